From an optimization exercise on the open Yosys and OpenROAD flow, aimed at small area and a short achievable clock period; shortcuts taken in it are not production practice.
RTL that was checked went through simulation tests only; none was proved equivalent to the original.
The runs stand in the order in which they began. Some may have run side by side, so a run need not build on the results above it, and the first need not be the original design.
Not every run is shown, and edits may drop behaviour that the tests do not exercise.
No functional check of the RTL was part of run 4.
Power figures rest on the tool's default switching activity, not on a simulated workload.

==> design.v <==
module FA(a, b, c, cout, sum);
    input a, b, c;
    output cout, sum;
    wire   e1, e2, e3;
    xor (e1, a, b);
    and (e2, a, b);
    and (e3, e1, c);
    or (cout,e2, e3);
    xor  (sum, e1, c);
endmodule
module ALU_slice( a, b, cin, inv, less, op, cout, out, sum );
	input a,b,cin,inv,less; 
	input [1:0] op;
	output cout, out,sum;
	wire bi,and1,or1,temp,sum;	
	xor(bi,inv,b);
	and(and1,a,b);
	or(or1,a,b);
	FA FA( .a(a), .b(bi), .c(cin), .cout(cout), .sum(sum) );  
	assign out = ( op[1] ) ? ( op[0] ? less : sum ) : ( op[0] ? or1 : and1 );  
endmodule
module Mux_2to1(in0, in1, sel, out);
    input  in0, in1,sel; 
    output out;
	assign out = (sel) ? in1 : in0;
endmodule
module Shifter(in, shamt, out);
	input [31:0] in ; 
	input [4:0] shamt ;  
	output [31:0] out ;
	wire [31:0] x,y,z,w;
	Mux_2to1  s4_31 (.in0(in[31]),.in1(1'b0),.sel(shamt[4]),.out(w[31]) );
	Mux_2to1  s4_30 (.in0(in[30]),.in1(1'b0),.sel(shamt[4]),.out(w[30]) );
	Mux_2to1  s4_29 (.in0(in[29]),.in1(1'b0),.sel(shamt[4]),.out(w[29]) );
	Mux_2to1  s4_28 (.in0(in[28]),.in1(1'b0),.sel(shamt[4]),.out(w[28]) );
	Mux_2to1  s4_27 (.in0(in[27]),.in1(1'b0),.sel(shamt[4]),.out(w[27]) );
	Mux_2to1  s4_26 (.in0(in[26]),.in1(1'b0),.sel(shamt[4]),.out(w[26]) );
	Mux_2to1  s4_25 (.in0(in[25]),.in1(1'b0),.sel(shamt[4]),.out(w[25]) );
	Mux_2to1  s4_24 (.in0(in[24]),.in1(1'b0),.sel(shamt[4]),.out(w[24]) );
	Mux_2to1  s4_23 (.in0(in[23]),.in1(1'b0),.sel(shamt[4]),.out(w[23]) );
	Mux_2to1  s4_22 (.in0(in[22]),.in1(1'b0),.sel(shamt[4]),.out(w[22]) );
	Mux_2to1  s4_21 (.in0(in[21]),.in1(1'b0),.sel(shamt[4]),.out(w[21]) );
	Mux_2to1  s4_20 (.in0(in[20]),.in1(1'b0),.sel(shamt[4]),.out(w[20]) );
	Mux_2to1  s4_19 (.in0(in[19]),.in1(1'b0),.sel(shamt[4]),.out(w[19]) );
	Mux_2to1  s4_18 (.in0(in[18]),.in1(1'b0),.sel(shamt[4]),.out(w[18]) );
	Mux_2to1  s4_17 (.in0(in[17]),.in1(1'b0),.sel(shamt[4]),.out(w[17]) );
	Mux_2to1  s4_16 (.in0(in[16]),.in1(1'b0),.sel(shamt[4]),.out(w[16]) );
	Mux_2to1  s4_15 (.in0(in[15]),.in1(in[31]),.sel(shamt[4]),.out(w[15]) );
	Mux_2to1  s4_14 (.in0(in[14]),.in1(in[30]),.sel(shamt[4]),.out(w[14]) );
	Mux_2to1  s4_13 (.in0(in[13]),.in1(in[29]),.sel(shamt[4]),.out(w[13]) );
	Mux_2to1  s4_12 (.in0(in[12]),.in1(in[28]),.sel(shamt[4]),.out(w[12]) );
	Mux_2to1  s4_11 (.in0(in[11]),.in1(in[27]),.sel(shamt[4]),.out(w[11]) );
	Mux_2to1  s4_10 (.in0(in[10]),.in1(in[26]),.sel(shamt[4]),.out(w[10]) );
	Mux_2to1  s4_9 (.in0(in[9]),.in1(in[25]),.sel(shamt[4]),.out(w[9]) );
	Mux_2to1  s4_8 (.in0(in[8]),.in1(in[24]),.sel(shamt[4]),.out(w[8]) );
	Mux_2to1  s4_7 (.in0(in[7]),.in1(in[23]),.sel(shamt[4]),.out(w[7]) );
	Mux_2to1  s4_6 (.in0(in[6]),.in1(in[22]),.sel(shamt[4]),.out(w[6]) );
	Mux_2to1  s4_5 (.in0(in[5]),.in1(in[21]),.sel(shamt[4]),.out(w[5]) );
	Mux_2to1  s4_4 (.in0(in[4]),.in1(in[20]),.sel(shamt[4]),.out(w[4]) );
	Mux_2to1  s4_3 (.in0(in[3]),.in1(in[19]),.sel(shamt[4]),.out(w[3]) );
	Mux_2to1  s4_2 (.in0(in[2]),.in1(in[18]),.sel(shamt[4]),.out(w[2]) );
	Mux_2to1  s4_1 (.in0(in[1]),.in1(in[17]),.sel(shamt[4]),.out(w[1]) );
	Mux_2to1  s4_0 (.in0(in[0]),.in1(in[16]),.sel(shamt[4]),.out(w[0]) );
	Mux_2to1  s3_31 (.in0(w[31]),.in1(1'b0),.sel(shamt[3]),.out(z[31]) );
	Mux_2to1  s3_30 (.in0(w[30]),.in1(1'b0),.sel(shamt[3]),.out(z[30]) );
	Mux_2to1  s3_29 (.in0(w[29]),.in1(1'b0),.sel(shamt[3]),.out(z[29]) );
	Mux_2to1  s3_28 (.in0(w[28]),.in1(1'b0),.sel(shamt[3]),.out(z[28]) );
	Mux_2to1  s3_27 (.in0(w[27]),.in1(1'b0),.sel(shamt[3]),.out(z[27]) );
	Mux_2to1  s3_26 (.in0(w[26]),.in1(1'b0),.sel(shamt[3]),.out(z[26]) );
	Mux_2to1  s3_25 (.in0(w[25]),.in1(1'b0),.sel(shamt[3]),.out(z[25]) );
	Mux_2to1  s3_24 (.in0(w[24]),.in1(1'b0),.sel(shamt[3]),.out(z[24]) );
	Mux_2to1  s3_23 (.in0(w[23]),.in1(w[31]),.sel(shamt[3]),.out(z[23]) );
	Mux_2to1  s3_22 (.in0(w[22]),.in1(w[30]),.sel(shamt[3]),.out(z[22]) );
	Mux_2to1  s3_21 (.in0(w[21]),.in1(w[29]),.sel(shamt[3]),.out(z[21]) );
	Mux_2to1  s3_20 (.in0(w[20]),.in1(w[28]),.sel(shamt[3]),.out(z[20]) );
	Mux_2to1  s3_19 (.in0(w[19]),.in1(w[27]),.sel(shamt[3]),.out(z[19]) );
	Mux_2to1  s3_18 (.in0(w[18]),.in1(w[26]),.sel(shamt[3]),.out(z[18]) );
	Mux_2to1  s3_17 (.in0(w[17]),.in1(w[25]),.sel(shamt[3]),.out(z[17]) );
	Mux_2to1  s3_16 (.in0(w[16]),.in1(w[24]),.sel(shamt[3]),.out(z[16]) );
	Mux_2to1  s3_15 (.in0(w[15]),.in1(w[23]),.sel(shamt[3]),.out(z[15]) );
	Mux_2to1  s3_14 (.in0(w[14]),.in1(w[22]),.sel(shamt[3]),.out(z[14]) );
	Mux_2to1  s3_13 (.in0(w[13]),.in1(w[21]),.sel(shamt[3]),.out(z[13]) );
	Mux_2to1  s3_12 (.in0(w[12]),.in1(w[20]),.sel(shamt[3]),.out(z[12]) );
	Mux_2to1  s3_11 (.in0(w[11]),.in1(w[19]),.sel(shamt[3]),.out(z[11]) );
	Mux_2to1  s3_10 (.in0(w[10]),.in1(w[18]),.sel(shamt[3]),.out(z[10]) );
	Mux_2to1  s3_9 (.in0(w[9]),.in1(w[17]),.sel(shamt[3]),.out(z[9]) );
	Mux_2to1  s3_8 (.in0(w[8]),.in1(w[16]),.sel(shamt[3]),.out(z[8]) );
	Mux_2to1  s3_7 (.in0(w[7]),.in1(w[15]),.sel(shamt[3]),.out(z[7]) );
	Mux_2to1  s3_6 (.in0(w[6]),.in1(w[14]),.sel(shamt[3]),.out(z[6]) );
	Mux_2to1  s3_5 (.in0(w[5]),.in1(w[13]),.sel(shamt[3]),.out(z[5]) );
	Mux_2to1  s3_4 (.in0(w[4]),.in1(w[12]),.sel(shamt[3]),.out(z[4]) );
	Mux_2to1  s3_3 (.in0(w[3]),.in1(w[11]),.sel(shamt[3]),.out(z[3]) );
	Mux_2to1  s3_2 (.in0(w[2]),.in1(w[10]),.sel(shamt[3]),.out(z[2]) );
	Mux_2to1  s3_1 (.in0(w[1]),.in1(w[9]),.sel(shamt[3]),.out(z[1]) );
	Mux_2to1  s3_0 (.in0(w[0]),.in1(w[8]),.sel(shamt[3]),.out(z[0]) );
	Mux_2to1  s2_31 (.in0(z[31]),.in1(1'b0),.sel(shamt[2]),.out(y[31]) );
	Mux_2to1  s2_30 (.in0(z[30]),.in1(1'b0),.sel(shamt[2]),.out(y[30]) );
	Mux_2to1  s2_29 (.in0(z[29]),.in1(1'b0),.sel(shamt[2]),.out(y[29]) );
	Mux_2to1  s2_28 (.in0(z[28]),.in1(1'b0),.sel(shamt[2]),.out(y[28]) );
	Mux_2to1  s2_27 (.in0(z[27]),.in1(z[31]),.sel(shamt[2]),.out(y[27]) );
	Mux_2to1  s2_26 (.in0(z[26]),.in1(z[30]),.sel(shamt[2]),.out(y[26]) );
	Mux_2to1  s2_25 (.in0(z[25]),.in1(z[29]),.sel(shamt[2]),.out(y[25]) );
	Mux_2to1  s2_24 (.in0(z[24]),.in1(z[28]),.sel(shamt[2]),.out(y[24]) );
	Mux_2to1  s2_23 (.in0(z[23]),.in1(z[27]),.sel(shamt[2]),.out(y[23]) );
	Mux_2to1  s2_22 (.in0(z[22]),.in1(z[26]),.sel(shamt[2]),.out(y[22]) );
	Mux_2to1  s2_21 (.in0(z[21]),.in1(z[25]),.sel(shamt[2]),.out(y[21]) );
	Mux_2to1  s2_20 (.in0(z[20]),.in1(z[24]),.sel(shamt[2]),.out(y[20]) );
	Mux_2to1  s2_19 (.in0(z[19]),.in1(z[23]),.sel(shamt[2]),.out(y[19]) );
	Mux_2to1  s2_18 (.in0(z[18]),.in1(z[22]),.sel(shamt[2]),.out(y[18]) );
	Mux_2to1  s2_17 (.in0(z[17]),.in1(z[21]),.sel(shamt[2]),.out(y[17]) );
	Mux_2to1  s2_16 (.in0(z[16]),.in1(z[20]),.sel(shamt[2]),.out(y[16]) );
	Mux_2to1  s2_15 (.in0(z[15]),.in1(z[19]),.sel(shamt[2]),.out(y[15]) );
	Mux_2to1  s2_14 (.in0(z[14]),.in1(z[18]),.sel(shamt[2]),.out(y[14]) );
	Mux_2to1  s2_13 (.in0(z[13]),.in1(z[17]),.sel(shamt[2]),.out(y[13]) );
	Mux_2to1  s2_12 (.in0(z[12]),.in1(z[16]),.sel(shamt[2]),.out(y[12]) );
	Mux_2to1  s2_11 (.in0(z[11]),.in1(z[15]),.sel(shamt[2]),.out(y[11]) );
	Mux_2to1  s2_10 (.in0(z[10]),.in1(z[14]),.sel(shamt[2]),.out(y[10]) );
	Mux_2to1  s2_9 (.in0(z[9]),.in1(z[13]),.sel(shamt[2]),.out(y[9]) );
	Mux_2to1  s2_8 (.in0(z[8]),.in1(z[12]),.sel(shamt[2]),.out(y[8]) );
	Mux_2to1  s2_7 (.in0(z[7]),.in1(z[11]),.sel(shamt[2]),.out(y[7]) );
	Mux_2to1  s2_6 (.in0(z[6]),.in1(z[10]),.sel(shamt[2]),.out(y[6]) );
	Mux_2to1  s2_5 (.in0(z[5]),.in1(z[9]),.sel(shamt[2]),.out(y[5]) );
	Mux_2to1  s2_4 (.in0(z[4]),.in1(z[8]),.sel(shamt[2]),.out(y[4]) );
	Mux_2to1  s2_3 (.in0(z[3]),.in1(z[7]),.sel(shamt[2]),.out(y[3]) );
	Mux_2to1  s2_2 (.in0(z[2]),.in1(z[6]),.sel(shamt[2]),.out(y[2]) );
	Mux_2to1  s2_1 (.in0(z[1]),.in1(z[5]),.sel(shamt[2]),.out(y[1]) );
	Mux_2to1  s2_0 (.in0(z[0]),.in1(z[4]),.sel(shamt[2]),.out(y[0]) );
	Mux_2to1  s1_31 (.in0(y[31]),.in1(1'b0),.sel(shamt[1]),.out(x[31]) );
	Mux_2to1  s1_30 (.in0(y[30]),.in1(1'b0),.sel(shamt[1]),.out(x[30]) );
	Mux_2to1  s1_29 (.in0(y[29]),.in1(y[31]),.sel(shamt[1]),.out(x[29]) );
	Mux_2to1  s1_28 (.in0(y[28]),.in1(y[30]),.sel(shamt[1]),.out(x[28]) );
	Mux_2to1  s1_27 (.in0(y[27]),.in1(y[29]),.sel(shamt[1]),.out(x[27]) );
	Mux_2to1  s1_26 (.in0(y[26]),.in1(y[28]),.sel(shamt[1]),.out(x[26]) );
	Mux_2to1  s1_25 (.in0(y[25]),.in1(y[27]),.sel(shamt[1]),.out(x[25]) );
	Mux_2to1  s1_24 (.in0(y[24]),.in1(y[26]),.sel(shamt[1]),.out(x[24]) );
	Mux_2to1  s1_23 (.in0(y[23]),.in1(y[25]),.sel(shamt[1]),.out(x[23]) );
	Mux_2to1  s1_22 (.in0(y[22]),.in1(y[24]),.sel(shamt[1]),.out(x[22]) );
	Mux_2to1  s1_21 (.in0(y[21]),.in1(y[23]),.sel(shamt[1]),.out(x[21]) );
	Mux_2to1  s1_20 (.in0(y[20]),.in1(y[22]),.sel(shamt[1]),.out(x[20]) );
	Mux_2to1  s1_19 (.in0(y[19]),.in1(y[21]),.sel(shamt[1]),.out(x[19]) );
	Mux_2to1  s1_18 (.in0(y[18]),.in1(y[20]),.sel(shamt[1]),.out(x[18]) );
	Mux_2to1  s1_17 (.in0(y[17]),.in1(y[19]),.sel(shamt[1]),.out(x[17]) );
	Mux_2to1  s1_16 (.in0(y[16]),.in1(y[18]),.sel(shamt[1]),.out(x[16]) );
	Mux_2to1  s1_15 (.in0(y[15]),.in1(y[17]),.sel(shamt[1]),.out(x[15]) );
	Mux_2to1  s1_14 (.in0(y[14]),.in1(y[16]),.sel(shamt[1]),.out(x[14]) );
	Mux_2to1  s1_13 (.in0(y[13]),.in1(y[15]),.sel(shamt[1]),.out(x[13]) );
	Mux_2to1  s1_12 (.in0(y[12]),.in1(y[14]),.sel(shamt[1]),.out(x[12]) );
	Mux_2to1  s1_11 (.in0(y[11]),.in1(y[13]),.sel(shamt[1]),.out(x[11]) );
	Mux_2to1  s1_10 (.in0(y[10]),.in1(y[12]),.sel(shamt[1]),.out(x[10]) );
	Mux_2to1  s1_9 (.in0(y[9]),.in1(y[11]),.sel(shamt[1]),.out(x[9]) );
	Mux_2to1  s1_8 (.in0(y[8]),.in1(y[10]),.sel(shamt[1]),.out(x[8]) );
	Mux_2to1  s1_7 (.in0(y[7]),.in1(y[9]),.sel(shamt[1]),.out(x[7]) );
	Mux_2to1  s1_6 (.in0(y[6]),.in1(y[8]),.sel(shamt[1]),.out(x[6]) );
	Mux_2to1  s1_5 (.in0(y[5]),.in1(y[7]),.sel(shamt[1]),.out(x[5]) );
	Mux_2to1  s1_4 (.in0(y[4]),.in1(y[6]),.sel(shamt[1]),.out(x[4]) );
	Mux_2to1  s1_3 (.in0(y[3]),.in1(y[5]),.sel(shamt[1]),.out(x[3]) );
	Mux_2to1  s1_2 (.in0(y[2]),.in1(y[4]),.sel(shamt[1]),.out(x[2]) );
	Mux_2to1  s1_1 (.in0(y[1]),.in1(y[3]),.sel(shamt[1]),.out(x[1]) );
	Mux_2to1  s1_0 (.in0(y[0]),.in1(y[2]),.sel(shamt[1]),.out(x[0]) );	
	Mux_2to1  s0_31 (.in0(x[31]),.in1(1'b0),.sel(shamt[0]),.out(out[31]) );
	Mux_2to1  s0_30 (.in0(x[30]),.in1(x[31]),.sel(shamt[0]),.out(out[30]) );
	Mux_2to1  s0_29 (.in0(x[29]),.in1(x[30]),.sel(shamt[0]),.out(out[29]) );
	Mux_2to1  s0_28 (.in0(x[28]),.in1(x[29]),.sel(shamt[0]),.out(out[28]) );
	Mux_2to1  s0_27 (.in0(x[27]),.in1(x[28]),.sel(shamt[0]),.out(out[27]) );
	Mux_2to1  s0_26 (.in0(x[26]),.in1(x[27]),.sel(shamt[0]),.out(out[26]) );
	Mux_2to1  s0_25 (.in0(x[25]),.in1(x[26]),.sel(shamt[0]),.out(out[25]) );
	Mux_2to1  s0_24 (.in0(x[24]),.in1(x[25]),.sel(shamt[0]),.out(out[24]) );
	Mux_2to1  s0_23 (.in0(x[23]),.in1(x[24]),.sel(shamt[0]),.out(out[23]) );
	Mux_2to1  s0_22 (.in0(x[22]),.in1(x[23]),.sel(shamt[0]),.out(out[22]) );
	Mux_2to1  s0_21 (.in0(x[21]),.in1(x[22]),.sel(shamt[0]),.out(out[21]) );
	Mux_2to1  s0_20 (.in0(x[20]),.in1(x[21]),.sel(shamt[0]),.out(out[20]) );
	Mux_2to1  s0_19 (.in0(x[19]),.in1(x[20]),.sel(shamt[0]),.out(out[19]) );
	Mux_2to1  s0_18 (.in0(x[18]),.in1(x[19]),.sel(shamt[0]),.out(out[18]) );
	Mux_2to1  s0_17 (.in0(x[17]),.in1(x[18]),.sel(shamt[0]),.out(out[17]) );
	Mux_2to1  s0_16 (.in0(x[16]),.in1(x[17]),.sel(shamt[0]),.out(out[16]) );
	Mux_2to1  s0_15 (.in0(x[15]),.in1(x[16]),.sel(shamt[0]),.out(out[15]) );
	Mux_2to1  s0_14 (.in0(x[14]),.in1(x[15]),.sel(shamt[0]),.out(out[14]) );
	Mux_2to1  s0_13 (.in0(x[13]),.in1(x[14]),.sel(shamt[0]),.out(out[13]) );
	Mux_2to1  s0_12 (.in0(x[12]),.in1(x[13]),.sel(shamt[0]),.out(out[12]) );
	Mux_2to1  s0_11 (.in0(x[11]),.in1(x[12]),.sel(shamt[0]),.out(out[11]) );
	Mux_2to1  s0_10 (.in0(x[10]),.in1(x[11]),.sel(shamt[0]),.out(out[10]) );
	Mux_2to1  s0_9 (.in0(x[9]),.in1(x[10]),.sel(shamt[0]),.out(out[9]) );
	Mux_2to1  s0_8 (.in0(x[8]),.in1(x[9]),.sel(shamt[0]),.out(out[8]) );
	Mux_2to1  s0_7 (.in0(x[7]),.in1(x[8]),.sel(shamt[0]),.out(out[7]) );
	Mux_2to1  s0_6 (.in0(x[6]),.in1(x[7]),.sel(shamt[0]),.out(out[6]) );
	Mux_2to1  s0_5 (.in0(x[5]),.in1(x[6]),.sel(shamt[0]),.out(out[5]) );
	Mux_2to1  s0_4 (.in0(x[4]),.in1(x[5]),.sel(shamt[0]),.out(out[4]) );
	Mux_2to1  s0_3 (.in0(x[3]),.in1(x[4]),.sel(shamt[0]),.out(out[3]) );
	Mux_2to1  s0_2 (.in0(x[2]),.in1(x[3]),.sel(shamt[0]),.out(out[2]) );
	Mux_2to1  s0_1 (.in0(x[1]),.in1(x[2]),.sel(shamt[0]),.out(out[1]) );
	Mux_2to1  s0_0 (.in0(x[0]),.in1(x[1]),.sel(shamt[0]),.out(out[0]) );
endmodule
module ALU( ctl, a, b, out, shamt );
  input [31:0] a,b;
  input [2:0] ctl;
  input [4:0] shamt;
  output [31:0] out;
  wire cout,inv;
  wire [1:0] op;
  wire [31:0] c,sum,temp,srl_out;  
  assign op = ctl[1:0];
  assign inv = ctl[2];
  ALU_slice i0( .a(a[0]), .b(b[0]), .cin(inv), .inv(inv), .op(op), .less(sum[31]),  .cout(c[0]), .out(temp[0]), .sum(sum[0]) );
  ALU_slice i1( .a(a[1]), .b(b[1]), .cin(c[0]), .inv(inv), .op(op), .less(1'b0), .cout(c[1]), .out(temp[1]), .sum(sum[1]));
  ALU_slice i2( .a(a[2]), .b(b[2]), .cin(c[1]), .inv(inv), .op(op), .less(1'b0), .cout(c[2]), .out(temp[2]), .sum(sum[2]));
  ALU_slice i3( .a(a[3]), .b(b[3]), .cin(c[2]), .inv(inv), .op(op), .less(1'b0), .cout(c[3]), .out(temp[3]), .sum(sum[3]));	
  ALU_slice i4( .a(a[4]), .b(b[4]), .cin(c[3]), .inv(inv), .op(op), .less(1'b0), .cout(c[4]), .out(temp[4]), .sum(sum[4]));
  ALU_slice i5( .a(a[5]), .b(b[5]), .cin(c[4]), .inv(inv), .op(op), .less(1'b0), .cout(c[5]), .out(temp[5]), .sum(sum[5]));
  ALU_slice i6( .a(a[6]), .b(b[6]), .cin(c[5]), .inv(inv), .op(op), .less(1'b0), .cout(c[6]), .out(temp[6]), .sum(sum[6]));
  ALU_slice i7( .a(a[7]), .b(b[7]), .cin(c[6]), .inv(inv), .op(op), .less(1'b0), .cout(c[7]), .out(temp[7]), .sum(sum[7]));	
  ALU_slice i8( .a(a[8]), .b(b[8]), .cin(c[7]), .inv(inv), .op(op), .less(1'b0), .cout(c[8]), .out(temp[8]), .sum(sum[8]));
  ALU_slice i9( .a(a[9]), .b(b[9]), .cin(c[8]), .inv(inv), .op(op), .less(1'b0), .cout(c[9]), .out(temp[9]), .sum(sum[9]));
  ALU_slice i10( .a(a[10]), .b(b[10]), .cin(c[9]), .inv(inv), .op(op), .less(1'b0), .cout(c[10]), .out(temp[10]), .sum(sum[10]));
  ALU_slice i11( .a(a[11]), .b(b[11]), .cin(c[10]), .inv(inv), .op(op), .less(1'b0), .cout(c[11]), .out(temp[11]), .sum(sum[11]));
  ALU_slice i12( .a(a[12]), .b(b[12]), .cin(c[11]), .inv(inv), .op(op), .less(1'b0), .cout(c[12]), .out(temp[12]), .sum(sum[12]));
  ALU_slice i13( .a(a[13]), .b(b[13]), .cin(c[12]), .inv(inv), .op(op), .less(1'b0), .cout(c[13]), .out(temp[13]), .sum(sum[13]));	
  ALU_slice i14( .a(a[14]), .b(b[14]), .cin(c[13]), .inv(inv), .op(op), .less(1'b0), .cout(c[14]), .out(temp[14]), .sum(sum[14]));
  ALU_slice i15( .a(a[15]), .b(b[15]), .cin(c[14]), .inv(inv), .op(op), .less(1'b0), .cout(c[15]), .out(temp[15]), .sum(sum[15]));
  ALU_slice i16( .a(a[16]), .b(b[16]), .cin(c[15]), .inv(inv), .op(op), .less(1'b0), .cout(c[16]), .out(temp[16]), .sum(sum[16]));
  ALU_slice i17( .a(a[17]), .b(b[17]), .cin(c[16]), .inv(inv), .op(op), .less(1'b0), .cout(c[17]), .out(temp[17]), .sum(sum[17]));	
  ALU_slice i18( .a(a[18]), .b(b[18]), .cin(c[17]), .inv(inv), .op(op), .less(1'b0), .cout(c[18]), .out(temp[18]), .sum(sum[18]));
  ALU_slice i19( .a(a[19]), .b(b[19]), .cin(c[18]), .inv(inv), .op(op), .less(1'b0), .cout(c[19]), .out(temp[19]), .sum(sum[19]));
  ALU_slice i20( .a(a[20]), .b(b[20]), .cin(c[19]), .inv(inv), .op(op), .less(1'b0), .cout(c[20]), .out(temp[20]), .sum(sum[20]));
  ALU_slice i21( .a(a[21]), .b(b[21]), .cin(c[20]), .inv(inv), .op(op), .less(1'b0), .cout(c[21]), .out(temp[21]), .sum(sum[21]));
  ALU_slice i22( .a(a[22]), .b(b[22]), .cin(c[21]), .inv(inv), .op(op), .less(1'b0), .cout(c[22]), .out(temp[22]), .sum(sum[22]));
  ALU_slice i23( .a(a[23]), .b(b[23]), .cin(c[22]), .inv(inv), .op(op), .less(1'b0), .cout(c[23]), .out(temp[23]), .sum(sum[23]));	
  ALU_slice i24( .a(a[24]), .b(b[24]), .cin(c[23]), .inv(inv), .op(op), .less(1'b0), .cout(c[24]), .out(temp[24]), .sum(sum[24]));
  ALU_slice i25( .a(a[25]), .b(b[25]), .cin(c[24]), .inv(inv), .op(op), .less(1'b0), .cout(c[25]), .out(temp[25]), .sum(sum[25]));
  ALU_slice i26( .a(a[26]), .b(b[26]), .cin(c[25]), .inv(inv), .op(op), .less(1'b0), .cout(c[26]), .out(temp[26]), .sum(sum[26]));
  ALU_slice i27( .a(a[27]), .b(b[27]), .cin(c[26]), .inv(inv), .op(op), .less(1'b0), .cout(c[27]), .out(temp[27]), .sum(sum[27]));	
  ALU_slice i28( .a(a[28]), .b(b[28]), .cin(c[27]), .inv(inv), .op(op), .less(1'b0), .cout(c[28]), .out(temp[28]), .sum(sum[28]));
  ALU_slice i29( .a(a[29]), .b(b[29]), .cin(c[28]), .inv(inv), .op(op), .less(1'b0), .cout(c[29]), .out(temp[29]), .sum(sum[29]));
  ALU_slice i30( .a(a[30]), .b(b[30]), .cin(c[29]), .inv(inv), .op(op), .less(1'b0), .cout(c[30]), .out(temp[30]), .sum(sum[30]));
  ALU_slice i31( .a(a[31]), .b(b[31]), .cin(c[30]), .inv(inv), .op(op), .less(1'b0), .cout(c[31]), .out(temp[31]), .sum(sum[31]));
  Shifter shifter( .in(b), .shamt(shamt), .out(srl_out) );
  assign out = (ctl == 3'b011) ? srl_out : temp ;   
endmodule
module add32(a, b, result);
  input [31:0] a, b;
  output [31:0] result;
  assign result = a + b;
endmodule
module sign_extend( immed_in, ext_immed_out );
	input[15:0] immed_in;
	output[31:0] ext_immed_out;
	assign ext_immed_out = { {16{immed_in[15]}}, immed_in };
endmodule
module mux2( sel, a, b, y );
    parameter bitwidth=32;
    input sel;
    input  [bitwidth-1:0] a, b;
    output [bitwidth-1:0] y;
    assign y = sel ? b : a;
endmodule
module mux4( sel, a, b, c, y );
    parameter bitwidth=32;
    input [1:0] sel ;
    input  [bitwidth-1:0] a, b, c;
    output [bitwidth-1:0] y;
    assign y = (sel == 2'b00 ) ? a :(sel == 2'b01) ? b : (sel == 2'b10) ? c : 32'bx	;
endmodule
module branch_equ( opcode, zero, a, b );
    parameter BEQ = 6'd4;
    input  [5:0] opcode;
    input  [31:0] a, b;
    output zero ;
    assign zero = (opcode == BEQ && a == b) ? 1'b1 : 1'b0;
endmodule
module control_single( opcode, RegDst, ALUSrc, MemtoReg, RegWrite,
					   MemRead, MemWrite, Branch, Jump, ALUOp);
    input[5:0] opcode;
    output RegDst, ALUSrc, MemtoReg, RegWrite, MemRead, MemWrite, Branch, Jump;
    output[1:0] ALUOp;
    reg RegDst, ALUSrc, MemtoReg, RegWrite, MemRead, MemWrite, Branch, Jump;
    reg[1:0] ALUOp;
    parameter R_FORMAT = 6'd0;
	parameter MADDU = 6'd28;
	parameter ADDIU = 6'd9;
    parameter LW = 6'd35;
    parameter SW = 6'd43;
    parameter BEQ = 6'd4;
	parameter J = 6'd2;
    always @( opcode ) begin
        case ( opcode )
          R_FORMAT :
          begin
				RegDst = 1'b1; ALUSrc = 1'b0; MemtoReg = 1'b0; RegWrite = 1'b1; MemRead = 1'b0;
				MemWrite = 1'b0; Branch = 1'b0; Jump = 1'b0; ALUOp = 2'b10;
          end
		  ADDIU :
	      begin
				RegDst = 1'b0; ALUSrc = 1'b1; MemtoReg = 1'b0; RegWrite = 1'b1; MemRead = 1'b0;
				MemWrite = 1'b0; Branch = 1'b0; Jump = 1'b0; ALUOp = 2'b00;
		  end
          MADDU :
          begin
				RegDst = 1'b1; ALUSrc = 1'b0; MemtoReg = 1'b0; RegWrite = 1'b1; MemRead = 1'b0;
				MemWrite = 1'b0; Branch = 1'b0; Jump = 1'b0; ALUOp = 2'b10;
          end
          LW :
          begin
				RegDst = 1'b0; ALUSrc = 1'b1; MemtoReg = 1'b1; RegWrite = 1'b1; MemRead = 1'b1;
				MemWrite = 1'b0; Branch = 1'b0; Jump = 1'b0; ALUOp = 2'b00;
          end
          SW :
          begin
				RegDst = 1'b0; ALUSrc = 1'b1; MemtoReg = 1'b0; RegWrite = 1'b0; MemRead = 1'b0;
				MemWrite = 1'b1; Branch = 1'b0; Jump = 1'b0; ALUOp = 2'b00;
          end
          BEQ :
          begin
				RegDst = 1'b0; ALUSrc = 1'b0; MemtoReg = 1'b0; RegWrite = 1'b0; MemRead = 1'b0;
				MemWrite = 1'b0; Branch = 1'b1; Jump = 1'b0; ALUOp = 2'b01;
          end
		  J :
		  begin
				RegDst = 1'b0; ALUSrc = 1'b0; MemtoReg = 1'b0; RegWrite = 1'b0; MemRead = 1'b0;
				MemWrite = 1'b0; Branch = 1'b1; Jump = 1'b1; ALUOp = 2'b01;
		  end
          default
          begin
				RegDst=1'b0; ALUSrc=1'b0; MemtoReg=1'b0; RegWrite=1'b0; MemRead=1'b0;
				MemWrite=1'b0; Branch=1'b0; Jump = 1'b0; ALUOp = 2'b00;
          end
        endcase
    end
endmodule
module alu_ctl(ALUOp, Funct, ALUOperation, mul, sel );
    input [1:0] ALUOp;
    input [5:0] Funct;
    output [2:0] ALUOperation;
    reg    [2:0] ALUOperation;
    output reg [1:0] mul;
    output reg [1:0] sel;
    parameter F_add = 6'd32;
    parameter F_sub = 6'd34;
    parameter F_and = 6'd36;
    parameter F_or  = 6'd37;
    parameter F_slt = 6'd42;
	parameter F_srl = 6'd02;
    parameter F_multu = 6'd25;
	parameter F_maddu = 6'd01;
	parameter F_mfhi = 6'd16;
    parameter F_mflo = 6'd18;
	parameter F_NOP = 6'd0;
    parameter ALU_add = 3'b010;
    parameter ALU_sub = 3'b110;
    parameter ALU_and = 3'b000;
    parameter ALU_or  = 3'b001;
    parameter ALU_slt = 3'b111;
	parameter ALU_srl = 3'b011;
    always @(ALUOp or Funct)
    begin
	mul = 2'b00;
	sel = 2'b00;
	ALUOperation = ALU_and;
        case (ALUOp)
            2'b00 : ALUOperation = ALU_add;
            2'b01 : ALUOperation = ALU_sub;
            2'b10 : case (Funct)
                        F_add : ALUOperation = ALU_add;
                        F_sub : ALUOperation = ALU_sub;
                        F_and : ALUOperation = ALU_and;
                        F_or  : ALUOperation = ALU_or;
                        F_slt : ALUOperation = ALU_slt;
						F_srl : ALUOperation = ALU_srl;
						F_multu :  mul = 2'b01 ;
						F_maddu :  mul = 2'b10 ;
						F_mfhi : sel = 2'b01;
						F_mflo : sel = 2'b10;
                        default ALUOperation = ALU_and;
                    endcase
            default ALUOperation = ALU_and;
        endcase
    end
endmodule
module reg32 ( clk, rst, en_reg, d_in, d_out, mul );
    input clk, rst, en_reg;
	input [1:0] mul;
    input[31:0]	d_in;
    output[31:0] d_out;
    reg [31:0] d_out;
	reg [7:0] counter;
    always @( posedge clk ) begin
        if ( rst ) begin
			d_out <= 32'b0;
			counter <= 8'd0;
		end
		else if ( mul > 0 && counter < 32 )
		  counter <= counter + 1;
        else begin
		  counter <= 8'd0;
		  if ( en_reg )
			d_out <= d_in;
		end
    end
endmodule
module IF_ID ( clk, rst, en_reg, pc_out, ins_out, pc_in, ins_in, mul  );
    input clk, rst, en_reg;
    input[31:0]	pc_in, ins_in;
    output[31:0] pc_out, ins_out;
    reg [31:0] pc_out, ins_out;
   	reg [7:0] counter;
	input [1:0] mul;
    always @( posedge clk ) begin
      if ( rst ) begin
		pc_out  <= 32'b0;
		ins_out <= 32'b0;
		counter <= 8'd0;
	  end
	  else if ( mul > 0 && counter < 32 )
	    counter <= counter + 1;
      else begin
	    counter <= 8'd0;
	    if ( en_reg ) begin
		  pc_out  <= pc_in;
		  ins_out <= ins_in;
	    end
	  end
    end
endmodule
module ID_EX ( clk, rst, en_reg, WB_out, MEM_out, EX_out, shamt_out, funct_out, RD1_out, RD2_out, immed_out, rt_out, rd_out,
							mul, WB_in,  MEM_in,  EX_in,  shamt_in,  funct_in,  RD1_in,  RD2_in,  immed_in,  rt_in,  rd_in );
    input clk, rst, en_reg;
	input [1:0]  WB_in;
	input [1:0]  MEM_in;
	input [3:0]  EX_in;
	input [4:0]	 rt_in, rd_in, shamt_in;
	input [5:0]  funct_in;
    input [31:0] RD1_in, RD2_in, immed_in;
	output reg[1:0]  WB_out;
	output reg[1:0]  MEM_out;
	output reg[3:0]  EX_out;
	output reg[4:0]  rt_out, rd_out, shamt_out;
	output reg[5:0]  funct_out;
    output reg[31:0] RD1_out, RD2_out, immed_out;
   	reg [7:0] counter;
	input [1:0] mul;
    always @( posedge clk ) begin
    if ( rst ) begin
		WB_out    <= 2'b0;
		MEM_out   <= 2'b0;
		EX_out	  <= 4'b0;
		shamt_out <= 5'b0;
		funct_out <= 6'b0;
		RD1_out   <= 32'b0;
		RD2_out   <= 32'b0;
		immed_out <= 32'b0;
		rt_out    <= 5'b0;
		rd_out    <= 5'b0;
		counter   <= 8'd0;
	end
	else if ( mul > 0 && counter < 32 )
	  counter <= counter + 1;
    else begin
	  counter <= 8'd0;
	  if ( en_reg ) begin
		WB_out    <=  WB_in;
		MEM_out   <=  MEM_in;
		EX_out	  <=  EX_in;
		shamt_out <=  shamt_in;
		funct_out <=  funct_in;
		RD1_out   <=  RD1_in;
		RD2_out   <=  RD2_in;
		immed_out <=  immed_in;
		rt_out    <=  rt_in;
		rd_out    <=  rd_in;
	  end
	end
    end
endmodule
module EX_MEM ( clk, rst, en_reg, WB_out, MEM_out, alu_out, RD2_out, WN_out,
								  WB_in,  MEM_in,  alu_in,  RD2_in,  WN_in, mul);
    input clk, rst, en_reg;
	input [1:0]  WB_in;
	input [1:0]  MEM_in;
	input [4:0]	 WN_in;
    input [31:0] RD2_in, alu_in;
	output reg [1:0]  WB_out;
	output reg [1:0]  MEM_out;
	output reg [4:0]  WN_out;
    output reg [31:0] RD2_out, alu_out;
	reg [7:0] counter;
	input [1:0] mul;
    always @( posedge clk ) begin
      if ( rst ) begin
		WB_out    <= 2'b0;
		MEM_out   <= 2'b0;
		alu_out   <= 32'b0;
		RD2_out   <= 32'b0;
		WN_out    <= 5'b0;
		counter   <= 8'd0;
	  end
	  else if ( mul > 0 && counter < 32 )
	    counter <= counter + 1;
      else begin
	    counter <= 8'd0;
	    if ( en_reg ) begin
		  WB_out    <=  WB_in;
		  MEM_out   <=  MEM_in;
		  alu_out   <=  alu_in;
		  RD2_out   <=  RD2_in;
		  WN_out    <=  WN_in;
	    end
	  end
    end
endmodule
module MEM_WB ( clk, rst, en_reg, WB_out, RD_out, ADDR_out, WN_out,
								  WB_in,  RD_in,  ADDR_in,  WN_in , mul);
    input clk, rst, en_reg;
	input [1:0]  WB_in;
	input [4:0]	 WN_in;
    input [31:0] RD_in, ADDR_in;
	output reg[1:0]  WB_out;
	output reg[4:0]  WN_out;
    output reg[31:0] RD_out, ADDR_out;
	reg [7:0] counter;
	input [1:0] mul;
    always @( posedge clk ) begin
      if ( rst ) begin
		WB_out    <= 2'b0;
		RD_out    <= 32'b0;
		ADDR_out  <= 32'b0;
		WN_out    <= 5'b0;
		counter   <= 8'd0;
	  end
	  else if ( mul > 0 && counter < 32 )
	    counter <= counter + 1;
      else begin
	    counter <= 8'd0;
	    if ( en_reg ) begin
		  WB_out    <=  WB_in;
		  RD_out    <=  RD_in;
		  ADDR_out  <=  ADDR_in;
		  WN_out    <=  WN_in;
	    end
	  end
    end
endmodule
module reg_file( clk, RegWrite, RN1, RN2, WN, WD, RD1, RD2, mul );
	input clk;
	input RegWrite;
	input[4:0] RN1, RN2, WN;
	input[31:0] WD;
	output[31:0] RD1, RD2;
	reg [7:0] counter;
	input [1:0] mul;
	reg[31:0] RD1, RD2;
	reg[31:0] file_array[31:1];
	always @( * ) begin
		if ( RN1 == 0 )
			RD1 = 32'd0;
		else
			RD1 = file_array[RN1];
	end
	always @( * ) begin
		if ( RN2 == 0 )
			RD2 = 32'd0;
		else
			RD2 = file_array[RN2];
	end
	always @( posedge clk ) begin
		if ( mul > 0 && counter < 32 )
	      counter <= counter + 1;
		else begin
		  counter <= 8'd0;
		  if ( RegWrite && (WN != 0) )
			file_array[WN] <= WD;
		end
	end
endmodule
module Multiplier( in0, in1, out, reset, clk, mul, open ) ;
    input       [31:0] in0, in1 ;
	input       reset, clk ;
	input       [1:0] mul;
	output reg  [63:0] out ;
	output      open;
	reg         [6:0] count ;
	reg         [63:0] MCND, PROD ;
	reg         [31:0] MPY ;
	assign open = ( mul > 0 && count < 32 ) ;
	always @ ( posedge clk )
	begin
	    if( reset )
		begin
		    MCND <= 0 ;
		    MPY <= 0 ;
		    PROD <= 0 ;
	        count <= 0 ;
		    out <= 0 ;
	    end
		else if( open )
		begin
		    if( count == 0 )
		    begin
		        MCND <= { 31'b0, in0, 1'b0 } ;
		        MPY  <= in1 >> 1 ;
		        PROD <= in1[0] ? { 32'b0, in0 } : 64'b0 ;
		    end
		    else
		    begin
		        if( MPY[0] == 1'b1 )
			        PROD <= PROD + MCND ;
			    MCND <= MCND << 1 ;
			    MPY  <= MPY  >> 1 ;
			    if( count == 31 )
			        out <= MPY[0] ? PROD + MCND : PROD ;
		    end
			count <= count + 1 ;
		end
		else
		    count <= 0 ;
	end
endmodule
module HiLo( clk, MulAns, HiOut, LoOut, reset, mul, open );
	input clk ;
	input reset,open ;
	input [63:0]  MulAns ;
	input [1:0]	  mul;
	output [31:0] HiOut ;
	output [31:0] LoOut ;
	reg [63:0] HiLo ;
	always@( posedge clk )  begin
	  if ( reset == 1'b1 )
		HiLo <= 64'b0 ;
	  else if( open == 0 && mul > 0 ) begin
	    if( mul == 2'b01 )
		  HiLo <= MulAns ;
	    else if( mul == 2'b10 )
	      HiLo <= HiLo + MulAns;
	  end
	end
	assign HiOut = HiLo[63:32] ;
	assign LoOut = HiLo[31:0] ;
endmodule
module mips_single( clk, rst, imem_addr, imem_rdata, dmem_addr, dmem_wdata, dmem_we, dmem_re, dmem_rdata );
	input clk, rst;
	output [31:0] imem_addr;
	input  [31:0] imem_rdata;
	output [31:0] dmem_addr, dmem_wdata;
	output dmem_we, dmem_re;
	input  [31:0] dmem_rdata;
	wire[31:0] instr;
	wire [5:0] opcode, funct;
    wire [4:0] rs, rt, rd, shamt;
    wire [15:0] immed;
    wire [31:0] extend_immed, b_offset;
    wire [25:0] jumpoffset;
    wire [4:0] rfile_wn;
    wire [31:0] rfile_rd1, rfile_rd2, rfile_wd, alu_b, alu_ans, b_tgt, pc_next,
                pc, pc_incr, dmem_rdata_w, jump_addr, branch_addr,HiOut,LoOut;
    wire RegWrite, Branch, PCSrc, RegDst, MemtoReg, MemRead, MemWrite, ALUSrc, Zero, Jump, open;
    wire [1:0] ALUOp, ALU_Out_Sel,mul;
    wire [2:0] Operation;
	wire [63:0] mul_ans;
	wire [1:0] WB_reg_1, WB_reg_2, WB_reg_3, WB_reg_4;
	wire [1:0] MEM_reg_1, MEM_reg_2, MEM_reg_3;
	wire [3:0] EX_reg_1, EX_reg_2;
	wire [4:0] wn_2, wn_3, rt_out, rd_out, shamt_out;
	wire [5:0] funct_out;
	wire [31:0] rfile_rd1_out, rfile_rd2_out, rd2ToWD, aluToADDR, alu_out, ADDR_out, b_tgt_out, pc_incr_out, dmem_rdata_out,
				result_immd_out, instr_out;
    assign opcode = instr_out[31:26];
    assign rs = instr_out[25:21];
    assign rt = instr_out[20:16];
    assign rd = instr_out[15:11];
    assign shamt = instr_out[10:6];
    assign funct = instr_out[5:0];
    assign immed = instr_out[15:0];
    assign jumpoffset = instr_out[25:0];
    assign b_offset = extend_immed << 2;
	assign jump_addr = { pc_incr[31:28], jumpoffset << 2 };
	assign WB_reg_1 = { RegWrite, MemtoReg };
	assign MEM_reg_1 = { MemRead, MemWrite };
	assign EX_reg_1 = { RegDst, ALUOp, ALUSrc };
	assign imem_addr = pc;
	assign instr = imem_rdata;
	assign dmem_addr = aluToADDR;
	assign dmem_wdata = rd2ToWD;
	assign dmem_we = MEM_reg_3[0] & ~open;
	assign dmem_re = MEM_reg_3[1];
	assign dmem_rdata_w = dmem_rdata;
	reg32 PC( .clk(clk), .rst(rst), .en_reg(1'b1), .d_in(pc_next), .d_out(pc),.mul(mul) );
	sign_extend SignExt( .immed_in(immed), .ext_immed_out(extend_immed) );
	add32 PCADD( .a(pc), .b(32'd4), .result(pc_incr) );
    add32 BRADD( .a(pc_incr_out), .b(b_offset), .result(b_tgt) );
    ALU AlU( .a(rfile_rd1_out), .b(alu_b), .ctl(Operation), .out(alu_ans), .shamt(shamt_out) );
	Multiplier  multiplier( .clk(clk), .in0(rfile_rd1_out), .in1(rfile_rd2_out), .out(mul_ans), .mul(mul), .reset(rst), .open(open) );
	HiLo Hilo( .clk(clk), .MulAns(mul_ans), .HiOut(HiOut), .LoOut(LoOut), .reset(rst), .mul(mul), .open(open) );
	branch_equ equ( .opcode(opcode), .zero(Zero), .a(rfile_rd1), .b(rfile_rd2) );
    and BR_AND(PCSrc, Branch, Zero);
    mux2 #(5) RFMUX( .sel(EX_reg_2[3]), .a(rt_out), .b(rd_out), .y(wn_2) );  
    mux2 #(32) PCMUX( .sel(PCSrc), .a(pc_incr), .b(b_tgt), .y(branch_addr) );  
	mux2 #(32) JMUX( .sel(Jump), .a(branch_addr), .b(jump_addr), .y(pc_next) );  
    mux2 #(32) ALUMUX( .sel(EX_reg_2[0]), .a(rfile_rd2_out), .b(result_immd_out), .y(alu_b) );  
    mux2 #(32) WRMUX( .sel(WB_reg_4[0]), .a(ADDR_out), .b(dmem_rdata_out), .y(rfile_wd) );  
	mux4 #(32) OUTMUX( .sel(ALU_Out_Sel), .a(alu_ans), .b(HiOut), .c(LoOut), .y(alu_out) );  
    control_single CTL(.opcode(opcode), .RegDst(RegDst), .ALUSrc(ALUSrc), .MemtoReg(MemtoReg),
                       .RegWrite(RegWrite), .MemRead(MemRead), .MemWrite(MemWrite), .Branch(Branch),
                       .Jump(Jump), .ALUOp(ALUOp) );
    alu_ctl ALUCTL( .ALUOp(EX_reg_2[2:1]), .Funct(funct_out), .ALUOperation(Operation), .mul(mul), .sel(ALU_Out_Sel) );
	reg_file RegFile( .clk(clk), .RegWrite(WB_reg_4[1]), .RN1(rs), .RN2(rt), .WN(rfile_wn), .WD(rfile_wd), .RD1(rfile_rd1), .RD2(rfile_rd2), .mul(mul) );
	IF_ID IF_ID_Reg( .clk(clk), .rst(rst), .en_reg(1'b1), .pc_out(pc_incr_out), .ins_out(instr_out), .pc_in(pc_incr), .ins_in(instr), .mul(mul) );
	ID_EX ID_EX_Reg( .clk(clk), .rst(rst), .en_reg(1'b1), .WB_out(WB_reg_2), .MEM_out(MEM_reg_2), .EX_out(EX_reg_2), .shamt_out(shamt_out), .funct_out(funct_out),
					 .RD1_out(rfile_rd1_out), .RD2_out(rfile_rd2_out), .immed_out(result_immd_out), .rt_out(rt_out), .rd_out(rd_out),
					 .WB_in(WB_reg_1), .MEM_in(MEM_reg_1), .EX_in(EX_reg_1), .shamt_in(shamt), .funct_in(funct), .RD1_in(rfile_rd1), .RD2_in(rfile_rd2),
					 .immed_in(extend_immed), .rt_in(rt), .rd_in(rd), .mul(mul) );
	EX_MEM EX_MEM_Reg( .clk(clk), .rst(rst), .en_reg(1'b1), .WB_out(WB_reg_3), .MEM_out(MEM_reg_3), .alu_out(aluToADDR), .RD2_out(rd2ToWD), .WN_out(wn_3)
											, .mul(mul) , .WB_in(WB_reg_2), .MEM_in(MEM_reg_2), .alu_in(alu_out), .RD2_in(rfile_rd2_out), .WN_in(wn_2) );
	MEM_WB MEM_WB_Reg( .clk(clk), .rst(rst), .en_reg(1'b1), .WB_out(WB_reg_4), .RD_out(dmem_rdata_out), .ADDR_out(ADDR_out), .WN_out(rfile_wn)
														  ,	.WB_in(WB_reg_3), .RD_in(dmem_rdata_w), .ADDR_in(aluToADDR), .WN_in(wn_3), .mul(mul) );
endmodule
==> run.sh <==
#!/bin/bash
# synth_recipe.tcl (not shown) runs the flow's synth.tcl, then flattens the netlist and writes it again
# the make line also repeats each setting of config.mk as NAME=value (left out here)
make -C /OpenROAD-flow-scripts/flow DESIGN_CONFIG=/design/flow/config.mk WORK_HOME=/design/flow/orfs CLKGATE_MAP_FILE= SYNTH_SCRIPT=/design/flow/synth_recipe.tcl finish
==> config.mk <==
export PLATFORM = sky130hd
export DESIGN_NAME = mips_single
export DESIGN_NICKNAME = mips_single
export VERILOG_FILES = /design/flow/design.v
export SDC_FILE = /design/flow/constraint.sdc
export NUM_CORES = 4
export LEC_CHECK = 0
export CAP_MARGIN = 20
export CORE_MARGIN = 2
export CORE_UTILIZATION = 40
export SLEW_MARGIN = 20
==> constraint.sdc <==
create_clock -name core_clock -period 16.0 [get_ports {clk}]
set_input_delay 3.2000 -clock core_clock [delete_from_list [all_inputs] [get_ports {clk}]]
set_output_delay 3.2000 -clock core_clock [all_outputs]
set_load 0.01 [all_outputs]
==> reports/qor.txt, run 1 <==
CTS tree = yes
Sw Share = 26.0%
CP Capture Type = flip-flop
flops & latches, synth = 1674
max-slew violations = 0
Port Buffer Count = 163
DP Cell Count = 10535
worst r2r src = ID_EX_Reg.immed_out[0]$_SDFFE_PP0N_
FF/Latch Area = 0.0435 sq mm
worst slew pin tran = 1.24 ns
final setup fails = 0
Critical Path AT = 16.26 ns
post-CTS setup buffers = 0
Pwr Density = 104 mW/mm^2
Post-CTS Hold Buffers = 0
later-pin clock latency in the skew report = 0.88 ns
Setup TNS Final = 0 ns
grt ovf = 0
Clock Sinks = 1674
top cells by area, synth = edfxtp_1, dfxtp_1, mux2i_1, mux4_2, nand2_1
RD Place Congestion = 0.951
Max Cap Viol = 0
crit path launch type = flip-flop
Vias = 67429
worst stage delay on the critical path = 0.47 ns
clk slew on worst S/H paths = 0.07 ns
Root Driver = clkbuf_16
hold depth = 1
Hold Path Origin = PC.counter[0]$_SDFF_PP0_
Crit path max-delay family = adder cells
Row Count = 170
All-Layer GR Usage = 27.1%
vias in the first global route = 64172
first-pass GRT wire length = 445000 microns
initial antenna violation count = 6
Synth area leader = edfxtp_1
top_reg_cell synth = edfxtp_1
Die Y-Extent = 470 microns
Leak = 0.0335 uW
RSZ-0062 raised after global routing = no
Clock Skews = 0.0807 ns
Slew HR = 16.5%
Final period util = 96.6%
Synth async-reset ratio = 0%
FILL cells = 19572
Synth Area per Inst = 10.9 sq um
CP bufs+invs = 1
worst r2r path cells = 42
CP Class = flip-flop to flip-flop
Vias per Instance = 6.19
Worst R2R End = EX_MEM_Reg.alu_out[0]$_SDFFE_PP0N_
Design Power = 10100 uW
Clock Path Buffers = 3
post-synthesis cell type count = 93
HP Class = flip-flop to flip-flop
1st-iter DRT viols = 7734
Worst Hold End = PC.counter[0]$_SDFF_PP0_
FMAX = 64.7 MHz
Non-Filler Instances = 10889
Clk network pwr share = 43.0%
Fin Hold WS = 0.438 ns
Die X = 470 microns
P_sw = 2630 uW
Post-synth EDFFs = 992
Int Power = 7500 uW
drc violations = 0
CP most frequent cell = fa_1
core area = 0.215 sq mm
cells after synthesis = 7968
share of layout cells above drive strength 1 = 10.9%
yosys warns = 10
H-tree Lvls = 4
DRT Pass-1 Iters = 12
Initial Util = 40.3%
routed len/inst = 28.3 microns
pin count of the biggest net entering global routing = 150
Hold Vio Cnt, Final = 0
CP max-delay cell = fa_1
Yosys top cell area share = 34.3%
area delta synth->final = 12.2%
status = timing/DRC/antenna clean
Flop pwr share = 47.1%
final WL = 308000 microns
Post-DRT Antenna Nets = 0
register area share after synthesis = 50.1%
minimum clock period = 15.45 ns
Num CTS Buffers = 185
Cell Area, Synth = 0.0867 sq mm
critical path peak fanout = 5
VDD IR max = 98.8 uV
Die ar. = 0.221 sq mm
combinational share of power = 9.9%
final net count = 8148
Critical Path RT = 16.81 ns
flop-to-flop setup slack = 0.55 ns
IO Count = 164
post-DP HPWL = 201000 microns
multi-input logic area = 0.0408 sq mm
worst reg2reg max path: cells and delay by family (launching register included):
| kind | cells | cell delay [ns] |
|---|---|---|
| compound gates | 4 | 0.64 |
| xor+xnor | 3 | 0.51 |
| fa+ha+maj | 30 | 13.08 |
| buf+inv | 1 | 0.15 |
| flops | 1 | 0.32 |
| mux | 2 | 0.50 |
| simple gates | 2 | 0.18 |
registers in the layout, indices dropped and copies added, names as in the netlist, 16 cells and up, named ones only:
name / count
RegFile.file_array: 992
Hilo.HiLo: 64
multiplier.PROD: 64
multiplier.out: 64
multiplier.MCND: 63
EX_MEM_Reg.RD2_out: 32
EX_MEM_Reg.alu_out: 32
ID_EX_Reg.RD1_out: 32
ID_EX_Reg.RD2_out: 32
IF_ID_Reg.ins_out: 32
IF_ID_Reg.pc_out: 32
MEM_WB_Reg.ADDR_out: 32
MEM_WB_Reg.RD_out: 32
PC.d_out: 32
multiplier.MPY: 31
ID_EX_Reg.immed_out: 16
cells by family after synthesis:
group | share of synthesized area (%)
buffers and inverters | 3.45
other | 0.00432
AOI/OAI and AO/OA | 14.3
adders and majority gates | 3.50
and+or+nand+nor | 11.2
xor gates and xnor gates | 2.38
muxes | 15.1
DFF | 50.1
layout make-up:
class | count | area share (%)
Clock inverter | 102 | 1.24
Antenna cell | 7 | 0.0180
Sequential cell | 1674 | 44.7
Clock buffer | 245 | 5.13
Inverter | 87 | 0.336
Tap cell | 2838 | 3.65
Multi-Input combinational cell | 5616 | 42.0
Timing Repair Buffer | 320 | 2.98
metrics by stage:
stage	util (%)	setup WS (ns)	instance area (sq um)
after floorplan	-	0.344	86800
after global placement	42.4	0.280	91100
after detailed placement	42.4	0.326	91100
after CTS	45.2	0.281	97300
after global routing	45.3	0.0210	97300
final	45.3	0.548	97300
layer usage:
metal | global-route usage [%] | routed length [microns]
met5 | 0 | 0
met4 | 13.0 | 16000
met3 | 4.43 | 26300
met2 | 42.7 | 140000
met1 | 36.3 | 126000
synth_stat cells (all sizes together), types with 19 or more instances:
cell type,instances
edfxtp,992
a21oi,505
mux2i,714
a311oi,83
fa,33
o21bai,30
xor2,88
dfxtp,682
o21ai,322
nand4,93
mux2,145
o21a,26
nand2b,41
a22oi,228
nor3,103
a31oi,46
ha,165
mux4,191
nor2b,72
nor2,675
nand2,824
a222oi,27
or3,19
maj3,31
and3,48
buf,191
o31ai,19
a21o,83
a211oi,230
o211ai,56
nand3,248
inv,86
o22ai,70
xnor2,148
clkbuf,412
repair_timing:
action / in CTS / in global routing
hold endpoints to repair: 0 / 0
setup endpoints to repair: 0 / 2
resized for setup: 0 / 6
power by group through the flow:
| stage | clock network (uW) | registers [uW] | logic, uW |
|---|---|---|---|
| after global routing | 4580 | 4780 | 1050 |
| after floorplan | 0 | 4800 | 595 |
| after CTS | 4410 | 4770 | 983 |
| after detailed placement | 0 | 4860 | 979 |
| after global placement | 0 | 4860 | 972 |
| final | 4360 | 4770 | 1000 |
worst max path at each step:
stage	startpoint	end	slack, ns	cells past startpoint
floorplan	ID_EX_Reg.EX_out[0]$_SDFFE_PP0N_	EX_MEM_Reg.alu_out[0]$_SDFFE_PP0N_	0.34	44
global placement	ID_EX_Reg.immed_out[0]$_SDFFE_PP0N_	EX_MEM_Reg.alu_out[0]$_SDFFE_PP0N_	0.28	42
detailed placement	ID_EX_Reg.immed_out[0]$_SDFFE_PP0N_	EX_MEM_Reg.alu_out[0]$_SDFFE_PP0N_	0.33	42
CTS	ID_EX_Reg.immed_out[0]$_SDFFE_PP0N_	EX_MEM_Reg.alu_out[0]$_SDFFE_PP0N_	0.28	42
global route	ID_EX_Reg.immed_out[0]$_SDFFE_PP0N_	EX_MEM_Reg.alu_out[0]$_SDFFE_PP0N_	0.02	42
finish	ID_EX_Reg.immed_out[0]$_SDFFE_PP0N_	EX_MEM_Reg.alu_out[0]$_SDFFE_PP0N_	0.55	42
layout by cell type (no fill, tap or decap), types with 19 or more instances in the layout:
master           Yosys  layout
edfxtp_1           992     992
nand2_1            824     824
mux2i_1            714     714
dfxtp_1            682     670
nor2_1             674     641
a21oi_1            505     503
o21ai_0            318     316
nand3_1            248     248
a22oi_1            228     228
a211oi_1           230     224
clkbuf_16            0     186
mux4_2             182     182
ha_1               165     164
clkdlybuf4s50_1      0     162
buf_4               40     150
xnor2_1            148     148
mux2_2             145     145
nor3_1             103      99
nand4_1             92      92
xor2_1              88      88
inv_1               85      84
a21o_1              83      83
a311oi_1            83      83
o22ai_1             70      70
nor2b_1             72      66
o211ai_1            56      56
and3_1              48      47
clkbuf_1           410      47
a31oi_1             46      46
nand2b_1            41      40
nor2_4               1      34
clkinv_2             0      32
maj3_1              31      31
fa_1                33      31
o21bai_1            30      30
a222oi_1            27      27
clkinv_1             1      26
o21a_1              26      26
o31ai_1             19      19
==> run 2, diff against run 1 <==
==> design.v (replaced) <==
module mips_single( clk, rst, imem_addr, imem_rdata, dmem_addr, dmem_wdata, dmem_we, dmem_re, dmem_rdata );
	input clk, rst;
	output [31:0] imem_addr;
	input  [31:0] imem_rdata;
	output [31:0] dmem_addr, dmem_wdata;
	output dmem_we, dmem_re;
	input  [31:0] dmem_rdata;
	reg [31:2] pc;                  
	reg [31:2] pc4_d;               
	reg [31:0] ins_d;               
	reg [3:0]  s1h_d, s2h_d;        
	reg [7:0]  s1l_d, s2l_d;        
	reg        v_d;                 
	reg [31:0] a_e, b_e;            
	reg [15:0] imm_e;               
	reg [4:0]  wn_e;                
	reg        we_e, mr_e, mw_e;    
	reg        madd_e;              
	reg        isimm_e, inv_e;      
	reg [2:0]  rsel_e;              
	reg [31:0] alu_m, sd_m;         
	reg [4:0]  wn_m;
	reg        we_m, mr_m, mw_m;
	reg        ld_m;                
	reg        dwe;                 
	reg [31:0] wd_w;                
	reg [4:0]  wn_w;
	reg        we_w;
	reg [63:0] hilo;
	reg [4:0]  cnt;                 
	reg [5:0]  stl;                 
	reg        fin;                 
	reg        xk;                  
	reg        ya;                  
	reg        yh;                  
	reg [31:0] rf [31:1];
	wire [31:2] pc4f = pc + 30'd1;
	wire [5:0] op = ins_d[31:26];
	wire [4:0] rt = ins_d[20:16];
	wire [4:0] rd = ins_d[15:11];
	wire [5:0] fn = ins_d[5:0];
	wire [31:0] rd1, rd2;
	wire [31:1] sel1, sel2;
	genvar gi, gb;
	generate
		for (gi = 1; gi < 32; gi = gi + 1) begin : g_sel
			assign sel1[gi] = s1h_d[gi / 8] & s1l_d[gi % 8];
			assign sel2[gi] = s2h_d[gi / 8] & s2l_d[gi % 8];
		end
		for (gb = 0; gb < 32; gb = gb + 1) begin : g_rd
			wire [31:1] col;
			for (gi = 1; gi < 32; gi = gi + 1) begin : g_col
				assign col[gi] = rf[gi][gb];
			end
			rf_rdbit u1 (.d(col), .s(sel1), .y(rd1[gb]));
			rf_rdbit u2 (.d(col), .s(sel2), .y(rd2[gb]));
		end
	endgenerate
	wire rtyp   = (op == 6'd0) | (op == 6'd28);    
	wire i_addi = (op == 6'd9);
	wire i_lw   = (op == 6'd35);
	wire i_sw   = (op == 6'd43);
	wire i_beq  = (op == 6'd4);
	wire i_j    = (op == 6'd2);
	wire [4:0] wn_d = rtyp ? rd : rt;
	wire we_d  = v_d & (rtyp | i_addi | i_lw) & (wn_d != 5'd0);
	wire mul_d = v_d & rtyp & ~fn[5] & fn[0];
	reg [2:0] rsel_d;
	always @(*) begin
		if (!rtyp)        rsel_d = 3'd0;
		else if (fn[5]) begin
			if (fn[3])      rsel_d = 3'd1;
			else if (fn[2]) rsel_d = fn[0] ? 3'd3 : 3'd2;
			else            rsel_d = 3'd0;
		end
		else if (fn[4])   rsel_d = fn[1] ? 3'd6 : 3'd5;
		else              rsel_d = 3'd4;
	end
	wire inv_d = rtyp & fn[1] & fn[5];    
	wire taken = v_d & i_beq & (rd1 == rd2);
	wire jump  = v_d & i_j;
	wire [31:2] btgt = pc4_d + {{14{ins_d[15]}}, ins_d[15:0]};
	wire [31:2] jtgt = {2'b00, pc4f[31:28], ins_d[23:0]};
	wire [31:0] bop = isimm_e ? {{16{imm_e[15]}}, imm_e} : b_e;
	wire [31:0] sum = a_e + (bop ^ {32{inv_e}}) + {31'd0, inv_e};
	wire [31:0] srl = b_e >> imm_e[10:6];
	reg  [31:0] res;
	always @(*) begin
		case (rsel_e)
			3'd0: res = sum;
			3'd1: res = {31'd0, sum[31]};
			3'd2: res = a_e & b_e;
			3'd3: res = a_e | b_e;
			3'd4: res = srl;
			3'd5: res = hilo[63:32];
			3'd6: res = hilo[31:0];
			default: res = sum;
		endcase
	end
	wire [31:0] mx = hilo[31:0] & {32{~xk}};
	wire [31:0] my = (a_e & {32{ya}}) | (hilo[63:32] & {32{yh}});
	wire [32:0] msum = {1'b0, mx} + {1'b0, my};
	wire last = &cnt;               
	wire stall = stl[0];
	integer k;
	always @(posedge clk) begin
		for (k = 0; k < 6; k = k + 1)
			stl[k] <= ~rst & (stl[k] ? ~last : mul_d);
		fin <= ~rst & stall & last;
		xk  <= ~rst & ~stall & mul_d & fn[4];
		ya  <= ~rst & (stall ? (~last & b_e[1]) : (mul_d & rd2[0]));
		yh  <= ~rst & stall & last & madd_e;
		dwe <= ~rst & (stall ? (mw_m & last) : (mw_e & ~mul_d));
		cnt <= (rst | ~stall) ? 5'd0 : cnt + 5'd1;
	end
	always @(posedge clk) begin
		if (rst) begin
			pc <= 30'd0;
		end else if (v_d & i_beq & (rd1 == rd2) & ~stl[1]) begin
			pc <= btgt;
		end else if (!stl[1]) begin
			pc <= jump ? jtgt : pc4f;
		end
	end
	always @(posedge clk) begin
		if (rst) begin
			v_d <= 1'b0;
			we_e <= 1'b0; mr_e <= 1'b0; mw_e <= 1'b0;
			we_m <= 1'b0; mr_m <= 1'b0; mw_m <= 1'b0; ld_m <= 1'b0;
			we_w <= 1'b0;
		end else if (!stl[2]) begin
			v_d <= 1'b1;
			we_e <= we_d; mr_e <= v_d & i_lw; mw_e <= v_d & i_sw;
			we_m <= we_e; mr_m <= mr_e; mw_m <= mw_e; ld_m <= mr_e & we_e;
			we_w <= we_m;
		end
	end
	always @(posedge clk) begin
		if (!stl[1]) begin
			pc4_d <= pc4f;
			ins_d <= imem_rdata;
			s1h_d <= 4'b0001 << imem_rdata[25:24];
			s1l_d <= 8'b00000001 << imem_rdata[23:21];
			s2h_d <= 4'b0001 << imem_rdata[20:19];
			s2l_d <= 8'b00000001 << imem_rdata[18:16];
		end
	end
	always @(posedge clk) begin
		if (!stl[3]) begin
			a_e <= rd1;
			imm_e <= ins_d[15:0];
			wn_e <= wn_d;
			madd_e <= ~fn[4];
			isimm_e <= ~rtyp;
			inv_e <= inv_d;
			rsel_e <= rsel_d;
		end
	end
	always @(posedge clk) begin
		if (stl[3])
			b_e <= {msum[0], b_e[31:1]};
		else
			b_e <= rd2;
	end
	always @(posedge clk) begin
		if (!stl[4]) begin
			alu_m <= res;
			sd_m <= b_e;
			wn_m <= wn_e;
			wd_w <= ld_m ? dmem_rdata : alu_m;
			wn_w <= wn_m;
		end
	end
	always @(posedge clk) begin
		if (rst)
			hilo <= 64'd0;
		else if (stl[5])
			hilo[31:0] <= msum[32:1];
		else if (fin)
			hilo <= {msum[31:0], b_e};
	end
	always @(posedge clk) begin
		if (we_w & ~stl[5])
			rf[wn_w] <= wd_w;
	end
	assign imem_addr  = {pc, 2'b00};
	assign dmem_addr  = alu_m;
	assign dmem_wdata = sd_m;
	assign dmem_we    = dwe;
	assign dmem_re    = mr_m;
endmodule
module rf_rdbit( d, s, y );
	input  [31:1] d, s;
	output y;
	wire [10:0] n;
	genvar k;
	generate
		for (k = 0; k < 10; k = k + 1) begin : g_aoi
			aoi222 u( .a0(d[3*k+1]), .s0(s[3*k+1]), .a1(d[3*k+2]), .s1(s[3*k+2]),
			          .a2(d[3*k+3]), .s2(s[3*k+3]), .y(n[k]) );
		end
	endgenerate
	assign n[10] = ~(d[31] & s[31]);
	assign y = ~&n;
endmodule
module aoi222( a0, s0, a1, s1, a2, s2, y );
	input  a0, s0, a1, s1, a2, s2;
	output y;
	assign y = ~((a0 & s0) | (a1 & s1) | (a2 & s2));
endmodule
--- a/config.mk
+++ b/config.mk
@@ -8,4 +8,5 @@
 export CAP_MARGIN = 20
 export CORE_MARGIN = 2
-export CORE_UTILIZATION = 40
+export CORE_UTILIZATION = 60
 export SLEW_MARGIN = 20
+export SYNTH_HIERARCHICAL = 1
==> run 2 against run 1 <==
Compared with the run above: still clean; critical path depth is 41 lower; routed wire length is 26% lower; power is 5.8% lower; die area is 52% lower; combinational power is 45% higher; worst hold slack worse by 0.025 ns; setup slack better by 10 ns; clock power is 24% lower; design area is 27% lower; first-iteration DRC count is 48% higher; synthesized cell count is 45% lower; clock skew is 0.052 ns lower; largest power group unchanged.
==> reports/qor.txt, run 2 <==
status = timing/DRC/antenna clean
worst r2r src = s1h_d[2]$_SDFFCE_PN0N_
Clock Sinks = 1392 (-17%)
area delta synth->final = 14.6%
Synth area leader = edfxtp_1
post-CTS setup buffers = 0 (unchanged)
cell with the most instances after synthesis = edfxtp_1
Worst R2R End = pc[6]$_SDFFE_PP0P_
later-pin clock latency in the skew report = 0.79 ns (-0.09 ns)
Row Count = 118 (-31%)
post-synthesis cell type count = 96 (+3.2%)
Clock Skews = 0.0286 ns (-0.0520 ns)
top cells by count, synth = edfxtp_1, a222oi_1, nand2_1, a21oi_1, nor2_1
top_reg_cell synth = edfxtp_1
Num CTS Buffers = 144 (-22%)
final setup fails = 0 (unchanged)
hold depth = 0 (-1)
first-pass GRT wire length = 321000 microns (-28%)
Die Y-Extent = 326 microns (-31%)
crit path launch type = flip-flop
post-DP HPWL = 145000 microns (-28%)
pin count of the biggest net entering global routing = 79 (-47%)
H-tree Lvls = 4 (unchanged)
minimum clock period = 5.44 ns (-10.02 ns)
critical path peak fanout = 3 (-2)
Initial Util = 60.3% (+20 points)
Crit path max-delay family = flip-flops
Post-synth EDFFs = 1241 (+25%)
RSZ-0062 raised after global routing = no
CP max-delay cell = edfxtp_1
CP Class = flip-flop to primary output
Yosys top cell area share = 59.8% (+25 points)
flop-to-flop setup slack = 10.81 ns (+10.26 ns)
Critical Path AT = 2.24 ns (-14.02 ns)
Setup WS post-layout = 10.56 ns (+10.02 ns)
most common cell after layout, fill and taps aside = edfxtp_1
Setup crit end = dmem_addr[26]
Final period util = 34.0% (-63 points)
crit path cell chain = clkdlybuf4s50_1
final net count = 4888 (-40%)
Most flops, register = rf
CP bufs+invs = 1 (unchanged)
CTS tree = yes
1st-iter DRT viols = 11426 (+48%)
worst slew pin tran = 1.14 ns (-0.109 ns)
VDD IR max = 139 uV (+41%)
fin util = 69.2% (+24 points)
Leak = 0.0246 uW (-27%)
Hold Vio Cnt, Final = 0 (unchanged)
DRT Pass-1 Iters = 17 (+5)
Vias = 48234 (-28%)
share of layout cells above drive strength 1 = 11.3% (+0.36 points)
max-slew violations = 0 (unchanged)
CP Capture Type = primary output
RD Place Congestion = 1.02 (+7.5%)
register area share after synthesis = 64.7% (+15 points)
routed len/inst = 36.7 microns (+29%)
Place WS = 11.09 ns (+10.76 ns)
FMAX = 184 MHz (+180%)
Critical Path RT = 12.80 ns (-4.01 ns)
Vias per Instance = 7.75 (+25%)
Pwr Density = 134 mW/mm^2 (+28%)
Largest register FFs = 992 (unchanged)
Synth async-reset ratio = 0% (unchanged)
Die ar. = 0.106 sq mm (-52%)
worst stage delay on the critical path = 0.80 ns (+0.33 ns)
Die X = 326 microns (-31%)
Setup crit start = alu_m[26]$_DFFE_PN_
cells after synthesis = 4393 (-45%)
yosys warns = 7 (-3)
Port Buffer Count = 161 (-1.2%)
Post-CTS Resized = 0 (unchanged)
Max Cap Viol = 0 (unchanged)
Post-DRT Antenna Nets = 0 (unchanged)
IO Count = 164 (unchanged)
Synth Area per Inst = 14.2 sq um (+30%)
WP depth = 1 (-98%)
Slew HR = 24.2% (+7.6 points)
HP Class = flip-flop to flip-flop
core area = 0.103 sq mm (-52%)
clk slew on worst S/H paths = 0.06 ns (about the same)
worst r2r path cells = 13 (-69%)
All-Layer GR Usage = 42.0% (+15 points)
Cell Area, Synth = 0.0623 sq mm (-28%)
Post-CTS Hold Buffers = 0 (unchanged)
top cells by area, synth = edfxtp_1, a222oi_1, dfxtp_1, ha_1, xnor2_1
grt ovf = 0 (unchanged)
Top Registers = rf: 992 flops, hilo: 64 flops
commonest cells after routing, fill and taps aside = edfxtp_1, a222oi_1, nand2_1
final WL = 228000 microns (-26%)
initial antenna violation count = 13 (+7)
Root Driver = clkbuf_16
drc violations = 0 (unchanged)
Clock Path Buffers = 3 (unchanged)
Setup TNS Final = 0 ns (unchanged)
vias in the first global route = 45050 (-30%)
flops & latches, synth = 1392 (-17%)
==> run 2: worst min path at each step <==
stage | start | endpoint | slack [ns]
finish | wn_e[4]$_DFFE_PN_ | wn_m[4]$_DFFE_PN_ | 0.41
floorplan | wn_e[0]$_DFFE_PN_ | wn_m[0]$_DFFE_PN_ | 0.40
global route | wn_e[0]$_DFFE_PN_ | wn_m[0]$_DFFE_PN_ | 0.43
detailed placement | wn_m[1]$_DFFE_PN_ | wn_w[1]$_DFFE_PN_ | 0.40
global placement | wn_m[0]$_DFFE_PN_ | wn_w[0]$_DFFE_PN_ | 0.40
CTS | wn_e[3]$_DFFE_PN_ | wn_m[3]$_DFFE_PN_ | 0.42
==> run 2: power breakdown <==
part | internal (uW) | switching, uW | leakage (uW)
Combinational | 472 | 981 | 0.00939
Sequential | 4500 | 269 | 0.0129
Clock | 1880 | 1440 | 0.00228
Total | 6860 | 2690 | 0.0246
==> run 2: kinds of logic (layout without fill, tap and decap cells) <==
kind of cell,count (synthesis),in the layout,synth area share (%)
flops,1392,1392,64.7
fa+ha+maj,101,101,2.05
other cells,1,4,0.00602
compound gates,1407,1407,18.8
buf+inv,198,645,1.23
mux,184,184,3.19
simple gates,940,940,7.62
xor+xnor,170,170,2.39
==> run 2: through the flow <==
step	cells	instance area [sq um]	total power, uW	hold slack, ns
floorplan	4394	62300	5320	0.400
global placement	5940	66400	6130	0.404
detailed placement	5947	66600	6170	0.405
CTS	6209	71200	9440	0.419
global route	6221	71400	9750	0.426
finish	6223	71400	9550	0.413
==> run 2: final cells by class <==
| type | instances | area (sq um) |
|---|---|---|
| sequential | 1392 | 40300 |
| fill | 7173 | 31800 |
| multi-input combinational | 2804 | 21500 |
| clock buffer | 180 | 3830 |
| timing repair buffer | 325 | 3010 |
| tap | 1380 | 1730 |
| clock inverter | 82 | 812 |
| inverter | 58 | 223 |
| antenna | 2 | 5.00 |
==> run 2: routing by layer <==
layer | vias to the layer above | share of wire, % | track usage [%]
li1 | 19771 | - | -
met1 | 23538 | 35 | 57.2
met2 | 4185 | 42 | 60.3
met3 | 718 | 17 | 15.0
met4 | 22 | 5.4 | 19.6
met5 | - | 0.11 | 1.15
==> run 2: per-module statistics from Yosys (local to each module, per instance) <==
module / area (sq um) / copies in the design / flip-flops and latches / cells
mips_single: 54100 / 1 / 1392 / 3497
rf_rdbit: 27.5 / 64 / 0 / 4
aoi222: 10.0 / 640 / 0 / 1
==> run 3, diff against run 2 <==
--- a/design.v
+++ b/design.v
@@ -31,7 +31,8 @@
 	reg [5:0]  stl;                 
 	reg        fin;                 
-	reg        xk;                  
 	reg        ya;                  
 	reg        yh;                  
+	reg        sb;                  
+	reg        sl;                  
 	reg [31:0] rf [31:1];
 	wire [31:2] pc4f = pc + 30'd1;
@@ -82,11 +83,12 @@
 	wire [31:2] btgt = pc4_d + {{14{ins_d[15]}}, ins_d[15:0]};
 	wire [31:2] jtgt = {2'b00, pc4f[31:28], ins_d[23:0]};
-	wire [31:0] bop = isimm_e ? {{16{imm_e[15]}}, imm_e} : b_e;
-	wire [31:0] sum = a_e + (bop ^ {32{inv_e}}) + {31'd0, inv_e};
+	wire [31:0] ain = (a_e & {32{ya}}) | (hilo[63:32] & {32{yh}});
+	wire [31:0] bop = ({{16{imm_e[15]}}, imm_e} & {32{isimm_e}}) | (b_e & {32{sb}}) | (hilo[31:0] & {32{sl}});
+	wire [32:0] sum = {1'b0, ain} + {1'b0, bop ^ {32{inv_e}}} + {32'd0, inv_e};
 	wire [31:0] srl = b_e >> imm_e[10:6];
 	reg  [31:0] res;
 	always @(*) begin
 		case (rsel_e)
-			3'd0: res = sum;
+			3'd0: res = sum[31:0];
 			3'd1: res = {31'd0, sum[31]};
 			3'd2: res = a_e & b_e;
@@ -95,10 +97,7 @@
 			3'd5: res = hilo[63:32];
 			3'd6: res = hilo[31:0];
-			default: res = sum;
+			default: res = sum[31:0];
 		endcase
 	end
-	wire [31:0] mx = hilo[31:0] & {32{~xk}};
-	wire [31:0] my = (a_e & {32{ya}}) | (hilo[63:32] & {32{yh}});
-	wire [32:0] msum = {1'b0, mx} + {1'b0, my};
 	wire last = &cnt;               
 	wire stall = stl[0];
@@ -108,7 +107,8 @@
 			stl[k] <= ~rst & (stl[k] ? ~last : mul_d);
 		fin <= ~rst & stall & last;
-		xk  <= ~rst & ~stall & mul_d & fn[4];
-		ya  <= ~rst & (stall ? (~last & b_e[1]) : (mul_d & rd2[0]));
+		ya  <= rst | (stall ? (~last & b_e[1]) : (~mul_d | rd2[0]));
 		yh  <= ~rst & stall & last & madd_e;
+		sb  <= rst | (~stall & ~mul_d & rtyp);
+		sl  <= ~rst & (stall | (mul_d & ~fn[4]));
 		dwe <= ~rst & (stall ? (mw_m & last) : (mw_e & ~mul_d));
 		cnt <= (rst | ~stall) ? 5'd0 : cnt + 5'd1;
@@ -159,5 +159,5 @@
 	always @(posedge clk) begin
 		if (stl[3])
-			b_e <= {msum[0], b_e[31:1]};
+			b_e <= {sum[0], b_e[31:1]};
 		else
 			b_e <= rd2;
@@ -176,7 +176,7 @@
 			hilo <= 64'd0;
 		else if (stl[5])
-			hilo[31:0] <= msum[32:1];
+			hilo[31:0] <= sum[32:1];
 		else if (fin)
-			hilo <= {msum[31:0], b_e};
+			hilo <= {sum[31:0], b_e};
 	end
 	always @(posedge clk) begin
==> run 3 against run 2 <==
Compared with the run above: die area decreased by 2.1%; critical path depth is 12 higher; worst hold slack better by 0.0088 ns; core utilization up 0.47 points; setup slack improved by 0.020 ns; via count fell by 1.6%; combinational power is 17% higher; routed wire length decreased by 1.4%; flip-flop and latch count increased by 1; clock skew up 0.0074 ns; power up 2.1%; sequential power decreased by 1%; critical path type is now flip-flop to flip-flop; critical endpoint is now pc[20]$_SDFFE_PP0P_; largest cell class unchanged; highest routed layer unchanged.
==> reports/qor.txt, run 3 <==
Root Driver = clkbuf_16
most common cell after layout, fill and taps aside = edfxtp_1
H-tree Lvls = 4 (unchanged)
Die ar. = 0.104 sq mm (-2.1%)
commonest cells after routing, fill and taps aside = edfxtp_1, a222oi_1, nand2_1
Compound-Gate Fraction of Synth Area = 19.1% (+0.29 points)
yosys warns = 7 (unchanged)
HP Class = flip-flop to flip-flop
first-pass GRT wire length = 316000 microns (-1.7%)
worst stage delay on the critical path = 0.61 ns (-0.19 ns)
Synth area leader = edfxtp_1
status = timing/DRC/antenna clean
Die X = 323 microns (-1.1%)
FILL cells = 7019 (-2.1%)
minimum clock period = 5.42 ns (-0.0199 ns)
worst slew pin tran = 1.18 ns (+0.0455 ns)
grt ovf = 0 (unchanged)
Top Registers = rf: 992 flops, hilo: 64 flops
VDD IR max = 194 uV (+39%)
Synth Area per Inst = 14.5 sq um (+2.2%)
P_sw = 2820 uW (+4.8%)
CP Capture Type = flip-flop
Largest register FFs = 992 (unchanged)
max-slew violations = 0 (unchanged)
post-CTS setup buffers = 0 (unchanged)
top cells by area, synth = edfxtp_1, a222oi_1, dfxtp_1, nand2_1, mux2_2
main combinational cell family by area after synthesis = compound AO/OA/AOI/OAI gates
core area = 0.100 sq mm (-2.7%)
CTS tree = yes
top_reg_cell synth = edfxtp_1
Flop pwr share = 48.4% (-1.6 points)
post-route cell area = 0.0700 sq mm (-2.0%)
vias in the first global route = 44334 (-1.6%)
M3 GR Usage = 15.6% (+0.68 points)
Num CTS Buffers = 145 (+0.69%)
clk slew on worst S/H paths = 0.06 ns (about the same)
cells after synthesis = 4207 (-4.2%)
CP Class = flip-flop to flip-flop
critical path peak fanout = 28 (+25)
flop-to-flop setup slack = 10.58 ns (-0.23 ns)
worst r2r src = s2h_d[0]$_SDFFCE_PP0N_
combinational share of power = 17.4% (+2.2 points)
Initial Util = 60.7% (+0.35 points)
Max Cap Viol = 0 (unchanged)
final WL = 225000 microns (-1.4%)
Post-synth EDFFs = 1241 (unchanged)
post-synthesis simple-gate area fraction = 7.27% (-0.36 points)
FMAX = 185 MHz (+0.37%)
Critical Path AT = 6.06 ns (+3.82 ns)
top cells by count, synth = edfxtp_1, a222oi_1, nand2_1, nor2_1, a21oi_1
All-Layer GR Usage = 42.6% (+0.63 points)
Worst R2R End = pc[20]$_SDFFE_PP0P_
worst r2r path cells = 13 (unchanged)
DRT Pass-1 Iters = 17 (unchanged)
later-pin clock latency in the skew report = 0.77 ns (-0.02 ns)
register area share after synthesis = 66.1% (+1.4 points)
flops & latches, synth = 1393 (+0.072%)
Vias per Instance = 7.90 (+2.0%)
CP max-delay cell = nand4_1
Pwr Density = 139 mW/mm^2 (+4.2%)
Post-DRT Antenna Nets = 0 (unchanged)
Clock Skews = 0.0361 ns (+0.00742 ns)
Clock Sinks = 1393 (+0.072%)
Critical Path RT = 16.64 ns (+3.84 ns)
xor/xnor share of the synthesized area = 2.05% (-0.34 points)
pin count of the biggest net entering global routing = 71 (-10%)
placed cell areas = 0.0652 sq mm (-2.0%)
Most flops, register = rf
Hold Vio Cnt, Final = 0 (unchanged)
1st-iter DRT viols = 12082 (+5.7%)
post-synthesis adder-cell area fraction = 1.39% (-0.66 points)
post-DP HPWL = 143000 microns (-1.2%)
post-synthesis cell type count = 85 (-11%)
Sw Share = 29.0% (+0.75 points)
drc violations = 0 (unchanged)
met2 Use GR = 61.0% (+0.72 points)
crit path cell chain = and2_1 -> buf_4 -> a222oi_1 -> nand4_1 -> a2111o_1 -> xor2_1 -> nor4_1 -> nand4_1 -> nor4_4 -> nor2_2 -> buf_4 -> a221o_1 -> o221a_2
Setup TNS Final = 0 ns (unchanged)
mux contribution to synthesized area = 2.74% (-0.45 points)
Synth async-reset ratio = 0% (unchanged)
RD Place Congestion = 1.05 (+2.8%)
Cell Area, Synth = 0.0610 sq mm (-2.1%)
final net count = 4667 (-4.5%)
hold depth = 0 (unchanged)
Post-CTS Resized = 0 (unchanged)
IO Count = 164 (unchanged)
Port Buffer Count = 161 (unchanged)
routed len/inst = 37.5 microns (+2.1%)
crit path launch type = flip-flop
Slew HR = 20.5% (-3.7 points)
Hold Path Origin = wn_m[0]$_DFFE_PN_
Post-CTS Hold Buffers = 0 (unchanged)
cell with the most instances after synthesis = edfxtp_1
layer with the highest usage = met2
share of layout cells above drive strength 1 = 11.6% (+0.32 points)
area delta synth->final = 14.8%
Int Power = 6920 uW (+0.98%)
Vias = 47466 (-1.6%)
Leak = 0.0238 uW (-3.3%)
Yosys top cell area share = 61.1% (+1.3 points)
Clock Path Buffers = 3 (unchanged)
Die Y-Extent = 323 microns (-1.1%)
Row Count = 116 (-1.7%)
Final period util = 33.9% (-0.12 points)
Clk network pwr share = 34.2% (-0.6 points)
met1 usage = 57.1% (-0.15 points)
RSZ-0062 raised after global routing = no
Worst Hold End = wn_w[0]$_DFFE_PN_
final setup fails = 0 (unchanged)
initial antenna violation count = 16 (+3)
run 3: changes by cell type in the layout (fill, tap and decap cells not counted), moves of 31 or more:
| cell | delta |
|---|---|
| o21ai_1 | -32 |
| a221oi_1 | +43 |
| mux2i_1 | -36 |
| a21oi_1 | -41 |
| ha_1 | -31 |
| xnor2_1 | -42 |
run 3: Yosys stat by module, one instance, submodules excluded:
module,cells inside,times used,flip-flops and latches,area (sq um)
mips_single,3311,1,1393,52800
aoi222,1,640,0,10.0
rf_rdbit,4,64,0,27.5
run 3: how the worst max path moves through the flow:
stage / end / startpoint / depth (start not counted)
global route: pc[24]$_SDFFE_PP0P_ / s2h_d[2]$_SDFFCE_PN0N_ / 14
detailed placement: hilo[52]$_SDFFE_PP0P_ / rst / 4
finish: pc[20]$_SDFFE_PP0P_ / s2h_d[0]$_SDFFCE_PP0N_ / 13
floorplan: hilo[19]$_SDFFE_PP0P_ / rst / 3
CTS: pc[20]$_SDFFE_PP0P_ / s1h_d[2]$_SDFFCE_PN0N_ / 13
global placement: hilo[52]$_SDFFE_PP0P_ / rst / 4
run 3: power groups by stage:
stage / clock [uW] / combinational (uW) / sequential (uW)
finish: 3330 / 1690 / 4720
global route: 3480 / 1730 / 4730
floorplan: 0 / 559 / 4880
global placement: 0 / 1500 / 4830
CTS: 3330 / 1570 / 4740
detailed placement: 0 / 1560 / 4810
run 3: stage by stage:
stage                     instances  hold WS [ns]  worst slack [ns]  power [uW]  util [%]
after floorplan                4208         0.400             12.06        5440         -
after global placement         5737         0.406             10.91        6340      64.9
after detailed placement       5742         0.409             10.85        6370      65.0
after CTS                      6001         0.421             10.79        9630      69.6
after global routing           6005         0.428             10.45        9930      69.6
final                          6006         0.421             10.58        9750      69.6
run 3: layout make-up:
type	count	area, sq um	share of cell area [%]
clock inverters	83	787	1.13
inverters	67	255	0.365
clock buffers	176	3860	5.52
diodes	1	2.50	0.00358
multi-input cells	2607	20100	28.8
repair buffers	322	2910	4.16
flip-flops and latches	1393	40300	57.6
well taps	1357	1700	2.43
run 3: logic make-up (layout without fill, tap and decap cells):
group           after synthesis  in the layout
buf+inv                     208            648
fa+ha+maj                    67             67
compound gates             1359           1359
flops                      1393           1393
other cells                   1              3
mux                         145            145
xor+xnor                    143            143
simple gates                891            891
run 3: critical path, delay by kind of cell, from the launching register on:
kind            cells  cell delay [ns]
simple gates        6             2.38
compound gates      4             1.57
buf+inv             2             0.62
flops               1             0.47
xor+xnor            1             0.22
run 3: metal layers:
layer,up-vias,routed length (microns)
met3,840,37600
met2,4414,94700
met5,-,235
met4,14,14300
li1,19137,-
met1,23061,78100
==> run 4, diff against run 3 <==
--- a/design.v
+++ b/design.v
@@ -27,5 +27,6 @@
 	reg [4:0]  wn_w;
 	reg        we_w;
-	reg [63:0] hilo;
+	reg [63:0] hilo;                
+	reg        hz;                  
 	reg [4:0]  cnt;                 
 	reg [5:0]  stl;                 
@@ -67,4 +68,6 @@
 	wire we_d  = v_d & (rtyp | i_addi | i_lw) & (wn_d != 5'd0);
 	wire mul_d = v_d & rtyp & ~fn[5] & fn[0];
+	wire mfhi_d = rtyp & ~fn[5] & fn[4] & ~fn[0] & ~fn[1];
+	wire mflo_d = rtyp & ~fn[5] & fn[4] & ~fn[0] &  fn[1];
 	reg [2:0] rsel_d;
 	always @(*) begin
@@ -75,5 +78,5 @@
 			else            rsel_d = 3'd0;
 		end
-		else if (fn[4])   rsel_d = fn[1] ? 3'd6 : 3'd5;
+		else if (fn[4])   rsel_d = 3'd0;
 		else              rsel_d = 3'd4;
 	end
@@ -95,6 +98,4 @@
 			3'd3: res = a_e | b_e;
 			3'd4: res = srl;
-			3'd5: res = hilo[63:32];
-			3'd6: res = hilo[31:0];
 			default: res = sum[31:0];
 		endcase
@@ -102,4 +103,5 @@
 	wire last = &cnt;               
 	wire stall = stl[0];
+	wire hz_n = rst | (hz & ~fin);
 	integer k;
 	always @(posedge clk) begin
@@ -107,8 +109,9 @@
 			stl[k] <= ~rst & (stl[k] ? ~last : mul_d);
 		fin <= ~rst & stall & last;
-		ya  <= rst | (stall ? (~last & b_e[1]) : (~mul_d | rd2[0]));
-		yh  <= ~rst & stall & last & madd_e;
-		sb  <= rst | (~stall & ~mul_d & rtyp);
-		sl  <= ~rst & (stall | (mul_d & ~fn[4]));
+		ya  <= stall ? (~last & b_e[1]) : (mul_d ? rd2[0] : ~(mfhi_d | mflo_d));
+		yh  <= stall ? (last & madd_e & ~hz) : (mfhi_d & ~hz_n);
+		sb  <= ~stall & ~mul_d & ~mfhi_d & ~mflo_d & rtyp;
+		sl  <= stall | (((mul_d & ~fn[4]) | mflo_d) & ~hz_n);
+		hz  <= hz_n;
 		dwe <= ~rst & (stall ? (mw_m & last) : (mw_e & ~mul_d));
 		cnt <= (rst | ~stall) ? 5'd0 : cnt + 5'd1;
@@ -149,6 +152,4 @@
 		if (!stl[3]) begin
 			a_e <= rd1;
-			imm_e <= ins_d[15:0];
-			wn_e <= wn_d;
 			madd_e <= ~fn[4];
 			isimm_e <= ~rtyp;
@@ -156,4 +157,8 @@
 			rsel_e <= rsel_d;
 		end
+	end
+	always @(posedge clk) begin
+		imm_e <= ins_d[15:0];
+		wn_e <= wn_d;
 	end
 	always @(posedge clk) begin
@@ -173,7 +178,5 @@
 	end
 	always @(posedge clk) begin
-		if (rst)
-			hilo <= 64'd0;
-		else if (stl[5])
+		if (stl[5])
 			hilo[31:0] <= sum[32:1];
 		else if (fin)
==> flow/run.sh (new file) <==
#!/bin/bash
# Own flow: the standard layout (standard synthesis unchanged, same constraints), with the
# timing repair steps asked to reach a setup margin, so that they size and buffer the critical
# paths instead of stopping at the clock period. Each tool's log stays under orfs/logs here;
# make's own output goes to run_make.log.
set -euo pipefail
bash standard.sh SETUP_SLACK_MARGIN=11.5 finish > run_make.log 2>&1
==> standard.sh (new file) <==
#!/bin/bash
# synth_recipe.tcl (not shown) runs the flow's synth.tcl, then flattens the netlist and writes it again
# the make line also repeats each setting of config.mk as NAME=value (left out here)
make -C /OpenROAD-flow-scripts/flow DESIGN_CONFIG=/design/flow/config.mk WORK_HOME=/design/flow/orfs CLKGATE_MAP_FILE= SYNTH_SCRIPT=/design/flow/synth_recipe.tcl "${@:-finish}"
removed: run.sh
==> run 4 against run 3 <==
Compared with the run above: non-clock buffer count increased by 95; maximum frequency rose by 15%; register-to-register slack gained 0.70 ns; core utilization increased by 1.2 points; clock power about the same; critical endpoint is now pc[29]$_SDFFE_PP0P_; first-iteration DRC count is 7.8% lower.
==> reports/qor.txt, run 4 <==
status = timing/DRC/antenna clean
minimum clock period = 4.72 ns (-0.696 ns)
Slew HR = 29.4% (+8.9 points)
Setup crit end = pc[29]$_SDFFE_PP0P_
first-pass GRT wire length = 311000 microns (-1.4%)
top cells by count, synth = edfxtp_1, a222oi_1, nand2_1, nor2_1, nand4_1
initial antenna violation count = 27 (+11)
Die ar. = 0.103 sq mm (-1.2%)
VDD IR max = 101 uV (-48%)
DRT Pass-1 Iters = 15 (-2)
clk slew on worst S/H paths = 0.06 ns (about the same)
IO Count = 164 (unchanged)
flops & latches, synth = 1394 (+0.072%)
top cells by area, synth = edfxtp_1, a222oi_1, dfxtp_1, mux2_2, nand4_1
core area = 0.0999 sq mm (-0.58%)
Worst R2R End = pc[29]$_SDFFE_PP0P_
DP Cell Count = 5457 (-5.0%)
Vias = 45833 (-3.4%)
H-tree Lvls = 4 (unchanged)
Setup WS post-layout = 11.28 ns (+0.696 ns)
Clock Skews = 0.0304 ns (-0.00569 ns)
most common cell after layout, fill and taps aside = edfxtp_1
1st-iter DRT viols = 11143 (-7.8%)
Root Driver = clkbuf_16
Post-synth EDFFs = 1284 (+3.5%)
Cell Area, Synth = 0.0602 sq mm (-1.2%)
Clock Sinks = 1394 (+0.072%)
area delta synth->final = 17.5%
post-synthesis cell type count = 84 (-1.2%)
drc violations = 0 (unchanged)
Design Power = 9710 uW (-0.32%)
grt ovf = 0 (unchanged)
Most flops, register = rf
Largest register FFs = 992 (unchanged)
fin util = 70.8% (+1.2 points)
Synth area leader = edfxtp_1
Clock Path Buffers = 3 (unchanged)
Final period util = 29.5% (-4.3 points)
Hold Vio Cnt, Final = 0 (unchanged)
Non-Filler Instances = 5829 (-2.9%)
Max Cap Viol = 0 (unchanged)
Yosys top cell area share = 64.0% (+2.9 points)
commonest cells after routing, fill and taps aside = edfxtp_1, a222oi_1, nand2_1
cells after synthesis = 3958 (-5.9%)
yosys warns = 7 (unchanged)
RD Place Congestion = 0.950 (-9.5%)
pin count of the biggest net entering global routing = 83 (+17%)
Num CTS Buffers = 143 (-1.4%)
Top Registers = rf: 992 flops, hilo: 64 flops
FMAX = 212 MHz (+15%)
FILL cells = 6634 (-5.5%)
CP Capture Type = flip-flop
worst slew pin tran = 1.05 ns (-0.127 ns)
Setup crit start = s1h_d[1]$_SDFFCE_PP0N_
later-pin clock latency in the skew report = 0.77 ns (about the same)
Post-DRT Antenna Nets = 0 (unchanged)
All-Layer GR Usage = 43.1% (+0.47 points)
flop-to-flop setup slack = 11.28 ns (+0.70 ns)
Pwr Density = 137 mW/mm^2 (-1.4%)
Place WS = 10.37 ns (-0.478 ns)
Vias per Instance = 7.86 (-0.51%)
final WL = 228000 microns (+1.5%)
CTS tree = yes
Row Count = 116 (unchanged)
CP Class = flip-flop to flip-flop
Synth async-reset ratio = 0% (unchanged)
vias in the first global route = 42594 (-3.9%)
Synth Area per Inst = 15.2 sq um (+5.0%)
worst r2r src = s1h_d[1]$_SDFFCE_PP0N_
Port Buffer Count = 161 (unchanged)
Die Y-Extent = 321 microns (-0.60%)
share of layout cells above drive strength 1 = 18.1% (+6.5 points)
register area share after synthesis = 67.7% (+1.6 points)
Leak = 0.0244 uW (+2.5%)
post-DP HPWL = 135000 microns (-5.3%)
final setup fails = 0 (unchanged)
routed len/inst = 39.2 microns (+4.6%)
Die X = 321 microns (-0.60%)
Initial Util = 60.3% (-0.39 points)
critical path peak fanout = 13 (-54%)
RSZ-0062 raised after global routing = yes
crit path launch type = flip-flop
HP Class = flip-flop to flip-flop
top_reg_cell synth = edfxtp_1
Critical Path AT = 5.42 ns (-0.64 ns)
Setup TNS Final = 0 ns (unchanged)
final net count = 4543 (-2.7%)
cell with the most instances after synthesis = edfxtp_1
max-slew violations = 0 (unchanged)
worst r2r path cells = 13 (unchanged)
Critical Path RT = 16.70 ns (+0.06 ns)
==> run 4: final cells by class <==
| cell class | count | area, sq um | area share [%] |
|---|---|---|---|
| flip-flops and latches | 1394 | 40900 | 57.8 |
| multi-input cells | 2409 | 19500 | 27.6 |
| clock buffers | 191 | 3990 | 5.63 |
| repair buffers | 417 | 3850 | 5.44 |
| well taps | 1298 | 1620 | 2.30 |
| clock inverters | 71 | 717 | 1.01 |
| inverters | 46 | 185 | 0.262 |
| repair inverters | 1 | 7.51 | 0.0106 |
| diodes | 2 | 5.00 | 0.00708 |
==> run 4: modules after synthesis (local to each module, per instance) <==
module       cells  cell area (sq um)  copies in the design
mips_single   3062              52100                     1
aoi222           1               10.0                   640
rf_rdbit         4               27.5                    64
==> run 4: what timing repair did <==
action / in CTS / in global routing
resized for setup: 522 / 97
endpoints found under the hold margin: 0 / 0
setup buffers: 54 / 32
pin swaps: 52 / 65
setup endpoints to repair: 153 / 112
cloned: 6 / 6
hold buffers: 0 / 0
==> run 4: worst min-delay path by stage <==
stage	from	end	slack [ns]	depth (start not counted)
floorplan	ins_d[6]$_DFFE_PN_	imm_e[6]$_DFF_P_	0.37	0
global placement	wn_e[4]$_DFF_P_	wn_m[4]$_DFFE_PN_	0.39	0
detailed placement	wn_e[0]$_DFF_P_	wn_m[0]$_DFFE_PN_	0.39	0
CTS	wn_e[4]$_DFF_P_	wn_m[4]$_DFFE_PN_	0.40	0
global route	wn_e[4]$_DFF_P_	wn_m[4]$_DFFE_PN_	0.42	0
finish	wn_e[4]$_DFF_P_	wn_m[4]$_DFFE_PN_	0.40	0
==> run 4: metal layers <==
metal	share of wire, %	up-vias	track usage (%)
met4	7.8	34	28.2
met2	42	4276	61.2
li1	-	18534	-
met1	34	22163	56.0
met5	0.11	-	0
met3	17	826	15.5
==> run 4: metrics by stage <==
stage	hold slack, ns	area, sq um
after floorplan	0.374	60200
after global placement	0.389	64400
after detailed placement	0.389	64400
after CTS	0.405	69700
after global routing	0.415	70700
final	0.401	70700
==> run 4: critical path, cell delays in order, from the launching register on <==
cell and delay (ns):
edfxtp_1 0.40, buf_4 0.17, and2_4 0.20, buf_12 0.17, a222oi_1 0.39, nand4_1 0.63, a2111o_1 0.70, xor2_4 0.22
nor4_4 0.32, nand4b_1 0.13, or3_4 0.41, buf_12 0.17, or4b_2 0.63, nand3_1 0.10
==> run 4: where the power goes <==
part           switching, uW  internal [uW]  leakage (uW)
logic                   1140            482       0.00912
clock network           1420           1940       0.00230
registers                197           4540        0.0129
total                   2750           6960        0.0244
==> run 4: cells by family after synthesis <==
kind of cell	after synthesis	share of synthesized area, %
muxes	157	2.98
xor gates and xnor gates	139	2.02
and+or+nand+nor	801	6.84
AOI/OAI and AO/OA	1238	18.0
buffers and inverters	156	0.991
DFF	1394	67.7
adders and majority gates	72	1.49
other	1	0.00623
==> run 5, diff against run 4 <==
--- a/design.v
+++ b/design.v
@@ -170,6 +170,4 @@
 	always @(posedge clk) begin
 		if (!stl[4]) begin
-			alu_m <= res;
-			sd_m <= b_e;
 			wn_m <= wn_e;
 			wd_w <= ld_m ? dmem_rdata : alu_m;
@@ -182,4 +180,13 @@
 		else if (fin)
 			hilo <= {sum[31:0], b_e};
+	end
+	always @(posedge clk) begin
+		if (rst) begin
+			alu_m <= 32'd0;
+			sd_m <= 32'd0;
+		end else if (!stl[4]) begin
+			alu_m <= res;
+			sd_m <= b_e;
+		end
 	end
 	always @(posedge clk) begin
--- a/config.mk
+++ b/config.mk
@@ -9,4 +9,6 @@
 export CORE_MARGIN = 2
 export CORE_UTILIZATION = 60
+export CTS_CLUSTER_DIAMETER = 100
+export CTS_CLUSTER_SIZE = 24
 export SLEW_MARGIN = 20
 export SYNTH_HIERARCHICAL = 1
==> run 5 against run 4 <==
Compared with the run above: critical endpoint is now pc[7]$_SDFFE_PP0P_; worst hold slack better by 0.017 ns; power is 21% lower; cell count is 3.5% lower; critical path depth is 3 higher; die area is 0.71% lower.
==> reports/qor.txt, run 5 <==
RD Place Congestion = 0.977 (+2.8%)
minimum clock period = 4.63 ns (-0.0889 ns)
Max Cap Viol = 0 (unchanged)
initial antenna violation count = 5 (-81%)
xor/xnor share of the synthesized area = 2.11% (+0.084 points)
Top Registers = rf: 992 flops, hilo: 64 flops
Setup crit start = s1h_d[3]$_SDFFCE_PN0N_
commonest cells after routing, fill and taps aside = edfxtp_1, a222oi_1, nand2_1
area delta synth->final = 12.8%
Num CTS Buffers = 68 (-52%)
Synth area leader = edfxtp_1
later-pin clock latency in the skew report = 0.71 ns (-0.06 ns)
Hold Vio Cnt, Final = 0 (unchanged)
Pwr Density = 114 mW/mm^2 (-17%)
Final period util = 29.0% (-0.56 points)
combinational share of power = 15.3% (-1.4 points)
Cell Area, Synth = 0.0598 sq mm (-0.72%)
IO Count = 164 (unchanged)
CTS tree = yes
worst r2r src = s1h_d[3]$_SDFFCE_PN0N_
Setup TNS Final = 0 ns (unchanged)
status = timing/DRC/antenna clean
RSZ-0062 raised after global routing = yes
Sw Share = 27.8% (-0.60 points)
Initial Util = 60.7% (+0.35 points)
worst slew pin tran = 1.22 ns (+0.162 ns)
final net count = 4444 (-2.2%)
core area = 0.0986 sq mm (-1.3%)
Die Y-Extent = 320 microns (-0.36%)
critical path peak fanout = 32 (+19)
post-synthesis simple-gate area fraction = 6.51% (-0.34 points)
Most flops, register = rf
flops & latches, synth = 1394 (unchanged)
Critical Path RT = 16.58 ns (-0.12 ns)
most common cell after layout, fill and taps aside = edfxtp_1
Row Count = 115 (-0.86%)
yosys warns = 7 (unchanged)
vias in the first global route = 42512 (-0.19%)
HP Class = flip-flop to flip-flop
placed cell areas = 0.0638 sq mm (-0.96%)
cell with the most instances after synthesis = edfxtp_1
P_sw = 2130 uW (-23%)
Synth async-reset ratio = 0% (unchanged)
Leak = 0.0230 uW (-5.6%)
first-pass GRT wire length = 298000 microns (-4.1%)
Place WS = 10.69 ns (+0.325 ns)
register area share after synthesis = 67.1% (-0.58 points)
pin count of the biggest net entering global routing = 68 (-18%)
Clock Skews = 0.0367 ns (+0.00634 ns)
H-tree Lvls = 3 (-1)
top_reg_cell synth = edfxtp_1
crit path launch type = flip-flop
max-slew violations = 0 (unchanged)
post-route cell area = 0.0675 sq mm (-4.6%)
drc violations = 0 (unchanged)
final setup fails = 0 (unchanged)
Largest register FFs = 992 (unchanged)
Post-synth EDFFs = 1220 (-5.0%)
Setup WS post-layout = 11.37 ns (+0.0889 ns)
Clock Sinks = 1394 (unchanged)
Clk network pwr share = 25.7% (-8.9 points)
Die X = 320 microns (-0.36%)
Design Power = 7660 uW (-21%)
Vias per Instance = 7.94 (+1.0%)
grt ovf = 0 (unchanged)
Compound-Gate Fraction of Synth Area = 17.5% (-0.46 points)
FILL cells = 6917 (+4.3%)
post-synthesis cell type count = 87 (+3.6%)
top cells by count, synth = edfxtp_1, a222oi_1, nor2_1, nand2_1, dfxtp_1
clk slew on worst S/H paths = 0.10 ns (+0.04 ns)
Vias = 44689 (-2.5%)
1st-iter DRT viols = 11338 (+1.7%)
Clock Path Buffers = 3 (unchanged)
DRT Pass-1 Iters = 17 (+2)
Slew HR = 19.0% (-10 points)
Port Buffer Count = 161 (unchanged)
Critical Path AT = 5.21 ns (-0.21 ns)
routed len/inst = 38.3 microns (-2.2%)
Flop pwr share = 59.0% (+10 points)
CP Capture Type = flip-flop
VDD IR max = 152 uV (+50%)
Hold Path Origin = wn_e[3]$_DFF_P_
mux contribution to synthesized area = 3.86% (+0.87 points)
main combinational cell family by area after synthesis = compound AO/OA/AOI/OAI gates
CP Class = flip-flop to flip-flop
top cells by area, synth = edfxtp_1, a222oi_1, dfxtp_1, mux2_2, nand4_1
Die ar. = 0.102 sq mm (-0.71%)
Root Driver = clkbuf_16
Int Power = 5540 uW (-20%)
share of layout cells above drive strength 1 = 16.6% (-1.5 points)
Yosys top cell area share = 61.3% (-2.7 points)
post-synthesis adder-cell area fraction = 1.89% (+0.40 points)
FMAX = 216 MHz (+1.9%)
final WL = 216000 microns (-5.6%)
All-Layer GR Usage = 40.7% (-2.4 points)
post-DP HPWL = 127000 microns (-5.8%)
Synth Area per Inst = 15.2 sq um (-0.40%)
Fin Hold WS = 0.418 ns (+0.0169 ns)
cells after synthesis = 3945 (-0.33%)
Post-CTS Hold Buffers = 0 (unchanged)
Post-DRT Antenna Nets = 0 (unchanged)
## run 5: cell types whose count changed in the layout (fill, tap and decap cells not counted), moves of 31 or more
cell,before,now
clkdlybuf4s15_2,0,47
buf_2,81,27
edfxtp_1,1284,1220
dfxtp_2,13,44
clkbuf_16,154,78
## run 5: critical path, stage by stage, from the launching register on
cell,delay [ns]
edfxtp_1,0.43
buf_4,0.17
and2_1,0.16
buf_6,0.22
a222oi_1,0.39
nand4_1,0.15
a2111o_1,0.59
xnor2_4,0.25
nand4_1,0.32
or4_4,0.65
nor3_4,0.36
buf_12,0.17
buf_12,0.12
nand2_1,0.07
nand3_1,0.08
a21oi_1,0.07
a311oi_1,0.25
## run 5: path summary, 6_finish.rpt
check / to / slack, ns / cells after the start
max: pc[7]$_SDFFE_PP0P_ / 11.37 / 16
min: wn_m[3]$_DFFE_PN_ / 0.42 / 0
max reg2reg: pc[7]$_SDFFE_PP0P_ / 11.37 / 16
min reg2reg: wn_m[3]$_DFFE_PN_ / 0.42 / 0
## run 5: area by class of cell
cell class | instances | area, sq um | share of cell area (%)
Clock buffer | 86 | 1810 | 2.69
Sequential cell | 1394 | 40300 | 59.7
Multi-Input combinational cell | 2394 | 19500 | 28.9
Tap cell | 1287 | 1610 | 2.39
Antenna cell | 1 | 2.50 | 0.00371
Inverter | 46 | 178 | 0.263
Clock inverter | 9 | 126 | 0.187
Timing Repair Buffer | 409 | 3980 | 5.89
## run 5: power groups by stage
stage | registers (uW) | clock network [uW] | logic (uW)
3_3_place_gp | 4700 | 0 | 914
2_1_floorplan | 4530 | 0 | 517
5_1_grt | 4530 | 2080 | 1220
6_report | 4520 | 1970 | 1170
4_1_cts | 4620 | 1980 | 940
3_5_place_dp | 4710 | 0 | 913
## run 5: layer usage
layer  wire length, microns  vias to the layer above  global-route usage (%)  share of wire, %
met5                     22                        -                   0.189             0.010
met4                  11700                        4                    18.1               5.4
met3                  31400                      715                    11.3                15
met2                  97500                     3959                    63.5                45
met1                  75100                    21898                    53.6                35
li1                       -                    18113                       -                 -
## run 5: per-module statistics from Yosys (local to each module, per instance)
module	cell area [sq um]	cells	flops+latches	copies in the design
aoi222	10.0	1	0	640
mips_single	51600	3049	1394	1
rf_rdbit	27.5	4	0	64
## run 5: per-stage QoR
step,instances,util (%)
2_1_floorplan,3946,-
5_1_grt,5625,68.4
4_1_cts,5562,67.4
3_5_place_dp,5411,64.7
6_report,5626,68.4
3_3_place_gp,5411,64.7
## run 5: timing repair
| item | in CTS | in global routing |
|---|---|---|
| gates resized for setup | 392 | 141 |
| cloned | 1 | 8 |
| pin swaps | 11 | 41 |
| setup endpoints to repair | 130 | 66 |
| buffers inserted | 55 | 31 |
## run 5: logic make-up after synthesis
kind of cell | Yosys count
buf+inv | 158
compound gates | 1192
mux | 195
flops | 1394
simple gates | 768
fa+ha+maj | 95
other cells | 1
xor+xnor | 142
==> run 6, diff against run 5 <==
==> flow/run.sh (replaced) <==
#!/bin/bash
# Own flow: the standard layout (standard synthesis unchanged, same constraints), with
#  - the timing repair steps asked to reach a setup margin, so that they size and buffer the
#    critical paths instead of stopping at the clock period;
#  - every input and output port still buffered, with buf_2 rather than the default delay cell.
# Each tool's log stays under orfs/logs here; make's own output goes to run_make.log.
set -euo pipefail
bash standard.sh SETUP_SLACK_MARGIN=11.5 "BUFFER_PORTS_ARGS=-buffer_cell sky130_fd_sc_hd__buf_2" finish > run_make.log 2>&1
==> run 6 against run 5 <==
Compared with the run above: clock-buffer cell count did not move; critical path depth fell by 2; area after synthesis did not move; largest power group unchanged.
==> reports/qor.txt, run 6 <==
pin count of the biggest net entering global routing = 72 (+5.9%)
worst r2r path cells = 14 (-2)
Critical Path RT = 16.62 ns (+0.04 ns)
Row Count = 115 (unchanged)
H-tree Lvls = 3 (unchanged)
area delta synth->final = 10.7%
worst slew pin tran = 1.20 ns (-0.0118 ns)
IO Count = 164 (unchanged)
max-slew violations = 0 (unchanged)
share of layout cells above drive strength 1 = 16.6% (+0.019 points)
later-pin clock latency in the skew report = 0.72 ns (about the same)
top_reg_cell synth = edfxtp_1
mux contribution to synthesized area = 3.86% (unchanged)
Clock Path Buffers = 3 (unchanged)
Largest register FFs = 992 (unchanged)
Critical Path AT = 5.17 ns (-0.04 ns)
commonest cells after routing, fill and taps aside = edfxtp_1, a222oi_1, nand2_1
Synth async-reset ratio = 0% (unchanged)
CTS tree = yes
Vias per Instance = 8.11 (+2.1%)
Root Driver = clkbuf_16
grt ovf = 0 (unchanged)
minimum clock period = 4.55 ns (-0.0775 ns)
CP Capture Type = flip-flop
Post-CTS Hold Buffers = 0 (unchanged)
routed len/inst = 38.8 microns (+1.1%)
CP Class = flip-flop to flip-flop
post-synthesis simple-gate area fraction = 6.51% (unchanged)
Compound-Gate Fraction of Synth Area = 17.5% (unchanged)
core area = 0.0986 sq mm (unchanged)
flops & latches, synth = 1394 (unchanged)
DP Cell Count = 5410 (-0.018%)
final net count = 4384 (-1.4%)
Leak = 0.0227 uW (-1.4%)
multi-input logic area = 0.0195 sq mm (+0.13%)
Clock Skews = 0.0321 ns (-0.00464 ns)
Die X = 320 microns (unchanged)
Slew HR = 19.7% (+0.79 points)
RSZ-0062 raised after global routing = yes
Pwr Density = 115 mW/mm^2 (+1.6%)
Clock Sinks = 1394 (unchanged)
FF/Latch Area = 0.0402 sq mm (-0.17%)
first-pass GRT wire length = 303000 microns (+1.6%)
status = timing/DRC/antenna clean
RD Place Congestion = 0.973 (-0.42%)
VDD IR max = 90.4 uV (-40%)
initial antenna violation count = 11 (+6)
Post-synth EDFFs = 1220 (unchanged)
final WL = 216000 microns (about the same)
hold depth = 0 (unchanged)
cells after synthesis = 3945 (unchanged)
drc violations = 0 (unchanged)
Vias = 45147 (+1.0%)
FILL cells = 6883 (-0.49%)
All-Layer GR Usage = 41.2% (+0.49 points)
main combinational cell family by area after synthesis = compound AO/OA/AOI/OAI gates
most common cell after layout, fill and taps aside = edfxtp_1
Synth Area per Inst = 15.2 sq um (unchanged)
Setup TNS Final = 0 ns (unchanged)
final setup fails = 0 (unchanged)
clk slew on worst S/H paths = 0.10 ns (about the same)
post-synthesis cell type count = 87 (unchanged)
Most flops, register = rf
post-DP HPWL = 129000 microns (+0.90%)
xor/xnor share of the synthesized area = 2.11% (unchanged)
crit path launch type = flip-flop
yosys warns = 7 (unchanged)
1st-iter DRT viols = 10660 (-6.0%)
top cells by count, synth = edfxtp_1, a222oi_1, nor2_1, nand2_1, dfxtp_1
FMAX = 220 MHz (+1.7%)
HP Class = flip-flop to flip-flop
Yosys top cell area share = 61.3% (unchanged)
cell with the most instances after synthesis = edfxtp_1
post-synthesis adder-cell area fraction = 1.89% (unchanged)
Synth area leader = edfxtp_1
Die Y-Extent = 320 microns (unchanged)
Hold Vio Cnt, Final = 0 (unchanged)
Initial Util = 60.7% (unchanged)
Max Cap Viol = 0 (unchanged)
critical path peak fanout = 32 (unchanged)
Die ar. = 0.102 sq mm (unchanged)
Top Registers = rf: 992 flops, hilo: 64 flops
vias in the first global route = 43678 (+2.7%)
Non-Filler Instances = 5568 (-1.0%)
Post-DRT Antenna Nets = 0 (unchanged)
Port Buffer Count = 161 (unchanged)
Final period util = 28.5% (-0.48 points)
Num CTS Buffers = 69 (+1.5%)
Cell Area, Synth = 0.0598 sq mm (unchanged)
DRT Pass-1 Iters = 14 (-3)
register area share after synthesis = 67.1% (unchanged)
top cells by area, synth = edfxtp_1, a222oi_1, dfxtp_1, mux2_2, nand4_1
-- run 6: changes by cell type in the layout (fill, tap and decap cells not counted), moves of 6 or more --
| cell | before | now |
|---|---|---|
| buf_4 | 174 | 131 |
| buf_2 | 27 | 160 |
| buf_12 | 17 | 9 |
| clkbuf_16 | 78 | 70 |
| clkdlybuf4s15_1 | 6 | 0 |
| clkdlybuf4s50_1 | 64 | 0 |
| buf_8 | 28 | 18 |
| clkdlybuf4s15_2 | 47 | 0 |
| dfxtp_4 | 32 | 15 |
| dfxtp_1 | 98 | 120 |
| clkbuf_2 | 17 | 0 |
-- run 6: worst max-delay path, cell delays in order, from the launching register on --
cell and delay, ns:
edfxtp_1 0.44, buf_4 0.17, and2_1 0.14, buf_4 0.34
a222oi_1 0.54, nand2_1 0.13, a2111o_1 0.54, xor2_1 0.60
nor4_1 0.15, and4_1 0.23, and4b_4 0.26, nor2_4 0.29
buf_12 0.21, nand2_1 0.07, a311oi_1 0.27
-- run 6: timing repair --
item                       CTS  global route
gates resized for setup     68           108
setup buffers               15            23
setup endpoints to repair  111            58
gates cloned                 1             1
hold endpoints to repair     0             0
pin swaps                   19            48
-- run 6: path summary, 6_finish.rpt --
path | from | endpoint | slack (ns)
worst max register to register | s1h_d[0]$_SDFFCE_PP0N_ | pc[7]$_SDFFE_PP0P_ | 11.45
worst min register to register | wn_e[2]$_DFF_P_ | wn_m[2]$_DFFE_PN_ | 0.42
worst max-delay path | s1h_d[0]$_SDFFCE_PP0N_ | pc[7]$_SDFFE_PP0P_ | 11.45
worst min-delay path | wn_e[2]$_DFF_P_ | wn_m[2]$_DFFE_PN_ | 0.42
-- run 6: cells by family after synthesis --
family,count (synthesis)
DFF,1394
AOI/OAI and AO/OA,1192
and+or+nand+nor,768
muxes,195
buffers and inverters,158
xor gates and xnor gates,142
adders and majority gates,95
other,1
-- run 6: area by class of cell --
type / count / area share [%]
Timing Repair Buffer: 348 / 4.01
Tap cell: 1287 / 2.43
Sequential cell: 1394 / 60.8
Inverter: 46 / 0.272
Clock inverter: 11 / 0.310
Multi-Input combinational cell: 2394 / 29.5
Antenna cell: 2 / 0.00756
Clock buffer: 86 / 2.71
-- run 6: power by group --
part           total [uW]  internal [uW]  switching (uW)  leakage (uW)
sequential           4560           4280             280        0.0130
combinational        1080            387             690       0.00877
clock                2000            819            1180      0.000958
-- run 6: metal layers --
layer	part of all wire (%)	global-route usage, %	wire [microns]	up-vias
met2	45	63.5	97600	4178
li1	-	-	-	18012
met4	5.6	20.9	12100	8
met5	0.11	0.567	242	-
met1	34	52.7	73000	22127
met3	15	13.1	32900	822
-- run 6: stage by stage --
stage               hold slack [ns]  area, sq um  setup WS [ns]  utilization (%)  power (uW)
floorplan                     0.374        59800          11.71                -        5050
global route                  0.423        66200          11.45             67.1        7800
global placement              0.392        63000           9.88             63.9        5550
detailed placement            0.396        63000           9.82             63.9        5580
CTS                           0.419        65300          11.50             66.2        7500
finish                        0.420        66200          11.45             67.1        7630
-- run 6: Yosys stat by module (local to each module, per instance) --
| module | cell area (sq um) | flops+latches |
|---|---|---|
| aoi222 | 10.0 | 0 |
| mips_single | 51600 | 1394 |
| rf_rdbit | 27.5 | 0 |
==> run 7, diff against run 6 <==
--- a/design.v
+++ b/design.v
@@ -88,5 +88,6 @@
 	wire [31:0] ain = (a_e & {32{ya}}) | (hilo[63:32] & {32{yh}});
 	wire [31:0] bop = ({{16{imm_e[15]}}, imm_e} & {32{isimm_e}}) | (b_e & {32{sb}}) | (hilo[31:0] & {32{sl}});
-	wire [32:0] sum = {1'b0, ain} + {1'b0, bop ^ {32{inv_e}}} + {32'd0, inv_e};
+	wire [32:0] sum;
+	add32bk u_add( .a(ain), .b(bop ^ {32{inv_e}}), .ci(inv_e), .s(sum) );
 	wire [31:0] srl = b_e >> imm_e[10:6];
 	reg  [31:0] res;
@@ -143,4 +144,10 @@
 			pc4_d <= pc4f;
 			ins_d <= imem_rdata;
+		end
+	end
+	always @(posedge clk) begin
+		if (rst) begin
+			s1h_d <= 4'd0; s1l_d <= 8'd0; s2h_d <= 4'd0; s2l_d <= 8'd0;
+		end else if (!stl[1]) begin
 			s1h_d <= 4'b0001 << imem_rdata[25:24];
 			s1l_d <= 8'b00000001 << imem_rdata[23:21];
@@ -219,2 +226,77 @@
 	assign y = ~((a0 & s0) | (a1 & s1) | (a2 & s2));
 endmodule
+module add32bk( a, b, ci, s );
+	input  [31:0] a, b;
+	input         ci;
+	output [32:0] s;
+	wire [31:0] p0 = a ^ b;
+	wire [31:0] g0 = a & b;
+	wire [31:0] g = {g0[31:1], g0[0] | (p0[0] & ci)};
+	wire [31:0] p = p0;
+	wire [31:0] g1, p1, g2, p2, g3, p3, g4, p4, g5, p5;
+	genvar i;
+	generate
+		for (i = 0; i < 32; i = i + 1) begin : l1
+			if (i % 2 == 1) begin : n
+				assign g1[i] = g[i] | (p[i] & g[i-1]);
+				assign p1[i] = p[i] & p[i-1];
+			end else begin : c
+				assign g1[i] = g[i]; assign p1[i] = p[i];
+			end
+		end
+		for (i = 0; i < 32; i = i + 1) begin : l2
+			if (i % 4 == 3) begin : n
+				assign g2[i] = g1[i] | (p1[i] & g1[i-2]);
+				assign p2[i] = p1[i] & p1[i-2];
+			end else begin : c
+				assign g2[i] = g1[i]; assign p2[i] = p1[i];
+			end
+		end
+		for (i = 0; i < 32; i = i + 1) begin : l3
+			if (i % 8 == 7) begin : n
+				assign g3[i] = g2[i] | (p2[i] & g2[i-4]);
+				assign p3[i] = p2[i] & p2[i-4];
+			end else begin : c
+				assign g3[i] = g2[i]; assign p3[i] = p2[i];
+			end
+		end
+		for (i = 0; i < 32; i = i + 1) begin : l4
+			if (i % 16 == 15) begin : n
+				assign g4[i] = g3[i] | (p3[i] & g3[i-8]);
+				assign p4[i] = p3[i] & p3[i-8];
+			end else begin : c
+				assign g4[i] = g3[i]; assign p4[i] = p3[i];
+			end
+		end
+		for (i = 0; i < 32; i = i + 1) begin : l5
+			if (i == 31) begin : n
+				assign g5[i] = g4[i] | (p4[i] & g4[i-16]);
+				assign p5[i] = p4[i] & p4[i-16];
+			end else begin : c
+				assign g5[i] = g4[i]; assign p5[i] = p4[i];
+			end
+		end
+	endgenerate
+	wire [31:0] c;
+	assign c[31] = g5[31]; assign c[15] = g5[15]; assign c[7] = g5[7]; assign c[3] = g5[3];
+	assign c[1] = g5[1]; assign c[0] = g5[0];
+	assign c[23] = g5[23] | (p5[23] & c[15]);
+	assign c[11] = g5[11] | (p5[11] & c[7]);
+	assign c[19] = g5[19] | (p5[19] & c[15]);
+	assign c[27] = g5[27] | (p5[27] & c[23]);
+	generate
+		for (i = 5; i < 32; i = i + 4) begin : d2
+			assign c[i] = g5[i] | (p5[i] & c[i-2]);
+		end
+		for (i = 2; i < 32; i = i + 2) begin : d1
+			assign c[i] = g[i] | (p[i] & c[i-1]);
+		end
+	endgenerate
+	assign s[0] = p0[0] ^ ci;
+	generate
+		for (i = 1; i < 32; i = i + 1) begin : sm
+			assign s[i] = p0[i] ^ c[i-1];
+		end
+	endgenerate
+	assign s[32] = c[31];
+endmodule
==> run 7 against run 6 <==
Compared with the run above: worst hold slack got worse by 0.0040 ns; setup slack improved by 0.046 ns; area after synthesis increased by 0.12%; sequential share of layout area increased by 0.26 points; combinational power decreased by 49%; cell count decreased by 0.92%; routed wire length decreased by 4.5%; maximum frequency increased by 1.0%; critical path type unchanged; critical endpoint is now pc[31]$_SDFFE_PP0P_; largest cell class unchanged.
==> reports/qor.txt, run 7 <==
status = timing/DRC/antenna clean
met2 Use GR = 61.1% (-2.4 points)
Largest register FFs = 992 (unchanged)
Port Buffer Count = 161 (unchanged)
Synth async-reset ratio = 0% (unchanged)
Hold Path Origin = wn_e[4]$_DFF_P_
top cells by count, synth = edfxtp_1, a222oi_1, dfxtp_1, nand2_1, nor2_1
drc violations = 0 (unchanged)
Max Cap Viol = 0 (unchanged)
later-pin clock latency in the skew report = 0.70 ns (-0.02 ns)
Setup WS post-layout = 11.49 ns (+0.0465 ns)
commonest cells after routing, fill and taps aside = edfxtp_1, a222oi_1, nand2_1
Crit path max-delay family = simple AND/OR/NAND/NOR gates
Num CTS Buffers = 68 (-1.4%)
met1 usage = 51.1% (-1.6 points)
Vias per Instance = 8.02 (-1.1%)
Clock Skews = 0.0362 ns (+0.00417 ns)
top_reg_cell synth = edfxtp_1
DRT Pass-1 Iters = 15 (+1)
Initial Util = 60.7% (+0.072 points)
Post-CTS Hold Buffers = 0 (unchanged)
worst slew pin tran = 1.19 ns (-0.0117 ns)
Critical Path RT = 16.62 ns (about the same)
FF/Latch Area = 0.0400 sq mm (-0.60%)
Worst Hold End = wn_m[4]$_DFFE_PN_
Die ar. = 0.102 sq mm (+0.12%)
Leak = 0.0226 uW (-0.49%)
Vias = 44226 (-2.0%)
All-Layer GR Usage = 39.2% (-2.0 points)
flops & latches, synth = 1394 (unchanged)
max-slew violations = 0 (unchanged)
first-pass GRT wire length = 293000 microns (-3.4%)
post-synthesis cell type count = 88 (+1.1%)
yosys warns = 7 (unchanged)
Slew HR = 20.5% (+0.78 points)
Post-DRT Antenna Nets = 0 (unchanged)
Die X = 320 microns (about the same)
Most flops, register = rf
final net count = 4342 (-0.96%)
RSZ-0062 raised after global routing = yes
Pwr Density = 104 mW/mm^2 (-9.9%)
Row Count = 115 (unchanged)
pin count of the biggest net entering global routing = 84 (+17%)
final setup fails = 0 (unchanged)
DP Cell Count = 5388 (-0.41%)
crit path launch type = flip-flop
Die Y-Extent = 320 microns (about the same)
flop-to-flop setup slack = 11.49 ns (+0.05 ns)
register area share after synthesis = 66.6% (-0.48 points)
area delta synth->final = 9.41%
VDD IR max = 90.4 uV (about the same)
minimum clock period = 4.51 ns (-0.0465 ns)
CP Capture Type = flip-flop
Non-Filler Instances = 5517 (-0.92%)
worst stage delay on the critical path = 0.49 ns (-0.11 ns)
core area = 0.0986 sq mm (unchanged)
Synth Area per Inst = 15.1 sq um (about the same)
CP most frequent cell = nand4_1
Post-synth EDFFs = 1196 (-2.0%)
Setup TNS Final = 0 ns (unchanged)
Worst R2R End = pc[31]$_SDFFE_PP0P_
critical path peak fanout = 32 (unchanged)
hold depth = 0 (unchanged)
post-DP HPWL = 129000 microns (+0.55%)
CP bufs+invs = 2 (-1)
CP max-delay cell = a222oi_1
Fin Hold WS = 0.416 ns (-0.00400 ns)
FILL cells = 6970 (+1.3%)
worst r2r src = s1h_d[2]$_SDFFE_PP0N_
M3 GR Usage = 11.1% (-2.1 points)
Root Driver = clkbuf_16
Hold Vio Cnt, Final = 0 (unchanged)
worst r2r path cells = 13 (-1)
initial antenna violation count = 5 (-6)
Setup crit start = s1h_d[2]$_SDFFE_PP0N_
FMAX = 222 MHz (+1.0%)
1st-iter DRT viols = 9696 (-9.0%)
Synth area leader = edfxtp_1
CTS tree = yes
clk slew on worst S/H paths = 0.10 ns (about the same)
HP Class = flip-flop to flip-flop
Cell Area, Synth = 0.0599 sq mm (+0.12%)
most common cell after layout, fill and taps aside = edfxtp_1
vias in the first global route = 43056 (-1.4%)
Yosys top cell area share = 60.0% (-1.3 points)
crit path cell chain = and2_1 -> buf_4 -> a222oi_1 -> nand4_1 -> a2111o_1 -> xnor2_1 -> nand4_1 -> nor4b_1 -> and4_2 -> buf_8 -> a211oi_1 -> a2111oi_2 -> and3_1
final WL = 206000 microns (-4.5%)
top cells by area, synth = edfxtp_1, a222oi_1, dfxtp_1, mux2_2, nand4_1
Clock Sinks = 1394 (unchanged)
RD Place Congestion = 1.01 (+3.8%)
cells after synthesis = 3952 (+0.18%)
share of layout cells above drive strength 1 = 15.4% (-1.2 points)
Place WS = 10.78 ns (+0.955 ns)
Top Registers = rf: 992 flops, hilo: 64 flops
layer with the highest usage = met2
H-tree Lvls = 3 (unchanged)
Critical Path AT = 5.13 ns (-0.04 ns)
Final period util = 28.2% (-0.29 points)
multi-input logic area = 0.0196 sq mm (+0.38%)
IO Count = 164 (unchanged)
Clock Path Buffers = 3 (unchanged)
CP Class = flip-flop to flip-flop
routed len/inst = 37.3 microns (-3.7%)
cell with the most instances after synthesis = edfxtp_1
grt ovf = 0 (unchanged)
run 7: cell type report:
| class | count | area share, % |
|---|---|---|
| clock buffer | 92 | 2.78 |
| multi-input combinational | 2347 | 29.9 |
| inverter | 74 | 0.432 |
| sequential | 1394 | 61.1 |
| tap | 1287 | 2.46 |
| antenna | 2 | 0.00764 |
| clock inverter | 10 | 0.197 |
| timing repair buffer | 311 | 3.19 |
run 7: logic make-up (layout without fill, tap and decap cells):
family,after synthesis,count (layout),share of synthesized area (%)
multiplexers,181,181,3.73
adder cells (fa/ha/maj),109,109,2.38
buffers and inverters,212,487,1.37
other,1,4,0.00627
AND/OR/NAND/NOR,772,772,6.63
AO/OA/AOI/OAI,1159,1159,17.4
flip-flops,1394,1394,66.6
XOR/XNOR,124,124,1.83
run 7: power breakdown:
group	total, uW	internal (uW)	switching, uW
clock network	1970	819	1150
logic	547	203	345
registers	4290	4110	180
run 7: layer usage:
metal  up-vias  part of all wire [%]
li1      17925                     -
met4         6                   5.3
met3       697                    14
met5         -                 0.017
met2      3822                    46
met1     21776                    35
run 7: worst max-delay path by stage:
stage | end | slack [ns] | depth (start not counted)
after CTS | imem_addr[3] | 11.50 | 1
after global routing | pc[12]$_SDFFE_PP0P_ | 11.40 | 13
after floorplan | alu_m[2]$_SDFFE_PP0N_ | 11.77 | 4
after detailed placement | pc[27]$_SDFFE_PP0P_ | 10.78 | 5
after global placement | pc[26]$_SDFFE_PP0P_ | 10.80 | 6
final | pc[31]$_SDFFE_PP0P_ | 11.49 | 13
run 7: per-module statistics from Yosys (local to each module, per instance):
module / cells inside / copies in the design / flip-flops and latches
add32bk: 155 / 1 / 0
rf_rdbit: 4 / 64 / 0
mips_single: 2901 / 1 / 1394
aoi222: 1 / 640 / 0
run 7: what timing repair did:
| item | 4_1_cts | 5_1_grt |
|---|---|---|
| buffers inserted | 5 | 7 |
| pin swaps | 3 | 16 |
| endpoints found under the setup margin | 67 | 50 |
| resized for setup | 51 | 54 |
| gates cloned | 0 | 2 |
run 7: metrics by stage:
stage | utilization, % | power (uW) | area [sq um]
global route | 66.4 | 6970 | 65500
global placement | 63.9 | 4840 | 62900
CTS | 66.0 | 6770 | 65000
detailed placement | 63.9 | 4860 | 63000
floorplan | - | 4570 | 59900
finish | 66.4 | 6810 | 65500
==> run 8, diff against run 7 <==
==> design.v: back to that of run 5 <==
--- a/config.mk
+++ b/config.mk
@@ -8,7 +8,8 @@
 export CAP_MARGIN = 20
 export CORE_MARGIN = 2
-export CORE_UTILIZATION = 60
+export CORE_UTILIZATION = 70
 export CTS_CLUSTER_DIAMETER = 100
 export CTS_CLUSTER_SIZE = 24
+export PLACE_DENSITY = 0.78
 export SLEW_MARGIN = 20
 export SYNTH_HIERARCHICAL = 1
==> run 8 against run 7 <==
Compared with the run above: sequential power grew 4%; routed wire length grew 1.6%; still clean on timing, DRC and antenna; core utilization grew 11 points; critical path depth grew 2; combinational power grew 120%; first-iteration DRC count grew 23%; global-route usage grew 7.3 points; via count grew 2.8%; largest cell class unchanged; flip-flop and latch count is the same.
==> reports/qor.txt, run 8 <==
Port Buffer Count = 161 (unchanged)
crit path launch type = flip-flop
final setup fails = 0 (unchanged)
Non-Filler Instances = 5444 (-1.3%)
CP most frequent cell = buf_12
crit path cell chain = and2_4 -> buf_12 -> a222oi_1 -> nand4_1 -> a2111o_1 -> xnor2_2 -> nand4_1 -> or4_4 -> nor3_4 -> buf_12 -> buf_12 -> inv_2 -> and3_1 -> a221oi_2 -> a211oi_1
worst slew pin tran = 1.17 ns (-0.0243 ns)
Die ar. = 0.0878 sq mm (-14%)
core area = 0.0849 sq mm (-14%)
Worst R2R End = pc[19]$_SDFFE_PP0P_
most common cell after layout, fill and taps aside = edfxtp_1
area delta synth->final = 10.4%
top cells by count, synth = edfxtp_1, a222oi_1, nor2_1, nand2_1, dfxtp_1
Synth async-reset ratio = 0% (unchanged)
worst r2r src = s1h_d[0]$_SDFFCE_PP0N_
main combinational cell family by area after synthesis = compound AO/OA/AOI/OAI gates
CP max-delay cell = or4_4
Clock Path Buffers = 3 (unchanged)
xor/xnor share of the synthesized area = 2.11% (+0.28 points)
mux contribution to synthesized area = 3.86% (+0.13 points)
All-Layer GR Usage = 46.5% (+7.3 points)
Synth Area per Inst = 15.2 sq um (about the same)
HP Class = flip-flop to flip-flop
Vias per Instance = 8.35 (+4.2%)
final net count = 4401 (+1.4%)
Clock Skews = 0.0473 ns (+0.0111 ns)
minimum clock period = 4.67 ns (+0.157 ns)
Slew HR = 22.2% (+1.6 points)
CP Capture Type = flip-flop
Critical Path AT = 5.19 ns (+0.06 ns)
Yosys top cell area share = 61.3% (+1.3 points)
Setup TNS Final = 0 ns (unchanged)
Synth area leader = edfxtp_1
CP bufs+invs = 4 (+2)
top_reg_cell synth = edfxtp_1
later-pin clock latency in the skew report = 0.69 ns (about the same)
first-pass GRT wire length = 290000 microns (-1.0%)
DRT Pass-1 Iters = 17 (+2)
CP Class = flip-flop to flip-flop
grt ovf = 0 (unchanged)
Final period util = 29.2% (+0.98 points)
post-synthesis simple-gate area fraction = 6.51% (-0.12 points)
post-synthesis cell type count = 87 (-1.1%)
Post-CTS Hold Buffers = 0 (unchanged)
placed cell areas = 0.0630 sq mm (about the same)
Critical Path RT = 16.53 ns (-0.09 ns)
Hold Path Origin = wn_e[3]$_DFF_P_
cell with the most instances after synthesis = edfxtp_1
flops & latches, synth = 1394 (unchanged)
cells after synthesis = 3945 (-0.18%)
share of layout cells above drive strength 1 = 16.4% (+0.96 points)
Top Registers = rf: 992 flops, hilo: 64 flops
IO Count = 164 (unchanged)
critical path peak fanout = 32 (unchanged)
Largest register FFs = 992 (unchanged)
Row Count = 107 (-7.0%)
DP Cell Count = 5280 (-2.0%)
yosys warns = 7 (unchanged)
Vias = 45478 (+2.8%)
FMAX = 214 MHz (-3.4%)
VDD IR max = 144 uV (+60%)
fin util = 77.8% (+11 points)
Post-synth EDFFs = 1220 (+2.0%)
clk slew on worst S/H paths = 0.10 ns (about the same)
Clock Sinks = 1394 (unchanged)
Compound-Gate Fraction of Synth Area = 17.5% (+0.079 points)
Die X = 296 microns (-7.4%)
Pwr Density = 115 mW/mm^2 (+11%)
worst stage delay on the critical path = 0.61 ns (+0.12 ns)
post-DP HPWL = 124000 microns (-4.1%)
Crit path max-delay family = simple AND/OR/NAND/NOR gates
Cell Area, Synth = 0.0598 sq mm (-0.12%)
top cells by area, synth = edfxtp_1, a222oi_1, dfxtp_1, mux2_2, nand4_1
Initial Util = 70.4% (+9.7 points)
Setup crit start = s1h_d[0]$_SDFFCE_PP0N_
initial antenna violation count = 11 (+6)
Num CTS Buffers = 68 (unchanged)
Leak = 0.0227 uW (+0.78%)
commonest cells after routing, fill and taps aside = edfxtp_1, a222oi_1, nand2_1
post-synthesis adder-cell area fraction = 1.89% (-0.50 points)
CTS tree = yes
worst r2r path cells = 15 (+2)
Max Cap Viol = 0 (unchanged)
Most flops, register = rf
RD Place Congestion = 1.01 (-0.26%)
vias in the first global route = 41803 (-2.9%)
Post-DRT Antenna Nets = 0 (unchanged)
register area share after synthesis = 67.1% (+0.48 points)
pin count of the biggest net entering global routing = 75 (-11%)
1st-iter DRT viols = 11926 (+23%)
H-tree Lvls = 3 (unchanged)
routed len/inst = 38.4 microns (+3.0%)
FILL cells = 5134 (-26%)
RSZ-0062 raised after global routing = yes
final WL = 209000 microns (+1.6%)
Hold Vio Cnt, Final = 0 (unchanged)
status = timing/DRC/antenna clean
Die Y-Extent = 296 microns (-7.4%)
Root Driver = clkbuf_16
WP depth = 15 (+2)
max-slew violations = 0 (unchanged)
drc violations = 0 (unchanged)
post-route cell area = 0.0660 sq mm (+0.82%)
Setup crit end = pc[19]$_SDFFE_PP0P_
Design Power = 7620 uW (+12%)
flop-to-flop setup slack = 11.33 ns (-0.16 ns)
-- run 8: cell count changes after synthesis, sizes merged, moves of 17 or more --
cell	previous run	this run
nand4	157	140
mux2	96	116
inv	74	45
nor3	40	22
dfxtp	198	174
edfxtp	1196	1220
o21ai	74	99
xor2	32	53
a221oi	91	61
a21oi	88	133
-- run 8: repair_timing --
item	4_1_cts	5_1_grt
pin swaps	12	49
cloned	0	2
gates resized for setup	45	96
setup buffers	10	32
endpoints found under the setup margin	58	45
-- run 8: worst min path at each step --
stage	to	slack, ns	cells past startpoint
after floorplan	imm_e[6]$_DFF_P_	0.37	0
after CTS	wn_m[3]$_DFFE_PN_	0.41	0
after global placement	wn_m[4]$_DFFE_PN_	0.39	0
after global routing	wn_m[3]$_DFFE_PN_	0.43	0
final	wn_m[3]$_DFFE_PN_	0.41	0
after detailed placement	wn_m[3]$_DFFE_PN_	0.39	0
-- run 8: where the power goes --
| group | internal (uW) | total (uW) | switching (uW) |
|---|---|---|---|
| clock network | 812 | 1950 | 1140 |
| logic | 399 | 1190 | 792 |
| registers | 4280 | 4480 | 207 |
-- run 8: per-layer routing --
layer	vias to the layer above	routed length, microns	GRT usage, %
met1	21767	66700	61.5
met5	-	411	1.50
met2	4728	88000	65.4
met3	928	39400	20.2
li1	18039	-	-
met4	16	14700	24.0
-- run 8: cells by family after synthesis --
kind of cell | Yosys count
adders and majority gates | 95
buffers and inverters | 158
AOI/OAI and AO/OA | 1192
xor gates and xnor gates | 142
muxes | 195
DFF | 1394
and+or+nand+nor | 768
other | 1
-- run 8: worst register-to-register path: stages, from the launching register on --
cell	delay (ns)
edfxtp_1	0.52
and2_4	0.23
buf_12	0.16
a222oi_1	0.49
nand4_1	0.46
a2111o_1	0.60
xnor2_2	0.20
nand4_1	0.23
or4_4	0.61
nor3_4	0.22
buf_12	0.15
buf_12	0.13
inv_2	0.08
and3_1	0.19
a221oi_2	0.16
a211oi_1	0.10
-- run 8: cell type report --
class	count	area, sq um	area share [%]
Clock buffer	90	1810	2.73
Timing Repair Buffer	366	2840	4.30
Sequential cell	1394	40200	60.8
Antenna cell	2	5.00	0.00758
Clock inverter	8	135	0.205
Inverter	46	175	0.265
Multi-Input combinational cell	2394	19500	29.5
Tap cell	1144	1430	2.17
-- run 8: metrics by stage --
step	hold slack [ns]	setup WS, ns
2_1_floorplan	0.374	11.71
3_3_place_gp	0.389	10.86
3_5_place_dp	0.391	10.86
4_1_cts	0.413	11.42
5_1_grt	0.428	11.36
6_report	0.411	11.33
-- run 8: per-module statistics from Yosys (local to each module, per instance) --
module / cells / flip-flops and latches / cell area, sq um
mips_single: 3049 / 1394 / 51600
rf_rdbit: 4 / 0 / 27.5
aoi222: 1 / 0 / 10.0
==> run 9, diff against run 8 <==
--- a/design.v
+++ b/design.v
@@ -88,5 +88,6 @@
 	wire [31:0] ain = (a_e & {32{ya}}) | (hilo[63:32] & {32{yh}});
 	wire [31:0] bop = ({{16{imm_e[15]}}, imm_e} & {32{isimm_e}}) | (b_e & {32{sb}}) | (hilo[31:0] & {32{sl}});
-	wire [32:0] sum = {1'b0, ain} + {1'b0, bop ^ {32{inv_e}}} + {32'd0, inv_e};
+	wire [32:0] sum;
+	add32bk u_add( .a(ain), .b(bop ^ {32{inv_e}}), .ci(inv_e), .s(sum) );
 	wire [31:0] srl = b_e >> imm_e[10:6];
 	reg  [31:0] res;
@@ -117,13 +118,9 @@
 		cnt <= (rst | ~stall) ? 5'd0 : cnt + 5'd1;
 	end
-	always @(posedge clk) begin
-		if (rst) begin
-			pc <= 30'd0;
-		end else if (v_d & i_beq & (rd1 == rd2) & ~stl[1]) begin
-			pc <= btgt;
-		end else if (!stl[1]) begin
-			pc <= jump ? jtgt : pc4f;
-		end
-	end
+	wire [31:2] pc_alt = rst ? 30'd0 : (stl[1] ? pc : (jump ? jtgt : pc4f));
+	wire [31:2] pc_nx;
+	mux30 u_pcmux( .s(v_d & i_beq & (rd1 == rd2) & ~stl[1] & ~rst), .a(pc_alt), .b(btgt), .y(pc_nx) );
+	always @(posedge clk)
+		pc <= pc_nx;
 	always @(posedge clk) begin
 		if (rst) begin
@@ -143,4 +140,10 @@
 			pc4_d <= pc4f;
 			ins_d <= imem_rdata;
+		end
+	end
+	always @(posedge clk) begin
+		if (rst) begin
+			s1h_d <= 4'd0; s1l_d <= 8'd0; s2h_d <= 4'd0; s2l_d <= 8'd0;
+		end else if (!stl[1]) begin
 			s1h_d <= 4'b0001 << imem_rdata[25:24];
 			s1l_d <= 8'b00000001 << imem_rdata[23:21];
@@ -219,2 +222,83 @@
 	assign y = ~((a0 & s0) | (a1 & s1) | (a2 & s2));
 endmodule
+module add32bk( a, b, ci, s );
+	input  [31:0] a, b;
+	input         ci;
+	output [32:0] s;
+	wire [31:0] p0 = a ^ b;
+	wire [31:0] g0 = a & b;
+	wire [31:0] g = {g0[31:1], g0[0] | (p0[0] & ci)};
+	wire [31:0] p = p0;
+	wire [31:0] g1, p1, g2, p2, g3, p3, g4, p4, g5, p5;
+	genvar i;
+	generate
+		for (i = 0; i < 32; i = i + 1) begin : l1
+			if (i % 2 == 1) begin : n
+				assign g1[i] = g[i] | (p[i] & g[i-1]);
+				assign p1[i] = p[i] & p[i-1];
+			end else begin : c
+				assign g1[i] = g[i]; assign p1[i] = p[i];
+			end
+		end
+		for (i = 0; i < 32; i = i + 1) begin : l2
+			if (i % 4 == 3) begin : n
+				assign g2[i] = g1[i] | (p1[i] & g1[i-2]);
+				assign p2[i] = p1[i] & p1[i-2];
+			end else begin : c
+				assign g2[i] = g1[i]; assign p2[i] = p1[i];
+			end
+		end
+		for (i = 0; i < 32; i = i + 1) begin : l3
+			if (i % 8 == 7) begin : n
+				assign g3[i] = g2[i] | (p2[i] & g2[i-4]);
+				assign p3[i] = p2[i] & p2[i-4];
+			end else begin : c
+				assign g3[i] = g2[i]; assign p3[i] = p2[i];
+			end
+		end
+		for (i = 0; i < 32; i = i + 1) begin : l4
+			if (i % 16 == 15) begin : n
+				assign g4[i] = g3[i] | (p3[i] & g3[i-8]);
+				assign p4[i] = p3[i] & p3[i-8];
+			end else begin : c
+				assign g4[i] = g3[i]; assign p4[i] = p3[i];
+			end
+		end
+		for (i = 0; i < 32; i = i + 1) begin : l5
+			if (i == 31) begin : n
+				assign g5[i] = g4[i] | (p4[i] & g4[i-16]);
+				assign p5[i] = p4[i] & p4[i-16];
+			end else begin : c
+				assign g5[i] = g4[i]; assign p5[i] = p4[i];
+			end
+		end
+	endgenerate
+	wire [31:0] c;
+	assign c[31] = g5[31]; assign c[15] = g5[15]; assign c[7] = g5[7]; assign c[3] = g5[3];
+	assign c[1] = g5[1]; assign c[0] = g5[0];
+	assign c[23] = g5[23] | (p5[23] & c[15]);
+	assign c[11] = g5[11] | (p5[11] & c[7]);
+	assign c[19] = g5[19] | (p5[19] & c[15]);
+	assign c[27] = g5[27] | (p5[27] & c[23]);
+	generate
+		for (i = 5; i < 32; i = i + 4) begin : d2
+			assign c[i] = g5[i] | (p5[i] & c[i-2]);
+		end
+		for (i = 2; i < 32; i = i + 2) begin : d1
+			assign c[i] = g[i] | (p[i] & c[i-1]);
+		end
+	endgenerate
+	assign s[0] = p0[0] ^ ci;
+	generate
+		for (i = 1; i < 32; i = i + 1) begin : sm
+			assign s[i] = p0[i] ^ c[i-1];
+		end
+	endgenerate
+	assign s[32] = c[31];
+endmodule
+module mux30( s, a, b, y );
+	input         s;
+	input  [29:0] a, b;
+	output [29:0] y;
+	assign y = s ? b : a;
+endmodule
--- a/config.mk
+++ b/config.mk
@@ -8,8 +8,7 @@
 export CAP_MARGIN = 20
 export CORE_MARGIN = 2
-export CORE_UTILIZATION = 70
+export CORE_UTILIZATION = 60
 export CTS_CLUSTER_DIAMETER = 100
 export CTS_CLUSTER_SIZE = 24
-export PLACE_DENSITY = 0.78
 export SLEW_MARGIN = 20
 export SYNTH_HIERARCHICAL = 1
==> run 9 against run 8 <==
Compared with the run above: cell count increased by 1.6%; clock skew decreased by 0.012 ns; still clean; clock power increased by 2%; critical path depth decreased by 2; combinational power decreased by 57%; largest cell class unchanged; worst hold slack got worse by 0.0052 ns; first-iteration DRC count decreased by 13%.
==> reports/qor.txt, run 9 <==
H-tree Lvls = 3 (unchanged)
Setup TNS Final = 0 ns (unchanged)
Critical Path RT = 16.57 ns (+0.04 ns)
minimum clock period = 4.56 ns (-0.110 ns)
Synth async-reset ratio = 0% (unchanged)
Most flops, register = rf
CP Class = flip-flop to flip-flop
All-Layer GR Usage = 39.1% (-7.4 points)
RSZ-0062 raised after global routing = no
HP Class = flip-flop to flip-flop
Clock Path Buffers = 3 (unchanged)
critical path peak fanout = 32 (unchanged)
Post-DRT Antenna Nets = 0 (unchanged)
VDD IR max = 108 uV (-25%)
commonest cells after routing, fill and taps aside = edfxtp_1, a222oi_1, nand2_1
post-synthesis cell type count = 94 (+8.0%)
top cells by count, synth = edfxtp_1, a222oi_1, dfxtp_1, nor2_1, nand2_1
Critical Path AT = 5.13 ns (-0.06 ns)
Pwr Density = 103 mW/mm^2 (-11%)
initial antenna violation count = 7 (-4)
Slew HR = 22.6% (+0.49 points)
yosys warns = 7 (unchanged)
top_reg_cell synth = edfxtp_1
CP Capture Type = flip-flop
IO Count = 164 (unchanged)
Clock Sinks = 1394 (unchanged)
final setup fails = 0 (unchanged)
most common cell after layout, fill and taps aside = edfxtp_1
cell with the most instances after synthesis = edfxtp_1
worst slew pin tran = 1.16 ns (-0.00734 ns)
flops & latches, synth = 1394 (unchanged)
Die X = 321 microns (+8.3%)
Port Buffer Count = 161 (unchanged)
pin count of the biggest net entering global routing = 97 (+29%)
Root Driver = clkbuf_16
worst stage delay on the critical path = 0.52 ns (-0.09 ns)
Row Count = 116 (+8.4%)
final WL = 206000 microns (-1.3%)
Largest register FFs = 992 (unchanged)
RD Place Congestion = 0.976 (-3.1%)
Cell Area, Synth = 0.0602 sq mm (+0.72%)
register area share after synthesis = 66.2% (-0.88 points)
Synth area leader = edfxtp_1
drc violations = 0 (unchanged)
CP max-delay cell = a222oi_1
Vias = 43942 (-3.4%)
top cells by area, synth = edfxtp_1, a222oi_1, dfxtp_1, mux2_2, nand4_1
Setup WS post-layout = 11.44 ns (+0.110 ns)
Vias per Instance = 7.94 (-4.9%)
FMAX = 220 MHz (+2.4%)
Place WS = 10.49 ns (-0.373 ns)
grt ovf = 0 (unchanged)
Post-synth EDFFs = 1196 (-2.0%)
Yosys top cell area share = 59.6% (-1.6 points)
Top Registers = rf: 992 flops, hilo: 64 flops
Initial Util = 60.3% (-10 points)
status = timing/DRC/antenna clean
routed len/inst = 37.3 microns (-2.9%)
share of layout cells above drive strength 1 = 16.3% (-0.10 points)
cells after synthesis = 3943 (-0.051%)
Synth Area per Inst = 15.3 sq um (+0.77%)
Num CTS Buffers = 68 (unchanged)
1st-iter DRT viols = 10374 (-13%)
antenna cells = 0 (-2)
Final period util = 28.5% (-0.69 points)
DRT Pass-1 Iters = 14 (-3)
post-DP HPWL = 129000 microns (+3.9%)
vias in the first global route = 42835 (+2.5%)
crit path launch type = flip-flop
first-pass GRT wire length = 293000 microns (+1.0%)
final net count = 4339 (-1.4%)
Leak = 0.0228 uW (about the same)
Max Cap Viol = 0 (unchanged)
area delta synth->final = 9.26%
Die Y-Extent = 321 microns (+8.3%)
crit path cell chain = and2_1 -> buf_4 -> a222oi_1 -> nand4_1 -> a2111o_1 -> xor2_1 -> nor3_1 -> nand4_1 -> nor4_4 -> buf_6 -> buf_4 -> clkbuf_16 -> mux2_4
core area = 0.0999 sq mm (+18%)
Hold Vio Cnt, Final = 0 (unchanged)
Die ar. = 0.103 sq mm (+17%)
later-pin clock latency in the skew report = 0.70 ns (about the same)
Post-CTS Hold Buffers = 0 (unchanged)
CTS tree = yes
Clock Skews = 0.0354 ns (-0.0120 ns)
clk slew on worst S/H paths = 0.10 ns (about the same)
max-slew violations = 0 (unchanged)
-- run 9: changes by cell type after synthesis, moves of 16 or more --
cell / change
edfxtp_1: -24
o21ai_0: -17
dfxtp_1: +24
mux2_4: +28
and3_1: -16
a21oi_1: -28
fa_1: +16
a21o_1: -17
a221oi_1: -16
-- run 9: kinds of logic after synthesis --
logic type,after synthesis,synth area share [%]
other cells,1,0.00623
xor+xnor,135,1.96
mux,245,5.07
flops,1394,66.2
simple gates,763,6.43
buf+inv,168,1.17
fa+ha+maj,111,2.40
compound gates,1126,16.7
-- run 9: final cells by class --
type                       count  area, sq um
sequential                  1394        40000
fill                        7104        34100
multi-input combinational   2382        20000
timing repair buffer         302         2050
clock buffer                 101         1860
tap                         1298         1620
inverter                      45          170
clock inverter                 9          124
-- run 9: timing repair --
item                       CTS  global route
gates cloned                 1             1
setup endpoints to repair   81            39
setup buffers                6             2
pin swaps                    4             8
gates resized for setup     56            16
-- run 9: path summary, 6_finish.rpt --
check / slack, ns / depth (start not counted) / start / to
min reg2reg: 0.41 / 0 / wn_e[1]$_DFF_P_ / wn_m[1]$_DFFE_PN_
max reg2reg: 11.44 / 13 / s2h_d[1]$_SDFFE_PP0N_ / pc[19]$_DFF_P_
min: 0.41 / 0 / wn_e[1]$_DFF_P_ / wn_m[1]$_DFFE_PN_
max: 11.44 / 13 / s2h_d[1]$_SDFFE_PP0N_ / pc[19]$_DFF_P_
-- run 9: modules after synthesis, one instance, submodules excluded --
module / flip-flops and latches / cell area [sq um]
mux30: 0 / 484
add32bk: 0 / 1440
aoi222: 0 / 10.0
mips_single: 1394 / 50100
rf_rdbit: 0 / 27.5
-- run 9: worst max-delay path: cells and delay by family, from the launching register on --
kind | cells | cell delay, ns
AO/OA/AOI/OAI | 2 | 1.03
multiplexers | 1 | 0.30
flip-flops | 1 | 0.40
AND/OR/NAND/NOR | 5 | 1.62
buffers and inverters | 4 | 0.79
XOR/XNOR | 1 | 0.25
-- run 9: power breakdown --
group | total [uW] | internal (uW) | switching [uW]
clock network | 1990 | 826 | 1160
registers | 4300 | 4110 | 188
logic | 512 | 197 | 314
total | 6800 | 5130 | 1660
-- run 9: through the flow --
stage | std cells | area, sq um | util [%] | hold WS [ns] | power [uW]
CTS | 5517 | 65500 | 65.6 | 0.412 | 6760
global placement | 5400 | 63300 | 63.4 | 0.393 | 4820
global route | 5531 | 65800 | 65.9 | 0.425 | 6960
finish | 5531 | 65800 | 65.9 | 0.406 | 6800
floorplan | 3944 | 60200 | - | 0.365 | 4560
detailed placement | 5400 | 63300 | 63.4 | 0.389 | 4840
-- run 9: metal layers --
metal | routed length [microns] | GRT usage [%] | vias up
li1 | - | - | 17836
met1 | 71000 | 50.8 | 21655
met2 | 94400 | 60.7 | 3728
met3 | 29600 | 11.2 | 717
met4 | 11400 | 19.4 | 6
met5 | 50 | 0 | -
==> run 10, diff against run 9 <==
--- a/design.v
+++ b/design.v
@@ -118,9 +118,13 @@
 		cnt <= (rst | ~stall) ? 5'd0 : cnt + 5'd1;
 	end
-	wire [31:2] pc_alt = rst ? 30'd0 : (stl[1] ? pc : (jump ? jtgt : pc4f));
-	wire [31:2] pc_nx;
-	mux30 u_pcmux( .s(v_d & i_beq & (rd1 == rd2) & ~stl[1] & ~rst), .a(pc_alt), .b(btgt), .y(pc_nx) );
-	always @(posedge clk)
-		pc <= pc_nx;
+	always @(posedge clk) begin
+		if (rst) begin
+			pc <= 30'd0;
+		end else if (v_d & i_beq & (rd1 == rd2) & ~stl[1]) begin
+			pc <= btgt;
+		end else if (!stl[1]) begin
+			pc <= jump ? jtgt : pc4f;
+		end
+	end
 	always @(posedge clk) begin
 		if (rst) begin
@@ -297,8 +301,2 @@
 	assign s[32] = c[31];
 endmodule
-module mux30( s, a, b, y );
-	input         s;
-	input  [29:0] a, b;
-	output [29:0] y;
-	assign y = s ? b : a;
-endmodule
--- a/config.mk
+++ b/config.mk
@@ -6,9 +6,9 @@
 export NUM_CORES = 4
 export LEC_CHECK = 0
-export CAP_MARGIN = 20
+export CAP_MARGIN = 10
 export CORE_MARGIN = 2
 export CORE_UTILIZATION = 60
 export CTS_CLUSTER_DIAMETER = 100
 export CTS_CLUSTER_SIZE = 24
-export SLEW_MARGIN = 20
+export SLEW_MARGIN = 10
 export SYNTH_HIERARCHICAL = 1
==> run 10 against run 9 <==
Compared with the run above: register-to-register slack improved by 0.02 ns; power about the same; sequential share of layout area increased by 0.40 points; global-route usage increased by 0.098 points; critical path depth unchanged; critical endpoint is now pc[31]$_SDFFE_PP0P_; first-iteration DRC count decreased by 10%; cell count decreased by 0.38%; flip-flop and latch count unchanged; via count increased by 0.78%; still clean; combinational power about the same.
==> reports/qor.txt, run 10 <==
Port Buffer Count = 161 (unchanged)
Most flops, register = rf
Final period util = 28.4% (-0.11 points)
H-tree Lvls = 3 (unchanged)
WL met3 = 28600 microns (-3.3%)
CP max-delay cell = a2111o_1
Die Y-Extent = 320 microns (-0.29%)
RD Place Congestion = 1.01 (+3.4%)
Sw Share = 24.5% (about the same)
FMAX = 220 MHz (+0.37%)
highest routed layer = met5
post-synthesis cell type count = 88 (-6.4%)
routed len/inst = 37.3 microns (about the same)
Root Driver = clkbuf_16
Die X = 320 microns (-0.29%)
most common cell after layout, fill and taps aside = edfxtp_1
HP Class = flip-flop to flip-flop
initial antenna violation count = 5 (-2)
grt ovf = 0 (unchanged)
yosys warns = 7 (unchanged)
clk slew on worst S/H paths = 0.10 ns (about the same)
final net count = 4336 (-0.069%)
DRT Pass-1 Iters = 15 (+1)
area delta synth->final = 9.18% (about the same)
Pwr Density = 104 mW/mm^2 (+0.61%)
Post-DRT Antenna Nets = 0 (unchanged)
register area share after synthesis = 66.6% (+0.40 points)
top_reg_cell synth = edfxtp_1
Vias per Instance = 8.04 (+1.2%)
combinational share of power = 7.5% (about the same)
pin count of the biggest net entering global routing = 84 (-13%)
post-DP HPWL = 129000 microns (+0.23%)
Largest register FFs = 992 (unchanged)
Critical Path AT = 5.16 ns (+0.03 ns)
crit path cell chain = and2_1 -> buf_4 -> a222oi_1 -> nand4_1 -> a2111o_1 -> xnor2_2 -> nand4_1 -> nor4_1 -> and4_2 -> buf_12 -> a211oi_1 -> a2111oi_2 -> and3_1
cell with the most instances after synthesis = edfxtp_1
met2 wire len = 94200 microns (-0.15%)
Die ar. = 0.102 sq mm (-0.58%)
Max Cap Viol = 0 (unchanged)
Critical Path RT = 16.62 ns (+0.05 ns)
Post-synth EDFFs = 1196 (unchanged)
final setup fails = 0 (unchanged)
Int Power = 5130 uW (about the same)
final WL = 206000 microns (-0.42%)
drc violations = 0 (unchanged)
top cells by area, synth = edfxtp_1, a222oi_1, dfxtp_1, mux2_2, nand4_1
Top Registers = rf: 992 flops, hilo: 64 flops
crit path launch type = flip-flop
critical path peak fanout = 32 (unchanged)
Synth Area per Inst = 15.1 sq um (-0.82%)
Synth area leader = edfxtp_1
Clock Skews = 0.0318 ns (-0.00354 ns)
share of layout cells above drive strength 1 = 15.2% (-1.1 points)
1st-iter DRT viols = 9322 (-10%)
core area = 0.0986 sq mm (-1.3%)
Non-Filler Instances = 5510 (-0.38%)
IO Count = 164 (unchanged)
All-Layer GR Usage = 39.2% (+0.098 points)
CP Class = flip-flop to flip-flop
first-pass GRT wire length = 293000 microns (about the same)
Clk network pwr share = 28.9% (-0.4 points)
minimum clock period = 4.54 ns (-0.0169 ns)
commonest cells after routing, fill and taps aside = edfxtp_1, a222oi_1, nand2_1
CP bufs+invs = 2 (-2)
max-slew violations = 0 (unchanged)
Synth async-reset ratio = 0% (unchanged)
worst slew pin tran = 1.31 ns (+0.154 ns)
CTS tree = yes
Flop pwr share = 63.6% (+0.4 points)
Initial Util = 60.7% (+0.43 points)
Crit path max-delay family = simple AND/OR/NAND/NOR gates
flops & latches, synth = 1394 (unchanged)
Row Count = 115 (-0.86%)
status = timing/DRC/antenna clean
DP Cell Count = 5387 (-0.24%)
CP Capture Type = flip-flop
wire length on met1 = 71400 microns (+0.52%)
cells after synthesis = 3952 (+0.23%)
Hold Vio Cnt, Final = 0 (unchanged)
Setup TNS Final = 0 ns (unchanged)
VDD IR max = 97.0 uV (-10%)
Clock Path Buffers = 3 (unchanged)
Vias = 44284 (+0.78%)
Leak = 0.0225 uW (-1.1%)
worst stage delay on the critical path = 0.54 ns (+0.02 ns)
P_sw = 1660 uW (about the same)
Yosys top cell area share = 60.0% (+0.36 points)
CP most frequent cell = nand4_1
RSZ-0062 raised after global routing = no
Cell Area, Synth = 0.0599 sq mm (-0.59%)
Slew HR = 12.4% (-10 points)
Clock Sinks = 1394 (unchanged)
top cells by count, synth = edfxtp_1, a222oi_1, dfxtp_1, nand2_1, nor2_1
Num CTS Buffers = 68 (unchanged)
vias in the first global route = 43059 (+0.52%)
later-pin clock latency in the skew report = 0.70 ns (about the same)
run 10: cell count changes after synthesis, moves of 17 or more:
cell      previous run  this run
clkbuf_1            88       105
xor2_1              53        31
mux2_2             120        96
nand3_1             48        30
inv_1               42        74
mux2_4              30         0
a221oi_1            45        90
run 10: final timing paths:
check / startpoint / end / slack (ns) / cells after the start
setup / recovery: s2h_d[2]$_SDFFE_PP0N_ / pc[31]$_SDFFE_PP0P_ / 11.46 / 13
setup reg to reg: s2h_d[2]$_SDFFE_PP0N_ / pc[31]$_SDFFE_PP0P_ / 11.46 / 13
hold / removal: wn_e[4]$_DFF_P_ / wn_m[4]$_DFFE_PN_ / 0.42 / 0
hold reg to reg: wn_e[4]$_DFF_P_ / wn_m[4]$_DFFE_PN_ / 0.42 / 0
run 10: power groups by stage:
| stage | clock network (uW) | logic, uW | registers, uW |
|---|---|---|---|
| after CTS | 1980 | 471 | 4320 |
| final | 1970 | 510 | 4320 |
| after floorplan | 0 | 282 | 4290 |
| after global routing | 2090 | 536 | 4330 |
| after detailed placement | 0 | 464 | 4400 |
| after global placement | 0 | 458 | 4380 |
run 10: kinds of logic after synthesis:
kind of cell | Yosys count | synth area share [%]
compound gates | 1159 | 17.4
xor+xnor | 124 | 1.83
fa+ha+maj | 109 | 2.38
buf+inv | 212 | 1.37
flops | 1394 | 66.6
mux | 181 | 3.73
other cells | 1 | 0.00627
simple gates | 772 | 6.63
run 10: repair_timing:
action / in CTS / in global routing
hold buffers: 0 / 0
setup buffers: 6 / 11
resized for setup: 45 / 50
pin swaps: 3 / 27
setup endpoints to repair: 64 / 45
run 10: Yosys stat by module (local to each module, per instance):
module / copies in the design / flops+latches
mips_single: 1 / 1394
add32bk: 1 / 0
rf_rdbit: 64 / 0
aoi222: 640 / 0
run 10: area by class of cell:
| class | count | area, sq um |
|---|---|---|
| fill | 6953 | 33200 |
| timing repair buffer | 305 | 1990 |
| sequential | 1394 | 40000 |
| tap | 1287 | 1610 |
| antenna | 2 | 5.00 |
| clock buffer | 94 | 1850 |
| clock inverter | 7 | 81.3 |
| multi-input combinational | 2347 | 19600 |
| inverter | 74 | 283 |
run 10: layer usage:
metal | track usage (%) | vias to the layer above
li1 | - | 17923
met1 | 50.8 | 21830
met2 | 61.4 | 3816
met3 | 10.9 | 707
met4 | 19.2 | 8
met5 | 0 | -
run 10: stage by stage:
stage	area, sq um	setup WS (ns)	hold WS, ns	utilization (%)	total power (uW)
2_1_floorplan	59900	11.77	0.374	-	4570
3_3_place_gp	62900	10.80	0.397	63.9	4840
3_5_place_dp	62900	10.78	0.394	63.9	4860
4_1_cts	65000	11.49	0.418	66.0	6770
5_1_grt	65300	11.42	0.426	66.3	6950
6_report	65400	11.46	0.416	66.3	6790
run 10: worst register-to-register path, cell delays in order, from the launching register on:
cell and delay (ns):
dfxtp_1 0.43, and2_1 0.22, buf_4 0.30, a222oi_1 0.49, nand4_1 0.40, a2111o_1 0.54, xnor2_2 0.36, nand4_1 0.13
nor4_1 0.35, and4_2 0.34, buf_12 0.19, a211oi_1 0.09, a2111oi_2 0.40, and3_1 0.21
==> run 11, diff against run 10 <==
--- a/config.mk
+++ b/config.mk
@@ -11,4 +11,5 @@
 export CTS_CLUSTER_DIAMETER = 100
 export CTS_CLUSTER_SIZE = 24
+export PLACE_DENSITY = 0.7
 export SLEW_MARGIN = 10
 export SYNTH_HIERARCHICAL = 1
==> run 11 against run 10 <==
Compared with the run above: still clean; first-iteration DRC count increased by 4.8%; worst hold slack got worse by 0.00052 ns; register-to-register slack improved by 0.06 ns; non-clock buffer count down 2; sequential share of layout area grew 0.093 points.
==> reports/qor.txt, run 11 <==
CP bufs+invs = 1 (-1)
Clock Sinks = 1394 (unchanged)
core area = 0.0986 sq mm (unchanged)
vias in the first global route = 42209 (-2.0%)
top cells by count, synth = edfxtp_1, a222oi_1, dfxtp_1, nand2_1, nor2_1
Clock Skews = 0.0234 ns (-0.00840 ns)
CP max-delay cell = dfxtp_1
CP Class = flip-flop to primary output
All-Layer GR Usage = 38.3% (-0.95 points)
share of layout cells above drive strength 1 = 14.9% (-0.27 points)
Setup crit end = dmem_addr[13]
Synth async-reset ratio = 0% (unchanged)
flops & latches, synth = 1394 (unchanged)
Vias per Instance = 7.97 (-0.88%)
initial antenna violation count = 3 (-2)
top cells by area, synth = edfxtp_1, a222oi_1, dfxtp_1, mux2_2, nand4_1
minimum clock period = 4.48 ns (-0.0574 ns)
critical path peak fanout = 2 (-94%)
crit path cell chain = buf_2
Most flops, register = rf
clk slew on worst S/H paths = 0.10 ns (about the same)
worst stage delay on the critical path = 0.42 ns (-0.12 ns)
Yosys top cell area share = 60.0% (unchanged)
later-pin clock latency in the skew report = 0.70 ns (about the same)
Pwr Density = 104 mW/mm^2 (about the same)
max-slew violations = 0 (unchanged)
top_reg_cell synth = edfxtp_1
Fin Hold WS = 0.415 ns (-0.000522 ns)
DRT Pass-1 Iters = 14 (-1)
commonest cells after routing, fill and taps aside = edfxtp_1, a222oi_1, nand2_1
Die Y-Extent = 320 microns (unchanged)
drc violations = 0 (unchanged)
Setup TNS Final = 0 ns (unchanged)
RD Place Congestion = 0.960 (-4.9%)
register area share after synthesis = 66.6% (unchanged)
Slew HR = 13.4% (+1.0 points)
Root Driver = clkbuf_16
Setup WS post-layout = 11.52 ns (+0.0574 ns)
Hold Vio Cnt, Final = 0 (unchanged)
final net count = 4334 (-0.046%)
cells after synthesis = 3952 (unchanged)
flop-to-flop setup slack = 11.52 ns (+0.06 ns)
Crit path max-delay family = flip-flops
routed len/inst = 36.3 microns (-2.7%)
Leak = 0.0225 uW (-0.13%)
Post-DRT Antenna Nets = 0 (unchanged)
status = timing/DRC/antenna clean
Post-synth EDFFs = 1196 (unchanged)
post-synthesis cell type count = 88 (unchanged)
pin count of the biggest net entering global routing = 80 (-4.8%)
Place WS = 10.71 ns (-0.0705 ns)
most common cell after layout, fill and taps aside = edfxtp_1
Critical Path AT = 1.28 ns (-3.88 ns)
HP Class = flip-flop to flip-flop
post-DP HPWL = 123000 microns (-4.5%)
Hold Path Origin = wn_e[4]$_DFF_P_
FMAX = 223 MHz (+1.3%)
worst r2r src = s1h_d[2]$_SDFFE_PP0N_
final setup fails = 0 (unchanged)
VDD IR max = 114 uV (+18%)
Setup crit start = alu_m[13]$_SDFFE_PP0N_
Non-Filler Instances = 5511 (+0.018%)
first-pass GRT wire length = 286000 microns (-2.2%)
Max Cap Viol = 0 (unchanged)
Critical Path RT = 12.80 ns (-3.82 ns)
Synth Area per Inst = 15.1 sq um (unchanged)
WP depth = 1 (-12)
worst r2r path cells = 13 (unchanged)
RSZ-0062 raised after global routing = no
grt ovf = 0 (unchanged)
IO Count = 164 (unchanged)
Synth area leader = edfxtp_1
Die X = 320 microns (unchanged)
Row Count = 115 (unchanged)
Worst R2R End = pc[31]$_SDFFE_PP0P_
yosys warns = 7 (unchanged)
fin util = 66.2% (-0.070 points)
cell with the most instances after synthesis = edfxtp_1
Cell Area, Synth = 0.0599 sq mm (unchanged)
Vias = 43903 (-0.86%)
Largest register FFs = 992 (unchanged)
final WL = 200000 microns (-2.6%)
Top Registers = rf: 992 flops, hilo: 64 flops
Clock Path Buffers = 3 (unchanged)
Port Buffer Count = 161 (unchanged)
CTS tree = yes
Die ar. = 0.102 sq mm (unchanged)
Final period util = 28.0% (-0.36 points)
H-tree Lvls = 3 (unchanged)
DP Cell Count = 5391 (+0.074%)
area delta synth->final = 9.07%
crit path launch type = flip-flop
worst slew pin tran = 1.30 ns (-0.0152 ns)
1st-iter DRT viols = 9765 (+4.8%)
CP Capture Type = primary output
Initial Util = 60.7% (unchanged)
Num CTS Buffers = 68 (unchanged)
==> run 11: per-layer routing <==
metal | wire, microns | global-route usage (%) | vias to the layer above
met3 | 29200 | 11.2 | 564
li1 | - | - | 17920
met1 | 70600 | 50.9 | 21790
met4 | 8980 | 16.0 | 4
met5 | 21 | 0.236 | -
met2 | 91300 | 59.4 | 3625
==> run 11: kinds of logic after synthesis <==
logic type	after synthesis	synth area share [%]
AO/OA/AOI/OAI	1159	17.4
AND/OR/NAND/NOR	772	6.63
multiplexers	181	3.73
adder cells (fa/ha/maj)	109	2.38
other	1	0.00627
buffers and inverters	212	1.37
XOR/XNOR	124	1.83
flip-flops	1394	66.6
==> run 11: power by group <==
part / internal (uW) / total (uW) / leakage (uW) / switching (uW)
Clock: 810 / 1970 / 0.000933 / 1160
Combinational: 191 / 494 / 0.00865 / 302
Sequential: 4110 / 4320 / 0.0129 / 208
Total: 5110 / 6790 / 0.0225 / 1670
==> run 11: modules after synthesis (local to each module, per instance) <==
module | flip-flops and latches | cell area [sq um] | cells inside | copies in the design
aoi222 | 0 | 10.0 | 1 | 640
mips_single | 1394 | 50300 | 2901 | 1
rf_rdbit | 0 | 27.5 | 4 | 64
add32bk | 0 | 1390 | 155 | 1
==> run 11: repair_timing <==
item                                    in CTS  in global routing
setup buffers                                6                  8
hold buffers                                 0                  0
pin swaps                                    3                 20
endpoints found under the setup margin      56                 49
gates resized for setup                     50                 40
==> run 11: cell type report <==
cell class                 count  area, sq um
sequential                  1394        40000
fill                        7022        33300
multi-input combinational   2347        19600
timing repair buffer         303         1910
clock buffer                  96         1810
tap                         1287         1610
inverter                      74          283
clock inverter                 9          136
antenna                        1         2.50
==> run 11: worst min path at each step <==
| stage | to | slack [ns] | cells after the start |
|---|---|---|---|
| floorplan | imm_e[10]$_DFF_P_ | 0.37 | 0 |
| global placement | wn_m[2]$_DFFE_PN_ | 0.39 | 0 |
| detailed placement | wn_m[4]$_DFFE_PN_ | 0.40 | 0 |
| CTS | wn_m[1]$_DFFE_PN_ | 0.41 | 0 |
| global route | wn_m[1]$_DFFE_PN_ | 0.42 | 0 |
| finish | wn_m[4]$_DFFE_PN_ | 0.42 | 0 |
==> run 11: worst reg2reg max path, delay by kind of cell (launching register included) <==
| family | cells | cell delay, ns |
|---|---|---|
| AO/OA/AOI/OAI | 4 | 1.64 |
| XOR/XNOR | 1 | 0.24 |
| buffers and inverters | 2 | 0.50 |
| flip-flops | 1 | 0.40 |
| AND/OR/NAND/NOR | 6 | 1.66 |
==> run 11: stage by stage <==
| stage | area, sq um | power, uW |
|---|---|---|
| after global placement | 63000 | 4840 |
| after global routing | 65300 | 6940 |
| after floorplan | 59900 | 4570 |
| after detailed placement | 63000 | 4850 |
| after CTS | 65000 | 6740 |
| final | 65300 | 6790 |
==> run 12, diff against run 11 <==
--- a/config.mk
+++ b/config.mk
@@ -8,8 +8,7 @@
 export CAP_MARGIN = 10
 export CORE_MARGIN = 2
-export CORE_UTILIZATION = 60
+export CORE_UTILIZATION = 50
 export CTS_CLUSTER_DIAMETER = 100
 export CTS_CLUSTER_SIZE = 24
-export PLACE_DENSITY = 0.7
 export SLEW_MARGIN = 10
 export SYNTH_HIERARCHICAL = 1
==> run 12 against run 11 <==
Compared with the run above: global-route usage decreased by 4.8 points; critical endpoint is now dmem_addr[4]; still clean on timing, DRC and antenna; power increased by 0.64%; register-to-register slack improved by 0.07 ns.
==> reports/qor.txt, run 12 <==
Largest register FFs = 992 (unchanged)
Worst Hold End = wn_m[0]$_DFFE_PN_
post-synthesis adder-cell area fraction = 2.38% (unchanged)
Hold Vio Cnt, Final = 0 (unchanged)
CP bufs+invs = 1 (unchanged)
crit path cell chain = buf_2
IO Count = 164 (unchanged)
CP Capture Type = primary output
top cells by area, synth = edfxtp_1, a222oi_1, dfxtp_1, mux2_2, nand4_1
crit path launch type = flip-flop
Hold Path Origin = wn_e[0]$_DFF_P_
CTS tree = yes
Top Registers = rf: 992 flops, hilo: 64 flops
Initial Util = 50.6% (-10 points)
Crit path max-delay family = flip-flops
FILL cells = 9563 (+36%)
final net count = 4333 (-0.023%)
mux contribution to synthesized area = 3.73% (unchanged)
drc violations = 0 (unchanged)
area delta synth->final = 9.95%
RD Place Congestion = 0.979 (+2.0%)
Pwr Density = 104 mW/mm^2 (-0.16%)
Clock Path Buffers = 3 (unchanged)
FMAX = 223 MHz (+0.11%)
Post-synth EDFFs = 1196 (unchanged)
hold depth = 0 (unchanged)
Die Y-Extent = 350 microns (+9.4%)
Worst R2R End = pc[31]$_SDFFE_PP0P_
cell with the most instances after synthesis = edfxtp_1
Root Driver = clkbuf_16
xor/xnor share of the synthesized area = 1.83% (unchanged)
vias in the first global route = 41134 (-2.5%)
later-pin clock latency in the skew report = 0.71 ns (about the same)
Max Cap Viol = 0 (unchanged)
Clock Skews = 0.0400 ns (+0.0166 ns)
flop-to-flop setup slack = 11.59 ns (+0.07 ns)
Setup crit start = alu_m[4]$_SDFFE_PP0N_
pin count of the biggest net entering global routing = 64 (-20%)
flops & latches, synth = 1394 (unchanged)
top cells by count, synth = edfxtp_1, a222oi_1, dfxtp_1, nand2_1, nor2_1
register area share after synthesis = 66.6% (unchanged)
worst slew pin tran = 1.27 ns (-0.0311 ns)
Die X = 350 microns (+9.4%)
Synth area leader = edfxtp_1
worst stage delay on the critical path = 0.42 ns (about the same)
1st-iter DRT viols = 8485 (-13%)
post-DP HPWL = 131000 microns (+5.8%)
Compound-Gate Fraction of Synth Area = 17.4% (unchanged)
worst r2r src = s1h_d[1]$_SDFFE_PP0N_
yosys warns = 7 (unchanged)
final setup fails = 0 (unchanged)
Port Buffer Count = 161 (unchanged)
Critical Path AT = 1.28 ns (about the same)
first-pass GRT wire length = 295000 microns (+3.0%)
HP Class = flip-flop to flip-flop
Yosys top cell area share = 60.0% (unchanged)
most common cell after layout, fill and taps aside = edfxtp_1
main combinational cell family by area after synthesis = compound AO/OA/AOI/OAI gates
H-tree Lvls = 3 (unchanged)
Cell Area, Synth = 0.0599 sq mm (unchanged)
worst r2r path cells = 13 (unchanged)
DRT Pass-1 Iters = 17 (+3)
top_reg_cell synth = edfxtp_1
FF/Latch Area = 0.0400 sq mm (about the same)
Final period util = 28.0% (-0.031 points)
CP max-delay cell = dfxtp_1
minimum clock period = 4.48 ns (-0.00490 ns)
Slew HR = 15.5% (+2.1 points)
Synth Area per Inst = 15.1 sq um (unchanged)
Vias per Instance = 7.41 (-7.0%)
Post-DRT Antenna Nets = 0 (unchanged)
clk slew on worst S/H paths = 0.10 ns (about the same)
Critical Path RT = 12.80 ns (about the same)
core area = 0.118 sq mm (+20%)
Row Count = 126 (+9.6%)
critical path peak fanout = 2 (unchanged)
RSZ-0062 raised after global routing = no
Num CTS Buffers = 69 (+1.5%)
Clock Sinks = 1394 (unchanged)
status = timing/DRC/antenna clean
final WL = 211000 microns (+5.3%)
Die ar. = 0.122 sq mm (+20%)
initial antenna violation count = 9 (+6)
Setup TNS Final = 0 ns (unchanged)
grt ovf = 0 (unchanged)
cells after synthesis = 3952 (unchanged)
multi-input logic area = 0.0196 sq mm (about the same)
share of layout cells above drive strength 1 = 15.0% (+0.15 points)
post-synthesis cell type count = 88 (unchanged)
VDD IR max = 90.3 uV (-21%)
max-slew violations = 0 (unchanged)
Fin Hold WS = 0.403 ns (-0.0123 ns)
All-Layer GR Usage = 33.5% (-4.8 points)
CP Class = flip-flop to primary output
Leak = 0.0225 uW (+0.10%)
routed len/inst = 36.1 microns (-0.53%)
Most flops, register = rf
post-synthesis simple-gate area fraction = 6.63% (unchanged)
commonest cells after routing, fill and taps aside = edfxtp_1, a222oi_1, nand2_1
Vias = 43221 (-1.6%)
Synth async-reset ratio = 0% (unchanged)
run 12: cell counts after synthesis:
No cell type changed its count.
run 12: where the power goes:
part           total (uW)  internal, uW  switching (uW)
clock network        2000           831            1170
registers            4320          4110             212
logic                 500           192             308
total                6830          5140            1690
run 12: worst max path at each step:
stage,slack (ns),depth (start not counted),to
finish,11.52,1,dmem_addr[4]
global route,11.49,13,pc[20]$_SDFFE_PP0P_
CTS,11.50,13,pc[22]$_SDFFE_PP0P_
detailed placement,10.91,4,alu_m[9]$_SDFFE_PP0N_
global placement,10.93,4,alu_m[9]$_SDFFE_PP0N_
floorplan,11.77,4,alu_m[2]$_SDFFE_PP0N_
run 12: per-layer routing:
layer / GRT usage [%] / share of wire (%) / up-vias / wire length, microns
li1: - / - / 17931 / -
met1: 44.5 / 37 / 21611 / 78600
met2: 52.4 / 46 / 3144 / 96200
met3: 8.93 / 13 / 527 / 26600
met4: 13.7 / 4.5 / 8 / 9390
met5: 0 / 0.026 / - / 55
run 12: repair_timing:
action / in CTS / in global routing
hold buffers: 0 / 0
endpoints found under the setup margin: 83 / 50
pin swaps: 1 / 28
gates resized for setup: 59 / 53
setup buffers: 6 / 7
run 12: area by class of cell:
class	instances	share of cell area, %
Antenna cell	5	0.0190
Clock buffer	101	2.84
Clock inverter	11	0.167
Inverter	74	0.424
Multi-Input combinational cell	2347	29.7
Sequential cell	1394	60.8
Tap cell	1600	3.04
Timing Repair Buffer	301	3.02
run 12: worst register-to-register path: stages, from the launching register on:
cell and delay [ns]:
dfxtp_1 0.40, and2_1 0.19, buf_4 0.30, a222oi_1 0.44, nand4_1 0.37, a2111o_1 0.49
xnor2_1 0.50, nand4_1 0.19, nor4b_2 0.34, and4_4 0.33, buf_12 0.20, a211oi_1 0.09
a2111oi_2 0.34, and3_1 0.20
run 12: Yosys stat by module, one instance, submodules excluded:
module	flops+latches	times used	cells	cell area [sq um]
mips_single	1394	1	2901	50300
add32bk	0	1	155	1390
rf_rdbit	0	64	4	27.5
aoi222	0	640	1	10.0
run 12: logic make-up (layout without fill, tap and decap cells):
logic type                 after synthesis  count (layout)
xor gates and xnor gates               124             124
buffers and inverters                  212             487
and+or+nand+nor                        772             772
muxes                                  181             181
DFF                                   1394            1394
adders and majority gates              109             109
AOI/OAI and AO/OA                     1159            1159
other                                    1               7
run 12: stage by stage:
step / instance area, sq um / power [uW] / utilization (%) / setup WS [ns] / std cells
after floorplan: 59900 / 4570 / - / 11.77 / 3953
after global placement: 63300 / 4860 / 53.5 / 10.93 / 5701
after detailed placement: 63300 / 4860 / 53.5 / 10.91 / 5701
after CTS: 65500 / 6810 / 55.3 / 11.50 / 5819
after global routing: 65800 / 7000 / 55.6 / 11.49 / 5828
final: 65800 / 6830 / 55.6 / 11.52 / 5833
==> run 13, diff against run 12 <==
--- a/config.mk
+++ b/config.mk
@@ -8,7 +8,8 @@
 export CAP_MARGIN = 10
 export CORE_MARGIN = 2
-export CORE_UTILIZATION = 50
+export CORE_UTILIZATION = 60
 export CTS_CLUSTER_DIAMETER = 100
 export CTS_CLUSTER_SIZE = 24
+export PLACE_DENSITY = 0.8
 export SLEW_MARGIN = 10
 export SYNTH_HIERARCHICAL = 1
==> run 13 against run 12 <==
Compared with the run above: register-to-register slack got worse by 0.14 ns; power fell by 0.93%; design area fell by 0.88%; clock-buffer cell count fell by 7; clock skew fell by 0.0048 ns; cell count fell by 5.8%; critical endpoint is now pc[31]$_SDFFE_PP0P_; first-iteration DRC count rose by 31%; still clean; setup slack got worse by 0.075 ns; critical path type is now flip-flop to flip-flop; sequential power barely moved.
==> reports/qor.txt, run 13 <==
drc violations = 0 (unchanged)
Int Power = 5120 uW (-0.37%)
CP max-delay cell = a2111o_1
yosys warns = 7 (unchanged)
crit path cell chain = and2_1 -> buf_4 -> a222oi_1 -> nand4_1 -> a2111o_1 -> xnor2_2 -> nand4_1 -> nor4b_4 -> and4_4 -> buf_12 -> nand3_1 -> or3_1 -> and3_1
Flop pwr share = 63.8% (+0.5 points)
Critical Path RT = 16.58 ns (+3.78 ns)
Synth async-reset ratio = 0% (unchanged)
Die ar. = 0.102 sq mm (-16%)
DRT Pass-1 Iters = 16 (-1)
post-DP HPWL = 121000 microns (-7.1%)
RSZ-0062 raised after global routing = no
routed len/inst = 36.0 microns (-0.41%)
clk slew on worst S/H paths = 0.10 ns (about the same)
Final period util = 28.4% (+0.47 points)
post-synthesis cell type count = 88 (unchanged)
flop-to-flop setup slack = 11.45 ns (-0.14 ns)
All-Layer GR Usage = 37.4% (+3.9 points)
Top Registers = rf: 992 flops, hilo: 64 flops
top cells by area, synth = edfxtp_1, a222oi_1, dfxtp_1, mux2_2, nand4_1
Fin Hold WS = 0.427 ns (+0.0242 ns)
area delta synth->final = 8.98%
FMAX = 220 MHz (-1.6%)
Synth Area per Inst = 15.1 sq um (unchanged)
share of layout cells above drive strength 1 = 14.6% (-0.42 points)
Yosys top cell area share = 60.0% (unchanged)
Pwr Density = 104 mW/mm^2 (about the same)
Root Driver = clkbuf_16
Setup TNS Final = 0 ns (unchanged)
Synth area leader = edfxtp_1
later-pin clock latency in the skew report = 0.71 ns (about the same)
worst stage delay on the critical path = 0.57 ns (+0.15 ns)
Clk network pwr share = 29.0% (-0.3 points)
met1 usage = 48.1% (+3.6 points)
IO Count = 164 (unchanged)
CP Capture Type = flip-flop
Largest register FFs = 992 (unchanged)
Post-synth EDFFs = 1196 (unchanged)
Die X = 320 microns (-8.6%)
initial antenna violation count = 4 (-5)
top cells by count, synth = edfxtp_1, a222oi_1, dfxtp_1, nand2_1, nor2_1
register area share after synthesis = 66.6% (unchanged)
Clock Sinks = 1394 (unchanged)
VDD IR max = 79.0 uV (-13%)
worst slew pin tran = 1.24 ns (-0.0284 ns)
critical path peak fanout = 32 (+30)
Most flops, register = rf
Clock Skews = 0.0353 ns (-0.00476 ns)
Initial Util = 60.7% (+10 points)
final WL = 198000 microns (-6.2%)
commonest cells after routing, fill and taps aside = edfxtp_1, a222oi_1, nand2_1
Vias per Instance = 8.10 (+9.4%)
top_reg_cell synth = edfxtp_1
Critical Path AT = 5.14 ns (+3.86 ns)
Port Buffer Count = 161 (unchanged)
Vias = 44531 (+3.0%)
Leak = 0.0224 uW (-0.37%)
layer with the highest usage = met2
max-slew violations = 0 (unchanged)
HP Class = flip-flop to flip-flop
M3 GR Usage = 12.8% (+3.9 points)
Sw Share = 24.4% (-0.43 points)
met2 Use GR = 58.0% (+5.6 points)
first-pass GRT wire length = 282000 microns (-4.6%)
status = timing/DRC/antenna clean
Slew HR = 17.4% (+1.9 points)
final net count = 4319 (-0.32%)
Hold Vio Cnt, Final = 0 (unchanged)
hold depth = 0 (unchanged)
Clock Path Buffers = 3 (unchanged)
CP most frequent cell = nand4_1
Num CTS Buffers = 68 (-1.4%)
post-route cell area = 0.0652 sq mm (-0.88%)
combinational share of power = 7.2% (about the same)
RD Place Congestion = 0.962 (-1.7%)
worst r2r src = s1h_d[2]$_SDFFE_PP0N_
Post-DRT Antenna Nets = 0 (unchanged)
CTS tree = yes
Row Count = 115 (-8.7%)
H-tree Lvls = 3 (unchanged)
core area = 0.0986 sq mm (-17%)
Die Y-Extent = 320 microns (-8.6%)
Post-CTS Hold Buffers = 0 (unchanged)
grt ovf = 0 (unchanged)
crit path launch type = flip-flop
flops & latches, synth = 1394 (unchanged)
1st-iter DRT viols = 11155 (+31%)
worst r2r path cells = 13 (unchanged)
placed cell areas = 0.0629 sq mm (-0.70%)
Worst Hold End = wn_w[0]$_DFFE_PN_
Max Cap Viol = 0 (unchanged)
cell with the most instances after synthesis = edfxtp_1
vias in the first global route = 42714 (+3.8%)
pin count of the biggest net entering global routing = 83 (+30%)
CP Class = flip-flop to flip-flop
Worst R2R End = pc[31]$_SDFFE_PP0P_
Hold Path Origin = wn_m[0]$_DFFE_PN_
P_sw = 1650 uW (-2.6%)
most common cell after layout, fill and taps aside = edfxtp_1
final setup fails = 0 (unchanged)
Cell Area, Synth = 0.0599 sq mm (unchanged)
cells after synthesis = 3952 (unchanged)
minimum clock period = 4.55 ns (+0.0750 ns)
-- run 13: cell count changes in the layout (fill, tap and decap cells not counted), sizes merged --
cell    change
buf        -12
clkbuf      -8
clkinv      -3
diode       -3
inv         +1
-- run 13: worst max-delay path, delay by kind of cell, from the launching register on --
| family | cells | cell delay (ns) |
|---|---|---|
| flip-flops | 1 | 0.41 |
| AND/OR/NAND/NOR | 8 | 2.18 |
| XOR/XNOR | 1 | 0.33 |
| AO/OA/AOI/OAI | 2 | 0.96 |
| buffers and inverters | 2 | 0.47 |
-- run 13: layout make-up --
cell class	count	area (sq um)
sequential	1394	40000
fill	6732	33300
multi-input combinational	2347	19600
timing repair buffer	288	1830
clock buffer	94	1820
tap	1287	1610
inverter	74	279
clock inverter	9	126
antenna	2	5.00
-- run 13: power groups by stage --
stage	Combinational (uW)	Clock [uW]	Sequential [uW]
5_1_grt	509	2070	4320
3_5_place_dp	449	0	4380
2_1_floorplan	282	0	4290
3_3_place_gp	442	0	4370
4_1_cts	457	1950	4300
6_report	484	1960	4320
-- run 13: what timing repair did --
item,CTS,global route
pin swaps,5,33
buffers inserted,5,4
hold endpoints to repair,0,0
setup endpoints to repair,62,38
resized for setup,53,41
-- run 13: worst max path at each step --
stage                             to  depth (start not counted)  slack (ns)                  start
2_1_floorplan  alu_m[2]$_SDFFE_PP0N_                          4       11.77                    rst
3_3_place_gp     pc[27]$_SDFFE_PP0P_                          5       10.91                    rst
3_5_place_dp     pc[27]$_SDFFE_PP0P_                          5       10.90                    rst
4_1_cts          pc[31]$_SDFFE_PP0P_                         13       11.50  s1h_d[1]$_SDFFE_PP0N_
5_1_grt          pc[31]$_SDFFE_PP0P_                         13       11.47  s1h_d[2]$_SDFFE_PP0N_
6_report         pc[31]$_SDFFE_PP0P_                         13       11.45  s1h_d[2]$_SDFFE_PP0N_
-- run 13: stage by stage --
step                      util, %  setup slack (ns)  power (uW)  instances
after floorplan                 -             11.77        4570       3953
after global placement       63.8             10.91        4810       5381
after detailed placement     63.8             10.90        4830       5381
after CTS                    65.9             11.50        6710       5489
after global routing         66.2             11.47        6900       5493
final                        66.2             11.45        6770       5495
-- run 13: modules after synthesis, one instance, submodules excluded --
module	cells inside	flops+latches
aoi222	1	0
rf_rdbit	4	0
add32bk	155	0
mips_single	2901	1394
-- run 13: per-layer routing --
metal	up-vias	share of wire, %
met4	6	4.7
met5	-	0.020
met1	21593	33
li1	17855	-
met2	4340	45
met3	737	17
-- run 13: cell families (layout without fill, tap and decap cells) --
logic type / after synthesis / after routing / synth area share, %
flops: 1394 / 1394 / 66.6
compound gates: 1159 / 1159 / 17.4
simple gates: 772 / 772 / 6.63
buf+inv: 212 / 465 / 1.37
mux: 181 / 181 / 3.73
xor+xnor: 124 / 124 / 1.83
fa+ha+maj: 109 / 109 / 2.38
other cells: 1 / 4 / 0.00627
==> run 14, diff against run 13 <==
--- a/config.mk
+++ b/config.mk
@@ -8,8 +8,8 @@
 export CAP_MARGIN = 10
 export CORE_MARGIN = 2
-export CORE_UTILIZATION = 60
+export CORE_UTILIZATION = 50
 export CTS_CLUSTER_DIAMETER = 100
 export CTS_CLUSTER_SIZE = 24
-export PLACE_DENSITY = 0.8
+export PLACE_DENSITY = 0.7
 export SLEW_MARGIN = 10
 export SYNTH_HIERARCHICAL = 1
==> run 14 against run 13 <==
Compared with the run above: clock skew is 0.0061 ns lower; first-iteration DRC count is 8.8% lower; non-clock buffer count up 6; sequential power about the same; largest power group unchanged.
==> reports/qor.txt, run 14 <==
Clock Path Buffers = 3 (unchanged)
Hold Vio Cnt, Final = 0 (unchanged)
RD Place Congestion = 0.988 (+2.6%)
post-synthesis simple-gate area fraction = 6.63% (unchanged)
top cells by area, synth = edfxtp_1, a222oi_1, dfxtp_1, mux2_2, nand4_1
Clock Skews = 0.0292 ns (-0.00611 ns)
Hold Path Origin = wn_e[4]$_DFF_P_
DP Cell Count = 5693 (+5.8%)
Leak = 0.0225 uW (+0.31%)
HP Class = flip-flop to flip-flop
Flop pwr share = 63.3% (-0.5 points)
Synth area leader = edfxtp_1
Critical Path AT = 1.28 ns (-3.86 ns)
Clk network pwr share = 29.6% (+0.6 points)
top cells by count, synth = edfxtp_1, a222oi_1, dfxtp_1, nand2_1, nor2_1
Post-synth EDFFs = 1196 (unchanged)
worst slew pin tran = 1.27 ns (+0.0327 ns)
IO Count = 164 (unchanged)
Max Cap Viol = 0 (unchanged)
Setup TNS Final = 0 ns (unchanged)
fin util = 55.5% (-11 points)
Critical Path RT = 12.80 ns (-3.78 ns)
Setup WS post-layout = 11.52 ns (+0.0695 ns)
post-synthesis cell type count = 88 (unchanged)
drc violations = 0 (unchanged)
initial antenna violation count = 6 (+2)
final WL = 199000 microns (+0.82%)
Vias = 43412 (-2.5%)
Place WS = 10.85 ns (-0.0498 ns)
Synth async-reset ratio = 0% (unchanged)
later-pin clock latency in the skew report = 0.70 ns (about the same)
FILL cells = 9275 (+38%)
flops & latches, synth = 1394 (unchanged)
Initial Util = 50.6% (-10 points)
cells after synthesis = 3952 (unchanged)
mux contribution to synthesized area = 3.73% (unchanged)
CP Class = flip-flop to primary output
cell with the most instances after synthesis = edfxtp_1
Row Count = 126 (+9.6%)
routed len/inst = 34.3 microns (-4.8%)
Worst Hold End = wn_m[4]$_DFFE_PN_
max-slew violations = 0 (unchanged)
grt ovf = 0 (unchanged)
critical path peak fanout = 3 (-91%)
Fin Hold WS = 0.406 ns (-0.0217 ns)
CP Capture Type = primary output
DRT Pass-1 Iters = 14 (-2)
final setup fails = 0 (unchanged)
Worst R2R End = pc[31]$_SDFFE_PP0P_
Cell Area, Synth = 0.0599 sq mm (unchanged)
worst stage delay on the critical path = 0.42 ns (-0.15 ns)
Sw Share = 24.3% (-0.044 points)
share of layout cells above drive strength 1 = 14.8% (+0.13 points)
Slew HR = 15.2% (-2.2 points)
Die X = 350 microns (+9.4%)
crit path launch type = flip-flop
pin count of the biggest net entering global routing = 73 (-12%)
H-tree Lvls = 3 (unchanged)
CP bufs+invs = 1 (-1)
top_reg_cell synth = edfxtp_1
Yosys top cell area share = 60.0% (unchanged)
final net count = 4326 (+0.16%)
combinational share of power = 7.1% (about the same)
worst r2r src = s2l_d[6]$_SDFFE_PP0N_
Vias per Instance = 7.46 (-7.9%)
Post-DRT Antenna Nets = 0 (unchanged)
post-DP HPWL = 121000 microns (about the same)
Die Y-Extent = 350 microns (+9.4%)
area delta synth->final = 9.84%
VDD IR max = 71.6 uV (-9.3%)
Most flops, register = rf
RSZ-0062 raised after global routing = yes
register area share after synthesis = 66.6% (unchanged)
post-synthesis adder-cell area fraction = 2.38% (unchanged)
Compound-Gate Fraction of Synth Area = 17.4% (unchanged)
Top Registers = rf: 992 flops, hilo: 64 flops
FMAX = 223 MHz (+1.6%)
first-pass GRT wire length = 282000 microns (+0.12%)
Synth Area per Inst = 15.1 sq um (unchanged)
commonest cells after routing, fill and taps aside = edfxtp_1, a222oi_1, nand2_1
crit path cell chain = buf_2
Int Power = 5160 uW (+0.75%)
All-Layer GR Usage = 31.5% (-5.9 points)
Clock Sinks = 1394 (unchanged)
Die ar. = 0.122 sq mm (+20%)
Crit path max-delay family = flip-flops
main combinational cell family by area after synthesis = compound AO/OA/AOI/OAI gates
most common cell after layout, fill and taps aside = edfxtp_1
hold depth = 0 (unchanged)
status = timing/DRC/antenna clean
worst r2r path cells = 13 (unchanged)
CTS tree = yes
1st-iter DRT viols = 10177 (-8.8%)
minimum clock period = 4.48 ns (-0.0695 ns)
Pwr Density = 104 mW/mm^2 (about the same)
Largest register FFs = 992 (unchanged)
clk slew on worst S/H paths = 0.11 ns (about the same)
CP max-delay cell = dfxtp_1
Root Driver = clkbuf_16
Non-Filler Instances = 5817 (+5.9%)
vias in the first global route = 41446 (-3.0%)
Num CTS Buffers = 69 (+1.5%)
Port Buffer Count = 161 (unchanged)
flop-to-flop setup slack = 11.56 ns (+0.11 ns)
Final period util = 28.0% (-0.43 points)
xor/xnor share of the synthesized area = 1.83% (unchanged)
Post-CTS Hold Buffers = 0 (unchanged)
core area = 0.118 sq mm (+20%)
P_sw = 1660 uW (+0.51%)
yosys warns = 7 (unchanged)
## run 14: cell counts after synthesis
Identical to the previous run, type by type.
## run 14: worst max-delay path by stage
| stage | end | cells past startpoint | startpoint | slack, ns |
|---|---|---|---|---|
| floorplan | alu_m[2]$_SDFFE_PP0N_ | 4 | rst | 11.77 |
| global placement | pc[27]$_SDFFE_PP0P_ | 5 | rst | 10.86 |
| detailed placement | pc[27]$_SDFFE_PP0P_ | 5 | rst | 10.85 |
| CTS | imem_addr[31] | 1 | pc[31]$_SDFFE_PP0P_ | 11.50 |
| global route | alu_m[0]$_SDFFE_PP0N_ | 16 | isimm_e$_DFFE_PN_ | 11.42 |
| finish | dmem_addr[15] | 1 | alu_m[15]$_SDFFE_PP0N_ | 11.52 |
## run 14: repair_timing
action | CTS | global route
resized for setup | 51 | 37
endpoints found under the setup margin | 61 | 35
hold endpoints to repair | 0 | 0
buffers inserted | 8 | 8
pin swaps | 6 | 21
## run 14: power by group through the flow
stage | clock network [uW] | registers, uW | logic, uW
floorplan | 0 | 4290 | 282
global placement | 0 | 4380 | 446
detailed placement | 0 | 4380 | 450
CTS | 2020 | 4300 | 457
global route | 2140 | 4330 | 509
finish | 2020 | 4310 | 482
## run 14: cells by family (layout without fill, tap and decap cells)
family / Yosys count / in the layout
adder cells (fa/ha/maj): 109 / 109
multiplexers: 181 / 181
AO/OA/AOI/OAI: 1159 / 1159
AND/OR/NAND/NOR: 772 / 772
other: 1 / 3
XOR/XNOR: 124 / 124
flip-flops: 1394 / 1394
buffers and inverters: 212 / 475
## run 14: metal layers
layer | global-route usage [%] | routed length, microns | vias to the layer above
met5 | 0 | 78 | -
met4 | 14.5 | 9040 | 10
met3 | 8.57 | 28800 | 569
li1 | - | - | 17884
met1 | 41.1 | 70300 | 21426
met2 | 49.2 | 91100 | 3523
## run 14: metrics by stage
| step | total power (uW) | instance area, sq um |
|---|---|---|
| 2_1_floorplan | 4570 | 59900 |
| 3_3_place_gp | 4820 | 63300 |
| 3_5_place_dp | 4830 | 63300 |
| 4_1_cts | 6780 | 65500 |
| 5_1_grt | 6970 | 65700 |
| 6_report | 6810 | 65700 |
## run 14: layout make-up
cell class | instances | area [sq um] | share of cell area (%)
antenna | 1 | 2.50 | 0.00381
sequential | 1394 | 40000 | 60.8
timing repair buffer | 294 | 1870 | 2.84
inverter | 74 | 283 | 0.430
multi-input combinational | 2347 | 19600 | 29.8
clock buffer | 98 | 1910 | 2.90
tap | 1600 | 2000 | 3.05
clock inverter | 9 | 144 | 0.219
## run 14: Yosys stat by module (local to each module, per instance)
module       flip-flops and latches  times used
add32bk                           0           1
aoi222                            0         640
mips_single                    1394           1
rf_rdbit                          0          64
==> run 15, diff against run 14 <==
--- a/config.mk
+++ b/config.mk
@@ -8,8 +8,7 @@
 export CAP_MARGIN = 10
 export CORE_MARGIN = 2
-export CORE_UTILIZATION = 50
+export CORE_UTILIZATION = 40
 export CTS_CLUSTER_DIAMETER = 100
 export CTS_CLUSTER_SIZE = 24
-export PLACE_DENSITY = 0.7
 export SLEW_MARGIN = 10
 export SYNTH_HIERARCHICAL = 1
==> run 15 against run 14 <==
Compared with the run above: combinational power increased by 2%; area after synthesis is the same; largest cell class unchanged; synthesized cell count unchanged; sequential power barely moved; clock-buffer cell count is 2 lower; design area grew 0.96%; die area rose by 25%; highest routed layer unchanged; via count grew 0.78%; worst hold slack got worse by 0.0038 ns; setup slack better by 0.0041 ns.
==> reports/qor.txt, run 15 <==
status = timing/DRC/antenna clean
Slew HR = 14.2% (-1.0 points)
All-Layer GR Usage = 27.3% (-4.2 points)
Cell Area, Synth = 0.0599 sq mm (unchanged)
Die Y-Extent = 391 microns (+12%)
hold depth = 0 (unchanged)
Yosys top cell area share = 60.0% (unchanged)
register area share after synthesis = 66.6% (unchanged)
CP bufs+invs = 1 (unchanged)
most common cell after layout, fill and taps aside = edfxtp_1
FMAX = 223 MHz (about the same)
Row Count = 141 (+12%)
post-DP HPWL = 131000 microns (+8.5%)
Setup TNS Final = 0 ns (unchanged)
clk slew on worst S/H paths = 0.10 ns (about the same)
core area = 0.148 sq mm (+25%)
Leak = 0.0226 uW (+0.47%)
M3 GR Usage = 7.87% (-0.70 points)
CP max-delay cell = dfxtp_4
cells after synthesis = 3952 (unchanged)
crit path launch type = flip-flop
Max Cap Viol = 0 (unchanged)
Largest register FFs = 992 (unchanged)
DP Cell Count = 6033 (+6.0%)
HP Class = flip-flop to flip-flop
Crit path max-delay family = flip-flops
pin count of the biggest net entering global routing = 80 (+9.6%)
Die X = 391 microns (+12%)
Clock Sinks = 1394 (unchanged)
final WL = 216000 microns (+8.5%)
critical path peak fanout = 2 (-1)
Top Registers = rf: 992 flops, hilo: 64 flops
Setup WS post-layout = 11.52 ns (+0.00410 ns)
Die ar. = 0.153 sq mm (+25%)
cell with the most instances after synthesis = edfxtp_1
1st-iter DRT viols = 8561 (-16%)
H-tree Lvls = 3 (unchanged)
vias in the first global route = 41676 (+0.55%)
worst r2r path cells = 13 (unchanged)
Synth area leader = edfxtp_1
first-pass GRT wire length = 303000 microns (+7.4%)
minimum clock period = 4.48 ns (-0.00410 ns)
worst slew pin tran = 1.29 ns (+0.0151 ns)
top cells by count, synth = edfxtp_1, a222oi_1, dfxtp_1, nand2_1, nor2_1
Root Driver = clkbuf_16
Place WS = 10.65 ns (-0.193 ns)
Vias per Instance = 7.09 (-5.0%)
IO Count = 164 (unchanged)
commonest cells after routing, fill and taps aside = edfxtp_1, a222oi_1, nand2_1
Synth async-reset ratio = 0% (unchanged)
Clock Skews = 0.0482 ns (+0.0190 ns)
worst stage delay on the critical path = 0.45 ns (+0.03 ns)
flops & latches, synth = 1394 (unchanged)
Pwr Density = 103 mW/mm^2 (-0.49%)
DRT Pass-1 Iters = 13 (-1)
met2 Use GR = 42.6% (-6.6 points)
Critical Path RT = 12.80 ns (about the same)
crit path cell chain = buf_6
final setup fails = 0 (unchanged)
grt ovf = 0 (unchanged)
Critical Path AT = 1.28 ns (about the same)
share of layout cells above drive strength 1 = 15.5% (+0.72 points)
VDD IR max = 76.0 uV (+6.1%)
later-pin clock latency in the skew report = 0.72 ns (+0.02 ns)
Post-synth EDFFs = 1196 (unchanged)
RD Place Congestion = 0.943 (-4.5%)
top_reg_cell synth = edfxtp_1
met1 usage = 35.3% (-5.7 points)
CP Class = flip-flop to primary output
post-synthesis cell type count = 88 (unchanged)
routed len/inst = 35.1 microns (+2.3%)
RSZ-0062 raised after global routing = yes
Vias = 43749 (+0.78%)
drc violations = 0 (unchanged)
Clock Path Buffers = 3 (unchanged)
WP depth = 1 (unchanged)
antenna cells = 0 (-1)
Initial Util = 40.4% (-10 points)
top cells by area, synth = edfxtp_1, a222oi_1, dfxtp_1, mux2_2, nand4_1
area delta synth->final = 10.9%
Most flops, register = rf
Hold Vio Cnt, Final = 0 (unchanged)
fin util = 44.8% (-11 points)
CTS tree = yes
final net count = 4347 (+0.49%)
Port Buffer Count = 161 (unchanged)
Num CTS Buffers = 69 (unchanged)
layer with the highest usage = met2
Post-CTS Hold Buffers = 0 (unchanged)
Final period util = 28.0% (about the same)
max-slew violations = 0 (unchanged)
initial antenna violation count = 8 (+2)
yosys warns = 7 (unchanged)
Non-Filler Instances = 6170 (+6.1%)
Post-DRT Antenna Nets = 0 (unchanged)
CP Capture Type = primary output
Synth Area per Inst = 15.1 sq um (unchanged)
[run 15: cell counts after synthesis]
Identical to the previous run, type by type.
[run 15: final cells by class]
type                            count  area (sq um)
Clock buffer                       96          1830
Clock inverter                     14           215
Fill cell                       13009         81800
Inverter                           74           279
Multi-Input combinational cell   2347         19600
Sequential cell                  1394         40000
Tap cell                         1930          2410
Timing Repair Buffer              315          2070
[run 15: stage by stage]
step / power (uW) / cell area [sq um] / hold WS (ns)
after floorplan: 4570 / 59900 / 0.374
after global placement: 4850 / 63800 / 0.391
after detailed placement: 4850 / 63800 / 0.396
after CTS: 6840 / 66100 / 0.398
after global routing: 7030 / 66400 / 0.404
final: 6840 / 66400 / 0.402
[run 15: per-module statistics from Yosys, one instance, submodules excluded]
| module | cell area (sq um) | cells |
|---|---|---|
| rf_rdbit | 27.5 | 4 |
| aoi222 | 10.0 | 1 |
| add32bk | 1390 | 155 |
| mips_single | 50300 | 2901 |
[run 15: cells by family (layout without fill, tap and decap cells)]
family                     Yosys count  in the layout  share of synthesized area [%]
DFF                               1394           1394                           66.6
AOI/OAI and AO/OA                 1159           1159                           17.4
and+or+nand+nor                    772            772                           6.63
buffers and inverters              212            499                           1.37
muxes                              181            181                           3.73
xor gates and xnor gates           124            124                           1.83
adders and majority gates          109            109                           2.38
other                                1              2                        0.00627
[run 15: metal layers]
metal  wire (microns)  up-vias
met1            79100    21975
met2            98300     3295
li1                 -    17934
met4             9840        8
met3            29000      537
met5               90        -
[run 15: power breakdown]
part / total, uW / internal, uW / leakage [uW] / switching, uW
Combinational: 492 / 192 / 0.00873 / 301
Sequential: 4320 / 4110 / 0.0129 / 210
Clock: 2030 / 828 / 0.000969 / 1200
[run 15: timing repair]
action	CTS	global route
setup buffers	15	11
pin swaps	4	17
setup endpoints to repair	96	38
resized for setup	92	33
cloned	0	1
[run 15: final timing paths]
check,start,to,slack (ns)
setup / recovery,alu_m[19]$_SDFFE_PP0N_,dmem_addr[19],11.52
hold / removal,wn_e[3]$_DFF_P_,wn_m[3]$_DFFE_PN_,0.40
setup reg to reg,s2h_d[1]$_SDFFE_PP0N_,pc[22]$_SDFFE_PP0P_,11.55
hold reg to reg,wn_e[3]$_DFF_P_,wn_m[3]$_DFFE_PN_,0.40
==> run 16, diff against run 15 <==
--- a/design.v
+++ b/design.v
@@ -9,6 +9,5 @@
 	reg [31:2] pc4_d;               
 	reg [31:0] ins_d;               
-	reg [3:0]  s1h_d, s2h_d;        
-	reg [7:0]  s1l_d, s2l_d;        
+	reg [31:1] sel1, sel2;          
 	reg        v_d;                 
 	reg [31:0] a_e, b_e;            
@@ -37,4 +36,12 @@
 	reg        sl;                  
 	reg [31:0] rf [31:1];
+	function [31:1] dec31;
+		input [4:0] r;
+		integer q;
+		begin
+			for (q = 1; q < 32; q = q + 1)
+				dec31[q] = (r == q);
+		end
+	endfunction
 	wire [31:2] pc4f = pc + 30'd1;
 	wire [5:0] op = ins_d[31:26];
@@ -43,10 +50,7 @@
 	wire [5:0] fn = ins_d[5:0];
 	wire [31:0] rd1, rd2;
-	wire [31:1] sel1, sel2;
 	genvar gi, gb;
 	generate
 		for (gi = 1; gi < 32; gi = gi + 1) begin : g_sel
-			assign sel1[gi] = s1h_d[gi / 8] & s1l_d[gi % 8];
-			assign sel2[gi] = s2h_d[gi / 8] & s2l_d[gi % 8];
 		end
 		for (gb = 0; gb < 32; gb = gb + 1) begin : g_rd
@@ -148,10 +152,8 @@
 	always @(posedge clk) begin
 		if (rst) begin
-			s1h_d <= 4'd0; s1l_d <= 8'd0; s2h_d <= 4'd0; s2l_d <= 8'd0;
+			sel1 <= 31'd0; sel2 <= 31'd0;
 		end else if (!stl[1]) begin
-			s1h_d <= 4'b0001 << imem_rdata[25:24];
-			s1l_d <= 8'b00000001 << imem_rdata[23:21];
-			s2h_d <= 4'b0001 << imem_rdata[20:19];
-			s2l_d <= 8'b00000001 << imem_rdata[18:16];
+			sel1 <= dec31(imem_rdata[25:21]);
+			sel2 <= dec31(imem_rdata[20:16]);
 		end
 	end
--- a/config.mk
+++ b/config.mk
@@ -8,7 +8,8 @@
 export CAP_MARGIN = 10
 export CORE_MARGIN = 2
-export CORE_UTILIZATION = 40
+export CORE_UTILIZATION = 50
 export CTS_CLUSTER_DIAMETER = 100
 export CTS_CLUSTER_SIZE = 24
+export PLACE_DENSITY = 0.7
 export SLEW_MARGIN = 10
 export SYNTH_HIERARCHICAL = 1
==> run 16 against run 15 <==
Compared with the run above: register-to-register slack worse by 0.06 ns; core utilization up 11 points; setup slack worse by 0.037 ns; die area down 19%; area after synthesis up 1.0%; sequential power up 5.6%; first-iteration DRC count up 33%; cell count down 4.2%; clock skew down 0.0069 ns; routed wire length down 7.0%; largest cell class unchanged.
==> reports/qor.txt, run 16 <==
final WL = 201000 microns (-7.0%)
M3 GR Usage = 7.90% (+0.025 points)
Post-DRT Antenna Nets = 0 (unchanged)
Setup TNS Final = 0 ns (unchanged)
Slew HR = 3.56% (-11 points)
Final period util = 28.2% (+0.23 points)
RSZ-0062 raised after global routing = yes
CTS tree = yes
Largest register FFs = 992 (unchanged)
Synth area leader = edfxtp_1
clk slew on worst S/H paths = 0.10 ns (about the same)
Initial Util = 50.4% (+10 points)
VDD IR max = 104 uV (+37%)
RD Place Congestion = 0.966 (+2.4%)
top cells by area, synth = edfxtp_1, a222oi_1, dfxtp_1, mux2_2, a221oi_1
Root Driver = clkbuf_16
Synth async-reset ratio = 0% (unchanged)
antenna cells = 0 (unchanged)
commonest cells after routing, fill and taps aside = edfxtp_1, a222oi_1, dfxtp_1
status = timing/DRC/antenna clean
top_reg_cell synth = edfxtp_1
Clock Skews = 0.0413 ns (-0.00689 ns)
Non-Filler Instances = 5909 (-4.2%)
FMAX = 222 MHz (-0.81%)
final setup fails = 0 (unchanged)
Hold Vio Cnt, Final = 0 (unchanged)
All-Layer GR Usage = 31.6% (+4.3 points)
Clock Path Buffers = 3 (unchanged)
final net count = 4392 (+1.0%)
cell with the most instances after synthesis = edfxtp_1
register area share after synthesis = 67.2% (+0.59 points)
DRT Pass-1 Iters = 15 (+2)
Vias = 44100 (+0.80%)
Leak = 0.0226 uW (-0.12%)
FF/Latch Area = 0.0407 sq mm (+1.7%)
later-pin clock latency in the skew report = 0.70 ns (-0.02 ns)
Num CTS Buffers = 70 (+1.4%)
core area = 0.120 sq mm (-19%)
minimum clock period = 4.51 ns (+0.0368 ns)
Row Count = 127 (-9.9%)
H-tree Lvls = 3 (unchanged)
area delta synth->final = 9.91%
FILL cells = 9473 (-27%)
HP Class = flip-flop to flip-flop
Most flops, register = rf
DP Cell Count = 5776 (-4.3%)
flops & latches, synth = 1432 (+2.7%)
drc violations = 0 (unchanged)
initial antenna violation count = 9 (+1)
most common cell after layout, fill and taps aside = edfxtp_1
fin util = 55.4% (+11 points)
Clock Sinks = 1432 (+2.7%)
Post-synth EDFFs = 1196 (unchanged)
Port Buffer Count = 161 (unchanged)
Vias per Instance = 7.46 (+5.3%)
Yosys top cell area share = 59.4% (-0.60 points)
worst slew pin tran = 1.44 ns (+0.157 ns)
routed len/inst = 34.0 microns (-2.9%)
post-synthesis cell type count = 84 (-4.5%)
Cell Area, Synth = 0.0605 sq mm (+1.0%)
Max Cap Viol = 0 (unchanged)
Critical Path RT = 16.53 ns (+3.73 ns)
Synth Area per Inst = 15.1 sq um (-0.24%)
cells after synthesis = 4002 (+1.3%)
top cells by count, synth = edfxtp_1, a222oi_1, dfxtp_1, nor2_1, nand2_1
critical path peak fanout = 25 (+23)
1st-iter DRT viols = 11424 (+33%)
first-pass GRT wire length = 287000 microns (-5.4%)
vias in the first global route = 41587 (-0.21%)
Die X = 352 microns (-10%)
multi-input logic area = 0.0194 sq mm (-0.99%)
Post-CTS Hold Buffers = 0 (unchanged)
grt ovf = 0 (unchanged)
Die ar. = 0.124 sq mm (-19%)
Top Registers = rf: 992 flops, hilo: 64 flops
crit path launch type = flip-flop
post-DP HPWL = 129000 microns (-1.8%)
IO Count = 164 (unchanged)
share of layout cells above drive strength 1 = 14.3% (-1.2 points)
met2 Use GR = 49.4% (+6.9 points)
Pwr Density = 109 mW/mm^2 (+6.0%)
layer with the highest usage = met2
pin count of the biggest net entering global routing = 89 (+11%)
max-slew violations = 0 (unchanged)
yosys warns = 7 (unchanged)
CP Class = flip-flop to flip-flop
Die Y-Extent = 352 microns (-10%)
met1 usage = 42.8% (+7.4 points)
CP Capture Type = flip-flop
Critical Path AT = 5.05 ns (+3.77 ns)
run 16: cell count changes after synthesis, moves of 9 or more:
cell / change
and2_1: -60
a22oi_1: +55
nor2_1: +47
dfxtp_1: +38
xor2_1: +18
nand4_1: -16
a221oi_1: +13
nand2b_1: +13
inv_1: +12
nand2_1: +10
mux2_2: -9
run 16: cells by family after synthesis:
family,Yosys count,share of synthesized area (%)
and+or+nand+nor,747,5.99
muxes,166,3.42
buffers and inverters,222,1.43
AOI/OAI and AO/OA,1192,17.6
xor gates and xnor gates,135,1.97
other,1,0.00620
DFF,1432,67.2
adders and majority gates,107,2.33
run 16: layout make-up:
cell class              count  share of cell area [%]
flip-flops and latches   1432                    61.2
multi-input cells        2349                    29.1
well taps                1612                    3.03
repair buffers            307                    3.00
clock buffers             115                    2.99
inverters                  86                   0.486
clock inverters             8                   0.126
run 16: routing by layer:
layer	vias up	wire, microns
li1	18050	-
met1	21616	72300
met4	8	8850
met2	3809	91200
met5	-	51
met3	617	28800
run 16: worst max-delay path, stage by stage (launching register included):
cell,delay (ns)
dfxtp_1,0.31
buf_4,0.22
buf_4,0.27
a222oi_1,0.40
nand4_1,0.45
a2111o_1,0.65
xor2_1,0.22
nor4_4,0.35
nand3_2,0.16
nor3_4,0.23
buf_12,0.15
buf_12,0.17
nor2_2,0.08
buf_6,0.20
a221o_1,0.32
o21ai_0,0.07
a21oi_1,0.08
run 16: timing repair:
item	in CTS	in global routing
setup endpoints to repair	60	45
buffers inserted	5	2
gates resized for setup	30	28
gates cloned	1	0
pin swaps	6	12
hold endpoints to repair	0	0
run 16: worst paths after layout:
| check | start | to | slack (ns) | depth (start not counted) |
|---|---|---|---|---|
| setup / recovery | sel2[16]$_SDFFE_PP0N_ | pc[28]$_SDFFE_PP0P_ | 11.49 | 16 |
| hold / removal | wn_e[0]$_DFF_P_ | wn_m[0]$_DFFE_PN_ | 0.43 | 0 |
| setup reg to reg | sel2[16]$_SDFFE_PP0N_ | pc[28]$_SDFFE_PP0P_ | 11.49 | 16 |
| hold reg to reg | wn_e[0]$_DFF_P_ | wn_m[0]$_DFFE_PN_ | 0.43 | 0 |
run 16: metrics by stage:
step           worst slack [ns]  power (uW)  hold slack (ns)  area (sq um)
6_report                  11.49        7260            0.425         66500
2_1_floorplan             12.06        4870            0.374         60500
3_5_place_dp              10.79        5230            0.404         64100
3_3_place_gp              10.84        5220            0.398         64100
4_1_cts                   11.48        7220            0.426         66300
5_1_grt                   11.38        7440            0.430         66500
run 16: power by group:
part           leakage (uW)  switching (uW)  internal (uW)  total [uW]
sequential           0.0132             275           4290        4560
clock              0.000991            1190            869        2060
combinational       0.00839             395            251         647
run 16: modules after synthesis, one instance, submodules excluded:
| module | cells | times used | area (sq um) |
|---|---|---|---|
| add32bk | 155 | 1 | 1410 |
| aoi222 | 1 | 640 | 10.0 |
| mips_single | 2951 | 1 | 50900 |
| rf_rdbit | 4 | 64 | 27.5 |
==> run 17, diff against run 16 <==
--- a/design.v
+++ b/design.v
@@ -9,5 +9,6 @@
 	reg [31:2] pc4_d;               
 	reg [31:0] ins_d;               
-	reg [31:1] sel1, sel2;          
+	reg [3:0]  s1h_d, s2h_d;        
+	reg [7:0]  s1l_d, s2l_d;        
 	reg        v_d;                 
 	reg [31:0] a_e, b_e;            
@@ -36,12 +37,4 @@
 	reg        sl;                  
 	reg [31:0] rf [31:1];
-	function [31:1] dec31;
-		input [4:0] r;
-		integer q;
-		begin
-			for (q = 1; q < 32; q = q + 1)
-				dec31[q] = (r == q);
-		end
-	endfunction
 	wire [31:2] pc4f = pc + 30'd1;
 	wire [5:0] op = ins_d[31:26];
@@ -50,7 +43,10 @@
 	wire [5:0] fn = ins_d[5:0];
 	wire [31:0] rd1, rd2;
+	wire [31:1] sel1, sel2;
 	genvar gi, gb;
 	generate
 		for (gi = 1; gi < 32; gi = gi + 1) begin : g_sel
+			assign sel1[gi] = s1h_d[gi / 8] & s1l_d[gi % 8];
+			assign sel2[gi] = s2h_d[gi / 8] & s2l_d[gi % 8];
 		end
 		for (gb = 0; gb < 32; gb = gb + 1) begin : g_rd
@@ -152,8 +148,10 @@
 	always @(posedge clk) begin
 		if (rst) begin
-			sel1 <= 31'd0; sel2 <= 31'd0;
+			s1h_d <= 4'd0; s1l_d <= 8'd0; s2h_d <= 4'd0; s2l_d <= 8'd0;
 		end else if (!stl[1]) begin
-			sel1 <= dec31(imem_rdata[25:21]);
-			sel2 <= dec31(imem_rdata[20:16]);
+			s1h_d <= 4'b0001 << imem_rdata[25:24];
+			s1l_d <= 8'b00000001 << imem_rdata[23:21];
+			s2h_d <= 4'b0001 << imem_rdata[20:19];
+			s2l_d <= 8'b00000001 << imem_rdata[18:16];
 		end
 	end
--- a/config.mk
+++ b/config.mk
@@ -10,5 +10,5 @@
 export CORE_UTILIZATION = 50
 export CTS_CLUSTER_DIAMETER = 100
-export CTS_CLUSTER_SIZE = 24
+export CTS_CLUSTER_SIZE = 20
 export PLACE_DENSITY = 0.7
 export SLEW_MARGIN = 10
==> run 17 against run 16 <==
Compared with the run above: clock power up 5%; first-iteration DRC count down 13%; area after synthesis shrank 1.0%; die area down 0.99%; clock-buffer cell count shrank 2; largest cell class unchanged; setup slack got worse by 0.046 ns; core utilization rose by 0.38 points; flip-flop and latch count is 38 lower; critical path type unchanged; highest routed layer unchanged; clock skew fell by 0.0017 ns; design area is 0.64% lower; worst hold slack got worse by 0.030 ns; routed wire length down 0.76%.
==> reports/qor.txt, run 17 <==
CP bufs+invs = 2 (-3)
grt ovf = 0 (unchanged)
Most flops, register = rf
crit path cell chain = and2_1 -> buf_6 -> a222oi_1 -> nand4_1 -> a2111o_1 -> xnor2_4 -> nand4_1 -> nor4b_2 -> and4_2 -> buf_12 -> a211oi_1 -> a2111oi_2 -> and3_1
DRT Pass-1 Iters = 14 (-1)
Die Y-Extent = 350 microns (-0.50%)
Sw Share = 24.3% (-1.3 points)
Clock Sinks = 1394 (-2.7%)
CP most frequent cell = nand4_1
Num CTS Buffers = 80 (+14%)
Critical Path RT = 16.64 ns (+0.11 ns)
Critical Path AT = 5.20 ns (+0.15 ns)
H-tree Lvls = 3 (unchanged)
drc violations = 0 (unchanged)
1st-iter DRT viols = 9974 (-13%)
routed len/inst = 34.2 microns (+0.55%)
RD Place Congestion = 0.988 (+2.2%)
worst stage delay on the critical path = 0.65 ns (about the same)
Synth area leader = edfxtp_1
Leak = 0.0226 uW (+0.22%)
yosys warns = 7 (unchanged)
worst slew pin tran = 1.25 ns (-0.197 ns)
crit path launch type = flip-flop
Root Driver = clkbuf_16
status = timing/DRC/antenna clean
Largest register FFs = 992 (unchanged)
Yosys top cell area share = 60.0% (+0.60 points)
antenna cells = 0 (unchanged)
post-route cell area = 0.0660 sq mm (-0.64%)
CP Capture Type = flip-flop
fin util = 55.8% (+0.38 points)
HP Class = flip-flop to flip-flop
Vias per Instance = 7.46 (about the same)
Worst R2R End = pc[31]$_SDFFE_PP0P_
flop-to-flop setup slack = 11.44 ns (-0.05 ns)
Fin Hold WS = 0.395 ns (-0.0297 ns)
final WL = 200000 microns (-0.76%)
Die X = 350 microns (-0.50%)
Worst Hold End = wn_m[4]$_DFFE_PN_
commonest cells after routing, fill and taps aside = edfxtp_1, a222oi_1, nand2_1
Crit path max-delay family = simple AND/OR/NAND/NOR gates
cells after synthesis = 3952 (-1.2%)
Design Power = 6960 uW (-4.2%)
top cells by count, synth = edfxtp_1, a222oi_1, dfxtp_1, nand2_1, nor2_1
Cell Area, Synth = 0.0599 sq mm (-1.0%)
Flop pwr share = 62.0% (-0.8 points)
register area share after synthesis = 66.6% (-0.59 points)
critical path peak fanout = 32 (+28%)
Port Buffer Count = 161 (unchanged)
cell with the most instances after synthesis = edfxtp_1
combinational share of power = 6.9% (-2.0 points)
Max Cap Viol = 0 (unchanged)
Initial Util = 50.6% (+0.16 points)
post-DP HPWL = 121000 microns (-6.1%)
Clock Path Buffers = 3 (unchanged)
RSZ-0062 raised after global routing = yes
post-synthesis cell type count = 88 (+4.8%)
later-pin clock latency in the skew report = 0.71 ns (about the same)
worst r2r src = s2h_d[1]$_SDFFE_PP0N_
most common cell after layout, fill and taps aside = edfxtp_1
share of layout cells above drive strength 1 = 15.0% (+0.67 points)
Vias = 43530 (-1.3%)
P_sw = 1690 uW (-9.1%)
Die ar. = 0.122 sq mm (-0.99%)
max-slew violations = 0 (unchanged)
Synth async-reset ratio = 0% (unchanged)
Synth Area per Inst = 15.1 sq um (+0.24%)
Setup TNS Final = 0 ns (unchanged)
Top Registers = rf: 992 flops, hilo: 64 flops
Post-synth EDFFs = 1196 (unchanged)
Post-DRT Antenna Nets = 0 (unchanged)
VDD IR max = 80.0 uV (-23%)
CP max-delay cell = a2111o_1
Hold Path Origin = wn_e[4]$_DFF_P_
clk slew on worst S/H paths = 0.09 ns (about the same)
final setup fails = 0 (unchanged)
placed cell areas = 0.0633 sq mm (-1.2%)
CP Class = flip-flop to flip-flop
first-pass GRT wire length = 283000 microns (-1.4%)
top cells by area, synth = edfxtp_1, a222oi_1, dfxtp_1, mux2_2, nand4_1
All-Layer GR Usage = 31.6% (-0.044 points)
area delta synth->final = 10.3%
initial antenna violation count = 5 (-4)
final net count = 4337 (-1.3%)
Row Count = 126 (-0.79%)
pin count of the biggest net entering global routing = 73 (-18%)
worst r2r path cells = 13 (-3)
Int Power = 5270 uW (-2.6%)
hold depth = 0 (unchanged)
core area = 0.118 sq mm (-1.3%)
top_reg_cell synth = edfxtp_1
vias in the first global route = 41439 (-0.36%)
minimum clock period = 4.56 ns (+0.0461 ns)
FMAX = 219 MHz (-1.0%)
Clock Skews = 0.0396 ns (-0.00174 ns)
Clk network pwr share = 31.0% (+2.7 points)
Pwr Density = 105 mW/mm^2 (-3.6%)
CTS tree = yes
Hold Vio Cnt, Final = 0 (unchanged)
Slew HR = 16.9% (+13 points)
Final period util = 28.5% (+0.29 points)
FILL cells = 9254 (-2.3%)
flops & latches, synth = 1394 (-2.7%)
IO Count = 164 (unchanged)
==> run 17: cell families (layout without fill, tap and decap cells) <==
family | count (synthesis) | in the layout | synth area share (%)
adder cells (fa/ha/maj) | 109 | 109 | 2.38
AND/OR/NAND/NOR | 772 | 772 | 6.63
buffers and inverters | 212 | 491 | 1.37
other | 1 | 2 | 0.00627
multiplexers | 181 | 181 | 3.73
AO/OA/AOI/OAI | 1159 | 1159 | 17.4
flip-flops | 1394 | 1394 | 66.6
XOR/XNOR | 124 | 124 | 1.83
==> run 17: repair_timing <==
item	CTS	global route
hold buffers	0	0
resized for setup	51	44
endpoints found under the setup margin	62	41
gates cloned	0	0
setup buffers	9	7
pin swaps	5	22
==> run 17: per-stage QoR <==
| step | setup WS (ns) | std cells |
|---|---|---|
| floorplan | 11.77 | 3953 |
| global placement | 10.86 | 5693 |
| detailed placement | 10.85 | 5693 |
| CTS | 11.50 | 5825 |
| global route | 11.46 | 5832 |
| finish | 11.44 | 5832 |
==> run 17: how the worst max path moves through the flow <==
stage | cells after the start | from | end
6_report | 13 | s2h_d[1]$_SDFFE_PP0N_ | pc[31]$_SDFFE_PP0P_
4_1_cts | 1 | alu_m[19]$_SDFFE_PP0N_ | dmem_addr[19]
3_3_place_gp | 5 | rst | pc[27]$_SDFFE_PP0P_
5_1_grt | 19 | sb$_DFF_P_ | alu_m[0]$_SDFFE_PP0N_
2_1_floorplan | 4 | rst | alu_m[2]$_SDFFE_PP0N_
3_5_place_dp | 5 | rst | pc[27]$_SDFFE_PP0P_
==> run 17: per-layer routing <==
| metal | global-route usage, % | wire length [microns] | vias up |
|---|---|---|---|
| li1 | - | - | 17917 |
| met1 | 41.4 | 69800 | 21368 |
| met2 | 49.3 | 90600 | 3655 |
| met3 | 8.63 | 30000 | 582 |
| met4 | 13.9 | 9240 | 8 |
| met5 | 0 | 47 | - |
==> run 17: final cells by class <==
cell class                 instances  area, sq um  share of cell area [%]
clock inverter                    10          185                   0.280
multi-input combinational       2347        19600                    29.7
inverter                          74          283                   0.428
sequential                      1394        40000                    60.5
clock buffer                     113         2150                    3.25
timing repair buffer             294         1880                    2.84
tap                             1600         2000                    3.03
==> run 17: power groups by stage <==
stage,sequential [uW],clock (uW),combinational (uW)
after floorplan,4290,0,282
after detailed placement,4380,0,450
after global placement,4380,0,446
final,4320,2160,481
after CTS,4300,2170,457
after global routing,4330,2290,509
==> run 17: Yosys stat by module, one instance, submodules excluded <==
module	copies in the design	flip-flops and latches	cells
mips_single	1	1394	2901
rf_rdbit	64	0	4
aoi222	640	0	1
add32bk	1	0	155
==> run 18, diff against run 17 <==
--- a/design.v
+++ b/design.v
@@ -9,6 +9,5 @@
 	reg [31:2] pc4_d;               
 	reg [31:0] ins_d;               
-	reg [3:0]  s1h_d, s2h_d;        
-	reg [7:0]  s1l_d, s2l_d;        
+	reg [31:1] sel1, sel2;          
 	reg        v_d;                 
 	reg [31:0] a_e, b_e;            
@@ -37,4 +36,12 @@
 	reg        sl;                  
 	reg [31:0] rf [31:1];
+	function [31:1] dec31;
+		input [4:0] r;
+		integer q;
+		begin
+			for (q = 1; q < 32; q = q + 1)
+				dec31[q] = (r == q);
+		end
+	endfunction
 	wire [31:2] pc4f = pc + 30'd1;
 	wire [5:0] op = ins_d[31:26];
@@ -43,10 +50,7 @@
 	wire [5:0] fn = ins_d[5:0];
 	wire [31:0] rd1, rd2;
-	wire [31:1] sel1, sel2;
 	genvar gi, gb;
 	generate
 		for (gi = 1; gi < 32; gi = gi + 1) begin : g_sel
-			assign sel1[gi] = s1h_d[gi / 8] & s1l_d[gi % 8];
-			assign sel2[gi] = s2h_d[gi / 8] & s2l_d[gi % 8];
 		end
 		for (gb = 0; gb < 32; gb = gb + 1) begin : g_rd
@@ -148,10 +152,8 @@
 	always @(posedge clk) begin
 		if (rst) begin
-			s1h_d <= 4'd0; s1l_d <= 8'd0; s2h_d <= 4'd0; s2l_d <= 8'd0;
+			sel1 <= 31'd0; sel2 <= 31'd0;
 		end else if (!stl[1]) begin
-			s1h_d <= 4'b0001 << imem_rdata[25:24];
-			s1l_d <= 8'b00000001 << imem_rdata[23:21];
-			s2h_d <= 4'b0001 << imem_rdata[20:19];
-			s2l_d <= 8'b00000001 << imem_rdata[18:16];
+			sel1 <= dec31(imem_rdata[25:21]);
+			sel2 <= dec31(imem_rdata[20:16]);
 		end
 	end
--- a/flow/run.sh
+++ b/flow/run.sh
@@ -6,3 +6,3 @@
 # Each tool's log stays under orfs/logs here; make's own output goes to run_make.log.
 set -euo pipefail
-bash standard.sh SETUP_SLACK_MARGIN=11.5 "BUFFER_PORTS_ARGS=-buffer_cell sky130_fd_sc_hd__buf_2" finish > run_make.log 2>&1
+bash standard.sh SETUP_SLACK_MARGIN=11.7 "BUFFER_PORTS_ARGS=-buffer_cell sky130_fd_sc_hd__buf_2" finish > run_make.log 2>&1
--- a/config.mk
+++ b/config.mk
@@ -10,5 +10,5 @@
 export CORE_UTILIZATION = 50
 export CTS_CLUSTER_DIAMETER = 100
-export CTS_CLUSTER_SIZE = 20
+export CTS_CLUSTER_SIZE = 24
 export PLACE_DENSITY = 0.7
 export SLEW_MARGIN = 10
==> run 18 against run 17 <==
Compared with the run above: largest cell class unchanged; critical endpoint is now dmem_addr[8]; highest routed layer unchanged; power is 5.5% higher; combinational power up 49%; flip-flop and latch count is 38 higher; still clean on timing, DRC and antenna; via count rose by 2.5%; critical path depth down 12.
==> reports/qor.txt, run 18 <==
Synth area leader = edfxtp_1
Top Registers = rf: 992 flops, hilo: 64 flops
area delta synth->final = 12.6%
top cells by count, synth = edfxtp_1, a222oi_1, dfxtp_1, nor2_1, nand2_1
first-pass GRT wire length = 290000 microns (+2.5%)
Setup crit start = alu_m[8]$_SDFFE_PP0N_
Post-DRT Antenna Nets = 0 (unchanged)
core area = 0.120 sq mm (+1.3%)
CTS tree = yes
1st-iter DRT viols = 11464 (+15%)
most common cell after layout, fill and taps aside = edfxtp_1
Critical Path RT = 12.80 ns (-3.84 ns)
flop-to-flop setup slack = 11.59 ns (+0.15 ns)
worst stage delay on the critical path = 0.42 ns (-0.23 ns)
cell with the most instances after synthesis = edfxtp_1
yosys warns = 7 (unchanged)
Largest register FFs = 992 (unchanged)
max-slew violations = 0 (unchanged)
Clock Path Buffers = 3 (unchanged)
initial antenna violation count = 11 (+6)
Die Y-Extent = 352 microns (+0.50%)
flops & latches, synth = 1432 (+2.7%)
clk slew on worst S/H paths = 0.09 ns (about the same)
HP Class = flip-flop to flip-flop
Cell Area, Synth = 0.0605 sq mm (+1.0%)
Fin Hold WS = 0.419 ns (+0.0232 ns)
grt ovf = 0 (unchanged)
Setup TNS Final = 0 ns (unchanged)
register area share after synthesis = 67.2% (+0.59 points)
post-DP HPWL = 129000 microns (+6.5%)
Post-synth EDFFs = 1196 (unchanged)
post-synthesis cell type count = 84 (-4.5%)
Design Power = 7340 uW (+5.5%)
final setup fails = 0 (unchanged)
antenna cells = 0 (unchanged)
IO Count = 164 (unchanged)
Most flops, register = rf
Worst R2R End = pc[28]$_SDFFE_PP0P_
routed len/inst = 34.2 microns (-0.12%)
Root Driver = clkbuf_16
worst r2r src = sel1[16]$_SDFFE_PP0N_
Die X = 352 microns (+0.50%)
Max Cap Viol = 0 (unchanged)
H-tree Lvls = 3 (unchanged)
critical path peak fanout = 2 (-94%)
VDD IR max = 105 uV (+31%)
FMAX = 226 MHz (+2.9%)
All-Layer GR Usage = 32.0% (+0.40 points)
CP Class = flip-flop to primary output
status = timing/DRC/antenna clean
vias in the first global route = 42091 (+1.6%)
Num CTS Buffers = 70 (-13%)
crit path cell chain = buf_6
crit path launch type = flip-flop
final WL = 204000 microns (+2.3%)
Leak = 0.0231 uW (+2.3%)
cells after synthesis = 4002 (+1.3%)
top_reg_cell synth = edfxtp_1
Die ar. = 0.124 sq mm (+1.0%)
multi-input logic area = 0.0195 sq mm (-0.18%)
Synth async-reset ratio = 0% (unchanged)
Crit path max-delay family = flip-flops
CP bufs+invs = 1 (-1)
RD Place Congestion = 0.966 (-2.2%)
Final period util = 27.7% (-0.82 points)
Row Count = 127 (+0.79%)
FILL cells = 9272 (+0.19%)
final net count = 4459 (+2.8%)
later-pin clock latency in the skew report = 0.70 ns (about the same)
commonest cells after routing, fill and taps aside = edfxtp_1, a222oi_1, nand2_1
Hold Vio Cnt, Final = 0 (unchanged)
RSZ-0062 raised after global routing = yes
drc violations = 0 (unchanged)
share of layout cells above drive strength 1 = 17.9% (+3.0 points)
DRT Pass-1 Iters = 15 (+1)
Clock Skews = 0.0383 ns (-0.00127 ns)
Setup crit end = dmem_addr[8]
Initial Util = 50.4% (-0.16 points)
pin count of the biggest net entering global routing = 89 (+22%)
Pwr Density = 108 mW/mm^2 (+2.4%)
Critical Path AT = 1.23 ns (-3.97 ns)
WP depth = 1 (-12)
top cells by area, synth = edfxtp_1, a222oi_1, dfxtp_1, mux2_2, a221oi_1
CP Capture Type = primary output
Slew HR = 6.54% (-10 points)
CP max-delay cell = dfxtp_4
Port Buffer Count = 161 (unchanged)
Clock Sinks = 1432 (+2.7%)
FF/Latch Area = 0.0408 sq mm (+2.2%)
Yosys top cell area share = 59.4% (-0.60 points)
minimum clock period = 4.43 ns (-0.130 ns)
Vias = 44608 (+2.5%)
worst r2r path cells = 15 (+2)
worst slew pin tran = 1.40 ns (+0.152 ns)
Vias per Instance = 7.46 (about the same)
Synth Area per Inst = 15.1 sq um (-0.24%)
run 18: cell count changes after synthesis, moves of 10 or more:
| cell | delta |
|---|---|
| a221oi_1 | +13 |
| a22oi_1 | +55 |
| and2_1 | -60 |
| dfxtp_1 | +38 |
| inv_1 | +12 |
| nand2_1 | +10 |
| nand2b_1 | +13 |
| nand4_1 | -16 |
| nor2_1 | +47 |
| xor2_1 | +18 |
run 18: routing by layer:
metal  GRT usage, %  vias up  wire [microns]  share of wire [%]
met1           42.8    21921           73000                 36
met3           8.29      687           28800                 14
li1               -    18191               -                  -
met2           50.0     3797           92300                 45
met4           12.7       12           10100                5.0
met5              0        -              79              0.039
run 18: logic make-up (layout without fill, tap and decap cells):
group	Yosys count	count (layout)	share of synthesized area [%]
simple gates	747	747	5.99
buf+inv	222	583	1.43
other cells	1	2	0.00620
flops	1432	1432	67.2
compound gates	1192	1192	17.6
mux	166	166	3.42
fa+ha+maj	107	107	2.33
xor+xnor	135	135	1.97
run 18: Yosys stat by module (local to each module, per instance):
module       cell area [sq um]  cells
add32bk                   1410    155
aoi222                    10.0      1
mips_single              50900   2951
rf_rdbit                  27.5      4
run 18: how the worst min path moves through the flow:
stage / start / to / slack (ns) / cells after the start
detailed placement: wn_e[1]$_DFF_P_ / wn_m[1]$_DFFE_PN_ / 0.40 / 0
floorplan: ins_d[10]$_DFFE_PN_ / imm_e[10]$_DFF_P_ / 0.37 / 0
global route: wn_e[0]$_DFF_P_ / wn_m[0]$_DFFE_PN_ / 0.43 / 0
global placement: wn_e[0]$_DFF_P_ / wn_m[0]$_DFFE_PN_ / 0.40 / 0
finish: wn_e[0]$_DFF_P_ / wn_m[0]$_DFFE_PN_ / 0.42 / 0
CTS: wn_e[1]$_DFF_P_ / wn_m[1]$_DFFE_PN_ / 0.43 / 0
run 18: repair_timing:
| action | in CTS | in global routing |
|---|---|---|
| setup endpoints to repair | 164 | 147 |
| pin swaps | 9 | 35 |
| hold endpoints to repair | 0 | 0 |
| hold buffers | 0 | 0 |
| resized for setup | 253 | 83 |
| cloned | 1 | 1 |
| setup buffers | 53 | 20 |
run 18: cell type report:
class	instances	area share, %
timing repair buffer	374	4.80
sequential	1432	60.0
multi-input combinational	2349	28.7
inverter	86	0.474
tap	1612	2.96
clock buffer	115	2.92
clock inverter	8	0.123
run 18: power breakdown:
group	internal [uW]	leakage, uW	switching (uW)	total, uW
clock network	869	0.000991	1190	2060
logic	303	0.00892	413	717
registers	4290	0.0132	280	4570
run 18: metrics by stage:
step           cell area (sq um)  setup slack, ns  utilization, %  std cells
2_1_floorplan              60500            12.06               -       4003
3_3_place_gp               64100            10.84            53.4       5776
3_5_place_dp               64100            10.79            53.4       5776
4_1_cts                    67500            11.54            56.3       5953
5_1_grt                    68100            11.54            56.7       5976
6_report                   68100            11.57            56.7       5976

[re-timing with driven ports]
In the flow no input, the clock included, has a driving cell. The finished layouts below were timed again as built, in two steps.
Step 1 assumes that a clkbuf_16 drives the clock port and a buf_2 every other input.
Step 2 moves the port delays by t, midway between the first and last clock arrival at a register: inputs arrive t later, outputs are due t later. That takes back most of the time a late clock gives input paths.
Three values: no drivers, after step 1, after step 2; two values: the first two.
| run | shift t [ns] | slack for setup (ns) | clock arrival spread, ns | worst slew at a driven data input, ns |
|---|---|---|---|---|
| run 1 | 0.934 | 0.548 / 0.548 / 0.548 | 0.095 / 0.095 | 0.11 |
| run 2 | 0.849 | 10.563 / 10.488 / 10.812 | 0.032 / 0.031 | 0.15 |
| run 3 | 0.826 | 10.583 / 10.583 / 10.583 | 0.038 / 0.038 | 0.09 |
| run 4 | 0.839 | 11.279 / 11.242 / 10.888 | 0.038 / 0.038 | 0.09 |
| run 5 | 0.760 | 11.368 / 11.368 / 10.952 | 0.038 / 0.039 | 0.06 |
| run 6 | 0.773 | 11.445 / 11.442 / 10.901 | 0.040 / 0.040 | 0.06 |
| run 7 | 0.765 | 11.492 / 11.432 / 11.075 | 0.036 / 0.036 | 0.07 |
| run 8 | 0.735 | 11.335 / 11.335 / 11.015 | 0.048 / 0.048 | 0.14 |
| run 9 | 0.758 | 11.444 / 11.444 / 10.870 | 0.036 / 0.035 | 0.09 |
| run 10 | 0.764 | 11.461 / 11.426 / 11.069 | 0.032 / 0.032 | 0.06 |
| run 11 | 0.758 | 11.519 / 11.447 / 10.996 | 0.028 / 0.027 | 0.07 |
| run 12 | 0.762 | 11.524 / 11.449 / 10.869 | 0.040 / 0.040 | 0.08 |
| run 13 | 0.759 | 11.449 / 11.449 / 10.842 | 0.040 / 0.040 | 0.05 |
| run 14 | 0.762 | 11.518 / 11.441 / 10.914 | 0.033 / 0.033 | 0.06 |
| run 15 | 0.786 | 11.522 / 11.438 / 10.854 | 0.053 / 0.052 | 0.07 |
| run 16 | 0.755 | 11.486 / 11.427 / 11.023 | 0.041 / 0.042 | 0.15 |
| run 17 | 0.766 | 11.439 / 11.439 / 10.890 | 0.051 / 0.051 | 0.07 |
| run 18 | 0.755 | 11.570 / 11.496 / 11.087 | 0.039 / 0.038 | 0.13 |
After both steps every run listed still meets setup and hold. For run 15, which loses most, drivers alone change the setup slack by -0.084 ns; drivers and shift together by -0.668 ns.
